This design comes from an exercise in tuning for small area on the open sky130 flow, not from production work.
At most, simulation tests tie the RTL to the original design; equivalence was not proved.
Order is by start time. A run may have started before the one above it ended, and the first run may already hold edits.
Some runs may be left out. An edit can pass the tests and still lose a function that they never use.
No functional check of the RTL was part of runs 1 to 3, 10, 12 to 14 and 17.
Power and IR drop assume default switching activity.

$ cat flow/design.v
module rf_aoi222 (
    input  a1, a2, b1, b2, c1, c2,
    output y
);
    assign y = ~((a1 & a2) | (b1 & b2) | (c1 & c2));
endmodule
module rf_read_bit (
    input  [31:1] sel,
    input  [31:1] d,
    output        y
);
    wire [10:0] n;
    genvar g;
    generate
        for (g = 0; g < 10; g = g + 1) begin : grp
            rf_aoi222 u (.a1(sel[3*g+1]), .a2(d[3*g+1]),
                         .b1(sel[3*g+2]), .b2(d[3*g+2]),
                         .c1(sel[3*g+3]), .c2(d[3*g+3]), .y(n[g]));
        end
    endgenerate
    assign n[10] = ~(sel[31] & d[31]);
    assign y = ~&n;
endmodule
module rv16_core (
    input         clk,
    input         rst,
    output [15:0] imem_addr,
    input  [31:0] imem_rdata,
    output [15:0] dmem_addr,
    output [15:0] dmem_wdata,
    output        dmem_we,
    output        dmem_re,
    input  [15:0] dmem_rdata
);
    wire [31:0] i = imem_rdata;
    wire [4:0]  rd  = i[11:7];
    wire [2:0]  f3  = i[14:12];
    wire [4:0]  rs1 = i[19:15];
    wire [4:0]  rs2 = i[24:20];
    wire op_r   = i[6:0] == 7'b0110011;
    wire op_i   = i[6:0] == 7'b0010011;
    wire op_ld  = i[6:0] == 7'b0000011;
    wire op_st  = i[6:0] == 7'b0100011;
    wire op_br  = i[6:0] == 7'b1100011;
    wire op_jal = i[6:0] == 7'b1101111;
    reg  [15:1] pc;
    reg  [15:0] rf [1:31];
    wire [15:0] a, b;
    wire [31:1] sel_a, sel_b;
    genvar gk, gj;
    generate
        for (gk = 1; gk < 32; gk = gk + 1) begin : dec
            assign sel_a[gk] = rs1 == gk;
            assign sel_b[gk] = rs2 == gk;
        end
        for (gj = 0; gj < 16; gj = gj + 1) begin : rbit
            wire [31:1] col;
            for (gk = 1; gk < 32; gk = gk + 1) begin : c
                assign col[gk] = rf[gk][gj];
            end
            rf_read_bit ua (.sel(sel_a), .d(col), .y(a[gj]));
            rf_read_bit ub (.sel(sel_b), .d(col), .y(b[gj]));
        end
    endgenerate
    integer k;
    wire [15:0] imm_i = {{4{i[31]}}, i[31:20]};
    wire [15:0] imm_s = {{4{i[31]}}, i[31:25], i[11:7]};
    wire [15:0] imm_b = {{4{i[31]}}, i[7], i[30:25], i[11:8], 1'b0};
    wire [15:0] imm_j = {i[15:12], i[20], i[30:21], 1'b0};
    wire        alu_rr  = op_r;
    wire        alu_ri  = op_i;
    wire        use_pc  = op_br | op_jal;
    wire        sub     = (alu_rr | alu_ri) & (f3 == 3'd1 | f3 == 3'd5);
    wire [15:0] opb     = op_r ? b : op_st ? imm_s : op_br ? imm_b : op_jal ? imm_j : imm_i;
    wire [15:0] opa     = use_pc ? {pc, 1'b0} : a;
    wire [16:0] sum     = {1'b0, opa} + {1'b0, opb ^ {16{sub}}} + {16'd0, sub};
    wire        ltu     = ~sum[16];
    reg  [15:0] alu;
    always @(*) begin
        case (f3)
            3'd0, 3'd1: alu = sum[15:0];
            3'd2:       alu = a & opb;
            3'd3:       alu = a | opb;
            3'd4:       alu = a ^ opb;
            3'd5:       alu = {15'd0, ltu};
            default:    alu = 16'd0;
        endcase
    end
    wire [15:1] pc4   = pc + 15'd2;
    wire        eq    = a == b;
    wire        taken = op_jal | (op_br & (eq ^ f3[0]));
    wire        wen   = (op_r | op_i | op_ld | op_jal) & ~rst;
    wire [15:0] wd    = op_jal ? {pc4, 1'b0} : op_ld ? dmem_rdata : alu;
    always @(posedge clk) begin
        for (k = 1; k < 32; k = k + 1)
            if (wen && rd == k) rf[k] <= wd;
        if (rst)        pc <= 15'd0;
        else if (taken) pc <= sum[15:1];
        else            pc <= pc4;
    end
    assign imem_addr  = {pc, 1'b0};
    assign dmem_addr  = sum[15:0];
    assign dmem_wdata = b;
    assign dmem_we    = op_st;
    assign dmem_re    = op_ld;
endmodule
$ cat flow/config.mk
export PLATFORM = sky130hd
export DESIGN_NAME = rv16_core
export DESIGN_NICKNAME = rv16_core
export VERILOG_FILES = /design/flow/design.v
export SDC_FILE = /design/flow/constraint.sdc
export NUM_CORES = 4
export LEC_CHECK = 0
export CAP_MARGIN = 20
export CORE_MARGIN = 2
export CORE_UTILIZATION = 40
export SLEW_MARGIN = 20
export SYNTH_HIERARCHICAL = 1
export SYNTH_MINIMUM_KEEP_SIZE = 0
$ cat flow/constraint.sdc
create_clock -name core_clock -period 11.0 [get_ports {clk}]
set_input_delay 2.2000 -clock core_clock [delete_from_list [all_inputs] [get_ports {clk}]]
set_output_delay 2.2000 -clock core_clock [all_outputs]
set_load 0.01 [all_outputs]
$ cat flow/run.sh
#!/bin/bash
# synth_recipe.tcl (not shown) runs the flow's synth.tcl, then flattens the netlist and writes it again
# the make line also repeats each setting of config.mk as NAME=value (left out here)
make -C /OpenROAD-flow-scripts/flow DESIGN_CONFIG=/design/flow/config.mk WORK_HOME=/design/flow/orfs CLKGATE_MAP_FILE= SYNTH_SCRIPT=/design/flow/synth_recipe.tcl finish
==> summary.txt, run 1 <==
Setup path
  • CP startpoint kind: input port
  • WS Path Type: input port to primary output
  • Critical Path Max Stage Delay: 0.95 ns
  • Worst-path cell chain: clkdlybuf4s50_1 > nand2_1 > nor3_2 > buf_4 > a222oi_1 > nand4_1 > a2111o_1 > nor2_1 > a21oi_1 > xnor2_1 > fa_1 > a211oi_1 > o21a_1 > o21ai_0 > a2111oi_0 > buf_4 > o31ai_1 > a21oi_1 > xor2_1 > inv_1 > clkdlybuf4s50_1
  • Worst EP arrival: 8.59 ns
  • Crit-path max FO: 10
  • RR Startpoint: rf[19][0]$_DFFE_PP_
  • Depth of the most critical reg-to-reg path: 18
  • Crit path required time: 8.80 ns
  • CP endpoint kind: primary output
  • FF-to-FF End: rf[31][14]$_DFFE_PP_
  • Slowest CP cell: nor3_2
  • Register-to-register setup slack: 4.80 ns

STA
  • Final hold violations: 0
  • Relative slew slack: 0.197
  • Slew Limit Fails: 0
  • Hold slack: 0.598 ns
  • Max Freq: 92.6 MHz
  • Post-route setup slack: 0.206 ns
  • Slew @ Worst Pin: 1.20 ns
  • Count of endpoints failing setup in the final report: 0
  • Period minus WS final: 10.79 ns
  • Skew final: 0.0477 ns
  • Final period utilization: 0.981

Clock network
  • Clock Sinks: 511
  • CTS Hold Bufs: 0
  • H-tree levels: 2
  • Worst-path clk slew: 0.06 ns
  • CTS root buf: clkbuf_16
  • Max clock buf depth: 3
  • Total clock buffers created by CTS: 54
  • Clock Latency Late Sink: 0.63 ns
  • CTS tree: yes

Global routing
  • Total global-route track usage: 0.278
  • Initial antenna violation count: 0
  • Vias in the first global route: 17000
  • M3 GR Usage: 0.0543
  • Most Used Layer, Global Route: met2
  • GR Util met1: 0.394
  • Met2 Usage GRT: 0.408
  • Wire length of the first global-routing pass: 121000 microns
  • Pin count of the biggest net entering global routing: 32
  • Total grt overflow: 0

Synthesis
  • Yosys top cell area share: 0.637
  • Largest family of logic cells by synthesized area: compound AO/OA/AOI/OAI gates
  • Post-Syn Area: 23400 sq um
  • Avg Inst Size Synth: 14.5 sq um
  • XOR/XNOR Fraction of Synth Area: 0.0217
  • Synth Area in Compound Gates: 0.195
  • Simple-gate area share of the yosys netlist: 0.0776
  • Sequential-to-total area share from yosys stat: 0.650
  • Mapped Cells: 1610
  • EDFF count, synth: 496
  • Yosys cell types: 67
  • Most numerous cell in the Yosys netlist: edfxtp_1
  • Main synth FF type: edfxtp_1
  • Ys async rst share: 0
  • Adder-cell share of the synthesized area: 0.0265
  • Yosys Warn Count: 8
  • Mux share of post-synthesis cell area: 0.0143
  • Post-synth top area cell: edfxtp_1
  • Post-synthesis register bit count: 511
  • Synth area leaders: edfxtp_1, a222oi_1, ha_1, nor2_1, nand4_1
  • Most frequent cells after synthesis: edfxtp_1, a222oi_1, nor2_1

Routing
  • Via count: 18400
  • Wirelength per Cell: 32.8 microns
  • DRT antenna net count: 0
  • Initial drt markers: 3770
  • DRC: 0
  • Via/cell ratio: 6.99
  • Detailed Route WL: 86600 microns
  • Drt first pass iters: 12

Finish
  • Post-route non-filler standard cell count: 2639
  • Nets@finish: 1929
  • Antenna diodes: 0
  • Final instance area: 27900 sq um
  • Area grow syn2layout: 19.4%
  • Fraction of layout cells with a size suffix above 1: 0.138

Pwr
  • Clock share of power: 0.385
  • Sw frac: 0.260
  • Int Pwr: 3.50 mW
  • Worst VDD drop: 0.000125 V
  • Part of the power in registers: 0.470
  • Net Switching: 1.22 mW
  • Combinational Power Share: 0.146
  • Static Leak: 9.39 nW
  • PD cells: 169 nW/um^2

Min path
  • Worst hold path class: flop to flop
  • Critical hold path startpoint: pc[1]$_SDFFE_PP0P_
  • Hold EP: pc[1]$_SDFFE_PP0P_
  • WHS Path Cells: 2

Die
  • Die H: 246 microns
  • # rows: 88
  • Core area: 57800 sq um
  • Initial core utilization: 0.405
  • IO Pins: 100
  • DIE WIDTH: 246 microns
  • Die footprint: 60400 sq um

Placed design
  • Placement Setup Slack: 0.293 ns
  • DP HPWL: 59700 microns
  • Placed instance area: 26100 sq um
  • Placed Instances: 2538
  • Number of port buffers: 98
  • GPL Wtd Cong: 0.948

Status
  • Status: complete, no violations

Job
  • Max cap viols: 0
==> worst max-delay path by stage <==
stage / to / startpoint / cells after the start
finish: dmem_addr[14] / imem_rdata[24] / 21
CTS: dmem_addr[14] / imem_rdata[20] / 20
global placement: dmem_addr[14] / imem_rdata[21] / 21
floorplan: dmem_addr[14] / imem_rdata[24] / 18
detailed placement: dmem_addr[14] / imem_rdata[20] / 20
global route: dmem_addr[14] / imem_rdata[24] / 22
==> timing repair <==
action                                  4_1_cts  5_1_grt
gates resized for setup                       0        2
hold endpoints to repair                      0        0
endpoints found under the setup margin        0        1
setup buffers                                 0        0
==> layout make-up <==
class                   instances  area (sq um)
inverters                      46           173
repair buffers                206          1790
clock buffers                  65          1440
fillers                      5032         29900
well taps                     765           957
flip-flops and latches        511         15200
clock inverters                35           332
multi-input cells            1011          8040
==> state kept, by name, summed over array words and instances (netlist names) <==
register	flops
rf	496
pc	15
==> metal layers <==
metal | part of all wire | up-vias
met5 | 0 | -
met4 | 0.053 | 0
met3 | 0.12 | 162
met2 | 0.43 | 1379
met1 | 0.39 | 9237
li1 | - | 7670
==> kinds of logic after synthesis <==
group / after synthesis
other: 1
adder cells (fa/ha/maj): 49
AND/OR/NAND/NOR: 374
AO/OA/AOI/OAI: 497
XOR/XNOR: 58
buffers and inverters: 88
multiplexers: 32
flip-flops: 511
==> Yosys stat by module, one instance, submodules excluded <==
module / cells / flops+latches
rf_aoi222: 1 / 0
rf_read_bit: 4 / 0
rv16_core: 1162 / 511
==> cell usage in the layout, fill, tap and decap left out, drive strengths merged, types with 4 or more instances in the layout <==
cell           instances
a2111o                32
a211oi                 7
a21oi                 38
a222oi               323
a22oi                 19
and3                   6
and4                   4
buf                  108
bufinv                 5
clkbuf                65
clkdlybuf4s50         97
clkinv                26
dfxtp                 15
edfxtp               496
ha                    48
inv                   49
mux2                  12
mux2i                 20
nand2                 77
nand2b                12
nand3                 19
nand4                 71
nor2                 129
nor2b                  5
nor3                  25
o21a                   5
o21ai                 34
o221ai                 6
o22ai                  9
or3                    6
xnor2                 39
xor2                  19
==> power by group through the flow <==
| stage | clock network, mW | registers [mW] | logic, mW |
|---|---|---|---|
| final | 1.82 | 2.22 | 0.687 |
| after global routing | 1.92 | 2.22 | 0.725 |
| after CTS | 1.84 | 2.22 | 0.680 |
| after detailed placement | 0 | 2.26 | 0.677 |
| after global placement | 0 | 2.26 | 0.668 |
| after floorplan | 0 | 2.26 | 0.332 |
==> worst max-delay path: cells and delay by family <==
| family | cells | cell delay, ns |
|---|---|---|
| adders and majority gates | 1 | 0.49 |
| buffers and inverters | 5 | 1.84 |
| xor gates and xnor gates | 2 | 0.49 |
| AOI/OAI and AO/OA | 9 | 2.04 |
| and+or+nand+nor | 4 | 1.50 |
==> metrics by stage <==
| step | setup TNS [ns] | power [mW] | utilization |
|---|---|---|---|
| CTS | 0 | 4.74 | 0.482 |
| floorplan | 0 | 2.59 | - |
| global placement | 0 | 2.93 | 0.452 |
| global route | -0.0472 | 4.86 | 0.483 |
| finish | 0 | 4.72 | 0.483 |
| detailed placement | 0 | 2.94 | 0.452 |
==> inputs of run 2 (changes only) <==
==> flow/design.v (replaced) <==
module alu (
    input  [15:0] a,
    input  [15:0] b,
    input         sub,       
    input         r_sum,     
    input         r_and,
    input         r_or,
    input         r_xor,
    input         r_ltu,
    output [15:0] sum,
    output [15:0] res,
    output        eq         
);
    wire [15:0] t = b ^ {16{sub}};
    wire [15:0] p = a ^ t;
    wire [15:0] g = a & t;
    wire [16:0] c;
    assign c[0] = sub;
    genvar k;
    generate
        for (k = 0; k < 16; k = k + 1) begin : rc
            assign c[k+1] = g[k] | (p[k] & c[k]);
        end
    endgenerate
    assign sum = p ^ c[15:0];
    assign eq  = ~|p;
    assign res = ({16{r_sum}} & sum) | ({16{r_and}} & g) | ({16{r_or}} & (p | g)) |
                 ({16{r_xor}} & p)   | {15'd0, r_ltu & ~c[16]};
endmodule
module rf_aoi222 (
    input  a1, a2, b1, b2, c1, c2,
    output y
);
    assign y = ~((a1 & a2) | (b1 & b2) | (c1 & c2));
endmodule
module rf_aoi22 (
    input  a1, a2, b1, b2,
    output y
);
    assign y = ~((a1 & a2) | (b1 & b2));
endmodule
module rf_read_bit (
    input  [31:0] sel,
    input  [31:0] d,
    output        y
);
    wire [10:0] n;
    genvar g;
    generate
        for (g = 0; g < 10; g = g + 1) begin : grp
            rf_aoi222 u (.a1(sel[3*g]),   .a2(d[3*g]),
                         .b1(sel[3*g+1]), .b2(d[3*g+1]),
                         .c1(sel[3*g+2]), .c2(d[3*g+2]), .y(n[g]));
        end
    endgenerate
    rf_aoi22 u_last (.a1(sel[30]), .a2(d[30]), .b1(sel[31]), .b2(d[31]), .y(n[10]));
    assign y = ~&n;
endmodule
module rv16_core (
    input         clk,
    input         rst,
    output [15:0] imem_addr,
    input  [31:0] imem_rdata,
    output [15:0] dmem_addr,
    output [15:0] dmem_wdata,
    output        dmem_we,
    output        dmem_re,
    input  [15:0] dmem_rdata
);
    wire [31:0] i = imem_rdata;
    wire [4:0]  rd  = i[11:7];
    wire [2:0]  f3  = i[14:12];
    wire [4:0]  rs1 = i[19:15];
    wire [4:0]  rs2 = i[24:20];
    wire op_r   = i[6:0] == 7'b0110011;
    wire op_i   = i[6:0] == 7'b0010011;
    wire op_ld  = i[6:0] == 7'b0000011;
    wire op_st  = i[6:0] == 7'b0100011;
    wire op_br  = i[6:0] == 7'b1100011;
    wire op_jal = i[6:0] == 7'b1101111;
    reg  [15:1] pc;
    reg  [15:0] rf [1:31];
    wire [15:0] a, b;
    wire [31:0] sel_a, sel_b;
    assign sel_a[0] = 1'b0;
    assign sel_b[0] = 1'b0;
    genvar gk, gj;
    generate
        for (gk = 1; gk < 32; gk = gk + 1) begin : dec
            assign sel_a[gk] = rs1 == gk && !op_jal;
            assign sel_b[gk] = rs2 == gk;
        end
        for (gj = 0; gj < 16; gj = gj + 1) begin : rbit
            wire [31:0] col_a, col_b;
            assign col_a[0] = 1'b0;
            assign col_b[0] = 1'b0;
            for (gk = 1; gk < 32; gk = gk + 1) begin : c
                assign col_a[gk] = rf[gk][gj];
                assign col_b[gk] = rf[gk][gj];
            end
            wire [31:0] da = {col_a[31:1], gj == 0 ? 1'b0 : pc[gj]};
            wire [31:0] sa = {sel_a[31:1], op_jal};
            rf_read_bit ua (.sel(sa), .d(da), .y(a[gj]));
            rf_read_bit ub (.sel(sel_b), .d(col_b), .y(b[gj]));
        end
    endgenerate
    wire [15:0] imm_i = {{4{i[31]}}, i[31:20]};
    wire [15:0] imm_s = {{4{i[31]}}, i[31:25], i[11:7]};
    wire [15:0] imm_b = {{4{i[31]}}, i[7], i[30:25], i[11:8], 1'b0};
    wire [15:0] imm_j = {i[15:12], i[20], i[30:21], 1'b0};
    wire [15:0] opb = (op_r | op_br) ? b :
                      op_st  ? imm_s :
                      op_jal ? 16'd4 : imm_i;
    wire        arith = op_r | op_i;
    wire        sub   = arith & f3[0] & ~f3[1];
    wire [15:0] sum, res;
    wire        eq;
    alu u_alu (
        .a(a), .b(opb), .sub(sub),
        .r_sum(op_jal | (f3[2:1] == 2'b00)),
        .r_and(!op_jal && f3 == 3'd2),
        .r_or (!op_jal && f3 == 3'd3),
        .r_xor(!op_jal && f3 == 3'd4),
        .r_ltu(!op_jal && f3 == 3'd5),
        .sum(sum), .res(res), .eq(eq)
    );
    wire        taken  = op_jal | (op_br & (eq ^ f3[0]));
    wire [15:1] offs   = taken ? (op_jal ? imm_j[15:1] : imm_b[15:1]) : 15'd2;
    wire [15:1] pc_nxt = pc + offs;
    wire        wen = (arith | op_ld | op_jal) & ~rst;
    wire [15:0] wd  = op_ld ? dmem_rdata : res;
    integer k;
    always @(posedge clk) begin
        for (k = 1; k < 32; k = k + 1)
            if (wen && rd == k) rf[k] <= wd;
        pc <= rst ? 15'd0 : pc_nxt;
    end
    assign imem_addr  = {pc, 1'b0};
    assign dmem_addr  = sum;
    assign dmem_wdata = b;
    assign dmem_we    = op_st;
    assign dmem_re    = op_ld;
endmodule
==> summary.txt, run 2 <==
Synthesis
  • Synth area leaders: edfxtp_1, a222oi_1, ha_1, nor2_1, nand4_1 (unchanged)
  • Ys async rst share: 0 (unchanged)
  • Main synth FF type: edfxtp_1 (unchanged)
  • Post-synthesis register bit count: 511 (unchanged)
  • Yosys cell types: 69 (was 67)
  • Most frequent cells after synthesis: edfxtp_1, a222oi_1, nor2_1 (unchanged)
  • Sequential-to-total area share from yosys stat: 0.654 (was 0.650)
  • Yosys top cell area share: 0.641 (was 0.637)
  • Most numerous cell in the Yosys netlist: edfxtp_1 (unchanged)
  • Post-synth top area cell: edfxtp_1 (unchanged)
  • Avg Inst Size Synth: 15.1 sq um (was 14.5 sq um)
  • Post-Syn Area: 23200 sq um (was 23400 sq um)
  • Mapped Cells: 1536 (was 1610)
  • Yosys Warn Count: 8 (unchanged)
  • EDFF count, synth: 496 (unchanged)

Job
  • Max cap viols: 0 (unchanged)

Finish
  • Nets@finish: 2143 (was 1929)
  • # fillers: 4750 (was 5032)
  • Final instance area: 30100 sq um (was 27900 sq um)
  • Commonest cells after routing, fill and taps aside: edfxtp_1, a222oi_1, buf_4 (unchanged)
  • Area grow syn2layout: 29.5% (was 19.4%)
  • Biggest regs: rf x496, pc x15 (unchanged)
  • Reg with most FFs: rf (unchanged)
  • Post-route non-filler standard cell count: 2835 (was 2639)
  • Fraction of layout cells with a size suffix above 1: 0.297 (was 0.138)
  • Footprint of the multi-input gates: 8400 sq um (was 8040 sq um)
  • Commonest non-fill, non-tap cell in the layout: edfxtp_1 (unchanged)
  • Register Area: 15200 sq um (unchanged)
  • Largest register FFs: 496 (unchanged)

Clock network
  • Clock Sinks: 511 (unchanged)
  • Total clock buffers created by CTS: 53 (was 54)
  • Max clock buf depth: 3 (unchanged)
  • H-tree levels: 2 (unchanged)
  • CTS Hold Bufs: 0 (unchanged)
  • Clock Latency Late Sink: 0.62 ns (was 0.63 ns)
  • CTS root buf: clkbuf_16 (unchanged)
  • CTS tree: yes (unchanged)
  • Worst-path clk slew: 0.06 ns (about the same)

Placed design
  • Number of port buffers: 98 (unchanged)
  • GPL Wtd Cong: 1.01 (was 0.948)
  • DP HPWL: 59100 microns (was 59700 microns)
  • Placed instance area: 27500 sq um (was 26100 sq um)
  • Placed Instances: 2679 (was 2538)

STA
  • Hold slack: 0.724 ns (was 0.598 ns)
  • Period minus WS final: 12.33 ns (was 10.79 ns)
  • Count of endpoints failing setup in the final report: 5 (was 0)
  • Final hold violations: 0 (unchanged)
  • Relative slew slack: 0.323 (was 0.197)
  • Post-route setup slack: -1.33 ns (was 0.206 ns)
  • Slew @ Worst Pin: 1.01 ns (was 1.20 ns)
  • Slew Limit Fails: 0 (unchanged)
  • Max Freq: 81.1 MHz (was 92.6 MHz)
  • Setup TNS: -3.35 ns (was 0 ns)
  • Skew final: 0.0236 ns (was 0.0477 ns)
  • Setup repair after global routing missed its margin: true
  • Final period utilization: 1.12 (was 0.981)

Status
  • Failed Checks: setup timing
  • Status: failed layout checks (was complete, no violations)

Setup path
  • WS Path Type: input port to primary output (unchanged)
  • Worst EP arrival: 10.13 ns (was 8.59 ns)
  • Crit path required time: 8.80 ns (about the same)
  • CP endpoint kind: primary output (unchanged)
  • CP startpoint kind: input port (unchanged)
  • Crit-path max FO: 6 (was 10)

Routing
  • Via count: 18900 (was 18400)
  • Via/cell ratio: 6.66 (was 6.99)
  • Drt first pass iters: 13 (was 12)
  • DRC: 0 (unchanged)
  • Wirelength per Cell: 30.5 microns (was 32.8 microns)
  • Initial drt markers: 3947 (was 3770)
  • DRT antenna net count: 0 (unchanged)
  • Detailed Route WL: 86500 microns (was 86600 microns)

Pwr
  • PD cells: 156 nW/um^2 (was 169 nW/um^2)
  • Part of the power in registers: 0.474 (was 0.470)
  • Clock share of power: 0.380 (was 0.385)
  • Net Switching: 1.18 mW (was 1.22 mW)
  • Static Leak: 10.6 nW (was 9.39 nW)
  • Worst VDD drop: 0.000114 V (was 0.000125 V)
  • Int Pwr: 3.52 mW (was 3.50 mW)
  • Combinational Power Share: 0.146 (about the same)
  • Sw frac: 0.252 (was 0.260)

Global routing
  • Initial antenna violation count: 2 (was 0)
  • Wire length of the first global-routing pass: 123000 microns (was 121000 microns)
  • Total global-route track usage: 0.281 (was 0.278)
  • Vias in the first global route: 18200 (was 17000)
  • Total grt overflow: 0 (unchanged)
  • Pin count of the biggest net entering global routing: 32 (unchanged)

Min path
  • Worst hold path class: flop to flop (unchanged)

Die
  • Die H: 245 microns (was 246 microns)
  • DIE WIDTH: 245 microns (was 246 microns)
  • Core area: 57600 sq um (was 57800 sq um)
  • Initial core utilization: 0.404 (was 0.405)
  • IO Pins: 100 (unchanged)
  • # rows: 88 (unchanged)
  • Die footprint: 60000 sq um (was 60400 sq um)
==> run 2: power by group through the flow <==
stage	clock [mW]	sequential [mW]	combinational (mW)
final	1.79	2.23	0.686
after global routing	1.88	2.23	0.718
after CTS	1.81	2.23	0.662
after detailed placement	0	2.27	0.632
after global placement	0	2.27	0.620
after floorplan	0	2.27	0.278
==> run 2: layer usage <==
| layer | GRT usage | share of wire |
|---|---|---|
| met4 | 0.157 | 0.061 |
| met2 | 0.411 | 0.43 |
| met1 | 0.384 | 0.38 |
| met5 | 0 | 0.00015 |
| met3 | 0.0705 | 0.13 |
==> run 2: Yosys stat by module, one instance, submodules excluded <==
module / cells / cell area (sq um) / times used / flip-flops and latches
alu: 162 / 1440 / 1 / 0
rv16_core: 894 / 17400 / 1 / 511
rf_aoi222: 1 / 10.0 / 320 / 0
rf_read_bit: 4 / 23.8 / 32 / 0
rf_aoi22: 1 / 12.5 / 32 / 0
==> run 2: final cells by class <==
cell class	instances	area share
diodes	1	0.0000831
clock buffers	62	0.0452
clock inverters	31	0.0116
inverters	35	0.00445
multi-input cells	991	0.279
flip-flops and latches	511	0.505
well taps	765	0.0318
repair buffers	439	0.123
==> run 2: per-stage QoR <==
| step | setup WS (ns) | util | power, mW |
|---|---|---|---|
| global route | -1.36 | 0.523 | 4.83 |
| finish | -1.33 | 0.523 | 4.71 |
| CTS | -1.15 | 0.519 | 4.70 |
| floorplan | -1.01 | - | 2.55 |
| global placement | -2.13 | 0.478 | 2.89 |
| detailed placement | -2.20 | 0.478 | 2.90 |
==> run 2: final timing paths <==
path                       startpoint                 to  slack [ns]  cells after the start
setup / recovery        imem_rdata[4]      dmem_addr[15]       -1.33                     27
hold / removal      pc[15]$_SDFF_PP0_  pc[15]$_SDFF_PP0_        0.72                      3
setup reg to reg  rf[21][0]$_DFFE_PP_  pc[14]$_SDFF_PP0_        1.96                     55
hold reg to reg     pc[15]$_SDFF_PP0_  pc[15]$_SDFF_PP0_        0.72                      3
==> run 2: cells by family after synthesis <==
| logic type | share of synthesized area |
|---|---|
| buf+inv | 0.0148 |
| other cells | 0.000161 |
| fa+ha+maj | 0.0386 |
| simple gates | 0.0853 |
| mux | 0.00969 |
| flops | 0.654 |
| compound gates | 0.186 |
| xor+xnor | 0.0120 |
==> run 2: repair_timing <==
item	in CTS	in global routing
resized for setup	138	50
pin swaps	24	22
setup endpoints to repair	7	19
buffers inserted	49	17
gates cloned	1	0
==> run 2: critical path, cell delays in order <==
cell	delay (ns)
buf_6	0.09
and3b_2	0.26
nand2_4	0.09
inv_4	0.07
or3_1	0.15
buf_12	0.13
nor2_1	0.07
a222oi_1	0.45
nand4_1	0.27
or3_4	0.41
mux2_4	0.28
fa_2	0.34
fa_2	0.35
fa_2	0.38
fa_2	0.36
fa_2	0.36
fa_2	0.36
fa_2	0.36
fa_2	0.36
fa_2	0.36
fa_2	0.35
fa_2	0.35
fa_2	0.34
fa_2	0.34
fa_2	0.35
fa_1	0.54
buf_6	0.13
==> inputs of run 3 (changes only) <==
--- a/flow/config.mk
+++ b/flow/config.mk
@@ -10,2 +10,3 @@
 export CORE_UTILIZATION = 40
+export CTS_BUF_LIST = sky130_fd_sc_hd__clkbuf_4 sky130_fd_sc_hd__clkbuf_8
 export SLEW_MARGIN = 20
==> summary.txt, run 3 <==
Routing
  • DRC: 0 (unchanged)
  • Initial drt markers: 4141 (was 3947)
  • Detailed Route WL: 87300 microns (was 86500 microns)
  • Wirelength per Cell: 30.2 microns (was 30.5 microns)
  • Via count: 19000 (was 18900)
  • Via/cell ratio: 6.58 (was 6.66)
  • Drt first pass iters: 11 (was 13)
  • DRT antenna net count: 0 (unchanged)

Finish
  • Biggest regs: rf x496, pc x15 (unchanged)
  • Commonest non-fill, non-tap cell in the layout: edfxtp_1 (unchanged)
  • Commonest cells after routing, fill and taps aside: edfxtp_1, a222oi_1, buf_4 (unchanged)
  • Reg with most FFs: rf (unchanged)
  • Final core utilization: 0.523 (about the same)
  • Fraction of layout cells with a size suffix above 1: 0.316 (was 0.297)
  • Nets@finish: 2171 (was 2143)
  • Largest register FFs: 496 (unchanged)
  • Area grow syn2layout: 29.5% (about the same)

Global routing
  • Wire length of the first global-routing pass: 123000 microns (about the same)
  • Pin count of the biggest net entering global routing: 32 (unchanged)
  • Total global-route track usage: 0.284 (was 0.281)
  • Total grt overflow: 0 (unchanged)
  • Vias in the first global route: 18400 (was 18200)
  • Initial antenna violation count: 8 (was 2)

STA
  • Period minus WS final: 12.26 ns (was 12.33 ns)
  • Post-route setup slack: -1.26 ns (was -1.33 ns)
  • Final period utilization: 1.11 (was 1.12)
  • Slew @ Worst Pin: 1.02 ns (was 1.01 ns)
  • Setup repair after global routing missed its margin: true (unchanged)
  • Relative slew slack: 0.316 (was 0.323)
  • Max Freq: 81.6 MHz (was 81.1 MHz)
  • Count of endpoints failing setup in the final report: 5 (unchanged)
  • Skew final: 0.0401 ns (was 0.0236 ns)
  • Final hold violations: 0 (unchanged)
  • Slew Limit Fails: 0 (unchanged)
  • Hold slack: 0.712 ns (was 0.724 ns)

Setup path
  • WS Path Type: input port to primary output (unchanged)
  • Crit-path max FO: 5 (was 6)
  • Crit path from: imem_rdata[4] (unchanged)
  • FF-to-FF End: pc[15]$_SDFF_PP0_ (was pc[14]$_SDFF_PP0_)
  • Register-to-register setup slack: 1.76 ns (was 1.96 ns)
  • Depth of the most critical reg-to-reg path: 57 (was 55)
  • CP endpoint kind: primary output (unchanged)
  • RR Startpoint: rf[21][0]$_DFFE_PP_ (unchanged)
  • Worst EP arrival: 10.06 ns (was 10.13 ns)
  • Crit path required time: 8.80 ns (about the same)
  • CP startpoint kind: input port (unchanged)
  • Crit path to: dmem_addr[15] (unchanged)

Synthesis
  • Most numerous cell in the Yosys netlist: edfxtp_1 (unchanged)
  • Most frequent cells after synthesis: edfxtp_1, a222oi_1, nor2_1 (unchanged)
  • Post-Syn Area: 23200 sq um (unchanged)
  • Mapped Cells: 1536 (unchanged)
  • Yosys top cell area share: 0.641 (unchanged)
  • Ys async rst share: 0 (unchanged)
  • Post-synth top area cell: edfxtp_1 (unchanged)
  • Yosys Warn Count: 8 (unchanged)
  • Synth area leaders: edfxtp_1, a222oi_1, ha_1, nor2_1, nand4_1 (unchanged)
  • Sequential-to-total area share from yosys stat: 0.654 (unchanged)
  • EDFF count, synth: 496 (unchanged)
  • Post-synthesis register bit count: 511 (unchanged)
  • Avg Inst Size Synth: 15.1 sq um (unchanged)
  • Main synth FF type: edfxtp_1 (unchanged)
  • Yosys cell types: 69 (unchanged)

Status
  • Status: failed layout checks (unchanged)
  • Failed Checks: setup timing (unchanged)

Die
  • IO Pins: 100 (unchanged)
  • Core area: 57600 sq um (unchanged)
  • # rows: 88 (unchanged)
  • Die H: 245 microns (unchanged)
  • Die footprint: 60000 sq um (unchanged)
  • DIE WIDTH: 245 microns (unchanged)
  • Initial core utilization: 0.404 (unchanged)

Placed design
  • DP HPWL: 59100 microns (unchanged)
  • Number of port buffers: 98 (unchanged)
  • GPL Wtd Cong: 1.01 (unchanged)

Pwr
  • Static Leak: 10.6 nW (about the same)
  • Worst VDD drop: 0.0000825 V (was 0.000114 V)
  • PD cells: 152 nW/um^2 (was 156 nW/um^2)

Clock network
  • Clock Latency Late Sink: 0.71 ns (was 0.62 ns)
  • CTS Hold Bufs: 0 (unchanged)
  • CTS tree: yes (unchanged)
  • CTS root buf: clkbuf_8 (was clkbuf_16)
  • Clock Sinks: 511 (unchanged)
  • Total clock buffers created by CTS: 83 (was 53)
  • Max clock buf depth: 3 (unchanged)
  • Worst-path clk slew: 0.07 ns (was 0.06 ns)
  • H-tree levels: 3 (was 2)

Job
  • Max cap viols: 0 (unchanged)

Min path
  • Worst hold path class: flop to flop (unchanged)
==> run 3: cell counts after synthesis <==
Identical to the previous run, type by type.
==> run 3: routing by layer <==
metal / wire (microns) / track usage / vias up
met5: 34 / 0 / -
met4: 4570 / 0.153 / 4
met3: 11900 / 0.0762 / 208
met2: 38200 / 0.419 / 1457
met1: 32600 / 0.380 / 9422
li1: - / - / 7952
==> run 3: how the worst min path moves through the flow <==
stage	startpoint	to	slack, ns	cells past startpoint
detailed placement	pc[15]$_SDFF_PP0_	pc[15]$_SDFF_PP0_	0.70	3
global placement	pc[15]$_SDFF_PP0_	pc[15]$_SDFF_PP0_	0.68	3
floorplan	pc[1]$_SDFF_PP0_	pc[1]$_SDFF_PP0_	0.65	2
global route	pc[15]$_SDFF_PP0_	pc[15]$_SDFF_PP0_	0.76	3
finish	pc[15]$_SDFF_PP0_	pc[15]$_SDFF_PP0_	0.71	3
CTS	pc[15]$_SDFF_PP0_	pc[15]$_SDFF_PP0_	0.71	3
==> run 3: area by class of cell <==
type	instances	area [sq um]
inverters	35	134
flip-flops and latches	511	15200
clock buffers	110	1350
fillers	4784	27500
clock inverters	39	315
diodes	4	10.0
multi-input cells	991	8440
repair buffers	437	3680
well taps	765	957
==> run 3: cell families after synthesis <==
kind of cell | Yosys count | synth area share
buffers and inverters | 67 | 0.0148
other | 1 | 0.000161
AND/OR/NAND/NOR | 391 | 0.0853
adder cells (fa/ha/maj) | 62 | 0.0386
flip-flops | 511 | 0.654
multiplexers | 17 | 0.00969
AO/OA/AOI/OAI | 457 | 0.186
XOR/XNOR | 30 | 0.0120
==> run 3: where the power goes <==
| part | internal, mW | switching, mW |
|---|---|---|
| registers | 2.23 | 0.00294 |
| clock network | 0.881 | 0.784 |
| logic | 0.265 | 0.423 |
| total | 3.37 | 1.21 |
==> run 3: repair_timing <==
item                       4_1_cts  5_1_grt
setup buffers                   51       14
setup endpoints to repair        7       19
resized for setup              150       44
pin swaps                       25       24
gates cloned                     1        0
==> run 3: modules after synthesis (local to each module, per instance) <==
| module | cells inside | area (sq um) |
|---|---|---|
| rv16_core | 894 | 17400 |
| alu | 162 | 1440 |
| rf_read_bit | 4 | 23.8 |
| rf_aoi22 | 1 | 12.5 |
| rf_aoi222 | 1 | 10.0 |
==> run 3: worst max-delay path, cell delays in order <==
cell and delay, ns:
buf_6 0.09, and3b_2 0.26, nand2_4 0.09, inv_4 0.07
nor2_2 0.04, nand2_2 0.10, buf_12 0.13, nor2_2 0.06
a222oi_1 0.39, nand4_1 0.24, or3_4 0.46, mux2_4 0.28
fa_2 0.34, fa_2 0.35, fa_2 0.38, fa_2 0.36
fa_2 0.36, fa_2 0.36, fa_2 0.35, fa_2 0.36
fa_2 0.36, fa_2 0.35, fa_2 0.35, fa_2 0.34
fa_2 0.34, fa_2 0.35, fa_1 0.54, buf_6 0.13
==> run 3: through the flow <==
step | setup TNS (ns) | instances | setup WS [ns] | power (mW) | cell area (sq um)
3_3_place_gp | -22.11 | 2679 | -2.13 | 2.89 | 27500
6_report | -3.27 | 2892 | -1.26 | 4.58 | 30100
4_1_cts | -3.31 | 2880 | -1.13 | 4.58 | 29900
2_1_floorplan | -1.91 | 1569 | -1.01 | 2.55 | 23600
5_1_grt | -3.71 | 2890 | -1.32 | 4.71 | 30100
3_5_place_dp | -27.44 | 2679 | -2.20 | 2.90 | 27500
==> inputs of run 4 (changes only) <==
--- a/flow/design.v
+++ b/flow/design.v
@@ -1 +1,10 @@
+module c_xor2  (input a, b, output y); assign y = a ^ b;     endmodule
+module c_xnor2 (input a, b, output y); assign y = ~(a ^ b);  endmodule
+module c_and2  (input a, b, output y); assign y = a & b;     endmodule
+module c_nand2 (input a, b, output y); assign y = ~(a & b);  endmodule
+module c_nor2  (input a, b, output y); assign y = ~(a | b);  endmodule
+module c_aoi21 (input a1, a2, b1, output y); assign y = ~((a1 & a2) | b1); endmodule
+module c_aoi222 (input a1, a2, b1, b2, c1, c2, output y);
+    assign y = ~((a1 & a2) | (b1 & b2) | (c1 & c2));
+endmodule
 module alu (
@@ -4,15 +13,14 @@
     input         sub,       
-    input         r_sum,     
-    input         r_and,
-    input         r_or,
-    input         r_xor,
-    input         r_ltu,
+    input         s_sum,     
+    input         s_g,       
+    input         s_p,       
+    input         s_ltu,     
+    input         ld,        
+    input  [15:0] ld_data,
     output [15:0] sum,
-    output [15:0] res,
+    output [15:0] wd,        
     output        eq         
 );
-    wire [15:0] t = b ^ {16{sub}};
-    wire [15:0] p = a ^ t;
-    wire [15:0] g = a & t;
-    wire [16:0] c;
+    wire [15:0] t, p, g, rn, ln;
+    wire [16:0] c;           
     assign c[0] = sub;
@@ -20,10 +28,29 @@
     generate
-        for (k = 0; k < 16; k = k + 1) begin : rc
-            assign c[k+1] = g[k] | (p[k] & c[k]);
+        for (k = 0; k < 16; k = k + 1) begin : bit_
+            c_xor2  u_t (.a(b[k]), .b(sub), .y(t[k]));
+            c_xor2  u_p (.a(a[k]), .b(t[k]), .y(p[k]));
+            if (k % 2 == 0) begin : ev
+                c_and2  u_g (.a(a[k]), .b(t[k]), .y(g[k]));
+                c_aoi21 u_c (.a1(p[k]), .a2(c[k]), .b1(g[k]), .y(c[k+1]));
+                c_xor2  u_s (.a(p[k]), .b(c[k]), .y(sum[k]));
+            end else begin : od
+                wire gn;   
+                c_nor2  u_gn (.a(a[k]), .b(t[k]), .y(gn));
+                c_nor2  u_g  (.a(p[k]), .b(gn), .y(g[k]));
+                c_aoi21 u_c  (.a1(p[k]), .a2(c[k]), .b1(gn), .y(c[k+1]));
+                c_xnor2 u_s  (.a(p[k]), .b(c[k]), .y(sum[k]));
+            end
+            c_aoi222 u_r (.a1(s_sum), .a2(sum[k]), .b1(s_g), .b2(g[k]),
+                          .c1(s_p), .c2(p[k]), .y(rn[k]));
+            c_nand2 u_l (.a(ld), .b(ld_data[k]), .y(ln[k]));
+            if (k == 0) begin : b0
+                wire ltn;
+                assign ltn = ~(s_ltu & ~c[16]);
+                assign wd[k] = ~(rn[k] & ln[k] & ltn);
+            end else begin : bn
+                c_nand2 u_w (.a(rn[k]), .b(ln[k]), .y(wd[k]));
+            end
         end
     endgenerate
-    assign sum = p ^ c[15:0];
-    assign eq  = ~|p;
-    assign res = ({16{r_sum}} & sum) | ({16{r_and}} & g) | ({16{r_or}} & (p | g)) |
-                 ({16{r_xor}} & p)   | {15'd0, r_ltu & ~c[16]};
+    assign eq = ~|p;
 endmodule
@@ -35,7 +62,7 @@
 endmodule
-module rf_aoi22 (
-    input  a1, a2, b1, b2,
+module rf_nand2 (
+    input  a, b,
     output y
 );
-    assign y = ~((a1 & a2) | (b1 & b2));
+    assign y = ~(a & b);
 endmodule
@@ -46,3 +73,3 @@
 );
-    wire [10:0] n;
+    wire [11:0] n;
     genvar g;
@@ -55,3 +82,4 @@
     endgenerate
-    rf_aoi22 u_last (.a1(sel[30]), .a2(d[30]), .b1(sel[31]), .b2(d[31]), .y(n[10]));
+    rf_nand2 u_30 (.a(sel[30]), .b(d[30]), .y(n[10]));
+    rf_nand2 u_31 (.a(sel[31]), .b(d[31]), .y(n[11]));
     assign y = ~&n;
@@ -115,12 +143,13 @@
     wire        sub   = arith & f3[0] & ~f3[1];
-    wire [15:0] sum, res;
+    wire [15:0] sum, wd;
     wire        eq;
+    wire        nl = ~op_ld;
     alu u_alu (
         .a(a), .b(opb), .sub(sub),
-        .r_sum(op_jal | (f3[2:1] == 2'b00)),
-        .r_and(!op_jal && f3 == 3'd2),
-        .r_or (!op_jal && f3 == 3'd3),
-        .r_xor(!op_jal && f3 == 3'd4),
-        .r_ltu(!op_jal && f3 == 3'd5),
-        .sum(sum), .res(res), .eq(eq)
+        .s_sum(nl & (op_jal | (f3[2:1] == 2'b00))),
+        .s_g  (nl & !op_jal && (f3 == 3'd2 || f3 == 3'd3)),
+        .s_p  (nl & !op_jal && (f3 == 3'd3 || f3 == 3'd4)),
+        .s_ltu(nl & !op_jal && f3 == 3'd5),
+        .ld(op_ld), .ld_data(dmem_rdata),
+        .sum(sum), .wd(wd), .eq(eq)
     );
@@ -130,3 +159,2 @@
     wire        wen = (arith | op_ld | op_jal) & ~rst;
-    wire [15:0] wd  = op_ld ? dmem_rdata : res;
     integer k;
--- a/flow/config.mk
+++ b/flow/config.mk
@@ -10,3 +10,2 @@
 export CORE_UTILIZATION = 40
-export CTS_BUF_LIST = sky130_fd_sc_hd__clkbuf_4 sky130_fd_sc_hd__clkbuf_8
 export SLEW_MARGIN = 20
==> summary.txt, run 4 <==
STA
  • Max Freq: 93.4 MHz (was 81.6 MHz)
  • Final hold violations: 0 (unchanged)
  • Setup TNS: 0 ns (was -3.27 ns)
  • Skew final: 0.0239 ns (was 0.0401 ns)
  • Relative slew slack: 0.206 (was 0.316)
  • Count of endpoints failing setup in the final report: 0 (was 5)
  • Final period utilization: 0.973 (was 1.11)
  • Slew Limit Fails: 0 (unchanged)
  • Period minus WS final: 10.70 ns (was 12.26 ns)
  • Slew @ Worst Pin: 1.19 ns (was 1.02 ns)
  • Setup repair after global routing missed its margin: false (was true)

Routing
  • DRT antenna net count: 0 (unchanged)
  • Wirelength per Cell: 31.8 microns (was 30.2 microns)
  • Initial drt markers: 4254 (was 4141)
  • Via count: 18000 (was 19000)
  • Detailed Route WL: 83300 microns (was 87300 microns)
  • Drt first pass iters: 11 (unchanged)
  • Via/cell ratio: 6.86 (was 6.58)
  • DRC: 0 (unchanged)

Clock network
  • Clock Latency Late Sink: 0.60 ns (was 0.71 ns)
  • CTS tree: yes (unchanged)
  • CTS root buf: clkbuf_16 (was clkbuf_8)
  • Post-CTS Setup Bufs: 0 (was 51)
  • Worst-path clk slew: 0.06 ns (was 0.07 ns)
  • Max clock buf depth: 3 (unchanged)
  • Clock Sinks: 511 (unchanged)
  • H-tree levels: 2 (was 3)
  • CTS resizes: 0 (was 150)
  • CTS Hold Bufs: 0 (unchanged)
  • Total clock buffers created by CTS: 53 (was 83)

Synthesis
  • Yosys top cell area share: 0.660 (was 0.641)
  • Most frequent cells after synthesis: edfxtp_1, a222oi_1, nand2_1 (was edfxtp_1, a222oi_1, nor2_1)
  • Main synth FF type: edfxtp_1 (unchanged)
  • Yosys cell types: 61 (was 69)
  • Post-synthesis register bit count: 511 (unchanged)
  • Yosys Warn Count: 8 (unchanged)
  • Avg Inst Size Synth: 14.7 sq um (was 15.1 sq um)
  • Most numerous cell in the Yosys netlist: edfxtp_1 (unchanged)
  • Post-Syn Area: 22600 sq um (was 23200 sq um)
  • Synth area leaders: edfxtp_1, a222oi_1, nand4_1, nand2_1, nor2_1 (was edfxtp_1, a222oi_1, ha_1, nor2_1, nand4_1)
  • EDFF count, synth: 496 (unchanged)
  • Mapped Cells: 1536 (unchanged)
  • Ys async rst share: 0 (unchanged)
  • Sequential-to-total area share from yosys stat: 0.673 (was 0.654)
  • Post-synth top area cell: edfxtp_1 (unchanged)

Setup path
  • WP buf/inv: 3 (was 4)
  • Slowest CP cell: nor2_1 (was fa_1)
  • Worst EP arrival: 8.50 ns (was 10.06 ns)
  • Critical Path Max Stage Delay: 1.02 ns (was 0.54 ns)
  • RR Startpoint: rf[21][7]$_DFFE_PP_ (was rf[21][0]$_DFFE_PP_)
  • FF-to-FF End: pc[13]$_SDFF_PP0_ (was pc[15]$_SDFF_PP0_)
  • CP startpoint kind: input port (unchanged)
  • Crit-path max FO: 13 (was 5)
  • Cell mode on critical path: a21oi_2 (was fa_2)
  • Register-to-register setup slack: 4.96 ns (was 1.76 ns)
  • Crit path required time: 8.80 ns (about the same)
  • CP endpoint kind: primary output (unchanged)
  • Crit-path leading delay family: simple AND/OR/NAND/NOR gates (was adder cells)
  • Depth of the most critical reg-to-reg path: 21 (was 57)
  • WS Path Type: input port to primary output (unchanged)

Placed design
  • DP HPWL: 57400 microns (was 59100 microns)
  • GPL Wtd Cong: 0.996 (was 1.01)
  • Placed Instances: 2519 (was 2679)
  • Number of port buffers: 98 (unchanged)

Die
  • Initial core utilization: 0.403 (was 0.404)
  • Core area: 56100 sq um (was 57600 sq um)
  • IO Pins: 100 (unchanged)
  • Die H: 242 microns (was 245 microns)
  • # rows: 87 (was 88)
  • DIE WIDTH: 242 microns (was 245 microns)
  • Die footprint: 58300 sq um (was 60000 sq um)

Finish
  • Nets@finish: 1886 (was 2171)
  • Post-route non-filler standard cell count: 2624 (was 2892)
  • Area grow syn2layout: 21.0% (was 29.5%)
  • Largest register FFs: 496 (unchanged)
  • Reg with most FFs: rf (unchanged)
  • Fraction of layout cells with a size suffix above 1: 0.139 (was 0.316)
  • Commonest non-fill, non-tap cell in the layout: edfxtp_1 (unchanged)
  • Commonest cells after routing, fill and taps aside: edfxtp_1, a222oi_1, nand2_1 (was edfxtp_1, a222oi_1, buf_4)
  • Biggest regs: rf x496, pc x15 (unchanged)

Global routing
  • Initial antenna violation count: 6 (was 8)
  • Wire length of the first global-routing pass: 118000 microns (was 123000 microns)
  • Pin count of the biggest net entering global routing: 35 (was 32)
  • Vias in the first global route: 17000 (was 18400)
  • Total global-route track usage: 0.275 (was 0.284)
  • Total grt overflow: 0 (unchanged)

Pwr
  • PD cells: 171 nW/um^2 (was 152 nW/um^2)
  • Static Leak: 8.94 nW (was 10.6 nW)
  • Worst VDD drop: 0.000116 V (was 0.0000825 V)

Min path
  • Critical hold path startpoint: pc[15]$_SDFF_PP0_ (unchanged)
  • WHS Path Cells: 3 (unchanged)
  • Worst hold path class: flop to flop (unchanged)
  • Hold EP: pc[15]$_SDFF_PP0_ (unchanged)

Job
  • Max cap viols: 0 (unchanged)

Status
  • Status: complete, no violations (was failed layout checks)
-- run 4: per-layer routing --
layer | vias to the layer above | routed length, microns | track usage
li1 | 7487 | - | -
met1 | 9000 | 32800 | 0.387
met2 | 1378 | 36800 | 0.417
met3 | 146 | 10500 | 0.0633
met4 | 2 | 3240 | 0.102
met5 | - | 14 | 0
-- run 4: logic make-up after synthesis --
family	Yosys count	share of synthesized area
xor gates and xnor gates	57	0.0221
adders and majority gates	15	0.00865
DFF	511	0.673
muxes	2	0.000998
and+or+nand+nor	498	0.112
AOI/OAI and AO/OA	421	0.176
other	1	0.000166
buffers and inverters	31	0.00638
-- run 4: power breakdown --
part / switching (mW) / internal (mW)
clock network: 0.742 / 1.02
logic: 0.444 / 0.201
registers: 0.00404 / 2.25
total: 1.19 / 3.48
-- run 4: tightest hold or removal path, stage by stage, from the launching register on --
cell	delay (ns)
dfxtp_1	0.34
nand3_1	0.10
a211o_1	0.12
a21oi_1	0.06
-- run 4: Yosys stat by module, one instance, submodules excluded, excerpt --
module | area [sq um] | copies in the design | cells | flip-flops and latches
rf_aoi222 | 10.0 | 320 | 1 | 0
c_aoi21 | 8.76 | 16 | 1 | 0
c_nand2 | 3.75 | 31 | 1 | 0
c_xor2 | 8.76 | 40 | 1 | 0
c_nor2 | 3.75 | 16 | 1 | 0
c_aoi222 | 10.0 | 16 | 1 | 0
-- run 4: final cells by class --
type | instances | area (sq um)
repair buffers | 219 | 1920
flip-flops and latches | 511 | 15200
fillers | 4833 | 28800
well taps | 756 | 946
diodes | 3 | 7.51
clock inverters | 35 | 315
multi-input cells | 1027 | 7530
clock buffers | 64 | 1370
inverters | 9 | 33.8
-- run 4: worst max-delay path by stage --
stage | start | to | slack, ns | cells after the start
finish | imem_rdata[4] | dmem_addr[15] | 0.30 | 26
global route | imem_rdata[21] | dmem_addr[15] | 0.09 | 27
CTS | imem_rdata[4] | dmem_addr[15] | 0.46 | 26
detailed placement | imem_rdata[4] | dmem_addr[15] | 0.47 | 26
global placement | imem_rdata[21] | dmem_addr[15] | 0.25 | 27
floorplan | imem_rdata[3] | dmem_addr[15] | 1.65 | 20
-- run 4: through the flow --
step	hold WS (ns)	utilization	instance area (sq um)	setup slack [ns]	power, mW
6_report	0.675	0.487	27300	0.298	4.67
5_1_grt	0.726	0.487	27300	0.0899	4.79
4_1_cts	0.667	0.486	27200	0.459	4.67
3_5_place_dp	0.653	0.456	25600	0.467	2.92
3_3_place_gp	0.641	0.456	25600	0.250	2.91
2_1_floorplan	0.642	-	22700	1.65	2.57
==> inputs of run 5 (changes only) <==
==> flow/flow/run.sh (new file) <==
#!/bin/bash
# The standard layout, with the smallest buffer on the ports.
set -euo pipefail
bash standard.sh BUFFER_PORTS_ARGS="-buffer_cell sky130_fd_sc_hd__buf_1" finish > make.log 2>&1
==> flow/standard.sh (new file) <==
#!/bin/bash
# synth_recipe.tcl (not shown) runs the flow's synth.tcl, then flattens the netlist and writes it again
# the make line also repeats each setting of config.mk as NAME=value (left out here)
make -C /OpenROAD-flow-scripts/flow DESIGN_CONFIG=/design/flow/config.mk WORK_HOME=/design/flow/orfs CLKGATE_MAP_FILE= SYNTH_SCRIPT=/design/flow/synth_recipe.tcl "${@:-finish}"
--- a/flow/config.mk
+++ b/flow/config.mk
@@ -10,2 +10,4 @@
 export CORE_UTILIZATION = 40
+export CTS_CLUSTER_DIAMETER = 100
+export CTS_CLUSTER_SIZE = 30
 export SLEW_MARGIN = 20
removed: flow/run.sh
==> summary.txt, run 5 <==
Status
  • Status: complete, no violations (unchanged)

Setup path
  • Depth of the most critical reg-to-reg path: 20 (was 21)
  • FF-to-FF End: pc[13]$_SDFF_PP0_ (unchanged)
  • CP startpoint kind: input port (unchanged)
  • WS Path Type: input port to primary output (unchanged)
  • RR Startpoint: rf[18][14]$_DFFE_PP_ (was rf[21][7]$_DFFE_PP_)
  • Cell mode on critical path: a21oi_2 (unchanged)
  • Worst EP arrival: 8.21 ns (was 8.50 ns)
  • Register-to-register setup slack: 4.88 ns (was 4.96 ns)
  • Critical Path Max Stage Delay: 0.63 ns (was 1.02 ns)
  • Slowest CP cell: a222oi_1 (was nor2_1)
  • Crit-path leading delay family: compound AO/OA/AOI/OAI gates (was simple AND/OR/NAND/NOR gates)
  • Crit path required time: 8.80 ns (about the same)
  • WP buf/inv: 3 (unchanged)
  • CP endpoint kind: primary output (unchanged)
  • Crit-path max FO: 16 (was 13)

Die
  • DIE WIDTH: 242 microns (unchanged)
  • IO Pins: 100 (unchanged)
  • Core area: 56100 sq um (unchanged)
  • Initial core utilization: 0.403 (unchanged)
  • Die H: 242 microns (unchanged)
  • # rows: 87 (unchanged)
  • Die footprint: 58300 sq um (unchanged)

Finish
  • Nets@finish: 1838 (was 1886)
  • Biggest regs: rf x496, pc x15 (unchanged)
  • Reg with most FFs: rf (unchanged)
  • Largest register FFs: 496 (unchanged)
  • Footprint of the multi-input gates: 7520 sq um (was 7530 sq um)
  • Fraction of layout cells with a size suffix above 1: 0.112 (was 0.139)
  • Final instance area: 25500 sq um (was 27300 sq um)
  • Commonest cells after routing, fill and taps aside: edfxtp_1, a222oi_1, nand2_1 (unchanged)
  • Post-route non-filler standard cell count: 2540 (was 2624)
  • # fillers: 4968 (was 4833)
  • Commonest non-fill, non-tap cell in the layout: edfxtp_1 (unchanged)
  • Final core utilization: 0.455 (was 0.487)
  • Area grow syn2layout: 13.1% (was 21.0%)
  • Register Area: 15200 sq um (unchanged)

Global routing
  • Pin count of the biggest net entering global routing: 35 (unchanged)
  • Wire length of the first global-routing pass: 116000 microns (was 118000 microns)
  • Total global-route track usage: 0.271 (was 0.275)
  • Total grt overflow: 0 (unchanged)
  • Initial antenna violation count: 9 (was 6)
  • Vias in the first global route: 16200 (was 17000)

Synthesis
  • Main synth FF type: edfxtp_1 (unchanged)
  • EDFF count, synth: 496 (unchanged)
  • Sequential-to-total area share from yosys stat: 0.673 (unchanged)
  • Post-synthesis register bit count: 511 (unchanged)
  • Post-Syn Area: 22600 sq um (unchanged)
  • Mapped Cells: 1536 (unchanged)
  • Post-synth top area cell: edfxtp_1 (unchanged)
  • Yosys Warn Count: 8 (unchanged)
  • Yosys top cell area share: 0.660 (unchanged)
  • Most numerous cell in the Yosys netlist: edfxtp_1 (unchanged)
  • Avg Inst Size Synth: 14.7 sq um (unchanged)
  • Yosys cell types: 61 (unchanged)
  • Synth area leaders: edfxtp_1, a222oi_1, nand4_1, nand2_1, nor2_1 (unchanged)
  • Most frequent cells after synthesis: edfxtp_1, a222oi_1, nand2_1 (unchanged)
  • Ys async rst share: 0 (unchanged)

Placed design
  • Placed Instances: 2504 (was 2519)
  • DP HPWL: 57300 microns (was 57400 microns)
  • Number of port buffers: 98 (unchanged)
  • GPL Wtd Cong: 1.02 (was 0.996)
  • Placement Setup Slack: 0.800 ns (was 0.467 ns)
  • Placed instance area: 24800 sq um (was 25600 sq um)

STA
  • Relative slew slack: 0.202 (was 0.206)
  • Setup TNS: 0 ns (unchanged)
  • Final hold violations: 0 (unchanged)
  • Post-route setup slack: 0.591 ns (was 0.298 ns)
  • Slew @ Worst Pin: 1.19 ns (about the same)
  • Period minus WS final: 10.41 ns (was 10.70 ns)
  • Setup repair after global routing missed its margin: false (unchanged)
  • Final period utilization: 0.946 (was 0.973)
  • Max Freq: 96.1 MHz (was 93.4 MHz)
  • Skew final: 0.0243 ns (was 0.0239 ns)
  • Slew Limit Fails: 0 (unchanged)
  • Count of endpoints failing setup in the final report: 0 (unchanged)

Clock network
  • CTS resizes: 0 (unchanged)
  • Worst-path clk slew: 0.10 ns (was 0.06 ns)
  • Post-CTS Setup Bufs: 0 (unchanged)
  • CTS tree: yes (unchanged)
  • Total clock buffers created by CTS: 23 (was 53)
  • H-tree levels: 1 (was 2)
  • Clock Sinks: 511 (unchanged)
  • CTS root buf: clkbuf_16 (unchanged)
  • Max clock buf depth: 3 (unchanged)
  • CTS Hold Bufs: 0 (unchanged)
  • Clock Latency Late Sink: 0.59 ns (was 0.60 ns)

Routing
  • Via count: 17600 (was 18000)
  • Via/cell ratio: 6.94 (was 6.86)
  • Drt first pass iters: 11 (unchanged)
  • Initial drt markers: 4235 (was 4254)
  • Detailed Route WL: 82700 microns (was 83300 microns)
  • Wirelength per Cell: 32.6 microns (was 31.8 microns)
  • DRC: 0 (unchanged)
  • DRT antenna net count: 0 (unchanged)

Min path
  • WHS Path Cells: 3 (unchanged)
  • Worst hold path class: flop to flop (unchanged)
  • Hold EP: pc[15]$_SDFF_PP0_ (unchanged)
  • Critical hold path startpoint: pc[15]$_SDFF_PP0_ (unchanged)

Pwr
  • Static Leak: 8.08 nW (was 8.94 nW)
  • PD cells: 151 nW/um^2 (was 171 nW/um^2)
  • Worst VDD drop: 0.000105 V (was 0.000116 V)

Job
  • Max cap viols: 0 (unchanged)
==> run 5: logic make-up after synthesis <==
| logic type | Yosys count | share of synthesized area |
|---|---|---|
| AND/OR/NAND/NOR | 498 | 0.112 |
| XOR/XNOR | 57 | 0.0221 |
| buffers and inverters | 31 | 0.00638 |
| adder cells (fa/ha/maj) | 15 | 0.00865 |
| AO/OA/AOI/OAI | 421 | 0.176 |
| multiplexers | 2 | 0.000998 |
| flip-flops | 511 | 0.673 |
| other | 1 | 0.000166 |
==> run 5: final cells by class <==
| cell class | count | area share |
|---|---|---|
| clock inverters | 7 | 0.00421 |
| inverters | 9 | 0.00132 |
| clock buffers | 25 | 0.0228 |
| diodes | 4 | 0.000392 |
| flip-flops and latches | 511 | 0.595 |
| repair buffers | 201 | 0.0447 |
| well taps | 756 | 0.0370 |
| multi-input cells | 1027 | 0.294 |
==> run 5: how the worst max path moves through the flow <==
stage | start | to | depth (start not counted)
5_1_grt | imem_rdata[6] | dmem_addr[15] | 28
3_3_place_gp | imem_rdata[6] | dmem_addr[15] | 28
4_1_cts | imem_rdata[6] | dmem_addr[15] | 28
3_5_place_dp | imem_rdata[6] | dmem_addr[15] | 28
2_1_floorplan | imem_rdata[3] | dmem_addr[15] | 20
6_report | imem_rdata[6] | dmem_addr[15] | 28
==> run 5: Yosys stat by module (local to each module, per instance) <==
module       times used  area (sq um)
rv16_core             1         17300
alu                   1          45.0
rf_read_bit          32          25.0
c_aoi222             16          10.0
rf_aoi222           320          10.0
c_aoi21              16          8.76
c_xnor2               8          8.76
c_xor2               40          8.76
c_and2                8          6.26
c_nand2              31          3.75
c_nor2               16          3.75
rf_nand2             64          3.75
==> run 5: tightest hold or removal path: cells and delay by family, from the launching register on <==
kind / cells / cell delay (ns)
AO/OA/AOI/OAI: 2 / 0.19
flip-flops: 1 / 0.37
AND/OR/NAND/NOR: 1 / 0.10
==> run 5: where the power goes <==
group,internal (mW),switching [mW],total [mW]
registers,2.25,0.00473,2.25
clock network,0.403,0.621,1.02
logic,0.134,0.438,0.572
==> run 5: stage by stage <==
step	hold slack, ns	total power, mW
after floorplan	0.642	2.57
after global placement	0.640	2.85
after detailed placement	0.666	2.86
after CTS	0.684	3.86
after global routing	0.753	3.96
final	0.694	3.85
==> run 5: per-layer routing <==
metal	vias up	share of wire	GRT usage
met5	-	0.00042	0
met4	6	0.033	0.0844
met3	99	0.13	0.0546
met2	1346	0.44	0.409
met1	8840	0.40	0.393
li1	7344	-	-
==> inputs of run 6 (changes only) <==
==> flow/run.sh (new file) <==
#!/bin/bash
# synth_recipe.tcl (not shown) runs the flow's synth.tcl, then flattens the netlist and writes it again
# the make line also repeats each setting of config.mk as NAME=value (left out here)
make -C /OpenROAD-flow-scripts/flow DESIGN_CONFIG=/design/flow/config.mk WORK_HOME=/design/flow/orfs CLKGATE_MAP_FILE= SYNTH_SCRIPT=/design/flow/synth_recipe.tcl finish
removed: flow/flow/run.sh
removed: flow/standard.sh
==> summary.txt, run 6 <==
Status
  • Status: complete, no violations (unchanged)

Synthesis
  • Adder-cell share of the synthesized area: 0.00865 (unchanged)
  • Simple-gate area share of the yosys netlist: 0.112 (unchanged)
  • Synth area leaders: edfxtp_1, a222oi_1, nand4_1, nand2_1, nor2_1 (unchanged)
  • Mapped Cells: 1536 (unchanged)
  • Post-synth top area cell: edfxtp_1 (unchanged)
  • Yosys top cell area share: 0.660 (unchanged)
  • Post-synthesis register bit count: 511 (unchanged)
  • Mux share of post-synthesis cell area: 0.000998 (unchanged)
  • Yosys cell types: 61 (unchanged)
  • Sequential-to-total area share from yosys stat: 0.673 (unchanged)
  • Avg Inst Size Synth: 14.7 sq um (unchanged)
  • Ys async rst share: 0 (unchanged)
  • Most numerous cell in the Yosys netlist: edfxtp_1 (unchanged)
  • Largest family of logic cells by synthesized area: compound AO/OA/AOI/OAI gates (unchanged)
  • EDFF count, synth: 496 (unchanged)
  • Synth Area in Compound Gates: 0.176 (unchanged)
  • Main synth FF type: edfxtp_1 (unchanged)
  • Yosys Warn Count: 8 (unchanged)
  • Post-Syn Area: 22600 sq um (unchanged)
  • Most frequent cells after synthesis: edfxtp_1, a222oi_1, nand2_1 (unchanged)
  • XOR/XNOR Fraction of Synth Area: 0.0221 (unchanged)

Finish
  • Commonest non-fill, non-tap cell in the layout: edfxtp_1 (unchanged)
  • Final instance area: 26300 sq um (was 25500 sq um)
  • # fillers: 4911 (was 4968)
  • Fraction of layout cells with a size suffix above 1: 0.123 (was 0.112)
  • Area grow syn2layout: 16.6% (was 13.1%)
  • Nets@finish: 1855 (was 1838)
  • Post-route non-filler standard cell count: 2558 (was 2540)
  • Largest register FFs: 496 (unchanged)
  • Reg with most FFs: rf (unchanged)
  • Footprint of the multi-input gates: 7530 sq um (was 7520 sq um)
  • Final core utilization: 0.470 (was 0.455)
  • Commonest cells after routing, fill and taps aside: edfxtp_1, a222oi_1, nand2_1 (unchanged)
  • Biggest regs: rf x496, pc x15 (unchanged)
  • Register Area: 15200 sq um (unchanged)

Die
  • Die H: 242 microns (unchanged)
  • Initial core utilization: 0.403 (unchanged)
  • Die footprint: 58300 sq um (unchanged)
  • # rows: 87 (unchanged)
  • Core area: 56100 sq um (unchanged)
  • DIE WIDTH: 242 microns (unchanged)
  • IO Pins: 100 (unchanged)

Placed design
  • Placement Setup Slack: 0.467 ns (was 0.800 ns)
  • DP HPWL: 57400 microns (was 57300 microns)
  • Number of port buffers: 98 (unchanged)
  • Placed instance area: 25600 sq um (was 24800 sq um)
  • Placed Instances: 2519 (was 2504)
  • GPL Wtd Cong: 0.996 (was 1.02)

Setup path
  • Crit-path max FO: 13 (was 16)
  • Depth of the most critical reg-to-reg path: 21 (was 20)
  • RR Startpoint: rf[18][9]$_DFFE_PP_ (was rf[18][14]$_DFFE_PP_)
  • Crit path required time: 8.80 ns (about the same)
  • CP endpoint kind: primary output (unchanged)
  • WS Path Type: input port to primary output (unchanged)
  • Register-to-register setup slack: 5.04 ns (was 4.88 ns)
  • CP startpoint kind: input port (unchanged)
  • Worst EP arrival: 8.47 ns (was 8.21 ns)
  • Crit path from: imem_rdata[4] (was imem_rdata[6])
  • Crit path to: dmem_addr[15] (unchanged)
  • FF-to-FF End: pc[13]$_SDFF_PP0_ (unchanged)

STA
  • Final hold violations: 0 (unchanged)
  • Relative slew slack: 0.230 (was 0.202)
  • Period minus WS final: 10.67 ns (was 10.41 ns)
  • Slew @ Worst Pin: 1.15 ns (was 1.19 ns)
  • Final period utilization: 0.970 (was 0.946)
  • Hold slack: 0.681 ns (was 0.694 ns)
  • Setup TNS: 0 ns (unchanged)
  • Setup repair after global routing missed its margin: false (unchanged)
  • Slew Limit Fails: 0 (unchanged)
  • Max Freq: 93.8 MHz (was 96.1 MHz)
  • Skew final: 0.0328 ns (was 0.0243 ns)
  • Post-route setup slack: 0.334 ns (was 0.591 ns)
  • Count of endpoints failing setup in the final report: 0 (unchanged)

Clock network
  • Clock Sinks: 511 (unchanged)
  • Max clock buf depth: 3 (unchanged)
  • Total clock buffers created by CTS: 23 (unchanged)
  • Post-CTS Setup Bufs: 0 (unchanged)
  • CTS root buf: clkbuf_16 (unchanged)
  • Clock Latency Late Sink: 0.60 ns (was 0.59 ns)
  • CTS tree: yes (unchanged)
  • Worst-path clk slew: 0.11 ns (was 0.10 ns)
  • H-tree levels: 1 (unchanged)

Min path
  • Worst hold path class: flop to flop (unchanged)
  • WHS Path Cells: 3 (unchanged)

Pwr
  • Worst VDD drop: 0.000130 V (was 0.000105 V)
  • Static Leak: 8.45 nW (was 8.08 nW)
  • PD cells: 149 nW/um^2 (was 151 nW/um^2)
  • Total Power: 3.93 mW (was 3.85 mW)

Global routing
  • Wire length of the first global-routing pass: 117000 microns (was 116000 microns)
  • Pin count of the biggest net entering global routing: 35 (unchanged)
  • Total global-route track usage: 0.272 (was 0.271)
  • Initial antenna violation count: 6 (was 9)
  • Vias in the first global route: 16700 (was 16200)
  • Total grt overflow: 0 (unchanged)

Routing
  • Detailed Route WL: 82500 microns (was 82700 microns)
  • DRT antenna net count: 0 (unchanged)
  • Via/cell ratio: 6.95 (was 6.94)
  • DRC: 0 (unchanged)
  • Via count: 17800 (was 17600)
  • Wirelength per Cell: 32.3 microns (was 32.6 microns)
  • Drt first pass iters: 14 (was 11)
  • Initial drt markers: 4074 (was 4235)

Job
  • Max cap viols: 0 (unchanged)
run 6: cell type report:
| class | count | area share |
|---|---|---|
| Sequential cell | 511 | 0.577 |
| Multi-Input combinational cell | 1027 | 0.286 |
| Timing Repair Buffer | 218 | 0.0725 |
| Tap cell | 756 | 0.0359 |
| Clock buffer | 23 | 0.0219 |
| Clock inverter | 10 | 0.00456 |
| Inverter | 9 | 0.00128 |
| Antenna cell | 4 | 0.000380 |
run 6: per-layer routing:
metal	vias up	wire (microns)	GRT usage
met5	-	0	0
met4	0	3180	0.0986
met3	129	10500	0.0529
met2	1362	36600	0.411
met1	8909	32300	0.389
li1	7383	-	-
run 6: worst min path at each step:
stage	from	slack, ns	end
2_1_floorplan	pc[15]$_SDFF_PP0_	0.64	pc[15]$_SDFF_PP0_
3_3_place_gp	pc[15]$_SDFF_PP0_	0.64	pc[15]$_SDFF_PP0_
3_5_place_dp	pc[15]$_SDFF_PP0_	0.65	pc[15]$_SDFF_PP0_
4_1_cts	pc[15]$_SDFF_PP0_	0.67	pc[15]$_SDFF_PP0_
5_1_grt	pc[15]$_SDFF_PP0_	0.73	pc[15]$_SDFF_PP0_
6_report	pc[15]$_SDFF_PP0_	0.68	pc[15]$_SDFF_PP0_
run 6: cells by family (layout without fill, tap and decap cells):
family,count (synthesis),after routing
other,1,38
adder cells (fa/ha/maj),15,15
flip-flops,511,511
AND/OR/NAND/NOR,498,498
multiplexers,2,2
AO/OA/AOI/OAI,421,421
XOR/XNOR,57,57
buffers and inverters,31,260
run 6: Yosys stat by module, one instance, submodules excluded:
module | flops+latches | area [sq um] | times used
c_and2 | 0 | 6.26 | 8
c_aoi21 | 0 | 8.76 | 16
alu | 0 | 45.0 | 1
c_nand2 | 0 | 3.75 | 31
rf_nand2 | 0 | 3.75 | 64
rf_read_bit | 0 | 25.0 | 32
c_aoi222 | 0 | 10.0 | 16
rf_aoi222 | 0 | 10.0 | 320
rv16_core | 511 | 17300 | 1
c_xnor2 | 0 | 8.76 | 8
c_nor2 | 0 | 3.75 | 16
c_xor2 | 0 | 8.76 | 40
run 6: worst max-delay path, stage by stage:
cell	delay, ns
clkdlybuf4s50_1	0.62
and3b_4	0.27
nand2_2	0.22
nand3_1	0.45
nor2_1	1.02
buf_4	0.32
nand2_1	0.07
nand4_1	0.12
or3_1	0.16
xor2_1	0.22
a21oi_2	0.11
a21oi_2	0.19
a21oi_2	0.10
a21oi_2	0.18
a21oi_2	0.10
a21oi_2	0.20
a21oi_2	0.09
a21oi_2	0.20
a21oi_2	0.10
a21oi_2	0.19
a21oi_2	0.09
a21oi_2	0.20
a21oi_2	0.10
a21oi_2	0.21
xnor2_1	0.16
clkdlybuf4s50_1	0.57
run 6: what timing repair did:
action	in CTS	in global routing
resized for setup	0	2
hold buffers	0	0
setup endpoints to repair	0	1
run 6: report_power, final:
part / total, mW / switching [mW] / internal (mW)
registers: 2.25 / 0.00396 / 2.25
clock network: 1.03 / 0.633 / 0.401
logic: 0.642 / 0.441 / 0.201
==> inputs of run 7 (changes only) <==
==> flow/flow/run.sh (new file) <==
#!/bin/bash
# The standard layout, with the smallest buffer on the ports.
set -euo pipefail
bash standard.sh BUFFER_PORTS_ARGS="-buffer_cell sky130_fd_sc_hd__buf_1" finish > make.log 2>&1
==> flow/standard.sh (new file) <==
#!/bin/bash
# synth_recipe.tcl (not shown) runs the flow's synth.tcl, then flattens the netlist and writes it again
# the make line also repeats each setting of config.mk as NAME=value (left out here)
make -C /OpenROAD-flow-scripts/flow DESIGN_CONFIG=/design/flow/config.mk WORK_HOME=/design/flow/orfs CLKGATE_MAP_FILE= SYNTH_SCRIPT=/design/flow/synth_recipe.tcl "${@:-finish}"
--- a/flow/config.mk
+++ b/flow/config.mk
@@ -12,2 +12,3 @@
 export CTS_CLUSTER_SIZE = 30
+export GPL_TIMING_DRIVEN = 0
 export SLEW_MARGIN = 20
removed: flow/run.sh
==> summary.txt, run 7 <==
Status
  • Status: complete, no violations (unchanged)

Setup path
  • WS Path Type: input port to primary output (unchanged)
  • Crit-path max FO: 16 (was 13)
  • Worst EP arrival: 8.51 ns (was 8.47 ns)
  • Crit path required time: 8.80 ns (about the same)
  • WP buf/inv: 3 (unchanged)
  • Crit path to: dmem_addr[15] (unchanged)
  • Worst path depth: 27 (was 26)
  • Cell mode on critical path: a21oi_2 (unchanged)
  • FF-to-FF End: rf[20][15]$_DFFE_PP_ (was pc[13]$_SDFF_PP0_)
  • Register-to-register setup slack: 4.36 ns (was 5.04 ns)
  • Crit path from: imem_rdata[4] (unchanged)
  • Critical Path Max Stage Delay: 0.69 ns (was 1.02 ns)
  • Crit-path leading delay family: compound AO/OA/AOI/OAI gates (was simple AND/OR/NAND/NOR gates)
  • CP endpoint kind: primary output (unchanged)
  • Slowest CP cell: a222oi_1 (was nor2_1)
  • RR Startpoint: rf[18][0]$_DFFE_PP_ (was rf[18][9]$_DFFE_PP_)
  • Depth of the most critical reg-to-reg path: 25 (was 21)
  • CP startpoint kind: input port (unchanged)

Clock network
  • Post-CTS Setup Bufs: 0 (unchanged)
  • CTS root buf: clkbuf_16 (unchanged)
  • Clock Sinks: 511 (unchanged)
  • Total clock buffers created by CTS: 21 (was 23)
  • H-tree levels: 1 (unchanged)
  • Max clock buf depth: 3 (unchanged)
  • CTS resizes: 0 (unchanged)
  • Worst-path clk slew: 0.12 ns (was 0.11 ns)
  • CTS tree: yes (unchanged)
  • Clock Latency Late Sink: 0.60 ns (about the same)
  • CTS Hold Bufs: 0 (unchanged)

Finish
  • Commonest non-fill, non-tap cell in the layout: edfxtp_1 (unchanged)
  • Fraction of layout cells with a size suffix above 1: 0.148 (was 0.123)
  • Commonest cells after routing, fill and taps aside: edfxtp_1, a222oi_1, nand2_1 (unchanged)
  • Register Area: 15200 sq um (unchanged)
  • Area grow syn2layout: 14.6% (was 16.6%)
  • Footprint of the multi-input gates: 7740 sq um (was 7530 sq um)
  • Nets@finish: 1835 (was 1855)
  • Final instance area: 25900 sq um (was 26300 sq um)
  • Reg with most FFs: rf (unchanged)
  • Biggest regs: rf x496, pc x15 (unchanged)
  • Largest register FFs: 496 (unchanged)
  • # fillers: 4922 (was 4911)

Routing
  • Wirelength per Cell: 31.7 microns (was 32.3 microns)
  • Initial drt markers: 4225 (was 4074)
  • DRC: 0 (unchanged)
  • Drt first pass iters: 13 (was 14)
  • Via/cell ratio: 7.02 (was 6.95)
  • Detailed Route WL: 80400 microns (was 82500 microns)
  • Via count: 17800 (about the same)
  • DRT antenna net count: 0 (unchanged)

Die
  • IO Pins: 100 (unchanged)
  • Core area: 56100 sq um (unchanged)
  • Initial core utilization: 0.403 (unchanged)
  • DIE WIDTH: 242 microns (unchanged)
  • Die footprint: 58300 sq um (unchanged)
  • # rows: 87 (unchanged)
  • Die H: 242 microns (unchanged)

STA
  • Skew final: 0.0488 ns (was 0.0328 ns)
  • Final period utilization: 0.974 (was 0.970)
  • Max Freq: 93.4 MHz (was 93.8 MHz)
  • Final hold violations: 0 (unchanged)
  • Setup repair after global routing missed its margin: false (unchanged)
  • Period minus WS final: 10.71 ns (was 10.67 ns)
  • Post-route setup slack: 0.290 ns (was 0.334 ns)
  • Count of endpoints failing setup in the final report: 0 (unchanged)
  • Slew Limit Fails: 0 (unchanged)
  • Relative slew slack: 0.321 (was 0.230)
  • Slew @ Worst Pin: 1.02 ns (was 1.15 ns)

Pwr
  • Static Leak: 8.07 nW (was 8.45 nW)
  • Worst VDD drop: 0.0000941 V (was 0.000130 V)
  • PD cells: 147 nW/um^2 (was 149 nW/um^2)

Global routing
  • Wire length of the first global-routing pass: 113000 microns (was 117000 microns)
  • Total global-route track usage: 0.264 (was 0.272)
  • Total grt overflow: 0 (unchanged)
  • Pin count of the biggest net entering global routing: 32 (was 35)
  • Vias in the first global route: 16600 (was 16700)
  • Initial antenna violation count: 6 (unchanged)

Synthesis
  • Most frequent cells after synthesis: edfxtp_1, a222oi_1, nand2_1 (unchanged)
  • Ys async rst share: 0 (unchanged)
  • Yosys Warn Count: 8 (unchanged)
  • EDFF count, synth: 496 (unchanged)
  • Post-synthesis register bit count: 511 (unchanged)
  • Main synth FF type: edfxtp_1 (unchanged)
  • Post-Syn Area: 22600 sq um (unchanged)
  • Sequential-to-total area share from yosys stat: 0.673 (unchanged)
  • Synth area leaders: edfxtp_1, a222oi_1, nand4_1, nand2_1, nor2_1 (unchanged)
  • Post-synth top area cell: edfxtp_1 (unchanged)
  • Most numerous cell in the Yosys netlist: edfxtp_1 (unchanged)
  • Mapped Cells: 1536 (unchanged)
  • Yosys top cell area share: 0.660 (unchanged)
  • Avg Inst Size Synth: 14.7 sq um (unchanged)
  • Yosys cell types: 61 (unchanged)

Placed design
  • Number of port buffers: 96 (was 98)
  • GPL Wtd Cong: 1.04 (was 0.996)
  • Placement Setup Slack: 0.365 ns (was 0.467 ns)
  • DP HPWL: 57600 microns (was 57400 microns)
  • Placed instance area: 25200 sq um (was 25600 sq um)

Job
  • Max cap viols: 0 (unchanged)

Min path
  • Worst hold path class: flop to flop (unchanged)
## run 7: cell count changes in the layout (fill, tap and decap cells not counted), moves of 3 or more
| cell | change |
|---|---|
| buf_2 | +12 |
| nor2_2 | +61 |
| clkbuf_1 | +14 |
| nand2_1 | -9 |
| nor2_1 | -66 |
| buf_4 | -82 |
| buf_1 | +96 |
| diode_2 | -3 |
| nor2_4 | +5 |
| buf_8 | +14 |
| nand2_2 | +9 |
| clkdlybuf4s50_1 | -98 |
| buf_6 | +28 |
## run 7: area by class of cell
type	count	area share
Antenna cell	1	0.0000968
Buffer	20	0.00406
Clock buffer	26	0.0211
Clock inverter	4	0.00261
Inverter	9	0.00131
Multi-Input combinational cell	1027	0.299
Sequential cell	511	0.588
Tap cell	756	0.0366
Timing Repair Buffer	180	0.0474
## run 7: logic make-up after synthesis
| kind of cell | Yosys count | synth area share |
|---|---|---|
| AOI/OAI and AO/OA | 421 | 0.176 |
| xor gates and xnor gates | 57 | 0.0221 |
| adders and majority gates | 15 | 0.00865 |
| buffers and inverters | 31 | 0.00638 |
| DFF | 511 | 0.673 |
| muxes | 2 | 0.000998 |
| other | 1 | 0.000166 |
| and+or+nand+nor | 498 | 0.112 |
## run 7: worst min-delay path by stage
stage,from,to,slack (ns),cells past startpoint
6_report,pc[15]$_SDFF_PP0_,pc[15]$_SDFF_PP0_,0.72,3
5_1_grt,pc[15]$_SDFF_PP0_,pc[15]$_SDFF_PP0_,0.76,3
4_1_cts,pc[15]$_SDFF_PP0_,pc[15]$_SDFF_PP0_,0.71,3
3_5_place_dp,pc[15]$_SDFF_PP0_,pc[15]$_SDFF_PP0_,0.70,3
3_3_place_gp,pc[15]$_SDFF_PP0_,pc[15]$_SDFF_PP0_,0.67,3
2_1_floorplan,pc[15]$_SDFF_PP0_,pc[15]$_SDFF_PP0_,0.64,3
## run 7: per-module statistics from Yosys (local to each module, per instance)
module	cells inside	flip-flops and latches	area, sq um
rv16_core	882	511	17300
alu	7	0	45.0
rf_read_bit	4	0	25.0
c_aoi222	1	0	10.0
rf_aoi222	1	0	10.0
c_aoi21	1	0	8.76
c_xnor2	1	0	8.76
c_xor2	1	0	8.76
c_and2	1	0	6.26
c_nand2	1	0	3.75
c_nor2	1	0	3.75
rf_nand2	1	0	3.75
## run 7: stage by stage
stage	TNS, ns	instances	util	hold WS, ns	power, mW
2_1_floorplan	0	1569	-	0.642	2.57
3_3_place_gp	-27.99	2421	0.428	0.669	2.81
3_5_place_dp	0	2505	0.450	0.696	2.84
4_1_cts	0	2535	0.461	0.709	3.78
5_1_grt	0	2533	0.461	0.758	3.88
6_report	0	2534	0.461	0.720	3.79
## run 7: where the power goes
| part | leakage, nW | switching, mW | internal [mW] |
|---|---|---|---|
| Sequential | 4.65 | 0.00430 | 2.25 |
| Clock | 0.298 | 0.589 | 0.386 |
| Combinational | 3.12 | 0.432 | 0.131 |
| Total | 8.07 | 1.02 | 2.77 |
## run 7: worst reg2reg max path, stage by stage (launching register included)
cell and delay (ns):
edfxtp_1 0.40, a222oi_1 0.66, nand4_1 0.41, or3_1 0.59, nand2_1 0.09, o21ai_0 0.09, xor2_1 0.19, xor2_1 0.36
a21oi_2 0.13, a21oi_2 0.19, a21oi_2 0.10, a21oi_2 0.24, a21oi_2 0.11, a21oi_2 0.20, a21oi_2 0.10, a21oi_2 0.21
a21oi_2 0.10, a21oi_2 0.23, a21oi_2 0.11, a21oi_2 0.19, a21oi_2 0.09, a21oi_2 0.18, a21oi_2 0.09, xnor2_1 0.16
a222oi_1 0.40, nand2_2 0.53
## run 7: per-layer routing
layer  vias to the layer above  share of wire  track usage
met5                         -        0.00045            0
met4                         6          0.047        0.103
met3                       178           0.14       0.0657
met2                      1434           0.45        0.413
met1                      8846           0.36        0.354
li1                       7335              -            -
==> inputs of run 8 (changes only) <==
--- a/flow/design.v
+++ b/flow/design.v
@@ -86,2 +86,19 @@
 endmodule
+module rf_read_bit31 (
+    input  [31:1] sel,
+    input  [31:1] d,
+    output        y
+);
+    wire [10:0] n;
+    genvar g;
+    generate
+        for (g = 0; g < 10; g = g + 1) begin : grp
+            rf_aoi222 u (.a1(sel[3*g+1]), .a2(d[3*g+1]),
+                         .b1(sel[3*g+2]), .b2(d[3*g+2]),
+                         .c1(sel[3*g+3]), .c2(d[3*g+3]), .y(n[g]));
+        end
+    endgenerate
+    rf_nand2 u_31 (.a(sel[31]), .b(d[31]), .y(n[10]));
+    assign y = ~&n;
+endmodule
 module rv16_core (
@@ -112,9 +129,24 @@
     wire [31:0] sel_a, sel_b;
+    wire [31:1] we;
     assign sel_a[0] = 1'b0;
     assign sel_b[0] = 1'b0;
+    wire [3:0] lo_a_n, lo_b_n, lo_w_n;
+    wire [7:0] hi_a_n, hi_b_n, hi_w_n;
+    wire       wen;
     genvar gk, gj;
     generate
+        for (gk = 0; gk < 4; gk = gk + 1) begin : pdl
+            assign lo_a_n[gk] = ~(rs1[1:0] == gk);
+            assign lo_b_n[gk] = ~(rs2[1:0] == gk);
+            assign lo_w_n[gk] = ~(rd[1:0] == gk);
+        end
+        for (gk = 0; gk < 8; gk = gk + 1) begin : pdh
+            assign hi_a_n[gk] = ~(rs1[4:2] == gk && !op_jal);
+            assign hi_b_n[gk] = ~(rs2[4:2] == gk);
+            assign hi_w_n[gk] = ~(rd[4:2] == gk && wen);
+        end
         for (gk = 1; gk < 32; gk = gk + 1) begin : dec
-            assign sel_a[gk] = rs1 == gk && !op_jal;
-            assign sel_b[gk] = rs2 == gk;
+            c_nor2 ua (.a(hi_a_n[gk/4]), .b(lo_a_n[gk%4]), .y(sel_a[gk]));
+            c_nor2 ub (.a(hi_b_n[gk/4]), .b(lo_b_n[gk%4]), .y(sel_b[gk]));
+            c_nor2 uw (.a(hi_w_n[gk/4]), .b(lo_w_n[gk%4]), .y(we[gk]));
         end
@@ -131,3 +163,3 @@
             rf_read_bit ua (.sel(sa), .d(da), .y(a[gj]));
-            rf_read_bit ub (.sel(sel_b), .d(col_b), .y(b[gj]));
+            rf_read_bit31 ub (.sel(sel_b[31:1]), .d(col_b[31:1]), .y(b[gj]));
         end
@@ -158,3 +190,3 @@
     wire [15:1] pc_nxt = pc + offs;
-    wire        wen = (arith | op_ld | op_jal) & ~rst;
+    assign      wen = (arith | op_ld | op_jal) & ~rst;
     integer k;
@@ -162,3 +194,3 @@
         for (k = 1; k < 32; k = k + 1)
-            if (wen && rd == k) rf[k] <= wd;
+            if (we[k]) rf[k] <= wd;
         pc <= rst ? 15'd0 : pc_nxt;
--- a/flow/config.mk
+++ b/flow/config.mk
@@ -7,3 +7,3 @@
 export LEC_CHECK = 0
-export CAP_MARGIN = 20
+export CAP_MARGIN = 0
 export CORE_MARGIN = 2
@@ -12,4 +12,3 @@
 export CTS_CLUSTER_SIZE = 30
-export GPL_TIMING_DRIVEN = 0
-export SLEW_MARGIN = 20
+export SLEW_MARGIN = 0
 export SYNTH_HIERARCHICAL = 1
==> summary.txt, run 8 <==
Die
  • IO Pins: 100 (unchanged)
  • Die H: 240 microns (was 242 microns)
  • Die footprint: 57700 sq um (was 58300 sq um)
  • # rows: 86 (was 87)
  • DIE WIDTH: 240 microns (was 242 microns)
  • Core area: 55100 sq um (was 56100 sq um)
  • Initial core utilization: 0.405 (was 0.403)

Synthesis
  • Sequential-to-total area share from yosys stat: 0.681 (was 0.673)
  • Post-Syn Area: 22300 sq um (was 22600 sq um)
  • Yosys Warn Count: 8 (unchanged)
  • Yosys cell types: 51 (was 61)
  • Post-synth top area cell: edfxtp_1 (unchanged)
  • Avg Inst Size Synth: 14.8 sq um (was 14.7 sq um)
  • Most frequent cells after synthesis: edfxtp_1, a222oi_1, nor2_1 (was edfxtp_1, a222oi_1, nand2_1)
  • Most numerous cell in the Yosys netlist: edfxtp_1 (unchanged)
  • Ys async rst share: 0 (unchanged)
  • Post-synthesis register bit count: 511 (unchanged)
  • Main synth FF type: edfxtp_1 (unchanged)
  • EDFF count, synth: 496 (unchanged)
  • Mapped Cells: 1505 (was 1536)
  • Yosys top cell area share: 0.668 (was 0.660)
  • Synth area leaders: edfxtp_1, a222oi_1, nand4_1, nor2_1, nand2_1 (was edfxtp_1, a222oi_1, nand4_1, nand2_1, nor2_1)

Global routing
  • Total grt overflow: 0 (unchanged)
  • Vias in the first global route: 16800 (was 16600)
  • Pin count of the biggest net entering global routing: 32 (unchanged)
  • Wire length of the first global-routing pass: 124000 microns (was 113000 microns)
  • Total global-route track usage: 0.307 (was 0.264)
  • Initial antenna violation count: 1 (was 6)

Clock network
  • Clock Latency Late Sink: 0.59 ns (was 0.60 ns)
  • Clock Sinks: 511 (unchanged)
  • H-tree levels: 1 (unchanged)
  • CTS resizes: 0 (unchanged)
  • Worst-path clk slew: 0.12 ns (about the same)
  • CTS root buf: clkbuf_16 (unchanged)
  • Post-CTS Setup Bufs: 0 (unchanged)
  • CTS Hold Bufs: 0 (unchanged)
  • Max clock buf depth: 3 (unchanged)
  • Total clock buffers created by CTS: 22 (was 21)
  • CTS tree: yes (unchanged)

Setup path
  • Crit-path max FO: 20 (was 16)
  • CP startpoint kind: input port (unchanged)
  • Cell mode on critical path: a21oi_2 (unchanged)
  • Slowest CP cell: or2_2 (was a222oi_1)
  • Depth of the most critical reg-to-reg path: 24 (was 25)
  • WS Path Type: input port to primary output (unchanged)
  • Worst EP arrival: 7.84 ns (was 8.51 ns)
  • Crit path required time: 8.80 ns (about the same)
  • CP endpoint kind: primary output (unchanged)
  • Critical Path Max Stage Delay: 0.49 ns (was 0.69 ns)

Status
  • Status: complete, no violations (unchanged)

STA
  • Final period utilization: 0.912 (was 0.974)
  • Slew @ Worst Pin: 1.37 ns (was 1.02 ns)
  • Count of endpoints failing setup in the final report: 0 (unchanged)
  • Period minus WS final: 10.04 ns (was 10.71 ns)
  • Max Freq: 99.6 MHz (was 93.4 MHz)
  • Skew final: 0.0238 ns (was 0.0488 ns)
  • Setup TNS: 0 ns (unchanged)
  • Slew Limit Fails: 0 (unchanged)
  • Relative slew slack: 0.0813 (was 0.321)
  • Final hold violations: 0 (unchanged)
  • Setup repair after global routing missed its margin: false (unchanged)

Routing
  • Initial drt markers: 4633 (was 4225)
  • Detailed Route WL: 90400 microns (was 80400 microns)
  • Wirelength per Cell: 36.5 microns (was 31.7 microns)
  • Via count: 17700 (was 17800)
  • DRT antenna net count: 0 (unchanged)
  • DRC: 0 (unchanged)
  • Drt first pass iters: 13 (unchanged)
  • Via/cell ratio: 7.12 (was 7.02)

Pwr
  • PD cells: 152 nW/um^2 (was 147 nW/um^2)
  • Total Power: 3.80 mW (was 3.79 mW)
  • Worst VDD drop: 0.0000976 V (was 0.0000941 V)
  • Static Leak: 8.06 nW (was 8.07 nW)

Finish
  • Commonest non-fill, non-tap cell in the layout: edfxtp_1 (unchanged)
  • Fraction of layout cells with a size suffix above 1: 0.0999 (was 0.148)
  • Area grow syn2layout: 12.4% (was 14.6%)
  • Nets@finish: 1784 (was 1835)
  • Footprint of the multi-input gates: 7070 sq um (was 7740 sq um)
  • Commonest cells after routing, fill and taps aside: edfxtp_1, a222oi_1, nand2_1 (unchanged)
  • Largest register FFs: 496 (unchanged)
  • Reg with most FFs: rf (unchanged)
  • Biggest regs: rf x496, pc x15 (unchanged)
  • Register Area: 15200 sq um (unchanged)
  • # fillers: 4976 (was 4922)

Placed design
  • Number of port buffers: 98 (was 96)
  • GPL Wtd Cong: 1.04 (about the same)
  • DP HPWL: 65400 microns (was 57600 microns)

Job
  • Max cap viols: 0 (unchanged)

Min path
  • Worst hold path class: flop to flop (unchanged)
  • WHS Path Cells: 2 (was 3)
==> run 8: changes by cell type after synthesis, sizes merged, moves of 3 or more <==
cell and change:
or2 +3, buf -7, and3 +4, nor2 +22, nor3b -3, nor3 -19
nand2 -23, nand3 +21, nand4 -17, nor4 -6, or3b +3, clkbuf -3
o211ai -3
==> run 8: Yosys stat by module (local to each module, per instance), excerpt <==
module         cells  copies in the design
rv16_core        774                     1
rf_read_bit        4                    16
rf_read_bit31      4                    16
c_aoi222           1                    16
rf_aoi222          1                   320
c_aoi21            1                    16
c_xnor2            1                     8
c_xor2             1                    40
c_and2             1                     8
rf_nand2           1                    48
==> run 8: worst max-delay path: cells and delay by family <==
| kind | cells | cell delay, ns |
|---|---|---|
| AOI/OAI and AO/OA | 16 | 2.54 |
| xor gates and xnor gates | 2 | 0.60 |
| buffers and inverters | 4 | 0.73 |
| and+or+nand+nor | 7 | 1.73 |
==> run 8: logic make-up after synthesis <==
kind of cell / synth area share
adder cells (fa/ha/maj): 0.00875
AO/OA/AOI/OAI: 0.177
XOR/XNOR: 0.0220
multiplexers: 0.00101
buffers and inverters: 0.00325
flip-flops: 0.681
other: 0.000168
AND/OR/NAND/NOR: 0.106
==> run 8: area by class of cell <==
type / count / area share
clock inverter: 6 / 0.00260
timing repair buffer: 201 / 0.0455
clock buffer: 31 / 0.0254
sequential: 511 / 0.606
multi-input combinational: 977 / 0.282
inverter: 6 / 0.000899
tap: 748 / 0.0373
antenna: 1 / 0.0000998
==> run 8: worst paths after layout <==
kind | end | start | slack (ns)
setup / recovery | dmem_addr[15] | imem_rdata[5] | 0.96
hold / removal | pc[1]$_SDFF_PP0_ | pc[1]$_SDFF_PP0_ | 0.76
setup reg to reg | rf[1][14]$_DFFE_PP_ | rf[6][0]$_DFFE_PP_ | 4.53
hold reg to reg | pc[1]$_SDFF_PP0_ | pc[1]$_SDFF_PP0_ | 0.76
==> run 8: layer usage <==
layer / up-vias / track usage / part of all wire
li1: 7222 / - / -
met1: 8783 / 0.397 / 0.36
met2: 1451 / 0.480 / 0.45
met3: 219 / 0.0611 / 0.13
met4: 2 / 0.187 / 0.070
met5: - / 0 / 0.00011
==> run 8: per-stage QoR <==
step,instance area [sq um],instances,setup WS [ns],hold WS [ns],utilization
global route,25100,2480,0.490,0.836,0.455
CTS,25100,2480,1.03,0.745,0.455
finish,25100,2481,0.965,0.763,0.455
detailed placement,24400,2443,1.07,0.718,0.442
floorplan,22300,1506,1.89,0.648,-
global placement,24400,2443,1.16,0.708,0.442
==> run 8: report_power, final <==
group	internal (mW)	total, mW	switching, mW
Clock	0.422	1.03	0.603
Sequential	2.25	2.25	0.00403
Combinational	0.124	0.523	0.399
Total	2.80	3.80	1.01
==> inputs of run 9 (changes only) <==
--- a/flow/config.mk
+++ b/flow/config.mk
@@ -7,3 +7,3 @@
 export LEC_CHECK = 0
-export CAP_MARGIN = 0
+export CAP_MARGIN = 20
 export CORE_MARGIN = 2
@@ -12,3 +12,3 @@
 export CTS_CLUSTER_SIZE = 30
-export SLEW_MARGIN = 0
+export SLEW_MARGIN = 20
 export SYNTH_HIERARCHICAL = 1
==> summary.txt, run 9 <==
Setup path
  • Crit path required time: 8.80 ns (about the same)
  • Crit-path max FO: 20 (unchanged)
  • Worst EP arrival: 7.86 ns (was 7.84 ns)
  • CP endpoint kind: primary output (unchanged)
  • Slowest CP cell: or2_2 (unchanged)
  • Critical Path Max Stage Delay: 0.49 ns (about the same)
  • CP startpoint kind: input port (unchanged)
  • WS Path Type: input port to primary output (unchanged)
  • Cell mode on critical path: a21oi_2 (unchanged)

Routing
  • Initial drt markers: 4557 (was 4633)
  • DRC: 0 (unchanged)
  • Wirelength per Cell: 36.6 microns (was 36.5 microns)
  • Via count: 17800 (was 17700)
  • DRT antenna net count: 0 (unchanged)
  • Drt first pass iters: 13 (unchanged)
  • Via/cell ratio: 7.18 (was 7.12)
  • Detailed Route WL: 90800 microns (was 90400 microns)

Clock network
  • CTS tree: yes (unchanged)
  • Clock Latency Late Sink: 0.60 ns (was 0.59 ns)
  • Max clock buf depth: 3 (unchanged)
  • CTS resizes: 0 (unchanged)
  • Worst-path clk slew: 0.12 ns (about the same)
  • Post-CTS Setup Bufs: 0 (unchanged)
  • H-tree levels: 1 (unchanged)
  • Clock Sinks: 511 (unchanged)
  • CTS root buf: clkbuf_16 (unchanged)
  • CTS Hold Bufs: 0 (unchanged)
  • Total clock buffers created by CTS: 21 (was 22)

Die
  • Die footprint: 57700 sq um (unchanged)
  • DIE WIDTH: 240 microns (unchanged)
  • Die H: 240 microns (unchanged)
  • IO Pins: 100 (unchanged)
  • # rows: 86 (unchanged)
  • Initial core utilization: 0.405 (unchanged)
  • Core area: 55100 sq um (unchanged)

STA
  • Relative slew slack: 0.259 (was 0.0813)
  • Skew final: 0.0247 ns (was 0.0238 ns)
  • Setup TNS: 0 ns (unchanged)
  • Setup repair after global routing missed its margin: false (unchanged)
  • Final period utilization: 0.915 (was 0.912)
  • Count of endpoints failing setup in the final report: 0 (unchanged)
  • Slew @ Worst Pin: 1.11 ns (was 1.37 ns)
  • Final hold violations: 0 (unchanged)
  • Hold slack: 0.756 ns (was 0.763 ns)
  • Max Freq: 99.4 MHz (was 99.6 MHz)
  • Slew Limit Fails: 0 (unchanged)
  • Period minus WS final: 10.06 ns (was 10.04 ns)

Pwr
  • Int Pwr: 2.78 mW (was 2.80 mW)
  • Static Leak: 8.04 nW (was 8.06 nW)
  • Net Switching: 1.00 mW (was 1.01 mW)
  • Part of the power in registers: 0.595 (was 0.593)
  • Clock share of power: 0.265 (was 0.270)
  • Worst VDD drop: 0.0000918 V (was 0.0000976 V)
  • PD cells: 151 nW/um^2 (was 152 nW/um^2)
  • Sw frac: 0.265 (about the same)
  • Combinational Power Share: 0.140 (was 0.138)

Synthesis
  • Sequential-to-total area share from yosys stat: 0.681 (unchanged)
  • Yosys cell types: 51 (unchanged)
  • Post-Syn Area: 22300 sq um (unchanged)
  • Most numerous cell in the Yosys netlist: edfxtp_1 (unchanged)
  • Ys async rst share: 0 (unchanged)
  • Synth area leaders: edfxtp_1, a222oi_1, nand4_1, nor2_1, nand2_1 (unchanged)
  • Mapped Cells: 1505 (unchanged)
  • Yosys Warn Count: 8 (unchanged)
  • EDFF count, synth: 496 (unchanged)
  • Yosys top cell area share: 0.668 (unchanged)
  • Post-synthesis register bit count: 511 (unchanged)
  • Most frequent cells after synthesis: edfxtp_1, a222oi_1, nor2_1 (unchanged)
  • Post-synth top area cell: edfxtp_1 (unchanged)
  • Avg Inst Size Synth: 14.8 sq um (unchanged)
  • Main synth FF type: edfxtp_1 (unchanged)

Placed design
  • GPL Wtd Cong: 1.04 (unchanged)
  • Number of port buffers: 98 (unchanged)
  • DP HPWL: 65300 microns (was 65400 microns)

Global routing
  • Wire length of the first global-routing pass: 124000 microns (about the same)
  • Total grt overflow: 0 (unchanged)
  • Total global-route track usage: 0.307 (about the same)
  • Vias in the first global route: 16800 (about the same)
  • Pin count of the biggest net entering global routing: 32 (unchanged)
  • Initial antenna violation count: 2 (was 1)

Status
  • Status: complete, no violations (unchanged)

Min path
  • Worst hold path class: flop to flop (unchanged)

Finish
  • Biggest regs: rf x496, pc x15 (unchanged)
  • Fraction of layout cells with a size suffix above 1: 0.101 (was 0.0999)
  • Commonest cells after routing, fill and taps aside: edfxtp_1, a222oi_1, nand2_1 (unchanged)
  • Register Area: 15200 sq um (unchanged)
  • # fillers: 4965 (was 4976)
  • Reg with most FFs: rf (unchanged)
  • Commonest non-fill, non-tap cell in the layout: edfxtp_1 (unchanged)
  • Footprint of the multi-input gates: 7090 sq um (was 7070 sq um)
  • Area grow syn2layout: 12.3% (was 12.4%)
  • Largest register FFs: 496 (unchanged)
  • Nets@finish: 1785 (was 1784)

Job
  • Max cap viols: 0 (unchanged)
-- run 9: cell counts after synthesis --
Identical to the previous run, type by type.
-- run 9: layout make-up --
type | instances | share of cell area
antenna | 2 | 0.000200
clock buffer | 28 | 0.0233
clock inverter | 5 | 0.00255
inverter | 6 | 0.000899
multi-input combinational | 977 | 0.283
sequential | 511 | 0.606
tap | 748 | 0.0374
timing repair buffer | 203 | 0.0463
-- run 9: kinds of logic after synthesis --
family                     share of synthesized area
AOI/OAI and AO/OA                              0.177
xor gates and xnor gates                      0.0220
adders and majority gates                    0.00875
buffers and inverters                        0.00325
DFF                                            0.681
muxes                                        0.00101
other                                       0.000168
and+or+nand+nor                                0.106
-- run 9: worst paths after layout --
| kind | from | end | slack, ns | depth (start not counted) |
|---|---|---|---|---|
| max | imem_rdata[4] | dmem_addr[15] | 0.94 | 29 |
| min | pc[1]$_SDFF_PP0_ | pc[1]$_SDFF_PP0_ | 0.76 | 2 |
| max reg2reg | rf[1][0]$_DFFE_PP_ | rf[21][11]$_DFFE_PP_ | 4.60 | 21 |
| min reg2reg | pc[1]$_SDFF_PP0_ | pc[1]$_SDFF_PP0_ | 0.76 | 2 |
-- run 9: routing by layer --
metal  vias up  GRT usage  share of wire
met4         2      0.179          0.067
met5         -          0        0.00014
met2      1485      0.483           0.45
met1      8863      0.395           0.36
li1       7222          -              -
met3       228     0.0637           0.12
-- run 9: stage by stage --
step                worst slack (ns)  cell area (sq um)  utilization  power (mW)  instances
finish                         0.938              25100        0.455        3.78       2480
floorplan                       1.89              22300            -        2.56       1506
CTS                             1.06              25000        0.454        3.77       2476
detailed placement              1.09              24400        0.442        2.81       2443
global route                   0.486              25000        0.455        3.88       2478
global placement                1.16              24400        0.442        2.80       2443
-- run 9: power groups by stage --
stage / combinational (mW) / sequential, mW / clock (mW)
floorplan: 0.266 / 2.29 / 0
global placement: 0.506 / 2.30 / 0
detailed placement: 0.511 / 2.30 / 0
CTS: 0.511 / 2.25 / 1.01
global route: 0.557 / 2.25 / 1.07
finish: 0.530 / 2.25 / 1.00
-- run 9: per-module statistics from Yosys, one instance, submodules excluded, a selection --
module         flops+latches  times used  cell area (sq um)  cells inside
c_xor2                     0          40               8.76             1
alu                        0           1               45.0             7
c_and2                     0           8               6.26             1
rf_read_bit                0          16               25.0             4
rv16_core                511           1              16800           774
c_nand2                    0          31               3.75             1
c_aoi21                    0          16               8.76             1
rf_nand2                   0          48               3.75             1
rf_aoi222                  0         320               10.0             1
rf_read_bit31              0          16               23.8             4
c_aoi222                   0          16               10.0             1
-- run 9: worst max-delay path: cells and delay by family --
kind	cells	cell delay, ns
AO/OA/AOI/OAI	16	2.56
XOR/XNOR	2	0.58
buffers and inverters	4	0.67
AND/OR/NAND/NOR	7	1.82
==> inputs of run 10 (changes only) <==
--- a/flow/design.v
+++ b/flow/design.v
@@ -128,6 +128,3 @@
     wire [15:0] a, b;
-    wire [31:0] sel_a, sel_b;
-    wire [31:1] we;
-    assign sel_a[0] = 1'b0;
-    assign sel_b[0] = 1'b0;
+    wire [31:1] sel_a0, sel_a1, sel_b0, sel_b1, we0, we1;
     wire [3:0] lo_a_n, lo_b_n, lo_w_n;
@@ -148,5 +145,8 @@
         for (gk = 1; gk < 32; gk = gk + 1) begin : dec
-            c_nor2 ua (.a(hi_a_n[gk/4]), .b(lo_a_n[gk%4]), .y(sel_a[gk]));
-            c_nor2 ub (.a(hi_b_n[gk/4]), .b(lo_b_n[gk%4]), .y(sel_b[gk]));
-            c_nor2 uw (.a(hi_w_n[gk/4]), .b(lo_w_n[gk%4]), .y(we[gk]));
+            c_nor2 ua0 (.a(hi_a_n[gk/4]), .b(lo_a_n[gk%4]), .y(sel_a0[gk]));
+            c_nor2 ua1 (.a(hi_a_n[gk/4]), .b(lo_a_n[gk%4]), .y(sel_a1[gk]));
+            c_nor2 ub0 (.a(hi_b_n[gk/4]), .b(lo_b_n[gk%4]), .y(sel_b0[gk]));
+            c_nor2 ub1 (.a(hi_b_n[gk/4]), .b(lo_b_n[gk%4]), .y(sel_b1[gk]));
+            c_nor2 uw0 (.a(hi_w_n[gk/4]), .b(lo_w_n[gk%4]), .y(we0[gk]));
+            c_nor2 uw1 (.a(hi_w_n[gk/4]), .b(lo_w_n[gk%4]), .y(we1[gk]));
         end
@@ -161,5 +161,5 @@
             wire [31:0] da = {col_a[31:1], gj == 0 ? 1'b0 : pc[gj]};
-            wire [31:0] sa = {sel_a[31:1], op_jal};
+            wire [31:0] sa = {gj < 8 ? sel_a0 : sel_a1, op_jal};
             rf_read_bit ua (.sel(sa), .d(da), .y(a[gj]));
-            rf_read_bit31 ub (.sel(sel_b[31:1]), .d(col_b[31:1]), .y(b[gj]));
+            rf_read_bit31 ub (.sel(gj < 8 ? sel_b0 : sel_b1), .d(col_b[31:1]), .y(b[gj]));
         end
@@ -193,4 +193,6 @@
     always @(posedge clk) begin
-        for (k = 1; k < 32; k = k + 1)
-            if (we[k]) rf[k] <= wd;
+        for (k = 1; k < 32; k = k + 1) begin
+            if (we0[k]) rf[k][7:0]  <= wd[7:0];
+            if (we1[k]) rf[k][15:8] <= wd[15:8];
+        end
         pc <= rst ? 15'd0 : pc_nxt;
==> summary.txt, run 10 <==
Pwr
  • Sw frac: 0.278 (was 0.265)
  • PD cells: 154 nW/um^2 (was 151 nW/um^2)
  • Part of the power in registers: 0.589 (was 0.595)
  • Worst VDD drop: 0.000114 V (was 0.0000918 V)
  • Clock share of power: 0.254 (was 0.265)
  • Combinational Power Share: 0.158 (was 0.140)
  • Net Switching: 1.06 mW (was 1.00 mW)
  • Int Pwr: 2.76 mW (was 2.78 mW)
  • Static Leak: 7.66 nW (was 8.04 nW)

Min path
  • Critical hold path startpoint: pc[1]$_SDFF_PP0_ (unchanged)
  • Worst hold path class: flop to flop (unchanged)
  • WHS Path Cells: 2 (unchanged)
  • Hold EP: pc[1]$_SDFF_PP0_ (unchanged)

Clock network
  • H-tree levels: 1 (unchanged)
  • Post-CTS Setup Bufs: 0 (unchanged)
  • Worst-path clk slew: 0.11 ns (was 0.12 ns)
  • CTS Hold Bufs: 0 (unchanged)
  • CTS tree: yes (unchanged)
  • Total clock buffers created by CTS: 21 (unchanged)
  • CTS root buf: clkbuf_16 (unchanged)
  • CTS resizes: 0 (unchanged)
  • Clock Latency Late Sink: 0.59 ns (was 0.60 ns)
  • Clock Sinks: 511 (unchanged)
  • Max clock buf depth: 3 (unchanged)

Synthesis
  • Synth area leaders: edfxtp_1, a222oi_1, nor2_1, nand4_1, nand2_1 (was edfxtp_1, a222oi_1, nand4_1, nor2_1, nand2_1)
  • EDFF count, synth: 496 (unchanged)
  • Yosys top cell area share: 0.656 (was 0.668)
  • Post-Syn Area: 22700 sq um (was 22300 sq um)
  • Most numerous cell in the Yosys netlist: edfxtp_1 (unchanged)
  • Sequential-to-total area share from yosys stat: 0.669 (was 0.681)
  • Yosys Warn Count: 8 (unchanged)
  • Post-synthesis register bit count: 511 (unchanged)
  • Ys async rst share: 0 (unchanged)
  • Mapped Cells: 1603 (was 1505)
  • Post-synth top area cell: edfxtp_1 (unchanged)
  • Most frequent cells after synthesis: edfxtp_1, a222oi_1, nor2_1 (unchanged)
  • Main synth FF type: edfxtp_1 (unchanged)
  • Avg Inst Size Synth: 14.2 sq um (was 14.8 sq um)
  • Yosys cell types: 60 (was 51)

Routing
  • Met1 Routed Length: 38900 microns (was 32400 microns)
  • Via count: 18600 (was 17800)
  • Initial drt markers: 4983 (was 4557)
  • Via/cell ratio: 7.41 (was 7.18)
  • Drt first pass iters: 14 (was 13)
  • Detailed Route WL: 95400 microns (was 90800 microns)
  • DRC: 0 (unchanged)
  • DRT antenna net count: 0 (unchanged)
  • Top sig layer: met5 (unchanged)
  • WL met3: 13800 microns (was 11200 microns)
  • Wirelength per Cell: 38.1 microns (was 36.6 microns)
  • Met2 WL: 39000 microns (was 41000 microns)

STA
  • Period minus WS final: 10.56 ns (was 10.06 ns)
  • Count of endpoints failing setup in the final report: 0 (unchanged)
  • Final period utilization: 0.960 (was 0.915)
  • Relative slew slack: 0.233 (was 0.259)
  • Max Freq: 94.7 MHz (was 99.4 MHz)
  • Setup TNS: 0 ns (unchanged)
  • Slew Limit Fails: 0 (unchanged)
  • Setup repair after global routing missed its margin: false (unchanged)
  • Skew final: 0.0176 ns (was 0.0247 ns)
  • Final hold violations: 0 (unchanged)
  • Slew @ Worst Pin: 1.15 ns (was 1.11 ns)

Setup path
  • Crit path required time: 8.80 ns (about the same)
  • RR Startpoint: rf[24][15]$_DFFE_PP_ (was rf[1][0]$_DFFE_PP_)
  • WS Path Type: input port to primary output (unchanged)
  • Crit path from: imem_rdata[6] (was imem_rdata[4])
  • Crit-path max FO: 8 (was 20)
  • FF-to-FF End: pc[9]$_SDFF_PP0_ (was rf[21][11]$_DFFE_PP_)
  • Worst EP arrival: 8.36 ns (was 7.86 ns)
  • Register-to-register setup slack: 4.53 ns (was 4.60 ns)
  • CP endpoint kind: primary output (unchanged)
  • Depth of the most critical reg-to-reg path: 19 (was 21)
  • CP startpoint kind: input port (unchanged)

Job
  • Max cap viols: 0 (unchanged)

Finish
  • Reg with most FFs: rf (unchanged)
  • Nets@finish: 1806 (was 1785)
  • Biggest regs: rf x496, pc x15 (unchanged)
  • Largest register FFs: 496 (unchanged)
  • Area grow syn2layout: 9.38% (was 12.3%)
  • # fillers: 5099 (was 4965)
  • Final instance area: 24800 sq um (was 25100 sq um)
  • Post-route non-filler standard cell count: 2506 (was 2480)
  • Fraction of layout cells with a size suffix above 1: 0.0600 (was 0.101)
  • Commonest non-fill, non-tap cell in the layout: edfxtp_1 (unchanged)
  • Commonest cells after routing, fill and taps aside: edfxtp_1, a222oi_1, nor2_1 (was edfxtp_1, a222oi_1, nand2_1)

Die
  • Initial core utilization: 0.403 (was 0.405)
  • Core area: 56300 sq um (was 55100 sq um)
  • # rows: 87 (was 86)
  • DIE WIDTH: 242 microns (was 240 microns)
  • Die footprint: 58700 sq um (was 57700 sq um)
  • Die H: 242 microns (was 240 microns)
  • IO Pins: 100 (unchanged)

Global routing
  • Total grt overflow: 0 (unchanged)
  • Vias in the first global route: 16600 (was 16800)
  • Total global-route track usage: 0.314 (was 0.307)
  • Wire length of the first global-routing pass: 131000 microns (was 124000 microns)
  • Pin count of the biggest net entering global routing: 32 (unchanged)
  • Initial antenna violation count: 3 (was 2)

Placed design
  • Number of port buffers: 98 (unchanged)
  • Placed instance area: 24200 sq um (was 24400 sq um)
  • Placed Instances: 2474 (was 2443)
  • DP HPWL: 70700 microns (was 65300 microns)
  • GPL Wtd Cong: 1.01 (was 1.04)

Status
  • Status: complete, no violations (unchanged)
## run 10: logic make-up (layout without fill, tap and decap cells)
logic type | Yosys count | count (layout) | share of synthesized area
xor+xnor | 54 | 54 | 0.0212
mux | 5 | 5 | 0.00248
simple gates | 579 | 579 | 0.121
buf+inv | 21 | 166 | 0.00430
flops | 511 | 511 | 0.669
compound gates | 417 | 417 | 0.173
other cells | 1 | 3 | 0.000165
fa+ha+maj | 15 | 15 | 0.00860
## run 10: area by class of cell
| class | instances | area, sq um | area share |
|---|---|---|---|
| diodes | 1 | 2.50 | 0.000101 |
| clock inverters | 3 | 30.0 | 0.00121 |
| flip-flops and latches | 511 | 15200 | 0.612 |
| inverters | 9 | 33.8 | 0.00136 |
| multi-input cells | 1072 | 7450 | 0.300 |
| clock buffers | 28 | 594 | 0.0239 |
| well taps | 756 | 946 | 0.0381 |
| repair buffers | 126 | 578 | 0.0233 |
## run 10: worst max-delay path by stage
| stage | endpoint | slack (ns) | cells past startpoint |
|---|---|---|---|
| after global placement | dmem_addr[15] | 0.97 | 26 |
| after detailed placement | dmem_addr[15] | 0.75 | 26 |
| after CTS | dmem_addr[15] | 0.75 | 26 |
| final | dmem_addr[15] | 0.44 | 26 |
| after global routing | dmem_addr[15] | 0.24 | 27 |
| after floorplan | dmem_addr[15] | 2.14 | 26 |
## run 10: stage by stage
| step | power, mW | util | hold WS [ns] | setup slack (ns) |
|---|---|---|---|---|
| after floorplan | 2.57 | - | 0.648 | 2.14 |
| after global placement | 2.87 | 0.430 | 0.655 | 0.968 |
| after detailed placement | 2.88 | 0.430 | 0.633 | 0.745 |
| after CTS | 3.81 | 0.441 | 0.666 | 0.747 |
| after global routing | 3.91 | 0.441 | 0.713 | 0.238 |
| final | 3.82 | 0.441 | 0.666 | 0.444 |
## run 10: worst max-delay path, stage by stage
cell	delay, ns
buf_1	0.24
and3b_4	0.27
nand2_1	0.20
nand3_1	0.59
nor2_1	0.29
a222oi_1	0.46
nand4_1	0.27
or3_1	0.51
xor2_1	0.39
a21oi_2	0.15
a21oi_2	0.19
a21oi_2	0.10
a21oi_2	0.20
a21oi_2	0.10
a21oi_2	0.19
a21oi_2	0.10
a21oi_2	0.20
a21oi_2	0.10
a21oi_2	0.21
a21oi_2	0.10
a21oi_2	0.21
a21oi_2	0.10
a21oi_2	0.37
a21oi_2	0.13
xnor2_1	0.26
buf_1	0.21
## run 10: per-module statistics from Yosys (local to each module, per instance), a selection
module	times used	flops+latches	cells
c_nand2	31	0	1
rf_nand2	48	0	1
c_xor2	40	0	1
c_nor2	202	0	1
c_xnor2	8	0	1
rf_read_bit	16	0	4
rf_read_bit31	16	0	4
rv16_core	1	511	779
alu	1	0	7
## run 10: power groups by stage
| stage | Clock, mW | Combinational (mW) | Sequential [mW] |
|---|---|---|---|
| final | 0.970 | 0.603 | 2.25 |
| after global routing | 1.04 | 0.620 | 2.25 |
| after CTS | 0.979 | 0.583 | 2.25 |
| after detailed placement | 0 | 0.584 | 2.30 |
| after global placement | 0 | 0.579 | 2.30 |
| after floorplan | 0 | 0.273 | 2.29 |
## run 10: per-layer routing
layer / up-vias / GRT usage
li1: 7358 / -
met1: 9240 / 0.470
met2: 1752 / 0.447
met3: 211 / 0.0781
met4: 2 / 0.101
met5: - / 0
==> inputs of run 11 (changes only) <==
--- a/flow/design.v
+++ b/flow/design.v
@@ -128,3 +128,6 @@
     wire [15:0] a, b;
-    wire [31:1] sel_a0, sel_a1, sel_b0, sel_b1, we0, we1;
+    wire [31:0] sel_a, sel_b;
+    wire [31:1] we;
+    assign sel_a[0] = 1'b0;
+    assign sel_b[0] = 1'b0;
     wire [3:0] lo_a_n, lo_b_n, lo_w_n;
@@ -145,8 +148,5 @@
         for (gk = 1; gk < 32; gk = gk + 1) begin : dec
-            c_nor2 ua0 (.a(hi_a_n[gk/4]), .b(lo_a_n[gk%4]), .y(sel_a0[gk]));
-            c_nor2 ua1 (.a(hi_a_n[gk/4]), .b(lo_a_n[gk%4]), .y(sel_a1[gk]));
-            c_nor2 ub0 (.a(hi_b_n[gk/4]), .b(lo_b_n[gk%4]), .y(sel_b0[gk]));
-            c_nor2 ub1 (.a(hi_b_n[gk/4]), .b(lo_b_n[gk%4]), .y(sel_b1[gk]));
-            c_nor2 uw0 (.a(hi_w_n[gk/4]), .b(lo_w_n[gk%4]), .y(we0[gk]));
-            c_nor2 uw1 (.a(hi_w_n[gk/4]), .b(lo_w_n[gk%4]), .y(we1[gk]));
+            c_nor2 ua (.a(hi_a_n[gk/4]), .b(lo_a_n[gk%4]), .y(sel_a[gk]));
+            c_nor2 ub (.a(hi_b_n[gk/4]), .b(lo_b_n[gk%4]), .y(sel_b[gk]));
+            c_nor2 uw (.a(hi_w_n[gk/4]), .b(lo_w_n[gk%4]), .y(we[gk]));
         end
@@ -161,5 +161,5 @@
             wire [31:0] da = {col_a[31:1], gj == 0 ? 1'b0 : pc[gj]};
-            wire [31:0] sa = {gj < 8 ? sel_a0 : sel_a1, op_jal};
+            wire [31:0] sa = {sel_a[31:1], op_jal};
             rf_read_bit ua (.sel(sa), .d(da), .y(a[gj]));
-            rf_read_bit31 ub (.sel(gj < 8 ? sel_b0 : sel_b1), .d(col_b[31:1]), .y(b[gj]));
+            rf_read_bit31 ub (.sel(sel_b[31:1]), .d(col_b[31:1]), .y(b[gj]));
         end
@@ -193,6 +193,4 @@
     always @(posedge clk) begin
-        for (k = 1; k < 32; k = k + 1) begin
-            if (we0[k]) rf[k][7:0]  <= wd[7:0];
-            if (we1[k]) rf[k][15:8] <= wd[15:8];
-        end
+        for (k = 1; k < 32; k = k + 1)
+            if (we[k]) rf[k] <= wd;
         pc <= rst ? 15'd0 : pc_nxt;
--- a/flow/config.mk
+++ b/flow/config.mk
@@ -9,3 +9,3 @@
 export CORE_MARGIN = 2
-export CORE_UTILIZATION = 40
+export CORE_UTILIZATION = 55
 export CTS_CLUSTER_DIAMETER = 100
==> summary.txt, run 11 <==
Status
  • Status: complete, no violations (unchanged)

Setup path
  • WP buf/inv: 4 (was 2)
  • Critical Path Max Stage Delay: 0.67 ns (was 0.59 ns)
  • Depth of the most critical reg-to-reg path: 21 (was 19)
  • Crit path required time: 8.80 ns (about the same)
  • CP startpoint kind: input port (unchanged)
  • Register-to-register setup slack: 4.72 ns (was 4.53 ns)
  • Cell mode on critical path: a21oi_2 (unchanged)
  • Crit-path max FO: 20 (was 8)
  • CP endpoint kind: primary output (unchanged)
  • Worst path depth: 29 (was 26)
  • Worst EP arrival: 8.20 ns (was 8.36 ns)
  • WS Path Type: input port to primary output (unchanged)
  • Slowest CP cell: nor2_1 (was nand3_1)
  • Crit-path leading delay family: compound AO/OA/AOI/OAI gates (unchanged)
  • RR Startpoint: rf[28][0]$_DFFE_PP_ (was rf[24][15]$_DFFE_PP_)
  • FF-to-FF End: rf[3][11]$_DFFE_PP_ (was pc[9]$_SDFF_PP0_)

Synthesis
  • Mux share of post-synthesis cell area: 0.00101 (was 0.00248)
  • Simple-gate area share of the yosys netlist: 0.106 (was 0.121)
  • Post-synth top area cell: edfxtp_1 (unchanged)
  • Largest family of logic cells by synthesized area: compound AO/OA/AOI/OAI gates (unchanged)
  • XOR/XNOR Fraction of Synth Area: 0.0220 (was 0.0212)
  • Synth area leaders: edfxtp_1, a222oi_1, nand4_1, nor2_1, nand2_1 (was edfxtp_1, a222oi_1, nor2_1, nand4_1, nand2_1)
  • Mapped Cells: 1505 (was 1603)
  • Yosys top cell area share: 0.668 (was 0.656)
  • Ys async rst share: 0 (unchanged)
  • Sequential-to-total area share from yosys stat: 0.681 (was 0.669)
  • Post-Syn Area: 22300 sq um (was 22700 sq um)
  • Adder-cell share of the synthesized area: 0.00875 (was 0.00860)
  • Yosys cell types: 51 (was 60)
  • Yosys Warn Count: 8 (unchanged)
  • EDFF count, synth: 496 (unchanged)
  • Synth Area in Compound Gates: 0.177 (was 0.173)
  • Most numerous cell in the Yosys netlist: edfxtp_1 (unchanged)
  • Main synth FF type: edfxtp_1 (unchanged)
  • Post-synthesis register bit count: 511 (unchanged)
  • Most frequent cells after synthesis: edfxtp_1, a222oi_1, nor2_1 (unchanged)
  • Avg Inst Size Synth: 14.8 sq um (was 14.2 sq um)

Clock network
  • CTS resizes: 0 (unchanged)
  • CTS tree: yes (unchanged)
  • Clock Sinks: 511 (unchanged)
  • Worst-path clk slew: 0.13 ns (was 0.11 ns)
  • Post-CTS Setup Bufs: 0 (unchanged)
  • H-tree levels: 1 (unchanged)
  • CTS root buf: clkbuf_16 (unchanged)
  • Clock Latency Late Sink: 0.60 ns (was 0.59 ns)
  • CTS Hold Bufs: 0 (unchanged)
  • Total clock buffers created by CTS: 21 (unchanged)
  • Max clock buf depth: 3 (unchanged)

Pwr
  • Worst VDD drop: 0.000123 V (was 0.000114 V)
  • PD cells: 151 nW/um^2 (was 154 nW/um^2)
  • Static Leak: 8.01 nW (was 7.66 nW)

STA
  • Max Freq: 96.1 MHz (was 94.7 MHz)
  • Count of endpoints failing setup in the final report: 0 (unchanged)
  • Setup TNS: 0 ns (unchanged)
  • Final period utilization: 0.946 (was 0.960)
  • Hold slack: 0.777 ns (was 0.666 ns)
  • Setup repair after global routing missed its margin: false (unchanged)
  • Period minus WS final: 10.40 ns (was 10.56 ns)
  • Relative slew slack: 0.162 (was 0.233)
  • Final hold violations: 0 (unchanged)
  • Skew final: 0.0311 ns (was 0.0176 ns)
  • Slew Limit Fails: 0 (unchanged)
  • Slew @ Worst Pin: 1.26 ns (was 1.15 ns)

Global routing
  • Total grt overflow: 0 (unchanged)
  • Wire length of the first global-routing pass: 120000 microns (was 131000 microns)
  • Pin count of the biggest net entering global routing: 32 (unchanged)
  • Total global-route track usage: 0.409 (was 0.314)
  • Vias in the first global route: 16800 (was 16600)
  • Initial antenna violation count: 1 (was 3)

Routing
  • Via/cell ratio: 8.09 (was 7.41)
  • Drt first pass iters: 14 (unchanged)
  • DRT antenna net count: 0 (unchanged)
  • Initial drt markers: 5602 (was 4983)
  • Via count: 18200 (was 18600)
  • DRC: 0 (unchanged)
  • Wirelength per Cell: 38.8 microns (was 38.1 microns)
  • Detailed Route WL: 87400 microns (was 95400 microns)

Finish
  • Commonest cells after routing, fill and taps aside: edfxtp_1, a222oi_1, nor2_1 (unchanged)
  • Largest register FFs: 496 (unchanged)
  • Commonest non-fill, non-tap cell in the layout: edfxtp_1 (unchanged)
  • Fraction of layout cells with a size suffix above 1: 0.0984 (was 0.0600)
  • Final core utilization: 0.619 (was 0.441)
  • Reg with most FFs: rf (unchanged)
  • Post-route non-filler standard cell count: 2253 (was 2506)
  • Nets@finish: 1785 (was 1806)
  • Biggest regs: rf x496, pc x15 (unchanged)
  • Final instance area: 24700 sq um (was 24800 sq um)
  • # fillers: 3022 (was 5099)
  • Area grow syn2layout: 10.7% (was 9.38%)

Die
  • DIE WIDTH: 205 microns (was 242 microns)
  • # rows: 73 (was 87)
  • Initial core utilization: 0.559 (was 0.403)
  • Core area: 39900 sq um (was 56300 sq um)
  • IO Pins: 100 (unchanged)
  • Die H: 205 microns (was 242 microns)
  • Die footprint: 42200 sq um (was 58700 sq um)

Min path
  • Hold EP: pc[15]$_SDFF_PP0_ (was pc[1]$_SDFF_PP0_)
  • WHS Path Cells: 3 (was 2)
  • Critical hold path startpoint: pc[15]$_SDFF_PP0_ (was pc[1]$_SDFF_PP0_)
  • Worst hold path class: flop to flop (unchanged)

Placed design
  • Placed instance area: 24100 sq um (was 24200 sq um)
  • Number of port buffers: 98 (unchanged)
  • GPL Wtd Cong: 1.06 (was 1.01)
  • DP HPWL: 62700 microns (was 70700 microns)
  • Placed Instances: 2219 (was 2474)

Job
  • Max cap viols: 0 (unchanged)
[run 11: cell types whose count changed after synthesis, moves of 3 or more]
cell,before,now
nor4_1,7,4
nor3_1,6,9
nand2_1,129,126
o21bai_1,4,0
nor2_1,223,128
nor3b_1,1,4
xor2_1,41,45
a21o_1,9,16
buf_4,4,1
inv_1,8,5
clkbuf_1,5,10
mux2_2,5,2
[run 11: metal layers]
| metal | vias up | wire length (microns) | GRT usage |
|---|---|---|---|
| li1 | 7215 | - | - |
| met1 | 8865 | 29200 | 0.524 |
| met2 | 1836 | 38200 | 0.630 |
| met3 | 310 | 13600 | 0.115 |
| met4 | 0 | 6490 | 0.232 |
| met5 | - | 0 | 0 |
[run 11: how the worst max path moves through the flow]
stage                              from       endpoint  slack (ns)
after floorplan           imem_rdata[4]  dmem_addr[15]        1.89
after global placement    imem_rdata[4]  dmem_addr[15]        1.06
after detailed placement  imem_rdata[4]  dmem_addr[15]        0.90
after CTS                 imem_rdata[4]  dmem_addr[15]        0.90
after global routing      imem_rdata[4]  dmem_addr[15]        0.35
final                     imem_rdata[4]  dmem_addr[15]        0.60
[run 11: layout make-up]
cell class | instances | area, sq um | area share
Sequential cell | 511 | 15200 | 0.615
Multi-Input combinational cell | 977 | 7070 | 0.286
Timing Repair Buffer | 203 | 1160 | 0.0468
Tap cell | 525 | 657 | 0.0266
Clock buffer | 26 | 544 | 0.0220
Clock inverter | 4 | 43.8 | 0.00177
Inverter | 6 | 22.5 | 0.000912
Antenna cell | 1 | 2.50 | 0.000101
[run 11: worst register-to-register path, cell delays in order, from the launching register on]
cell	delay, ns
edfxtp_1	0.43
a222oi_1	0.55
nand4_1	0.14
or3_1	0.49
nand2_1	0.10
o21ai_0	0.12
xor2_1	0.23
xor2_1	0.42
a21oi_2	0.14
a21oi_2	0.21
a21oi_2	0.10
a21oi_2	0.19
a21oi_2	0.09
a21oi_2	0.19
a21oi_2	0.10
a21oi_2	0.19
a21oi_2	0.10
a21oi_2	0.19
a21oi_2	0.10
xnor2_1	0.17
a222oi_1	0.70
nand2_1	0.81
[run 11: kinds of logic (layout without fill, tap and decap cells)]
logic type | count (synthesis) | count (layout)
compound gates | 420 | 420
xor+xnor | 56 | 56
fa+ha+maj | 15 | 15
buf+inv | 18 | 239
flops | 511 | 511
mux | 2 | 2
other cells | 1 | 3
simple gates | 482 | 482
[run 11: per-module statistics from Yosys (local to each module, per instance), excerpt]
module,times used,flip-flops and latches,cells,area [sq um]
rv16_core,1,511,774,16800
alu,1,0,7,45.0
rf_read_bit,16,0,4,25.0
rf_read_bit31,16,0,4,23.8
rf_aoi222,320,0,1,10.0
c_aoi21,16,0,1,8.76
c_xor2,40,0,1,8.76
c_xnor2,8,0,1,8.76
c_and2,8,0,1,6.26
c_nor2,109,0,1,3.75
[run 11: report_power, final]
part           internal, mW  switching (mW)  leakage [nW]
Sequential             2.25         0.00441          4.65
Clock                 0.363           0.592         0.283
Combinational         0.124           0.403          3.08
Total                  2.74           0.999          8.01
[run 11: metrics by stage]
stage | total power, mW | worst slack, ns
after floorplan | 2.56 | 1.89
after global placement | 2.79 | 1.06
after detailed placement | 2.79 | 0.899
after CTS | 3.70 | 0.899
after global routing | 3.81 | 0.352
final | 3.74 | 0.598
==> inputs of run 12 (changes only) <==
--- a/flow/design.v
+++ b/flow/design.v
@@ -102,2 +102,30 @@
     assign y = ~&n;
+endmodule
+module pc_add (
+    input  [15:1] pc,
+    input  [15:1] offs,
+    output [15:1] sum
+);
+    wire [15:1] p, g;
+    wire [16:1] c;           
+    assign c[1] = 1'b0;
+    genvar k;
+    generate
+        for (k = 1; k < 16; k = k + 1) begin : bit_
+            c_xor2 u_p (.a(pc[k]), .b(offs[k]), .y(p[k]));
+            if (k == 1) begin : first
+                c_nand2 u_c (.a(pc[k]), .b(offs[k]), .y(c[k+1]));
+                assign sum[k] = p[k];
+            end else if (k % 2 == 1) begin : od
+                c_and2  u_g (.a(pc[k]), .b(offs[k]), .y(g[k]));
+                c_aoi21 u_c (.a1(p[k]), .a2(c[k]), .b1(g[k]), .y(c[k+1]));
+                c_xor2  u_s (.a(p[k]), .b(c[k]), .y(sum[k]));
+            end else begin : ev
+                wire gn;
+                c_nor2  u_gn (.a(pc[k]), .b(offs[k]), .y(gn));
+                c_aoi21 u_c  (.a1(p[k]), .a2(c[k]), .b1(gn), .y(c[k+1]));
+                c_xnor2 u_s  (.a(p[k]), .b(c[k]), .y(sum[k]));
+            end
+        end
+    endgenerate
 endmodule
@@ -189,3 +217,4 @@
     wire [15:1] offs   = taken ? (op_jal ? imm_j[15:1] : imm_b[15:1]) : 15'd2;
-    wire [15:1] pc_nxt = pc + offs;
+    wire [15:1] pc_nxt;
+    pc_add u_pc_add (.pc(pc), .offs(offs), .sum(pc_nxt));
     assign      wen = (arith | op_ld | op_jal) & ~rst;
==> flow/flow/run.sh (replaced) <==
#!/bin/bash
# The standard layout, with the smallest buffer on the ports, and without
# keeping the timing-driven placer's trial buffering.
set -euo pipefail
bash standard.sh BUFFER_PORTS_ARGS="-buffer_cell sky130_fd_sc_hd__buf_1" GPL_KEEP_OVERFLOW=0 finish > make.log 2>&1
--- a/flow/config.mk
+++ b/flow/config.mk
@@ -9,3 +9,3 @@
 export CORE_MARGIN = 2
-export CORE_UTILIZATION = 55
+export CORE_UTILIZATION = 40
 export CTS_CLUSTER_DIAMETER = 100
==> summary.txt, run 12 <==
Status
  • Status: complete, no violations (unchanged)

Routing
  • Detailed Route WL: 94600 microns (was 87400 microns)
  • Drt first pass iters: 10 (was 14)
  • Via/cell ratio: 7.28 (was 8.09)
  • Initial drt markers: 4617 (was 5602)
  • Wirelength per Cell: 39.2 microns (was 38.8 microns)
  • DRT antenna net count: 0 (unchanged)
  • DRC: 0 (unchanged)
  • Via count: 17600 (was 18200)

Placed design
  • Placed instance area: 24900 sq um (was 24100 sq um)
  • Placed Instances: 2380 (was 2219)
  • DP HPWL: 70800 microns (was 62700 microns)
  • Number of port buffers: 98 (unchanged)
  • GPL Wtd Cong: 0.992 (was 1.06)

Synthesis
  • Most numerous cell in the Yosys netlist: edfxtp_1 (unchanged)
  • Most frequent cells after synthesis: edfxtp_1, a222oi_1, nor2_1 (unchanged)
  • Yosys top cell area share: 0.672 (was 0.668)
  • Sequential-to-total area share from yosys stat: 0.686 (was 0.681)
  • Main synth FF type: edfxtp_1 (unchanged)
  • EDFF count, synth: 496 (unchanged)
  • Synth area leaders: edfxtp_1, a222oi_1, xor2_1, nand4_1, nor2_1 (was edfxtp_1, a222oi_1, nand4_1, nor2_1, nand2_1)
  • Mapped Cells: 1463 (was 1505)
  • Yosys Warn Count: 8 (unchanged)
  • Ys async rst share: 0 (unchanged)
  • Post-synth top area cell: edfxtp_1 (unchanged)
  • Avg Inst Size Synth: 15.2 sq um (was 14.8 sq um)
  • Yosys cell types: 46 (was 51)
  • Post-synthesis register bit count: 511 (unchanged)
  • Post-Syn Area: 22200 sq um (was 22300 sq um)

Die
  • Die footprint: 57300 sq um (was 42200 sq um)
  • IO Pins: 100 (unchanged)
  • DIE WIDTH: 239 microns (was 205 microns)
  • Die H: 239 microns (was 205 microns)
  • Initial core utilization: 0.403 (was 0.559)
  • Core area: 55000 sq um (was 39900 sq um)
  • # rows: 86 (was 73)

Finish
  • Final instance area: 25500 sq um (was 24700 sq um)
  • Largest register FFs: 496 (unchanged)
  • Nets@finish: 1705 (was 1785)
  • Reg with most FFs: rf (unchanged)
  • Post-route non-filler standard cell count: 2414 (was 2253)
  • Commonest non-fill, non-tap cell in the layout: edfxtp_1 (unchanged)
  • Area grow syn2layout: 15.1% (was 10.7%)
  • Fraction of layout cells with a size suffix above 1: 0.154 (was 0.0984)
  • Commonest cells after routing, fill and taps aside: edfxtp_1, a222oi_1, buf_1 (was edfxtp_1, a222oi_1, nor2_1)
  • Biggest regs: rf x496, pc x15 (unchanged)

Setup path
  • RR Startpoint: rf[24][7]$_DFFE_PP_ (was rf[28][0]$_DFFE_PP_)
  • Crit path required time: 8.80 ns (about the same)
  • CP startpoint kind: input port (unchanged)
  • WS Path Type: input port to primary output (unchanged)
  • CP endpoint kind: primary output (unchanged)
  • Crit path from: imem_rdata[5] (was imem_rdata[4])
  • Worst EP arrival: 8.13 ns (was 8.20 ns)
  • Crit-path max FO: 16 (was 20)

STA
  • Final period utilization: 0.939 (was 0.946)
  • Relative slew slack: 0.235 (was 0.162)
  • Slew Limit Fails: 0 (unchanged)
  • Skew final: 0.0301 ns (was 0.0311 ns)
  • Final hold violations: 0 (unchanged)
  • Max Freq: 96.8 MHz (was 96.1 MHz)
  • Count of endpoints failing setup in the final report: 0 (unchanged)
  • Period minus WS final: 10.33 ns (was 10.40 ns)
  • Slew @ Worst Pin: 1.14 ns (was 1.26 ns)
  • Setup repair after global routing missed its margin: false (unchanged)

Pwr
  • Worst VDD drop: 0.000107 V (was 0.000123 V)
  • Total Power: 3.75 mW (was 3.74 mW)
  • PD cells: 147 nW/um^2 (was 151 nW/um^2)
  • Static Leak: 7.93 nW (was 8.01 nW)

Global routing
  • Initial antenna violation count: 2 (was 1)
  • Wire length of the first global-routing pass: 130000 microns (was 120000 microns)
  • Vias in the first global route: 16400 (was 16800)
  • Total global-route track usage: 0.327 (was 0.409)
  • Pin count of the biggest net entering global routing: 32 (unchanged)
  • Total grt overflow: 0 (unchanged)

Clock network
  • CTS root buf: clkbuf_16 (unchanged)
  • Total clock buffers created by CTS: 21 (unchanged)
  • Clock Latency Late Sink: 0.59 ns (was 0.60 ns)
  • CTS tree: yes (unchanged)
  • Post-CTS Setup Bufs: 0 (unchanged)
  • Max clock buf depth: 3 (unchanged)
  • Clock Sinks: 511 (unchanged)
  • H-tree levels: 1 (unchanged)
  • Worst-path clk slew: 0.12 ns (was 0.13 ns)

Min path
  • Critical hold path startpoint: pc[1]$_SDFF_PP0_ (was pc[15]$_SDFF_PP0_)
  • Worst hold path class: flop to flop (unchanged)

Job
  • Max cap viols: 0 (unchanged)
[run 12: power by group]
part / internal, mW / switching (mW) / leakage, nW
Clock: 0.364 / 0.587 / 0.289
Sequential: 2.25 / 0.00675 / 4.65
Combinational: 0.126 / 0.414 / 2.99
[run 12: repair_timing]
action	in CTS	in global routing
hold buffers	0	0
setup endpoints to repair	0	1
gates resized for setup	0	1
[run 12: cells by family (layout without fill, tap and decap cells)]
logic type,count (synthesis),in the layout,share of synthesized area
AOI/OAI and AO/OA,392,392,0.172
xor gates and xnor gates,79,79,0.0312
muxes,1,1,0.000452
other,1,4,0.000169
and+or+nand+nor,465,465,0.107
buffers and inverters,14,214,0.00384
DFF,511,511,0.686
[run 12: path summary, 6_finish.rpt]
check | slack [ns] | depth (start not counted) | end
min | 0.77 | 2 | pc[1]$_SDFF_PP0_
max reg2reg | 4.05 | 28 | pc[15]$_SDFF_PP0_
min reg2reg | 0.77 | 2 | pc[1]$_SDFF_PP0_
max | 0.67 | 27 | dmem_addr[15]
[run 12: metal layers]
metal / global-route usage / part of all wire / vias up / wire, microns
met5: 0 / 0 / - / 0
met4: 0.202 / 0.078 / 0 / 7420
met3: 0.0901 / 0.15 / 268 / 13900
met2: 0.497 / 0.44 / 1644 / 41200
met1: 0.415 / 0.34 / 8682 / 32100
li1: - / - / 6980 / -
[run 12: through the flow]
| step | setup WS [ns] | hold slack (ns) | utilization | setup TNS [ns] |
|---|---|---|---|---|
| final | 0.673 | 0.769 | 0.464 | 0 |
| after global routing | 0.303 | 0.860 | 0.464 | 0 |
| after CTS | 0.502 | 0.802 | 0.464 | 0 |
| after detailed placement | 0.507 | 0.782 | 0.453 | 0 |
| after global placement | -0.0123 | 0.764 | 0.426 | -0.0123 |
| after floorplan | 1.51 | 0.689 | - | 0 |
[run 12: area by class of cell]
cell class | count | area [sq um]
clock inverter | 5 | 46.3
fill | 4827 | 29500
sequential | 511 | 15200
tap | 748 | 936
clock buffer | 27 | 548
timing repair buffer | 179 | 1500
antenna | 2 | 5.00
multi-input combinational | 939 | 7260
inverter | 3 | 11.3
[run 12: per-module statistics from Yosys (local to each module, per instance), excerpt]
module / flops+latches / cells / area (sq um)
pc_add: 0 / 1 / 7.51
c_nand2: 0 / 1 / 3.75
rf_read_bit: 0 / 4 / 25.0
rv16_core: 511 / 675 / 16200
c_aoi21: 0 / 1 / 8.76
c_aoi222: 0 / 1 / 10.0
alu: 0 / 7 / 45.0
rf_aoi222: 0 / 1 / 10.0
c_xor2: 0 / 1 / 8.76
c_xnor2: 0 / 1 / 8.76
c_and2: 0 / 1 / 6.26
[run 12: worst max-delay path, stage by stage]
cell and delay, ns:
buf_1 0.27, nand3b_4 0.18, nor3_2 0.47, nor2_1 0.23, nand3b_1 0.29, nor2_2 0.24, a222oi_1 0.45, nand4_1 0.30
or3_1 0.50, xor2_1 0.36, a21oi_2 0.13, a21oi_2 0.19, a21oi_2 0.10, a21oi_2 0.21, a21oi_2 0.10, a21oi_2 0.21
a21oi_2 0.10, a21oi_2 0.21, a21oi_2 0.10, a21oi_2 0.19, a21oi_2 0.09, a21oi_2 0.19, a21oi_2 0.10, a21oi_2 0.22
a21oi_2 0.10, xnor2_1 0.20, buf_1 0.18
==> inputs of run 13 (changes only) <==
--- a/flow/design.v
+++ b/flow/design.v
@@ -156,6 +156,3 @@
     wire [15:0] a, b;
-    wire [31:0] sel_a, sel_b;
-    wire [31:1] we;
-    assign sel_a[0] = 1'b0;
-    assign sel_b[0] = 1'b0;
+    wire [31:1] sel_a0, sel_a1, sel_b0, sel_b1, we0, we1;
     wire [3:0] lo_a_n, lo_b_n, lo_w_n;
@@ -176,5 +173,8 @@
         for (gk = 1; gk < 32; gk = gk + 1) begin : dec
-            c_nor2 ua (.a(hi_a_n[gk/4]), .b(lo_a_n[gk%4]), .y(sel_a[gk]));
-            c_nor2 ub (.a(hi_b_n[gk/4]), .b(lo_b_n[gk%4]), .y(sel_b[gk]));
-            c_nor2 uw (.a(hi_w_n[gk/4]), .b(lo_w_n[gk%4]), .y(we[gk]));
+            c_nor2 ua0 (.a(hi_a_n[gk/4]), .b(lo_a_n[gk%4]), .y(sel_a0[gk]));
+            c_nor2 ua1 (.a(hi_a_n[gk/4]), .b(lo_a_n[gk%4]), .y(sel_a1[gk]));
+            c_nor2 ub0 (.a(hi_b_n[gk/4]), .b(lo_b_n[gk%4]), .y(sel_b0[gk]));
+            c_nor2 ub1 (.a(hi_b_n[gk/4]), .b(lo_b_n[gk%4]), .y(sel_b1[gk]));
+            c_nor2 uw0 (.a(hi_w_n[gk/4]), .b(lo_w_n[gk%4]), .y(we0[gk]));
+            c_nor2 uw1 (.a(hi_w_n[gk/4]), .b(lo_w_n[gk%4]), .y(we1[gk]));
         end
@@ -189,5 +189,5 @@
             wire [31:0] da = {col_a[31:1], gj == 0 ? 1'b0 : pc[gj]};
-            wire [31:0] sa = {sel_a[31:1], op_jal};
+            wire [31:0] sa = {gj < 8 ? sel_a0 : sel_a1, op_jal};
             rf_read_bit ua (.sel(sa), .d(da), .y(a[gj]));
-            rf_read_bit31 ub (.sel(sel_b[31:1]), .d(col_b[31:1]), .y(b[gj]));
+            rf_read_bit31 ub (.sel(gj < 8 ? sel_b0 : sel_b1), .d(col_b[31:1]), .y(b[gj]));
         end
@@ -222,4 +222,6 @@
     always @(posedge clk) begin
-        for (k = 1; k < 32; k = k + 1)
-            if (we[k]) rf[k] <= wd;
+        for (k = 1; k < 32; k = k + 1) begin
+            if (we0[k]) rf[k][7:0]  <= wd[7:0];
+            if (we1[k]) rf[k][15:8] <= wd[15:8];
+        end
         pc <= rst ? 15'd0 : pc_nxt;
==> flow/flow/run.sh (replaced) <==
#!/bin/bash
# The standard layout, with the smallest buffer on the ports.
set -euo pipefail
bash standard.sh BUFFER_PORTS_ARGS="-buffer_cell sky130_fd_sc_hd__buf_1" finish > make.log 2>&1
==> summary.txt, run 13 <==
STA
  • Count of endpoints failing setup in the final report: 0 (unchanged)
  • Slew Limit Fails: 0 (unchanged)
  • Max Freq: 93.0 MHz (was 96.8 MHz)
  • Post-route setup slack: 0.248 ns (was 0.673 ns)
  • Final hold violations: 0 (unchanged)
  • Setup TNS: 0 ns (unchanged)
  • Setup repair after global routing missed its margin: false (unchanged)
  • Period minus WS final: 10.75 ns (was 10.33 ns)
  • Slew @ Worst Pin: 1.04 ns (was 1.14 ns)
  • Final period utilization: 0.977 (was 0.939)
  • Relative slew slack: 0.304 (was 0.235)
  • Skew final: 0.0216 ns (was 0.0301 ns)

Finish
  • Largest register FFs: 496 (unchanged)
  • Reg with most FFs: rf (unchanged)
  • Nets@finish: 1757 (was 1705)
  • Biggest regs: rf x496, pc x15 (unchanged)
  • Area grow syn2layout: 9.77% (was 15.1%)
  • Commonest non-fill, non-tap cell in the layout: edfxtp_1 (unchanged)
  • Antenna diodes: 0 (was 2)
  • Commonest cells after routing, fill and taps aside: edfxtp_1, a222oi_1, nor2_1 (was edfxtp_1, a222oi_1, buf_1)
  • Fraction of layout cells with a size suffix above 1: 0.0680 (was 0.154)

Die
  • IO Pins: 100 (unchanged)
  • Die H: 241 microns (was 239 microns)
  • Initial core utilization: 0.406 (was 0.403)
  • Core area: 55400 sq um (was 55000 sq um)
  • Die footprint: 58200 sq um (was 57300 sq um)
  • DIE WIDTH: 241 microns (was 239 microns)
  • # rows: 86 (unchanged)

Routing
  • DRC: 0 (unchanged)
  • Drt first pass iters: 13 (was 10)
  • Via count: 18400 (was 17600)
  • Wirelength per Cell: 38.5 microns (was 39.2 microns)
  • Initial drt markers: 5293 (was 4617)
  • DRT antenna net count: 0 (unchanged)
  • Via/cell ratio: 7.43 (was 7.28)
  • Detailed Route WL: 95100 microns (was 94600 microns)

Synthesis
  • Yosys Warn Count: 8 (unchanged)
  • Yosys cell types: 46 (unchanged)
  • EDFF count, synth: 496 (unchanged)
  • Sequential-to-total area share from yosys stat: 0.675 (was 0.686)
  • Yosys top cell area share: 0.662 (was 0.672)
  • Synth area leaders: edfxtp_1, a222oi_1, nor2_1, xor2_1, nand4_1 (was edfxtp_1, a222oi_1, xor2_1, nand4_1, nor2_1)
  • Most frequent cells after synthesis: edfxtp_1, a222oi_1, nor2_1 (unchanged)
  • Post-synthesis register bit count: 511 (unchanged)
  • Most numerous cell in the Yosys netlist: edfxtp_1 (unchanged)
  • Avg Inst Size Synth: 14.5 sq um (was 15.2 sq um)
  • Main synth FF type: edfxtp_1 (unchanged)
  • Ys async rst share: 0 (unchanged)
  • Post-synth top area cell: edfxtp_1 (unchanged)
  • Mapped Cells: 1556 (was 1463)
  • Post-Syn Area: 22500 sq um (was 22200 sq um)

Global routing
  • Pin count of the biggest net entering global routing: 32 (unchanged)
  • Initial antenna violation count: 3 (was 2)
  • Total global-route track usage: 0.318 (was 0.327)
  • Total grt overflow: 0 (unchanged)
  • Wire length of the first global-routing pass: 128000 microns (was 130000 microns)
  • Vias in the first global route: 16500 (was 16400)

Setup path
  • CP endpoint kind: primary output (unchanged)
  • Slowest CP cell: a222oi_1 (was or3_1)
  • Crit path from: imem_rdata[5] (unchanged)
  • Crit-path max FO: 8 (was 16)
  • Critical Path Max Stage Delay: 0.87 ns (was 0.50 ns)
  • CP startpoint kind: input port (unchanged)
  • Worst EP arrival: 8.55 ns (was 8.13 ns)
  • WS Path Type: input port to primary output (unchanged)
  • RR Startpoint: rf[24][14]$_DFFE_PP_ (was rf[24][7]$_DFFE_PP_)
  • Cell mode on critical path: a21oi_2 (unchanged)
  • Crit path required time: 8.80 ns (about the same)

Min path
  • Worst hold path class: flop to flop (unchanged)
  • Critical hold path startpoint: pc[1]$_SDFF_PP0_ (unchanged)

Clock network
  • CTS tree: yes (unchanged)
  • CTS Hold Bufs: 0 (unchanged)
  • Worst-path clk slew: 0.11 ns (was 0.12 ns)
  • Clock Sinks: 511 (unchanged)
  • CTS root buf: clkbuf_16 (unchanged)
  • Clock Latency Late Sink: 0.59 ns (about the same)
  • H-tree levels: 1 (unchanged)
  • CTS resizes: 0 (unchanged)
  • Post-CTS Setup Bufs: 0 (unchanged)
  • Max clock buf depth: 3 (unchanged)
  • Total clock buffers created by CTS: 21 (unchanged)

Pwr
  • Worst VDD drop: 0.000114 V (was 0.000107 V)
  • Static Leak: 7.71 nW (was 7.93 nW)
  • PD cells: 156 nW/um^2 (was 147 nW/um^2)

Placed design
  • Placement Setup Slack: 0.537 ns (was 0.507 ns)
  • GPL Wtd Cong: 1.03 (was 0.992)
  • DP HPWL: 69100 microns (was 70800 microns)
  • Number of port buffers: 98 (unchanged)

Status
  • Status: complete, no violations (unchanged)

Job
  • Max cap viols: 0 (unchanged)
-- run 13: final timing paths --
path / endpoint / slack [ns] / depth (start not counted)
min reg2reg: pc[1]$_SDFF_PP0_ / 0.68 / 2
max: dmem_addr[15] / 0.25 / 26
max reg2reg: pc[15]$_SDFF_PP0_ / 3.87 / 27
min: pc[1]$_SDFF_PP0_ / 0.68 / 2
-- run 13: layout make-up --
type                       count  area [sq um]
sequential                   511         15200
fill                        4985         30700
tap                          748           936
timing repair buffer         138           668
clock buffer                  34           594
multi-input combinational   1032          7280
inverter                       3          11.3
clock inverter                 3          32.5
-- run 13: power breakdown --
group / internal [mW] / total [mW] / switching [mW]
clock: 0.382 / 0.974 / 0.593
sequential: 2.25 / 2.25 / 0.00393
combinational: 0.132 / 0.622 / 0.490
-- run 13: kinds of logic (layout without fill, tap and decap cells) --
kind of cell,Yosys count,count (layout),share of synthesized area
multiplexers,1,1,0.000445
flip-flops,511,511,0.675
other,1,2,0.000167
buffers and inverters,14,178,0.00378
XOR/XNOR,79,79,0.0307
AND/OR/NAND/NOR,558,558,0.121
AO/OA/AOI/OAI,392,392,0.169
-- run 13: worst max-delay path, delay by kind of cell --
kind | cells | cell delay, ns
AND/OR/NAND/NOR | 7 | 2.01
buffers and inverters | 2 | 0.46
AO/OA/AOI/OAI | 15 | 3.25
XOR/XNOR | 2 | 0.62
-- run 13: metrics by stage --
step / hold slack, ns / std cells / utilization / power [mW] / cell area (sq um)
5_1_grt: 0.737 / 2469 / 0.446 / 3.95 / 24700
2_1_floorplan: 0.689 / 1557 / - / 2.57 / 22500
6_report: 0.679 / 2469 / 0.446 / 3.85 / 24700
3_5_place_dp: 0.660 / 2432 / 0.435 / 2.90 / 24100
4_1_cts: 0.686 / 2469 / 0.446 / 3.84 / 24700
3_3_place_gp: 0.629 / 2432 / 0.435 / 2.89 / 24100
-- run 13: Yosys stat by module (local to each module, per instance), a selection --
module         cells  flip-flops and latches  cell area [sq um]  copies in the design
rf_aoi222          1                       0               10.0                   320
rf_nand2           1                       0               3.75                    48
alu                7                       0               45.0                     1
rv16_core        675                     511              16200                     1
c_xnor2            1                       0               8.76                    15
c_aoi222           1                       0               10.0                    16
c_and2             1                       0               6.26                    14
c_xor2             1                       0               8.76                    62
rf_read_bit31      4                       0               23.8                    16
pc_add             1                       0               7.51                     1
c_aoi21            1                       0               8.76                    29
c_nand2            1                       0               3.75                    32
-- run 13: layer usage --
metal,track usage,part of all wire
met2,0.450,0.41
met5,0,0.000095
met1,0.462,0.39
met3,0.102,0.16
met4,0.104,0.041
==> inputs of run 14 (changes only) <==
--- a/flow/design.v
+++ b/flow/design.v
@@ -153,2 +153,7 @@
     wire op_jal = i[6:0] == 7'b1101111;
+    wire jal_p = i[2];                       
+    wire rb_p  = (i[5] & i[4]) | (i[6] & ~i[2]);   
+    wire s_p   = i[5];                       
+    wire ri_p  = i[4];                       
+    wire ld_p  = ~i[4] & ~i[2];              
     reg  [15:1] pc;
@@ -168,3 +173,3 @@
         for (gk = 0; gk < 8; gk = gk + 1) begin : pdh
-            assign hi_a_n[gk] = ~(rs1[4:2] == gk && !op_jal);
+            assign hi_a_n[gk] = ~(rs1[4:2] == gk && !jal_p);
             assign hi_b_n[gk] = ~(rs2[4:2] == gk);
@@ -189,3 +194,3 @@
             wire [31:0] da = {col_a[31:1], gj == 0 ? 1'b0 : pc[gj]};
-            wire [31:0] sa = {gj < 8 ? sel_a0 : sel_a1, op_jal};
+            wire [31:0] sa = {gj < 8 ? sel_a0 : sel_a1, jal_p};
             rf_read_bit ua (.sel(sa), .d(da), .y(a[gj]));
@@ -198,17 +203,17 @@
     wire [15:0] imm_j = {i[15:12], i[20], i[30:21], 1'b0};
-    wire [15:0] opb = (op_r | op_br) ? b :
-                      op_st  ? imm_s :
-                      op_jal ? 16'd4 : imm_i;
+    wire [15:0] opb = jal_p ? 16'd4 :
+                      rb_p  ? b :
+                      s_p   ? imm_s : imm_i;
     wire        arith = op_r | op_i;
-    wire        sub   = arith & f3[0] & ~f3[1];
+    wire        sub   = ri_p & f3[0] & ~f3[1];
     wire [15:0] sum, wd;
     wire        eq;
-    wire        nl = ~op_ld;
+    wire        nl = ~ld_p;
     alu u_alu (
         .a(a), .b(opb), .sub(sub),
-        .s_sum(nl & (op_jal | (f3[2:1] == 2'b00))),
-        .s_g  (nl & !op_jal && (f3 == 3'd2 || f3 == 3'd3)),
-        .s_p  (nl & !op_jal && (f3 == 3'd3 || f3 == 3'd4)),
-        .s_ltu(nl & !op_jal && f3 == 3'd5),
-        .ld(op_ld), .ld_data(dmem_rdata),
+        .s_sum(nl & (jal_p | (f3[2:1] == 2'b00))),
+        .s_g  (nl & !jal_p && (f3 == 3'd2 || f3 == 3'd3)),
+        .s_p  (nl & !jal_p && (f3 == 3'd3 || f3 == 3'd4)),
+        .s_ltu(nl & !jal_p && f3 == 3'd5),
+        .ld(ld_p), .ld_data(dmem_rdata),
         .sum(sum), .wd(wd), .eq(eq)
@@ -216,3 +221,3 @@
     wire        taken  = op_jal | (op_br & (eq ^ f3[0]));
-    wire [15:1] offs   = taken ? (op_jal ? imm_j[15:1] : imm_b[15:1]) : 15'd2;
+    wire [15:1] offs   = taken ? (jal_p ? imm_j[15:1] : imm_b[15:1]) : 15'd2;
     wire [15:1] pc_nxt;
==> summary.txt, run 14 <==
Status
  • Status: complete, no violations (unchanged)

Routing
  • Initial drt markers: 5188 (was 5293)
  • Wirelength per Cell: 36.4 microns (was 38.5 microns)
  • DRC: 0 (unchanged)
  • Via/cell ratio: 7.27 (was 7.43)
  • Via count: 18000 (was 18400)
  • Detailed Route WL: 90000 microns (was 95100 microns)
  • DRT antenna net count: 0 (unchanged)
  • Drt first pass iters: 13 (unchanged)

Clock network
  • Max clock buf depth: 3 (unchanged)
  • Worst-path clk slew: 0.11 ns (about the same)
  • Post-CTS Setup Bufs: 0 (unchanged)
  • H-tree levels: 1 (unchanged)
  • CTS Hold Bufs: 0 (unchanged)
  • Clock Latency Late Sink: 0.58 ns (was 0.59 ns)
  • CTS root buf: clkbuf_16 (unchanged)
  • CTS resizes: 0 (unchanged)
  • Clock Sinks: 511 (unchanged)
  • Total clock buffers created by CTS: 21 (unchanged)
  • CTS tree: yes (unchanged)

Setup path
  • WP buf/inv: 2 (unchanged)
  • Crit-path leading delay family: compound AO/OA/AOI/OAI gates (unchanged)
  • Slowest CP cell: nand2_1 (was a222oi_1)
  • Cell mode on critical path: a21oi_2 (unchanged)
  • RR Startpoint: rf[24][15]$_DFFE_PP_ (was rf[24][14]$_DFFE_PP_)
  • WS Path Type: input port to primary output (unchanged)
  • Crit path from: imem_rdata[21] (was imem_rdata[5])
  • Crit path required time: 8.80 ns (about the same)
  • Crit-path max FO: 16 (was 8)
  • Worst EP arrival: 8.33 ns (was 8.55 ns)
  • CP startpoint kind: input port (unchanged)
  • CP endpoint kind: primary output (unchanged)
  • Critical Path Max Stage Delay: 0.82 ns (was 0.87 ns)

Global routing
  • Wire length of the first global-routing pass: 125000 microns (was 128000 microns)
  • Met2 Usage GRT: 0.441 (was 0.450)
  • Vias in the first global route: 16200 (was 16500)
  • Pin count of the biggest net entering global routing: 50 (was 32)
  • Total global-route track usage: 0.297 (was 0.318)
  • Total grt overflow: 0 (unchanged)
  • Most Used Layer, Global Route: met2 (was met1)
  • Initial antenna violation count: 4 (was 3)
  • GR Util met1: 0.436 (was 0.462)
  • M3 GR Usage: 0.0691 (was 0.102)

Finish
  • Biggest regs: rf x496, pc x15 (unchanged)
  • Reg with most FFs: rf (unchanged)
  • Nets@finish: 1749 (was 1757)
  • Final core utilization: 0.440 (was 0.446)
  • Commonest non-fill, non-tap cell in the layout: edfxtp_1 (unchanged)
  • Largest register FFs: 496 (unchanged)
  • Post-route non-filler standard cell count: 2470 (was 2469)
  • Fraction of layout cells with a size suffix above 1: 0.0665 (was 0.0680)
  • Commonest cells after routing, fill and taps aside: edfxtp_1, a222oi_1, nor2_1 (unchanged)
  • Area grow syn2layout: 9.02% (was 9.77%)
  • # fillers: 5078 (was 4985)
  • Final instance area: 24700 sq um (about the same)

Synthesis
  • Post-synth top area cell: edfxtp_1 (unchanged)
  • Yosys cell types: 46 (unchanged)
  • Yosys top cell area share: 0.658 (was 0.662)
  • Mapped Cells: 1571 (was 1556)
  • Yosys Warn Count: 8 (unchanged)
  • EDFF count, synth: 496 (unchanged)
  • Most numerous cell in the Yosys netlist: edfxtp_1 (unchanged)
  • Post-synthesis register bit count: 511 (unchanged)
  • Avg Inst Size Synth: 14.4 sq um (was 14.5 sq um)
  • Post-Syn Area: 22700 sq um (was 22500 sq um)
  • Main synth FF type: edfxtp_1 (unchanged)
  • Sequential-to-total area share from yosys stat: 0.671 (was 0.675)
  • Ys async rst share: 0 (unchanged)
  • Most frequent cells after synthesis: edfxtp_1, a222oi_1, nor2_1 (unchanged)
  • Synth area leaders: edfxtp_1, a222oi_1, nor2_1, xor2_1, nand4_1 (unchanged)

STA
  • Final hold violations: 0 (unchanged)
  • Setup repair after global routing missed its margin: false (unchanged)
  • Slew Limit Fails: 0 (unchanged)
  • Max Freq: 95.0 MHz (was 93.0 MHz)
  • Relative slew slack: 0.272 (was 0.304)
  • Count of endpoints failing setup in the final report: 0 (unchanged)
  • Skew final: 0.0206 ns (was 0.0216 ns)
  • Final period utilization: 0.957 (was 0.977)
  • Slew @ Worst Pin: 1.09 ns (was 1.04 ns)
  • Setup TNS: 0 ns (unchanged)
  • Period minus WS final: 10.53 ns (was 10.75 ns)

Die
  • Core area: 56200 sq um (was 55400 sq um)
  • Die H: 242 microns (was 241 microns)
  • DIE WIDTH: 242 microns (was 241 microns)
  • IO Pins: 100 (unchanged)
  • Die footprint: 58500 sq um (was 58200 sq um)
  • # rows: 87 (was 86)
  • Initial core utilization: 0.403 (was 0.406)

Placed design
  • Number of port buffers: 98 (unchanged)
  • Placed Instances: 2432 (unchanged)
  • Placed instance area: 24100 sq um (about the same)
  • GPL Wtd Cong: 1.06 (was 1.03)
  • DP HPWL: 67200 microns (was 69100 microns)

Pwr
  • Combinational Power Share: 0.171 (was 0.162)
  • Static Leak: 7.58 nW (was 7.71 nW)
  • PD cells: 159 nW/um^2 (was 156 nW/um^2)
  • Worst VDD drop: 0.0000901 V (was 0.000114 V)
  • Part of the power in registers: 0.586 (was 0.585)
  • Net Switching: 1.12 mW (was 1.09 mW)
  • Clock share of power: 0.243 (was 0.253)
  • Sw frac: 0.286 (was 0.282)
  • Int Pwr: 2.81 mW (was 2.76 mW)
  • Total Power: 3.93 mW (was 3.85 mW)

Job
  • Max cap viols: 0 (unchanged)

Min path
  • Critical hold path startpoint: pc[1]$_SDFF_PP0_ (unchanged)
  • Worst hold path class: flop to flop (unchanged)
run 14: cell types whose count changed after synthesis, sizes merged, moves of 7 or more:
cell,previous run,this run
a21o,9,0
a21oi,38,45
mux2i,1,13
nand2,105,95
nor3b,2,9
o21ai,0,11
run 14: Yosys stat by module, one instance, submodules excluded:
| module | cells | area (sq um) |
|---|---|---|
| c_aoi222 | 1 | 10.0 |
| c_nand2 | 1 | 3.75 |
| rf_read_bit31 | 4 | 23.8 |
| rf_nand2 | 1 | 3.75 |
| pc_add | 1 | 7.51 |
| c_xor2 | 1 | 8.76 |
| c_nor2 | 1 | 3.75 |
| c_xnor2 | 1 | 8.76 |
| c_aoi21 | 1 | 8.76 |
| rf_read_bit | 4 | 25.0 |
| rf_aoi222 | 1 | 10.0 |
| rv16_core | 690 | 16400 |
| c_and2 | 1 | 6.26 |
| alu | 7 | 45.0 |
run 14: path summary, 6_finish.rpt:
check	slack, ns	depth (start not counted)	end
setup / recovery	0.47	26	dmem_addr[15]
hold / removal	0.71	2	pc[1]$_SDFF_PP0_
setup reg to reg	4.14	29	pc[15]$_SDFF_PP0_
hold reg to reg	0.71	2	pc[1]$_SDFF_PP0_
run 14: area by class of cell:
cell class	count	area [sq um]	area share
Sequential cell	511	15200	0.615
Multi-Input combinational cell	1043	7390	0.299
Tap cell	756	946	0.0383
Clock buffer	33	581	0.0235
Timing Repair Buffer	121	542	0.0219
Clock inverter	4	36.3	0.00147
Inverter	1	3.75	0.000152
Antenna cell	1	2.50	0.000101
run 14: power by group through the flow:
stage / clock network, mW / registers, mW / logic [mW]
finish: 0.957 / 2.30 / 0.672
global route: 1.03 / 2.30 / 0.695
CTS: 0.970 / 2.30 / 0.649
detailed placement: 0 / 2.35 / 0.649
global placement: 0 / 2.35 / 0.644
floorplan: 0 / 2.34 / 0.316
run 14: cells by family (layout without fill, tap and decap cells):
kind of cell / Yosys count / after routing / synth area share
xor+xnor: 78 / 78 / 0.0302
compound gates: 400 / 400 / 0.169
simple gates: 549 / 549 / 0.119
flops: 511 / 511 / 0.671
buf+inv: 18 / 159 / 0.00475
other cells: 1 / 3 / 0.000166
mux: 14 / 14 / 0.00624
run 14: through the flow:
stage	setup slack, ns	hold WS (ns)
finish	0.475	0.709
global route	0.215	0.796
CTS	0.727	0.755
detailed placement	0.742	0.726
global placement	0.897	0.702
floorplan	2.02	0.689
run 14: metal layers:
layer | part of all wire | up-vias | wire length (microns)
li1 | - | 7205 | -
met1 | 0.39 | 8887 | 35500
met2 | 0.43 | 1667 | 38400
met3 | 0.14 | 196 | 12900
met4 | 0.034 | 2 | 3090
met5 | 0.00014 | - | 13
run 14: worst min-delay path: stages, from the launching register on:
cell and delay, ns:
dfxtp_1 0.41, xor2_1 0.15, nor2b_1 0.12
==> inputs of run 15 (changes only) <==
--- a/flow/design.v
+++ b/flow/design.v
@@ -21,2 +21,3 @@
     output [15:0] wd,        
+    output [15:0] wd2,       
     output        eq         
@@ -48,5 +49,7 @@
                 assign ltn = ~(s_ltu & ~c[16]);
-                assign wd[k] = ~(rn[k] & ln[k] & ltn);
+                assign wd[k]  = ~(rn[k] & ln[k] & ltn);
+                assign wd2[k] = ~(rn[k] & ln[k] & ltn);
             end else begin : bn
-                c_nand2 u_w (.a(rn[k]), .b(ln[k]), .y(wd[k]));
+                c_nand2 u_w  (.a(rn[k]), .b(ln[k]), .y(wd[k]));
+                c_nand2 u_w2 (.a(rn[k]), .b(ln[k]), .y(wd2[k]));
             end
@@ -153,7 +156,2 @@
     wire op_jal = i[6:0] == 7'b1101111;
-    wire jal_p = i[2];                       
-    wire rb_p  = (i[5] & i[4]) | (i[6] & ~i[2]);   
-    wire s_p   = i[5];                       
-    wire ri_p  = i[4];                       
-    wire ld_p  = ~i[4] & ~i[2];              
     reg  [15:1] pc;
@@ -173,3 +171,3 @@
         for (gk = 0; gk < 8; gk = gk + 1) begin : pdh
-            assign hi_a_n[gk] = ~(rs1[4:2] == gk && !jal_p);
+            assign hi_a_n[gk] = ~(rs1[4:2] == gk && !op_jal);
             assign hi_b_n[gk] = ~(rs2[4:2] == gk);
@@ -194,3 +192,3 @@
             wire [31:0] da = {col_a[31:1], gj == 0 ? 1'b0 : pc[gj]};
-            wire [31:0] sa = {gj < 8 ? sel_a0 : sel_a1, jal_p};
+            wire [31:0] sa = {gj < 8 ? sel_a0 : sel_a1, op_jal};
             rf_read_bit ua (.sel(sa), .d(da), .y(a[gj]));
@@ -203,21 +201,21 @@
     wire [15:0] imm_j = {i[15:12], i[20], i[30:21], 1'b0};
-    wire [15:0] opb = jal_p ? 16'd4 :
-                      rb_p  ? b :
-                      s_p   ? imm_s : imm_i;
+    wire [15:0] opb = (op_r | op_br) ? b :
+                      op_st  ? imm_s :
+                      op_jal ? 16'd4 : imm_i;
     wire        arith = op_r | op_i;
-    wire        sub   = ri_p & f3[0] & ~f3[1];
-    wire [15:0] sum, wd;
+    wire        sub   = arith & f3[0] & ~f3[1];
+    wire [15:0] sum, wd, wd2;
     wire        eq;
-    wire        nl = ~ld_p;
+    wire        nl = ~op_ld;
     alu u_alu (
         .a(a), .b(opb), .sub(sub),
-        .s_sum(nl & (jal_p | (f3[2:1] == 2'b00))),
-        .s_g  (nl & !jal_p && (f3 == 3'd2 || f3 == 3'd3)),
-        .s_p  (nl & !jal_p && (f3 == 3'd3 || f3 == 3'd4)),
-        .s_ltu(nl & !jal_p && f3 == 3'd5),
-        .ld(ld_p), .ld_data(dmem_rdata),
-        .sum(sum), .wd(wd), .eq(eq)
+        .s_sum(nl & (op_jal | (f3[2:1] == 2'b00))),
+        .s_g  (nl & !op_jal && (f3 == 3'd2 || f3 == 3'd3)),
+        .s_p  (nl & !op_jal && (f3 == 3'd3 || f3 == 3'd4)),
+        .s_ltu(nl & !op_jal && f3 == 3'd5),
+        .ld(op_ld), .ld_data(dmem_rdata),
+        .sum(sum), .wd(wd), .wd2(wd2), .eq(eq)
     );
     wire        taken  = op_jal | (op_br & (eq ^ f3[0]));
-    wire [15:1] offs   = taken ? (jal_p ? imm_j[15:1] : imm_b[15:1]) : 15'd2;
+    wire [15:1] offs   = taken ? (op_jal ? imm_j[15:1] : imm_b[15:1]) : 15'd2;
     wire [15:1] pc_nxt;
@@ -228,4 +226,4 @@
         for (k = 1; k < 32; k = k + 1) begin
-            if (we0[k]) rf[k][7:0]  <= wd[7:0];
-            if (we1[k]) rf[k][15:8] <= wd[15:8];
+            if (we0[k]) rf[k][7:0]  <= k < 16 ? wd[7:0]  : wd2[7:0];
+            if (we1[k]) rf[k][15:8] <= k < 16 ? wd[15:8] : wd2[15:8];
         end
--- a/flow/config.mk
+++ b/flow/config.mk
@@ -9,3 +9,3 @@
 export CORE_MARGIN = 2
-export CORE_UTILIZATION = 40
+export CORE_UTILIZATION = 50
 export CTS_CLUSTER_DIAMETER = 100
==> summary.txt, run 15 <==
Synthesis
  • Yosys cell types: 46 (unchanged)
  • Largest family of logic cells by synthesized area: compound AO/OA/AOI/OAI gates (unchanged)
  • Synth area leaders: edfxtp_1, a222oi_1, nor2_1, xor2_1, nand4_1 (unchanged)
  • Avg Inst Size Synth: 14.4 sq um (about the same)
  • Post-synth top area cell: edfxtp_1 (unchanged)
  • Simple-gate area share of the yosys netlist: 0.123 (was 0.119)
  • XOR/XNOR Fraction of Synth Area: 0.0306 (was 0.0302)
  • Mux share of post-synthesis cell area: 0.000443 (was 0.00624)
  • Ys async rst share: 0 (unchanged)
  • Yosys top cell area share: 0.660 (was 0.658)
  • Mapped Cells: 1572 (was 1571)
  • Yosys Warn Count: 8 (unchanged)
  • Most numerous cell in the Yosys netlist: edfxtp_1 (unchanged)
  • Post-Syn Area: 22600 sq um (was 22700 sq um)
  • Sequential-to-total area share from yosys stat: 0.673 (was 0.671)
  • Main synth FF type: edfxtp_1 (unchanged)
  • EDFF count, synth: 496 (unchanged)
  • Synth Area in Compound Gates: 0.168 (was 0.169)
  • Adder-cell share of the synthesized area: 0 (unchanged)
  • Most frequent cells after synthesis: edfxtp_1, a222oi_1, nor2_1 (unchanged)
  • Post-synthesis register bit count: 511 (unchanged)

Placed design
  • GPL Wtd Cong: 1.03 (was 1.06)
  • Placement Setup Slack: 0.603 ns (was 0.742 ns)
  • DP HPWL: 68300 microns (was 67200 microns)
  • Number of port buffers: 98 (unchanged)

Setup path
  • CP startpoint kind: input port (unchanged)
  • Worst EP arrival: 8.41 ns (was 8.33 ns)
  • Crit path to: dmem_addr[15] (unchanged)
  • WS Path Type: input port to primary output (unchanged)
  • Crit-path max FO: 8 (was 16)
  • Crit path from: imem_rdata[5] (was imem_rdata[21])
  • Register-to-register setup slack: 4.07 ns (was 4.14 ns)
  • RR Startpoint: rf[27][12]$_DFFE_PP_ (was rf[24][15]$_DFFE_PP_)
  • Depth of the most critical reg-to-reg path: 27 (was 29)
  • Crit path required time: 8.80 ns (about the same)
  • FF-to-FF End: pc[15]$_SDFF_PP0_ (unchanged)
  • CP endpoint kind: primary output (unchanged)

STA
  • Slew Limit Fails: 0 (unchanged)
  • Skew final: 0.0521 ns (was 0.0206 ns)
  • Setup repair after global routing missed its margin: false (unchanged)
  • Setup TNS: 0 ns (unchanged)
  • Period minus WS final: 10.61 ns (was 10.53 ns)
  • Final period utilization: 0.965 (was 0.957)
  • Post-route setup slack: 0.386 ns (was 0.475 ns)
  • Count of endpoints failing setup in the final report: 0 (unchanged)
  • Relative slew slack: 0.318 (was 0.272)
  • Slew @ Worst Pin: 1.02 ns (was 1.09 ns)
  • Max Freq: 94.2 MHz (was 95.0 MHz)
  • Final hold violations: 0 (unchanged)

Clock network
  • CTS Hold Bufs: 0 (unchanged)
  • H-tree levels: 1 (unchanged)
  • Max clock buf depth: 3 (unchanged)
  • CTS resizes: 0 (unchanged)
  • Total clock buffers created by CTS: 22 (was 21)
  • CTS tree: yes (unchanged)
  • CTS root buf: clkbuf_16 (unchanged)
  • Post-CTS Setup Bufs: 0 (unchanged)
  • Worst-path clk slew: 0.11 ns (about the same)
  • Clock Sinks: 511 (unchanged)
  • Clock Latency Late Sink: 0.61 ns (was 0.58 ns)

Finish
  • Register Area: 15200 sq um (unchanged)
  • Reg with most FFs: rf (unchanged)
  • Commonest cells after routing, fill and taps aside: edfxtp_1, a222oi_1, nor2_1 (unchanged)
  • Fraction of layout cells with a size suffix above 1: 0.0593 (was 0.0665)
  • # fillers: 3701 (was 5078)
  • Biggest regs: rf x496, pc x15 (unchanged)
  • Largest register FFs: 496 (unchanged)
  • Commonest non-fill, non-tap cell in the layout: edfxtp_1 (unchanged)
  • Antenna diodes: 0 (was 1)
  • Area grow syn2layout: 8.52% (was 9.02%)
  • Footprint of the multi-input gates: 7320 sq um (was 7390 sq um)
  • Nets@finish: 1762 (was 1749)

Routing
  • DRC: 0 (unchanged)
  • Met1 Routed Length: 34300 microns (was 35500 microns)
  • Via count: 18100 (was 18000)
  • Detailed Route WL: 89500 microns (was 90000 microns)
  • WL met3: 14800 microns (was 12900 microns)
  • Met2 WL: 37600 microns (was 38400 microns)
  • Wirelength per Cell: 38.7 microns (was 36.4 microns)
  • Top sig layer: met4 (was met5)
  • DRT antenna net count: 0 (unchanged)
  • Drt first pass iters: 14 (was 13)
  • Via/cell ratio: 7.84 (was 7.27)
  • Initial drt markers: 5481 (was 5188)

Pwr
  • PD cells: 157 nW/um^2 (was 159 nW/um^2)
  • Static Leak: 7.76 nW (was 7.58 nW)
  • Worst VDD drop: 0.000144 V (was 0.0000901 V)

Global routing
  • Initial antenna violation count: 5 (was 4)
  • Wire length of the first global-routing pass: 124000 microns (was 125000 microns)
  • Vias in the first global route: 16200 (about the same)
  • Pin count of the biggest net entering global routing: 32 (was 50)
  • Total global-route track usage: 0.374 (was 0.297)
  • Total grt overflow: 0 (unchanged)

Die
  • Core area: 44400 sq um (was 56200 sq um)
  • IO Pins: 100 (unchanged)
  • Die H: 217 microns (was 242 microns)
  • DIE WIDTH: 217 microns (was 242 microns)
  • Initial core utilization: 0.508 (was 0.403)
  • # rows: 77 (was 87)
  • Die footprint: 46900 sq um (was 58500 sq um)

Min path
  • Worst hold path class: flop to flop (unchanged)

Status
  • Status: complete, no violations (unchanged)

Job
  • Max cap viols: 0 (unchanged)
==> run 15: changes by cell type after synthesis, sizes merged, moves of 7 or more <==
cell	previous run	this run
o21ai	11	0
nand2	95	120
nor3b	9	2
mux2i	13	1
a21oi	45	38
a21o	0	9
==> run 15: how the worst min path moves through the flow <==
stage	startpoint	endpoint	slack [ns]	depth (start not counted)
after floorplan	pc[1]$_SDFF_PP0_	pc[2]$_SDFF_PP0_	0.69	3
after global placement	pc[1]$_SDFF_PP0_	pc[1]$_SDFF_PP0_	0.65	2
after detailed placement	pc[1]$_SDFF_PP0_	pc[1]$_SDFF_PP0_	0.65	2
after CTS	pc[1]$_SDFF_PP0_	pc[1]$_SDFF_PP0_	0.69	2
after global routing	pc[1]$_SDFF_PP0_	pc[1]$_SDFF_PP0_	0.70	2
final	pc[1]$_SDFF_PP0_	pc[1]$_SDFF_PP0_	0.69	2
==> run 15: worst max-delay path, cell delays in order <==
cell      delay [ns]
buf_1           0.27
nand3b_4        0.17
or3_1           0.48
nand4_1         0.49
nor2_1          0.29
a222oi_1        0.70
nand4_1         0.28
or3_1           0.46
xor2_1          0.36
a21oi_2         0.13
a21oi_2         0.21
a21oi_2         0.10
a21oi_2         0.19
a21oi_2         0.10
a21oi_2         0.20
a21oi_2         0.10
a21oi_2         0.21
a21oi_2         0.10
a21oi_2         0.22
a21oi_2         0.10
a21oi_2         0.20
a21oi_2         0.10
a21oi_2         0.20
a21oi_2         0.10
xnor2_1         0.23
buf_1           0.20
==> run 15: per-module statistics from Yosys (local to each module, per instance), excerpt <==
module         area, sq um  cells inside  flops+latches  times used
c_aoi21               8.76             1              0          29
alu                   52.6             8              0           1
c_and2                6.26             1              0          14
c_xor2                8.76             1              0          62
rv16_core            16200           675            511           1
rf_read_bit31         23.8             4              0          16
rf_read_bit           25.0             4              0          16
rf_aoi222             10.0             1              0         320
rf_nand2              3.75             1              0          48
c_xnor2               8.76             1              0          15
c_nor2                3.75             1              0         209
==> run 15: cell families (layout without fill, tap and decap cells) <==
logic type | after synthesis | in the layout
simple gates | 573 | 573
buf+inv | 15 | 162
flops | 511 | 511
compound gates | 392 | 392
mux | 1 | 1
xor+xnor | 79 | 79
other cells | 1 | 2
==> run 15: per-stage QoR <==
step	power [mW]	instance area (sq um)	instances	hold slack (ns)	util
after floorplan	2.58	22600	1573	0.689	-
after global placement	2.85	23900	2280	0.651	0.537
after detailed placement	2.86	23900	2280	0.650	0.537
after CTS	3.82	24500	2312	0.688	0.552
after global routing	3.93	24500	2312	0.703	0.552
final	3.84	24500	2312	0.694	0.552
==> run 15: final cells by class <==
class / count / share of cell area
sequential: 511 / 0.620
inverter: 3 / 0.000460
timing repair buffer: 127 / 0.0239
multi-input combinational: 1047 / 0.299
clock buffer: 26 / 0.0231
clock inverter: 6 / 0.00347
tap: 592 / 0.0302
==> run 15: metal layers <==
| metal | track usage | vias to the layer above |
|---|---|---|
| met5 | 0 | - |
| met4 | 0.0897 | 0 |
| met3 | 0.100 | 184 |
| met2 | 0.545 | 1832 |
| met1 | 0.560 | 8900 |
| li1 | - | 7213 |
==> run 15: where the power goes <==
| part | switching [mW] | internal (mW) | total [mW] |
|---|---|---|---|
| combinational | 0.464 | 0.122 | 0.586 |
| clock | 0.608 | 0.386 | 0.994 |
| sequential | 0.00337 | 2.25 | 2.26 |
==> inputs of run 16 (changes only) <==
--- a/flow/config.mk
+++ b/flow/config.mk
@@ -9,3 +9,3 @@
 export CORE_MARGIN = 2
-export CORE_UTILIZATION = 50
+export CORE_UTILIZATION = 60
 export CTS_CLUSTER_DIAMETER = 100
==> summary.txt, run 16 <==
Die
  • DIE WIDTH: 198 microns (was 217 microns)
  • Initial core utilization: 0.604 (was 0.508)
  • Core area: 37400 sq um (was 44400 sq um)
  • Die H: 198 microns (was 217 microns)
  • Die footprint: 39200 sq um (was 46900 sq um)
  • # rows: 71 (was 77)
  • IO Pins: 100 (unchanged)

Routing
  • DRT antenna net count: 0 (unchanged)
  • DRC: 0 (unchanged)
  • Via count: 18600 (was 18100)
  • Initial drt markers: 5903 (was 5481)
  • Detailed Route WL: 88100 microns (was 89500 microns)
  • Wirelength per Cell: 39.6 microns (was 38.7 microns)
  • Drt first pass iters: 17 (was 14)
  • Via/cell ratio: 8.36 (was 7.84)

Synthesis
  • Mapped Cells: 1572 (unchanged)
  • Main synth FF type: edfxtp_1 (unchanged)
  • Yosys cell types: 46 (unchanged)
  • Post-synth top area cell: edfxtp_1 (unchanged)
  • Most frequent cells after synthesis: edfxtp_1, a222oi_1, nor2_1 (unchanged)
  • EDFF count, synth: 496 (unchanged)
  • Yosys Warn Count: 8 (unchanged)
  • Avg Inst Size Synth: 14.4 sq um (unchanged)
  • Sequential-to-total area share from yosys stat: 0.673 (unchanged)
  • Yosys top cell area share: 0.660 (unchanged)
  • Synth area leaders: edfxtp_1, a222oi_1, nor2_1, xor2_1, nand4_1 (unchanged)
  • Post-Syn Area: 22600 sq um (unchanged)
  • Most numerous cell in the Yosys netlist: edfxtp_1 (unchanged)
  • Ys async rst share: 0 (unchanged)
  • Post-synthesis register bit count: 511 (unchanged)

STA
  • Max Freq: 94.2 MHz (about the same)
  • Period minus WS final: 10.62 ns (was 10.61 ns)
  • Slew @ Worst Pin: 1.12 ns (was 1.02 ns)
  • Skew final: 0.0311 ns (was 0.0521 ns)
  • Setup repair after global routing missed its margin: false (unchanged)
  • Final period utilization: 0.965 (about the same)
  • Relative slew slack: 0.249 (was 0.318)
  • Slew Limit Fails: 0 (unchanged)
  • Setup TNS: 0 ns (unchanged)
  • Count of endpoints failing setup in the final report: 0 (unchanged)
  • Final hold violations: 0 (unchanged)

Clock network
  • Clock Latency Late Sink: 0.59 ns (was 0.61 ns)
  • Max clock buf depth: 3 (unchanged)
  • CTS Hold Bufs: 0 (unchanged)
  • H-tree levels: 1 (unchanged)
  • CTS root buf: clkbuf_16 (unchanged)
  • CTS resizes: 0 (unchanged)
  • CTS tree: yes (unchanged)
  • Total clock buffers created by CTS: 21 (was 22)
  • Post-CTS Setup Bufs: 0 (unchanged)
  • Clock Sinks: 511 (unchanged)
  • Worst-path clk slew: 0.11 ns (about the same)

Setup path
  • WP buf/inv: 2 (unchanged)
  • WS Path Type: input port to primary output (unchanged)
  • Slowest CP cell: a222oi_1 (unchanged)
  • Cell mode on critical path: a21oi_2 (unchanged)
  • Crit-path max FO: 8 (unchanged)
  • Worst EP arrival: 8.42 ns (was 8.41 ns)
  • Crit-path leading delay family: compound AO/OA/AOI/OAI gates (unchanged)
  • Critical Path Max Stage Delay: 0.71 ns (was 0.70 ns)
  • Crit path required time: 8.80 ns (about the same)
  • CP startpoint kind: input port (unchanged)
  • CP endpoint kind: primary output (unchanged)

Pwr
  • Static Leak: 7.69 nW (was 7.76 nW)
  • Int Pwr: 2.73 mW (was 2.76 mW)
  • Worst VDD drop: 0.000209 V (was 0.000144 V)
  • Sw frac: 0.277 (was 0.280)
  • Net Switching: 1.05 mW (was 1.08 mW)
  • Combinational Power Share: 0.156 (was 0.153)
  • Part of the power in registers: 0.597 (was 0.588)
  • Clock share of power: 0.248 (was 0.259)
  • PD cells: 156 nW/um^2 (was 157 nW/um^2)

Finish
  • Fraction of layout cells with a size suffix above 1: 0.0538 (was 0.0593)
  • Area grow syn2layout: 7.55% (was 8.52%)
  • Reg with most FFs: rf (unchanged)
  • Largest register FFs: 496 (unchanged)
  • Final core utilization: 0.649 (was 0.552)
  • Nets@finish: 1753 (was 1762)
  • Commonest non-fill, non-tap cell in the layout: edfxtp_1 (unchanged)
  • Commonest cells after routing, fill and taps aside: edfxtp_1, a222oi_1, nor2_1 (unchanged)
  • Biggest regs: rf x496, pc x15 (unchanged)
  • Antenna diodes: 0 (unchanged)

Global routing
  • Total grt overflow: 0 (unchanged)
  • Vias in the first global route: 16500 (was 16200)
  • Total global-route track usage: 0.445 (was 0.374)
  • Initial antenna violation count: 2 (was 5)
  • Wire length of the first global-routing pass: 122000 microns (was 124000 microns)
  • Pin count of the biggest net entering global routing: 32 (unchanged)

Job
  • Max cap viols: 0 (unchanged)

Placed design
  • Number of port buffers: 98 (unchanged)
  • DP HPWL: 65800 microns (was 68300 microns)
  • GPL Wtd Cong: 1.13 (was 1.03)

Min path
  • Worst hold path class: flop to flop (unchanged)

Status
  • Status: complete, no violations (unchanged)
-- run 16: path summary, 6_finish.rpt --
check	startpoint	end	slack (ns)	cells after the start
min	pc[1]$_SDFF_PP0_	pc[1]$_SDFF_PP0_	0.69	2
min reg2reg	pc[1]$_SDFF_PP0_	pc[1]$_SDFF_PP0_	0.69	2
max reg2reg	rf[22][15]$_DFFE_PP_	pc[15]$_SDFF_PP0_	3.80	27
max	imem_rdata[5]	dmem_addr[15]	0.38	27
-- run 16: cell type report --
class,count,area [sq um]
fillers,2746,13100
multi-input cells,1047,7320
flip-flops and latches,511,15200
clock buffers,26,544
repair buffers,119,526
clock inverters,4,46.3
inverters,3,11.3
well taps,511,639
-- run 16: Yosys stat by module (local to each module, per instance), excerpt --
module / copies in the design / flops+latches
rv16_core: 1 / 511
rf_read_bit: 16 / 0
rf_read_bit31: 16 / 0
c_aoi222: 16 / 0
rf_aoi222: 320 / 0
c_aoi21: 29 / 0
pc_add: 1 / 0
c_nor2: 209 / 0
c_nand2: 47 / 0
-- run 16: power by group through the flow --
stage                     Combinational [mW]  Clock, mW  Sequential, mW
final                                  0.588      0.936            2.26
after global routing                   0.593       1.00            2.26
after CTS                              0.551      0.939            2.26
after detailed placement               0.550          0            2.30
after global placement                 0.539          0            2.30
after floorplan                        0.282          0            2.29
-- run 16: tightest hold or removal path, stage by stage (launching register included) --
cell	delay, ns
dfxtp_1	0.42
xor2_1	0.10
nor2b_1	0.13
-- run 16: cells by family after synthesis --
group	after synthesis	synth area share
AOI/OAI and AO/OA	392	0.168
xor gates and xnor gates	79	0.0306
buffers and inverters	15	0.00410
DFF	511	0.673
muxes	1	0.000443
other	1	0.000166
and+or+nand+nor	573	0.123
-- run 16: per-stage QoR --
stage	hold WS (ns)	setup WS, ns	instance area, sq um	std cells	total power, mW
5_1_grt	0.715	0.211	24300	2221	3.85
6_report	0.688	0.380	24300	2221	3.78
3_3_place_gp	0.629	0.933	23700	2190	2.84
2_1_floorplan	0.689	1.51	22600	1573	2.58
3_5_place_dp	0.693	0.710	23700	2190	2.85
4_1_cts	0.704	0.710	24300	2220	3.74
-- run 16: per-layer routing --
metal  track usage  share of wire  up-vias
li1              -              -     7192
met1         0.646           0.35     8805
met2         0.637           0.41     2240
met3         0.149           0.19      336
met4         0.145          0.047        4
met5             0        0.00052        -
==> inputs of run 17 (changes only) <==
--- a/flow/design.v
+++ b/flow/design.v
@@ -156,2 +156,7 @@
     wire op_jal = i[6:0] == 7'b1101111;
+    wire jal_p = i[2];                       
+    wire rb_p  = (i[5] & i[4]) | (i[6] & ~i[2]);   
+    wire s_p   = i[5];                       
+    wire ri_p  = i[4];                       
+    wire ld_p  = ~i[4] & ~i[2];              
     reg  [15:1] pc;
@@ -171,3 +176,3 @@
         for (gk = 0; gk < 8; gk = gk + 1) begin : pdh
-            assign hi_a_n[gk] = ~(rs1[4:2] == gk && !op_jal);
+            assign hi_a_n[gk] = ~(rs1[4:2] == gk && !jal_p);
             assign hi_b_n[gk] = ~(rs2[4:2] == gk);
@@ -192,3 +197,3 @@
             wire [31:0] da = {col_a[31:1], gj == 0 ? 1'b0 : pc[gj]};
-            wire [31:0] sa = {gj < 8 ? sel_a0 : sel_a1, op_jal};
+            wire [31:0] sa = {gj < 8 ? sel_a0 : sel_a1, jal_p};
             rf_read_bit ua (.sel(sa), .d(da), .y(a[gj]));
@@ -201,17 +206,17 @@
     wire [15:0] imm_j = {i[15:12], i[20], i[30:21], 1'b0};
-    wire [15:0] opb = (op_r | op_br) ? b :
-                      op_st  ? imm_s :
-                      op_jal ? 16'd4 : imm_i;
+    wire [15:0] opb = jal_p ? 16'd4 :
+                      rb_p  ? b :
+                      s_p   ? imm_s : imm_i;
     wire        arith = op_r | op_i;
-    wire        sub   = arith & f3[0] & ~f3[1];
+    wire        sub   = ri_p & f3[0] & ~f3[1];
     wire [15:0] sum, wd, wd2;
     wire        eq;
-    wire        nl = ~op_ld;
+    wire        nl = ~ld_p;
     alu u_alu (
         .a(a), .b(opb), .sub(sub),
-        .s_sum(nl & (op_jal | (f3[2:1] == 2'b00))),
-        .s_g  (nl & !op_jal && (f3 == 3'd2 || f3 == 3'd3)),
-        .s_p  (nl & !op_jal && (f3 == 3'd3 || f3 == 3'd4)),
-        .s_ltu(nl & !op_jal && f3 == 3'd5),
-        .ld(op_ld), .ld_data(dmem_rdata),
+        .s_sum(nl & (jal_p | (f3[2:1] == 2'b00))),
+        .s_g  (nl & !jal_p && (f3 == 3'd2 || f3 == 3'd3)),
+        .s_p  (nl & !jal_p && (f3 == 3'd3 || f3 == 3'd4)),
+        .s_ltu(nl & !jal_p && f3 == 3'd5),
+        .ld(ld_p), .ld_data(dmem_rdata),
         .sum(sum), .wd(wd), .wd2(wd2), .eq(eq)
@@ -219,3 +224,3 @@
     wire        taken  = op_jal | (op_br & (eq ^ f3[0]));
-    wire [15:1] offs   = taken ? (op_jal ? imm_j[15:1] : imm_b[15:1]) : 15'd2;
+    wire [15:1] offs   = taken ? (jal_p ? imm_j[15:1] : imm_b[15:1]) : 15'd2;
     wire [15:1] pc_nxt;
--- a/flow/config.mk
+++ b/flow/config.mk
@@ -9,3 +9,3 @@
 export CORE_MARGIN = 2
-export CORE_UTILIZATION = 60
+export CORE_UTILIZATION = 50
 export CTS_CLUSTER_DIAMETER = 100
==> summary.txt, run 17 <==
Status
  • Status: complete, no violations (unchanged)

Setup path
  • CP endpoint kind: primary output (unchanged)
  • Slowest CP cell: a222oi_1 (unchanged)
  • Crit-path max FO: 10 (was 8)
  • Crit path required time: 8.80 ns (about the same)
  • Crit path from: imem_rdata[22] (was imem_rdata[5])
  • Cell mode on critical path: a21oi_2 (unchanged)
  • Worst EP arrival: 8.28 ns (was 8.42 ns)
  • CP startpoint kind: input port (unchanged)
  • RR Startpoint: rf[22][7]$_DFFE_PP_ (was rf[22][15]$_DFFE_PP_)
  • WS Path Type: input port to primary output (unchanged)
  • Critical Path Max Stage Delay: 0.66 ns (was 0.71 ns)

Routing
  • DRC: 0 (unchanged)
  • Via/cell ratio: 7.87 (was 8.36)
  • Wirelength per Cell: 39.3 microns (was 39.6 microns)
  • Initial drt markers: 5809 (was 5903)
  • DRT antenna net count: 0 (unchanged)
  • Detailed Route WL: 91500 microns (was 88100 microns)
  • Via count: 18300 (was 18600)
  • Drt first pass iters: 13 (was 17)

Synthesis
  • Main synth FF type: edfxtp_1 (unchanged)
  • Yosys Warn Count: 8 (unchanged)
  • Most frequent cells after synthesis: edfxtp_1, a222oi_1, nor2_1 (unchanged)
  • Avg Inst Size Synth: 14.3 sq um (was 14.4 sq um)
  • Mapped Cells: 1587 (was 1572)
  • Most numerous cell in the Yosys netlist: edfxtp_1 (unchanged)
  • EDFF count, synth: 496 (unchanged)
  • Yosys top cell area share: 0.656 (was 0.660)
  • Synth area leaders: edfxtp_1, a222oi_1, nor2_1, xor2_1, nand4_1 (unchanged)
  • Post-Syn Area: 22700 sq um (was 22600 sq um)
  • Post-synth top area cell: edfxtp_1 (unchanged)
  • Ys async rst share: 0 (unchanged)
  • Post-synthesis register bit count: 511 (unchanged)
  • Sequential-to-total area share from yosys stat: 0.669 (was 0.673)
  • Yosys cell types: 46 (unchanged)

STA
  • Slew Limit Fails: 0 (unchanged)
  • Final period utilization: 0.952 (was 0.965)
  • Relative slew slack: 0.285 (was 0.249)
  • Count of endpoints failing setup in the final report: 0 (unchanged)
  • Skew final: 0.0322 ns (was 0.0311 ns)
  • Slew @ Worst Pin: 1.07 ns (was 1.12 ns)
  • Final hold violations: 0 (unchanged)
  • Setup TNS: 0 ns (unchanged)
  • Period minus WS final: 10.48 ns (was 10.62 ns)
  • Max Freq: 95.5 MHz (was 94.2 MHz)
  • Setup repair after global routing missed its margin: false (unchanged)

Placed design
  • DP HPWL: 69300 microns (was 65800 microns)
  • GPL Wtd Cong: 1.04 (was 1.13)
  • Number of port buffers: 98 (unchanged)
  • Placed instance area: 23900 sq um (was 23700 sq um)

Global routing
  • Total grt overflow: 0 (unchanged)
  • Wire length of the first global-routing pass: 126000 microns (was 122000 microns)
  • Total global-route track usage: 0.380 (was 0.445)
  • Pin count of the biggest net entering global routing: 50 (was 32)
  • Vias in the first global route: 16200 (was 16500)
  • Initial antenna violation count: 0 (was 2)

Clock network
  • H-tree levels: 1 (unchanged)
  • Max clock buf depth: 3 (unchanged)
  • CTS root buf: clkbuf_16 (unchanged)
  • Worst-path clk slew: 0.11 ns (about the same)
  • Clock Sinks: 511 (unchanged)
  • CTS tree: yes (unchanged)
  • Total clock buffers created by CTS: 22 (was 21)
  • CTS resizes: 0 (unchanged)
  • Post-CTS Setup Bufs: 0 (unchanged)
  • Clock Latency Late Sink: 0.60 ns (was 0.59 ns)
  • CTS Hold Bufs: 0 (unchanged)

Pwr
  • Part of the power in registers: 0.577 (was 0.597)
  • Worst VDD drop: 0.000171 V (was 0.000209 V)
  • Sw frac: 0.289 (was 0.277)
  • Static Leak: 7.66 nW (was 7.69 nW)
  • Combinational Power Share: 0.167 (was 0.156)
  • PD cells: 162 nW/um^2 (was 156 nW/um^2)
  • Net Switching: 1.15 mW (was 1.05 mW)
  • Int Pwr: 2.84 mW (was 2.73 mW)
  • Clock share of power: 0.256 (was 0.248)

Finish
  • Commonest non-fill, non-tap cell in the layout: edfxtp_1 (unchanged)
  • Antenna diodes: 0 (unchanged)
  • Reg with most FFs: rf (unchanged)
  • # fillers: 3780 (was 2746)
  • Largest register FFs: 496 (unchanged)
  • Nets@finish: 1760 (was 1753)
  • Biggest regs: rf x496, pc x15 (unchanged)
  • Final instance area: 24600 sq um (was 24300 sq um)
  • Fraction of layout cells with a size suffix above 1: 0.0591 (was 0.0538)
  • Commonest cells after routing, fill and taps aside: edfxtp_1, a222oi_1, nor2_1 (unchanged)
  • Register Area: 15200 sq um (unchanged)
  • Area grow syn2layout: 8.15% (was 7.55%)
  • Footprint of the multi-input gates: 7420 sq um (was 7320 sq um)

Die
  • Initial core utilization: 0.504 (was 0.604)
  • IO Pins: 100 (unchanged)
  • DIE WIDTH: 217 microns (was 198 microns)
  • Die footprint: 47100 sq um (was 39200 sq um)
  • # rows: 78 (was 71)
  • Die H: 217 microns (was 198 microns)
  • Core area: 45100 sq um (was 37400 sq um)

Min path
  • Worst hold path class: flop to flop (unchanged)
  • Critical hold path startpoint: pc[1]$_SDFF_PP0_ (unchanged)

Job
  • Max cap viols: 0 (unchanged)
-- run 17: area by class of cell --
type | count | share of cell area
inverters | 1 | 0.000153
repair buffers | 116 | 0.0205
flip-flops and latches | 511 | 0.619
multi-input cells | 1058 | 0.302
clock buffers | 35 | 0.0253
clock inverters | 5 | 0.00285
well taps | 600 | 0.0306
-- run 17: power by group through the flow --
stage | Sequential (mW) | Clock [mW] | Combinational (mW)
6_report | 2.30 | 1.02 | 0.664
5_1_grt | 2.30 | 1.10 | 0.684
4_1_cts | 2.30 | 1.03 | 0.637
3_5_place_dp | 2.35 | 0 | 0.636
3_3_place_gp | 2.35 | 0 | 0.626
2_1_floorplan | 2.34 | 0 | 0.325
-- run 17: path summary, 6_finish.rpt --
kind	endpoint	slack, ns	cells past startpoint
max reg2reg	pc[15]$_SDFF_PP0_	3.85	28
min reg2reg	pc[1]$_SDFF_PP0_	0.71	2
max	dmem_addr[15]	0.52	26
min	pc[1]$_SDFF_PP0_	0.71	2
-- run 17: cells by family (layout without fill, tap and decap cells) --
group	after synthesis	count (layout)	synth area share
AOI/OAI and AO/OA	400	400	0.169
other	1	2	0.000165
xor gates and xnor gates	78	78	0.0301
and+or+nand+nor	564	564	0.121
muxes	14	14	0.00622
DFF	511	511	0.669
buffers and inverters	19	157	0.00507
-- run 17: modules after synthesis, one instance, submodules excluded, excerpt --
module         flip-flops and latches  copies in the design  cell area (sq um)
c_xor2                              0                    62               8.76
pc_add                              0                     1               7.51
rv16_core                         511                     1              16400
rf_read_bit31                       0                    16               23.8
c_and2                              0                    14               6.26
c_nand2                             0                    47               3.75
rf_aoi222                           0                   320               10.0
-- run 17: metal layers --
layer | share of wire | global-route usage | wire, microns | vias to the layer above
met3 | 0.16 | 0.0927 | 15100 | 189
met2 | 0.42 | 0.549 | 38100 | 1865
met1 | 0.39 | 0.583 | 35700 | 9023
met4 | 0.030 | 0.0854 | 2700 | 0
li1 | - | - | - | 7236
met5 | 0 | 0 | 0 | -
-- run 17: metrics by stage --
step | hold slack, ns | cells | utilization | setup WS, ns | total power [mW]
CTS | 0.697 | 2326 | 0.545 | 0.534 | 3.97
finish | 0.707 | 2326 | 0.545 | 0.523 | 3.99
global placement | 0.644 | 2286 | 0.529 | 0.644 | 2.97
global route | 0.716 | 2326 | 0.545 | 0.387 | 4.09
detailed placement | 0.649 | 2286 | 0.529 | 0.545 | 2.98
floorplan | 0.689 | 1588 | - | 2.02 | 2.66
-- run 17: worst max-delay path: cells and delay by family --
kind / cells / cell delay, ns
AO/OA/AOI/OAI: 17 / 3.05
buffers and inverters: 2 / 0.58
AND/OR/NAND/NOR: 4 / 1.57
XOR/XNOR: 3 / 0.85
==> inputs of run 18 (changes only) <==
--- a/flow/design.v
+++ b/flow/design.v
@@ -156,7 +156,2 @@
     wire op_jal = i[6:0] == 7'b1101111;
-    wire jal_p = i[2];                       
-    wire rb_p  = (i[5] & i[4]) | (i[6] & ~i[2]);   
-    wire s_p   = i[5];                       
-    wire ri_p  = i[4];                       
-    wire ld_p  = ~i[4] & ~i[2];              
     reg  [15:1] pc;
@@ -176,3 +171,3 @@
         for (gk = 0; gk < 8; gk = gk + 1) begin : pdh
-            assign hi_a_n[gk] = ~(rs1[4:2] == gk && !jal_p);
+            assign hi_a_n[gk] = ~(rs1[4:2] == gk && !op_jal);
             assign hi_b_n[gk] = ~(rs2[4:2] == gk);
@@ -197,3 +192,3 @@
             wire [31:0] da = {col_a[31:1], gj == 0 ? 1'b0 : pc[gj]};
-            wire [31:0] sa = {gj < 8 ? sel_a0 : sel_a1, jal_p};
+            wire [31:0] sa = {gj < 8 ? sel_a0 : sel_a1, op_jal};
             rf_read_bit ua (.sel(sa), .d(da), .y(a[gj]));
@@ -206,17 +201,17 @@
     wire [15:0] imm_j = {i[15:12], i[20], i[30:21], 1'b0};
-    wire [15:0] opb = jal_p ? 16'd4 :
-                      rb_p  ? b :
-                      s_p   ? imm_s : imm_i;
+    wire [15:0] opb = (op_r | op_br) ? b :
+                      op_st  ? imm_s :
+                      op_jal ? 16'd4 : imm_i;
     wire        arith = op_r | op_i;
-    wire        sub   = ri_p & f3[0] & ~f3[1];
+    wire        sub   = arith & f3[0] & ~f3[1];
     wire [15:0] sum, wd, wd2;
     wire        eq;
-    wire        nl = ~ld_p;
+    wire        nl = ~op_ld;
     alu u_alu (
         .a(a), .b(opb), .sub(sub),
-        .s_sum(nl & (jal_p | (f3[2:1] == 2'b00))),
-        .s_g  (nl & !jal_p && (f3 == 3'd2 || f3 == 3'd3)),
-        .s_p  (nl & !jal_p && (f3 == 3'd3 || f3 == 3'd4)),
-        .s_ltu(nl & !jal_p && f3 == 3'd5),
-        .ld(ld_p), .ld_data(dmem_rdata),
+        .s_sum(nl & (op_jal | (f3[2:1] == 2'b00))),
+        .s_g  (nl & !op_jal && (f3 == 3'd2 || f3 == 3'd3)),
+        .s_p  (nl & !op_jal && (f3 == 3'd3 || f3 == 3'd4)),
+        .s_ltu(nl & !op_jal && f3 == 3'd5),
+        .ld(op_ld), .ld_data(dmem_rdata),
         .sum(sum), .wd(wd), .wd2(wd2), .eq(eq)
@@ -224,3 +219,3 @@
     wire        taken  = op_jal | (op_br & (eq ^ f3[0]));
-    wire [15:1] offs   = taken ? (jal_p ? imm_j[15:1] : imm_b[15:1]) : 15'd2;
+    wire [15:1] offs   = taken ? (op_jal ? imm_j[15:1] : imm_b[15:1]) : 15'd2;
     wire [15:1] pc_nxt;
==> flow/flow/run.sh (replaced) <==
#!/bin/bash
# The standard layout, with the smallest buffer on the ports and no dummy
# loads in the clock tree.
set -euo pipefail
bash standard.sh BUFFER_PORTS_ARGS="-buffer_cell sky130_fd_sc_hd__buf_1" \
  CTS_ARGS="-sink_clustering_enable -repair_clock_nets -sink_clustering_size 30 -sink_clustering_max_diameter 100 -dont_use_dummy_load" \
  finish > make.log 2>&1
==> summary.txt, run 18 <==
Routing
  • Via count: 18300 (about the same)
  • Detailed Route WL: 89900 microns (was 91500 microns)
  • Via/cell ratio: 7.93 (was 7.87)
  • Drt first pass iters: 13 (unchanged)
  • Wirelength per Cell: 39.1 microns (was 39.3 microns)
  • DRT antenna net count: 0 (unchanged)
  • Initial drt markers: 5484 (was 5809)
  • DRC: 0 (unchanged)

Setup path
  • WS Path Type: input port to primary output (unchanged)
  • Crit-path max FO: 8 (was 10)
  • CP startpoint kind: input port (unchanged)
  • CP endpoint kind: primary output (unchanged)
  • Crit path required time: 8.80 ns (about the same)
  • Worst EP arrival: 8.46 ns (was 8.28 ns)

Synthesis
  • Most frequent cells after synthesis: edfxtp_1, a222oi_1, nor2_1 (unchanged)
  • Post-synth top area cell: edfxtp_1 (unchanged)
  • Mapped Cells: 1572 (was 1587)
  • Yosys cell types: 46 (unchanged)
  • Main synth FF type: edfxtp_1 (unchanged)
  • Avg Inst Size Synth: 14.4 sq um (was 14.3 sq um)
  • Synth area leaders: edfxtp_1, a222oi_1, nor2_1, xor2_1, nand4_1 (unchanged)
  • Yosys top cell area share: 0.660 (was 0.656)
  • Sequential-to-total area share from yosys stat: 0.673 (was 0.669)
  • Most numerous cell in the Yosys netlist: edfxtp_1 (unchanged)
  • Ys async rst share: 0 (unchanged)
  • EDFF count, synth: 496 (unchanged)
  • Post-synthesis register bit count: 511 (unchanged)
  • Post-Syn Area: 22600 sq um (was 22700 sq um)
  • Yosys Warn Count: 8 (unchanged)

Die
  • # rows: 77 (was 78)
  • Initial core utilization: 0.508 (was 0.504)
  • Die H: 217 microns (about the same)
  • Die footprint: 46900 sq um (was 47100 sq um)
  • Core area: 44400 sq um (was 45100 sq um)
  • DIE WIDTH: 217 microns (about the same)
  • IO Pins: 100 (unchanged)

Clock network
  • CTS tree: yes (unchanged)
  • CTS Hold Bufs: 0 (unchanged)
  • CTS resizes: 0 (unchanged)
  • Max clock buf depth: 3 (unchanged)
  • Post-CTS Setup Bufs: 0 (unchanged)
  • Clock Sinks: 511 (unchanged)
  • CTS root buf: clkbuf_16 (unchanged)
  • Clock Latency Late Sink: 0.61 ns (was 0.60 ns)
  • H-tree levels: 1 (unchanged)
  • Worst-path clk slew: 0.11 ns (about the same)
  • Total clock buffers created by CTS: 22 (unchanged)

Pwr
  • PD cells: 154 nW/um^2 (was 162 nW/um^2)
  • Sw frac: 0.274 (was 0.289)
  • Net Switching: 1.03 mW (was 1.15 mW)
  • Combinational Power Share: 0.156 (was 0.167)
  • Clock share of power: 0.246 (was 0.256)
  • Part of the power in registers: 0.599 (was 0.577)
  • Int Pwr: 2.73 mW (was 2.84 mW)
  • Static Leak: 7.71 nW (was 7.66 nW)
  • Worst VDD drop: 0.000144 V (was 0.000171 V)

Global routing
  • Vias in the first global route: 16100 (was 16200)
  • Total global-route track usage: 0.374 (was 0.380)
  • Initial antenna violation count: 4 (was 0)
  • Total grt overflow: 0 (unchanged)
  • Pin count of the biggest net entering global routing: 32 (was 50)
  • Wire length of the first global-routing pass: 123000 microns (was 126000 microns)

Finish
  • Antenna diodes: 0 (unchanged)
  • # fillers: 3708 (was 3780)
  • Largest register FFs: 496 (unchanged)
  • Commonest cells after routing, fill and taps aside: edfxtp_1, a222oi_1, nor2_1 (unchanged)
  • Nets@finish: 1762 (was 1760)
  • Fraction of layout cells with a size suffix above 1: 0.0561 (was 0.0591)
  • Biggest regs: rf x496, pc x15 (unchanged)
  • Area grow syn2layout: 8.07% (was 8.15%)
  • Reg with most FFs: rf (unchanged)
  • Commonest non-fill, non-tap cell in the layout: edfxtp_1 (unchanged)
  • Final instance area: 24400 sq um (was 24600 sq um)

STA
  • Final hold violations: 0 (unchanged)
  • Count of endpoints failing setup in the final report: 0 (unchanged)
  • Period minus WS final: 10.66 ns (was 10.48 ns)
  • Setup TNS: 0 ns (unchanged)
  • Max Freq: 93.8 MHz (was 95.5 MHz)
  • Skew final: 0.0948 ns (was 0.0322 ns)
  • Relative slew slack: 0.321 (was 0.285)
  • Slew @ Worst Pin: 1.02 ns (was 1.07 ns)
  • Slew Limit Fails: 0 (unchanged)
  • Final period utilization: 0.969 (was 0.952)
  • Setup repair after global routing missed its margin: false (unchanged)

Placed design
  • DP HPWL: 68300 microns (was 69300 microns)
  • GPL Wtd Cong: 1.03 (was 1.04)
  • Placed instance area: 23900 sq um (about the same)
  • Number of port buffers: 98 (unchanged)

Job
  • Max cap viols: 0 (unchanged)

Min path
  • Worst hold path class: flop to flop (unchanged)

Status
  • Status: complete, no violations (unchanged)
-- run 18: cell count changes after synthesis, moves of 4 or more --
| cell | previous run | this run |
|---|---|---|
| mux2i_1 | 13 | 1 |
| a21o_1 | 0 | 9 |
| nand2_1 | 110 | 119 |
| a21oi_1 | 16 | 9 |
| o21ai_0 | 7 | 0 |
| nor2_1 | 218 | 224 |
| nor3_2 | 8 | 2 |
| and2_1 | 16 | 21 |
| nand3_1 | 33 | 28 |
| nand3b_1 | 6 | 11 |
| nor3b_1 | 7 | 2 |
| a22o_1 | 0 | 4 |
| o21ai_1 | 4 | 0 |
-- run 18: area by class of cell --
class | instances | area (sq um) | area share
Multi-Input combinational cell | 1047 | 7320 | 0.300
Clock buffer | 22 | 551 | 0.0226
Sequential cell | 511 | 15200 | 0.623
Inverter | 3 | 11.3 | 0.000461
Tap cell | 592 | 741 | 0.0304
Timing Repair Buffer | 127 | 586 | 0.0240
-- run 18: cell families after synthesis --
kind of cell,Yosys count,synth area share
mux,1,0.000443
xor+xnor,79,0.0306
other cells,1,0.000166
flops,511,0.673
buf+inv,15,0.00410
compound gates,392,0.168
simple gates,573,0.123
-- run 18: power groups by stage --
stage	clock network [mW]	registers (mW)	logic, mW
after global routing	0.996	2.26	0.602
after global placement	0	2.30	0.554
final	0.925	2.26	0.587
after floorplan	0	2.29	0.282
after CTS	0.933	2.26	0.562
after detailed placement	0	2.30	0.561
-- run 18: worst max-delay path: stages --
cell and delay [ns]:
buf_1 0.27, nand3b_4 0.17, or3_1 0.48, nand4_1 0.48, nor2_1 0.29, a222oi_1 0.75, nand4_1 0.28, or3_1 0.46
xor2_1 0.36, a21oi_2 0.13, a21oi_2 0.21, a21oi_2 0.10, a21oi_2 0.19, a21oi_2 0.10, a21oi_2 0.20, a21oi_2 0.10
a21oi_2 0.21, a21oi_2 0.10, a21oi_2 0.22, a21oi_2 0.10, a21oi_2 0.20, a21oi_2 0.10, a21oi_2 0.20, a21oi_2 0.10
xnor2_1 0.22, buf_1 0.20
-- run 18: stage by stage --
| stage | hold slack (ns) | setup slack (ns) | power [mW] | util | std cells |
|---|---|---|---|---|---|
| after detailed placement | 0.650 | 0.603 | 2.86 | 0.537 | 2280 |
| after global routing | 0.703 | 0.163 | 3.85 | 0.549 | 2302 |
| after global placement | 0.651 | 0.824 | 2.85 | 0.537 | 2280 |
| after CTS | 0.688 | 0.607 | 3.75 | 0.549 | 2302 |
| final | 0.693 | 0.343 | 3.77 | 0.549 | 2302 |
| after floorplan | 0.689 | 1.51 | 2.58 | - | 1573 |
-- run 18: path summary, 6_finish.rpt --
check | slack [ns] | start | cells past startpoint | to
worst max-delay path | 0.34 | imem_rdata[5] | 26 | dmem_addr[15]
worst min-delay path | 0.69 | pc[1]$_SDFF_PP0_ | 2 | pc[1]$_SDFF_PP0_
worst max register to register | 4.00 | rf[27][12]$_DFFE_PP_ | 27 | pc[15]$_SDFF_PP0_
worst min register to register | 0.69 | pc[1]$_SDFF_PP0_ | 2 | pc[1]$_SDFF_PP0_
-- run 18: per-module statistics from Yosys (local to each module, per instance), excerpt --
module         cell area (sq um)  cells inside  flip-flops and latches
c_aoi21                     8.76             1                       0
c_nand2                     3.75             1                       0
rv16_core                  16200           675                     511
rf_read_bit                 25.0             4                       0
alu                         52.6             8                       0
c_xor2                      8.76             1                       0
pc_add                      7.51             1                       0
c_and2                      6.26             1                       0
rf_read_bit31               23.8             4                       0
rf_nand2                    3.75             1                       0
c_xnor2                     8.76             1                       0
-- run 18: layer usage --
layer,up-vias,routed length [microns],track usage
met5,-,0,0
met4,0,2870,0.0911
met3,183,14500,0.102
met2,1867,37600,0.544
met1,9004,34900,0.558
li1,7197,-,-
==> inputs of run 19 (changes only) <==
--- a/flow/design.v
+++ b/flow/design.v
@@ -6,2 +6,3 @@
 module c_aoi21 (input a1, a2, b1, output y); assign y = ~((a1 & a2) | b1); endmodule
+module c_oai22 (input a1, a2, b1, b2, output y); assign y = ~((a1 | a2) & (b1 | b2)); endmodule
 module c_aoi222 (input a1, a2, b1, b2, c1, c2, output y);
@@ -34,3 +35,3 @@
                 c_and2  u_g (.a(a[k]), .b(t[k]), .y(g[k]));
-                c_aoi21 u_c (.a1(p[k]), .a2(c[k]), .b1(g[k]), .y(c[k+1]));
+                c_oai22 u_c (.a1(a[k]), .a2(t[k]), .b1(g[k]), .b2(c[k]), .y(c[k+1]));
                 c_xor2  u_s (.a(p[k]), .b(c[k]), .y(sum[k]));
@@ -123,3 +124,3 @@
                 c_and2  u_g (.a(pc[k]), .b(offs[k]), .y(g[k]));
-                c_aoi21 u_c (.a1(p[k]), .a2(c[k]), .b1(g[k]), .y(c[k+1]));
+                c_oai22 u_c (.a1(pc[k]), .a2(offs[k]), .b1(g[k]), .b2(c[k]), .y(c[k+1]));
                 c_xor2  u_s (.a(p[k]), .b(c[k]), .y(sum[k]));
--- a/flow/config.mk
+++ b/flow/config.mk
@@ -9,3 +9,3 @@
 export CORE_MARGIN = 2
-export CORE_UTILIZATION = 50
+export CORE_UTILIZATION = 60
 export CTS_CLUSTER_DIAMETER = 100
==> summary.txt, run 19 <==
Finish
  • Biggest regs: rf x496, pc x15 (unchanged)
  • Area grow syn2layout: 7.47% (was 8.07%)
  • Largest register FFs: 496 (unchanged)
  • Commonest non-fill, non-tap cell in the layout: edfxtp_1 (unchanged)
  • Commonest cells after routing, fill and taps aside: edfxtp_1, a222oi_1, nor2_1 (unchanged)
  • Antenna diodes: 0 (unchanged)
  • Fraction of layout cells with a size suffix above 1: 0.0496 (was 0.0561)
  • Register Area: 15200 sq um (unchanged)
  • Nets@finish: 1764 (was 1762)
  • Final core utilization: 0.659 (was 0.549)
  • Reg with most FFs: rf (unchanged)
  • # fillers: 2630 (was 3708)
  • Post-route non-filler standard cell count: 2180 (was 2302)
  • Final instance area: 24200 sq um (was 24400 sq um)
  • Footprint of the multi-input gates: 7290 sq um (was 7320 sq um)

Global routing
  • Total grt overflow: 0 (unchanged)
  • M3 GR Usage: 0.164 (was 0.102)
  • Vias in the first global route: 16500 (was 16100)
  • Total global-route track usage: 0.441 (was 0.374)
  • Initial antenna violation count: 4 (unchanged)
  • Pin count of the biggest net entering global routing: 32 (unchanged)
  • Met2 Usage GRT: 0.627 (was 0.544)
  • GR Util met1: 0.631 (was 0.558)
  • Wire length of the first global-routing pass: 120000 microns (was 123000 microns)
  • Most Used Layer, Global Route: met1 (unchanged)

Routing
  • Wirelength per Cell: 39.9 microns (was 39.1 microns)
  • Detailed Route WL: 86900 microns (was 89900 microns)
  • Via/cell ratio: 8.42 (was 7.93)
  • DRC: 0 (unchanged)
  • Initial drt markers: 5871 (was 5484)
  • Via count: 18400 (was 18300)
  • DRT antenna net count: 0 (unchanged)
  • Drt first pass iters: 14 (was 13)

Synthesis
  • Ys async rst share: 0 (unchanged)
  • Most numerous cell in the Yosys netlist: edfxtp_1 (unchanged)
  • Main synth FF type: edfxtp_1 (unchanged)
  • Post-synth top area cell: edfxtp_1 (unchanged)
  • Yosys cell types: 47 (was 46)
  • Mapped Cells: 1572 (unchanged)
  • Post-Syn Area: 22500 sq um (was 22600 sq um)
  • Most frequent cells after synthesis: edfxtp_1, a222oi_1, nor2_1 (unchanged)
  • Post-synthesis register bit count: 511 (unchanged)
  • Yosys Warn Count: 8 (unchanged)
  • Synth area leaders: edfxtp_1, a222oi_1, nor2_1, xor2_1, nand4_1 (unchanged)
  • Yosys top cell area share: 0.661 (was 0.660)
  • Avg Inst Size Synth: 14.3 sq um (was 14.4 sq um)
  • EDFF count, synth: 496 (unchanged)
  • Sequential-to-total area share from yosys stat: 0.674 (was 0.673)

STA
  • Final period utilization: 0.980 (was 0.969)
  • Period minus WS final: 10.78 ns (was 10.66 ns)
  • Count of endpoints failing setup in the final report: 0 (unchanged)
  • Setup repair after global routing missed its margin: false (unchanged)
  • Relative slew slack: 0.292 (was 0.321)
  • Slew @ Worst Pin: 1.06 ns (was 1.02 ns)
  • Setup TNS: 0 ns (unchanged)
  • Final hold violations: 0 (unchanged)
  • Max Freq: 92.7 MHz (was 93.8 MHz)
  • Skew final: 0.0929 ns (was 0.0948 ns)
  • Slew Limit Fails: 0 (unchanged)

Setup path
  • Depth of the most critical reg-to-reg path: 27 (unchanged)
  • Worst EP arrival: 8.58 ns (was 8.46 ns)
  • Crit-path leading delay family: compound AO/OA/AOI/OAI gates (unchanged)
  • WS Path Type: input port to primary output (unchanged)
  • Crit-path max FO: 8 (unchanged)
  • CP startpoint kind: input port (unchanged)
  • WP buf/inv: 2 (unchanged)
  • Cell mode on critical path: o22ai_1 (was a21oi_2)
  • Worst path depth: 27 (was 26)
  • CP endpoint kind: primary output (unchanged)
  • Critical Path Max Stage Delay: 0.63 ns (was 0.75 ns)
  • Crit path required time: 8.80 ns (about the same)
  • Slowest CP cell: a222oi_1 (unchanged)

Placed design
  • Placed Instances: 2157 (was 2280)
  • Placed instance area: 23700 sq um (was 23900 sq um)
  • GPL Wtd Cong: 1.11 (was 1.03)
  • DP HPWL: 65700 microns (was 68300 microns)
  • Number of port buffers: 98 (unchanged)

Die
  • # rows: 70 (was 77)
  • Initial core utilization: 0.613 (was 0.508)
  • IO Pins: 100 (unchanged)
  • Die footprint: 39100 sq um (was 46900 sq um)
  • Die H: 198 microns (was 217 microns)
  • DIE WIDTH: 198 microns (was 217 microns)
  • Core area: 36800 sq um (was 44400 sq um)

Status
  • Status: complete, no violations (unchanged)

Clock network
  • CTS tree: yes (unchanged)
  • Total clock buffers created by CTS: 21 (was 22)
  • Clock Latency Late Sink: 0.60 ns (was 0.61 ns)
  • CTS Hold Bufs: 0 (unchanged)
  • Max clock buf depth: 3 (unchanged)
  • CTS root buf: clkbuf_16 (unchanged)
  • H-tree levels: 1 (unchanged)
  • Clock Sinks: 511 (unchanged)
  • Worst-path clk slew: 0.11 ns (about the same)

Pwr
  • Worst VDD drop: 0.000176 V (was 0.000144 V)
  • Total Power: 3.72 mW (was 3.77 mW)
  • Static Leak: 7.71 nW (about the same)
  • PD cells: 154 nW/um^2 (about the same)

Min path
  • WHS Path Cells: 2 (unchanged)
  • Worst hold path class: flop to flop (unchanged)

Job
  • Max cap viols: 0 (unchanged)
-- run 19: cell types whose count changed in the layout (fill, tap and decap cells not counted) --
cell	change
a21oi_2	-14
buf_4	+2
nand3_2	+1
nand3_1	-1
clkbuf_16	-1
o22ai_1	+14
buf_12	+1
-- run 19: final cells by class --
type                       instances  share of cell area
clock buffer                      21              0.0217
inverter                           3            0.000465
multi-input combinational       1047               0.301
sequential                       511               0.627
tap                              468              0.0242
timing repair buffer             130              0.0256
-- run 19: per-module statistics from Yosys (local to each module, per instance), a selection --
module | area, sq um | flops+latches | copies in the design
alu | 52.6 | 0 | 1
pc_add | 7.51 | 0 | 1
rf_read_bit | 25.0 | 0 | 16
c_aoi222 | 10.0 | 0 | 16
c_and2 | 6.26 | 0 | 14
rf_read_bit31 | 23.8 | 0 | 16
-- run 19: metal layers --
layer | up-vias | wire length [microns]
met2 | 2093 | 35400
met4 | 8 | 3860
met1 | 8729 | 30500
li1 | 7221 | -
met3 | 299 | 17100
met5 | - | 48
-- run 19: power by group --
part	total [mW]	internal (mW)	switching, mW	leakage [nW]
clock network	0.891	0.345	0.547	0.259
logic	0.576	0.120	0.456	2.80
registers	2.25	2.25	0.00353	4.65
total	3.72	2.72	1.01	7.71
-- run 19: cells by family after synthesis --
logic type,Yosys count,synth area share
AO/OA/AOI/OAI,392,0.167
multiplexers,1,0.000444
flip-flops,511,0.674
buffers and inverters,15,0.00411
other,1,0.000166
AND/OR/NAND/NOR,573,0.123
XOR/XNOR,79,0.0307
-- run 19: stage by stage --
stage / hold slack [ns] / setup slack [ns]
floorplan: 0.689 / 1.30
global placement: 0.610 / 0.693
detailed placement: 0.620 / 0.519
CTS: 0.643 / 0.496
global route: 0.687 / 0.00918
finish: 0.639 / 0.216
-- run 19: timing repair --
item,CTS,global route
resized for setup,0,1
setup buffers,0,2
setup endpoints to repair,0,1
-- run 19: worst paths after layout --
| check | slack [ns] | end | start |
|---|---|---|---|
| max | 0.22 | dmem_addr[15] | imem_rdata[5] |
| max reg2reg | 3.08 | pc[15]$_SDFF_PP0_ | rf[24][11]$_DFFE_PP_ |
| min | 0.64 | pc[1]$_SDFF_PP0_ | pc[1]$_SDFF_PP0_ |
| min reg2reg | 0.64 | pc[1]$_SDFF_PP0_ | pc[1]$_SDFF_PP0_ |
-- run 19: tightest hold or removal path: cells and delay by family, from the launching register on --
kind / cells / cell delay (ns)
flip-flops: 1 / 0.41
XOR/XNOR: 1 / 0.08
AND/OR/NAND/NOR: 1 / 0.12
==> inputs of run 20 (changes only) <==
--- a/flow/design.v
+++ b/flow/design.v
@@ -6,3 +6,2 @@
 module c_aoi21 (input a1, a2, b1, output y); assign y = ~((a1 & a2) | b1); endmodule
-module c_oai22 (input a1, a2, b1, b2, output y); assign y = ~((a1 | a2) & (b1 | b2)); endmodule
 module c_aoi222 (input a1, a2, b1, b2, c1, c2, output y);
@@ -35,3 +34,3 @@
                 c_and2  u_g (.a(a[k]), .b(t[k]), .y(g[k]));
-                c_oai22 u_c (.a1(a[k]), .a2(t[k]), .b1(g[k]), .b2(c[k]), .y(c[k+1]));
+                c_aoi21 u_c (.a1(p[k]), .a2(c[k]), .b1(g[k]), .y(c[k+1]));
                 c_xor2  u_s (.a(p[k]), .b(c[k]), .y(sum[k]));
@@ -124,3 +123,3 @@
                 c_and2  u_g (.a(pc[k]), .b(offs[k]), .y(g[k]));
-                c_oai22 u_c (.a1(pc[k]), .a2(offs[k]), .b1(g[k]), .b2(c[k]), .y(c[k+1]));
+                c_aoi21 u_c (.a1(p[k]), .a2(c[k]), .b1(g[k]), .y(c[k+1]));
                 c_xor2  u_s (.a(p[k]), .b(c[k]), .y(sum[k]));
==> summary.txt, run 20 <==
Global routing
  • Total grt overflow: 0 (unchanged)
  • Wire length of the first global-routing pass: 122000 microns (was 120000 microns)
  • Pin count of the biggest net entering global routing: 32 (unchanged)
  • Total global-route track usage: 0.445 (was 0.441)
  • Initial antenna violation count: 1 (was 4)
  • Vias in the first global route: 16500 (about the same)

Clock network
  • Post-CTS Setup Bufs: 0 (unchanged)
  • CTS Hold Bufs: 0 (unchanged)
  • CTS resizes: 0 (unchanged)
  • Max clock buf depth: 3 (unchanged)
  • Worst-path clk slew: 0.11 ns (about the same)
  • Clock Latency Late Sink: 0.59 ns (was 0.60 ns)
  • CTS tree: yes (unchanged)
  • H-tree levels: 1 (unchanged)
  • Total clock buffers created by CTS: 21 (unchanged)
  • Clock Sinks: 511 (unchanged)
  • CTS root buf: clkbuf_16 (unchanged)

Placed design
  • Placed instance area: 23700 sq um (about the same)
  • DP HPWL: 65800 microns (was 65700 microns)
  • Placement Setup Slack: 0.710 ns (was 0.519 ns)
  • Number of port buffers: 98 (unchanged)
  • Placed Instances: 2190 (was 2157)
  • GPL Wtd Cong: 1.13 (was 1.11)

Die
  • Die H: 198 microns (about the same)
  • Die footprint: 39200 sq um (was 39100 sq um)
  • IO Pins: 100 (unchanged)
  • Core area: 37400 sq um (was 36800 sq um)
  • # rows: 71 (was 70)
  • Initial core utilization: 0.604 (was 0.613)
  • DIE WIDTH: 198 microns (about the same)

Setup path
  • Crit-path leading delay family: compound AO/OA/AOI/OAI gates (unchanged)
  • WS Path Type: input port to primary output (unchanged)
  • Slowest CP cell: a222oi_1 (unchanged)
  • RR Startpoint: rf[24][14]$_DFFE_PP_ (was rf[24][11]$_DFFE_PP_)
  • Crit-path max FO: 8 (unchanged)
  • CP startpoint kind: input port (unchanged)
  • Crit path required time: 8.80 ns (about the same)
  • Register-to-register setup slack: 3.75 ns (was 3.08 ns)
  • CP endpoint kind: primary output (unchanged)
  • WP buf/inv: 2 (unchanged)
  • Critical Path Max Stage Delay: 0.70 ns (was 0.63 ns)
  • Cell mode on critical path: a21oi_2 (was o22ai_1)
  • Worst EP arrival: 8.42 ns (was 8.58 ns)
  • Crit path from: imem_rdata[5] (unchanged)

Synthesis
  • EDFF count, synth: 496 (unchanged)
  • Most frequent cells after synthesis: edfxtp_1, a222oi_1, nor2_1 (unchanged)
  • Synth Area in Compound Gates: 0.168 (was 0.167)
  • Mapped Cells: 1572 (unchanged)
  • Yosys top cell area share: 0.660 (was 0.661)
  • Post-synthesis register bit count: 511 (unchanged)
  • Adder-cell share of the synthesized area: 0 (unchanged)
  • Mux share of post-synthesis cell area: 0.000443 (was 0.000444)
  • Ys async rst share: 0 (unchanged)
  • XOR/XNOR Fraction of Synth Area: 0.0306 (was 0.0307)
  • Sequential-to-total area share from yosys stat: 0.673 (was 0.674)
  • Largest family of logic cells by synthesized area: compound AO/OA/AOI/OAI gates (unchanged)
  • Synth area leaders: edfxtp_1, a222oi_1, nor2_1, xor2_1, nand4_1 (unchanged)
  • Yosys Warn Count: 8 (unchanged)
  • Post-synth top area cell: edfxtp_1 (unchanged)
  • Yosys cell types: 46 (was 47)
  • Simple-gate area share of the yosys netlist: 0.123 (about the same)
  • Avg Inst Size Synth: 14.4 sq um (was 14.3 sq um)
  • Post-Syn Area: 22600 sq um (was 22500 sq um)
  • Most numerous cell in the Yosys netlist: edfxtp_1 (unchanged)
  • Main synth FF type: edfxtp_1 (unchanged)

STA
  • Final period utilization: 0.966 (was 0.980)
  • Max Freq: 94.1 MHz (was 92.7 MHz)
  • Setup TNS: 0 ns (unchanged)
  • Setup repair after global routing missed its margin: false (unchanged)
  • Slew @ Worst Pin: 1.11 ns (was 1.06 ns)
  • Slew Limit Fails: 0 (unchanged)
  • Count of endpoints failing setup in the final report: 0 (unchanged)
  • Skew final: 0.0479 ns (was 0.0929 ns)
  • Relative slew slack: 0.258 (was 0.292)
  • Post-route setup slack: 0.377 ns (was 0.216 ns)
  • Hold slack: 0.680 ns (was 0.639 ns)
  • Period minus WS final: 10.62 ns (was 10.78 ns)
  • Final hold violations: 0 (unchanged)

Finish
  • Commonest cells after routing, fill and taps aside: edfxtp_1, a222oi_1, nor2_1 (unchanged)
  • Final core utilization: 0.648 (was 0.659)
  • Nets@finish: 1753 (was 1764)
  • Area grow syn2layout: 7.27% (was 7.47%)
  • Biggest regs: rf x496, pc x15 (unchanged)
  • Post-route non-filler standard cell count: 2213 (was 2180)
  • Final instance area: 24200 sq um (about the same)
  • Largest register FFs: 496 (unchanged)
  • Commonest non-fill, non-tap cell in the layout: edfxtp_1 (unchanged)
  • Reg with most FFs: rf (unchanged)
  • Fraction of layout cells with a size suffix above 1: 0.0517 (was 0.0496)

Pwr
  • Clock share of power: 0.240 (was 0.239)
  • Int Pwr: 2.72 mW (about the same)
  • Part of the power in registers: 0.603 (was 0.606)
  • Sw frac: 0.275 (was 0.270)
  • Static Leak: 7.66 nW (was 7.71 nW)
  • Total Power: 3.74 mW (was 3.72 mW)
  • Net Switching: 1.03 mW (was 1.01 mW)
  • Combinational Power Share: 0.157 (was 0.155)
  • PD cells: 155 nW/um^2 (was 154 nW/um^2)
  • Worst VDD drop: 0.000211 V (was 0.000176 V)

Routing
  • Via/cell ratio: 8.32 (was 8.42)
  • Drt first pass iters: 17 (was 14)
  • Wirelength per Cell: 39.7 microns (was 39.9 microns)
  • Initial drt markers: 6179 (was 5871)
  • DRT antenna net count: 0 (unchanged)
  • DRC: 0 (unchanged)
  • Top sig layer: met5 (unchanged)
  • Detailed Route WL: 87900 microns (was 86900 microns)
  • Met1 Routed Length: 31300 microns (was 30500 microns)
  • Met2 WL: 36000 microns (was 35400 microns)
  • Via count: 18400 (about the same)
  • WL met3: 16300 microns (was 17100 microns)

Min path
  • Critical hold path startpoint: pc[1]$_SDFF_PP0_ (unchanged)
  • Worst hold path class: flop to flop (unchanged)

Job
  • Max cap viols: 0 (unchanged)

Status
  • Status: complete, no violations (unchanged)
run 20: worst reg2reg max path, cell delays in order, from the launching register on:
cell      delay, ns
edfxtp_1       0.46
a222oi_1       0.77
nand4_1        0.27
or3_1          0.55
a21o_1         0.21
xor2_1         0.16
xor2_1         0.23
nor4_1         0.39
and4_1         0.29
xnor2_1        0.14
nor4b_4        0.55
a22oi_1        0.38
xor2_1         0.38
a21oi_2        0.12
a21oi_2        0.19
a21oi_2        0.09
a21oi_2        0.20
a21oi_2        0.10
a21oi_2        0.32
a21oi_2        0.13
a21oi_2        0.20
a21oi_2        0.10
a21oi_2        0.19
a21oi_2        0.10
a21oi_2        0.19
a21oi_2        0.08
xor2_1         0.16
nor2b_1        0.12
run 20: power by group through the flow:
| stage | Combinational (mW) | Sequential [mW] | Clock, mW |
|---|---|---|---|
| after floorplan | 0.282 | 2.29 | 0 |
| after global placement | 0.539 | 2.30 | 0 |
| after detailed placement | 0.550 | 2.30 | 0 |
| after CTS | 0.551 | 2.26 | 0.901 |
| after global routing | 0.592 | 2.26 | 0.961 |
| final | 0.589 | 2.26 | 0.900 |
run 20: kinds of logic (layout without fill, tap and decap cells):
family          count (synthesis)  in the layout
mux                             1              1
xor+xnor                       79             79
other cells                     1              3
flops                         511            511
buf+inv                        15            143
compound gates                392            392
simple gates                  573            573
run 20: final cells by class:
| class | count | area [sq um] |
|---|---|---|
| clock buffers | 21 | 526 |
| repair buffers | 119 | 526 |
| multi-input cells | 1047 | 7320 |
| flip-flops and latches | 511 | 15200 |
| well taps | 511 | 639 |
| fillers | 2752 | 13200 |
| inverters | 3 | 11.3 |
| diodes | 1 | 2.50 |
run 20: modules after synthesis (local to each module, per instance), excerpt:
module	times used	area [sq um]
rv16_core	1	16200
c_nand2	47	3.75
alu	1	52.6
rf_read_bit	16	25.0
c_nor2	209	3.75
c_xor2	62	8.76
c_and2	14	6.26
pc_add	1	7.51
rf_nand2	48	3.75
run 20: final timing paths:
kind / to / cells after the start
worst max register to register: pc[15]$_SDFF_PP0_ / 27
worst min-delay path: pc[1]$_SDFF_PP0_ / 2
worst min register to register: pc[1]$_SDFF_PP0_ / 2
worst max-delay path: dmem_addr[15] / 27
run 20: routing by layer:
layer | vias to the layer above | GRT usage
li1 | 7178 | -
met1 | 8811 | 0.651
met4 | 2 | 0.147
met3 | 302 | 0.142
met5 | - | 0
met2 | 2119 | 0.635

-- port drivers added, routing unchanged --
The flow's constraints put no driver on any port. The routed layouts listed below were extracted and timed again, unchanged, in two steps. Step 1: set_driving_cell puts a clkbuf_16 on clk and a buf_2 on each other input, an assumption about the parent block. Step 2 adds t to the input delays and takes it off the output delays; t is the mean of the earliest and latest rising clock arrival at the registers after step 1. Input paths then give back, and output paths get back, about the clock's delay inside the block. Slacks: no drivers / after step 1 / after step 2; pairs: no drivers / after step 1.
| run | shift t [ns] | setup slack, ns | latest minus earliest clock arrival (ns) | cell pins on the clock port's net |
|---|---|---|---|---|
| run 1 | 0.663 | 0.206 / 0.146 / 0.146 | 0.047 / 0.047 | 1 |
| run 2 | 0.673 | -1.329 / -1.368 / -1.368 | 0.023 / 0.024 | 1 |
| run 3 | 0.744 | -1.260 / -1.299 / -1.299 | 0.041 / 0.041 | 1 |
| run 4 | 0.651 | 0.298 / 0.270 / 0.270 | 0.024 / 0.024 | 1 |
| run 5 | 0.639 | 0.591 / 0.563 / 0.563 | 0.025 / 0.025 | 1 |
| run 6 | 0.637 | 0.334 / 0.307 / 0.307 | 0.033 / 0.033 | 1 |
| run 7 | 0.637 | 0.290 / 0.269 / 0.269 | 0.049 / 0.049 | 1 |
| run 8 | 0.635 | 0.965 / 0.942 / 0.942 | 0.024 / 0.024 | 1 |
| run 9 | 0.653 | 0.938 / 0.904 / 0.904 | 0.025 / 0.025 | 1 |
| run 10 | 0.635 | 0.444 / 0.380 / 0.380 | 0.018 / 0.018 | 1 |
| run 11 | 0.643 | 0.598 / 0.572 / 0.572 | 0.031 / 0.031 | 1 |
| run 12 | 0.635 | 0.673 / 0.648 / 0.648 | 0.030 / 0.030 | 1 |
| run 13 | 0.638 | 0.248 / 0.223 / 0.223 | 0.022 / 0.022 | 1 |
| run 14 | 0.629 | 0.475 / 0.450 / 0.450 | 0.021 / 0.021 | 1 |
| run 15 | 0.646 | 0.386 / 0.359 / 0.359 | 0.052 / 0.052 | 1 |
| run 16 | 0.633 | 0.380 / 0.340 / 0.340 | 0.031 / 0.031 | 1 |
| run 17 | 0.642 | 0.523 / 0.497 / 0.497 | 0.032 / 0.032 | 1 |
| run 18 | 0.625 | 0.343 / 0.316 / 0.316 | 0.095 / 0.095 | 1 |
| run 19 | 0.607 | 0.216 / 0.174 / 0.067 | 0.093 / 0.093 | 1 |
| run 20 | 0.619 | 0.377 / 0.339 / 0.339 | 0.048 / 0.048 | 1 |
For run 19, which loses most, drivers alone change the setup slack by -0.042 ns; drivers and shift together by -0.149 ns.
